This design comes from an exercise in tuning for small area on the open sky130 flow, not from production work. At most, simulation tests tie the RTL to the original design; equivalence was not proved. Order is by start time. A run may have started before the one above it ended, and the first run may already hold edits. Some runs may be left out. An edit can pass the tests and still lose a function that they never use. The RTL of run 24 was laid out without a check of its function. In runs 10 and 13 the design's own scripts or RTL, not TritonCTS, make the clock network. No driver is modelled on the clock port, so clock power and skew are understated where the tree is cut down; a real chip needs a root buffer or a tree. Power and IR drop assume default switching activity.

==> flow/design.v <==
`timescale 1ns / 1ps
module hamming74en(
input [3:0]data,
output [6:0]o_hammingcode,
output parity
    );
reg p1,p2,p4;
always @(*)
begin
 p1 = data[0]^data[1]^data[3];
 p2 = data[0]^data[2]^data[3];
 p4 = data[1]^data[2]^data[3];
end
assign o_hammingcode = {data[3:1],p4,data[0],p2,p1};
assign parity = ^o_hammingcode;
endmodule
module noise(
input [7:0]data_in,
input [4:0]i_noise,
output [7:0]data_out
    );
reg [6:0]noise;
always @(*) begin 
case(i_noise[2:0])
  default: noise = {i_noise[3],6'b000000};
  3'd0: noise = {i_noise[3],6'b000000};
  3'd1: noise = {i_noise[3],6'b000001};
  3'd2: noise = {i_noise[3],6'b000010};
  3'd3: noise = {i_noise[3],6'b000100};
  3'd4: noise = {i_noise[3],6'b001000};
  3'd5: noise = {i_noise[3],6'b010000};
  3'd6: noise = {i_noise[3],6'b100000};
  3'd7: noise = {6'b100000,i_noise[3]};
endcase
end
assign data_out = data_in ^{i_noise[4],noise[6:0]};
endmodule
module hamming74dec(
input [6:0]data_in,
input i_parity,
output [3:0]data_dec,
output error_1bit,
output error_2bit,
output parity_error
    );
reg p1,p2,p4;
reg [6:0]syndrome;
wire [6:0]out_data;
always @(*) begin 
p1 = data_in[0]^data_in[2]^data_in[4]^data_in[6];
p2 = data_in[1]^data_in[2]^data_in[5]^data_in[6];
p4 = data_in[3]^data_in[4]^data_in[5]^data_in[6];
end
always @(*)begin
case({p4,p2,p1})
default: syndrome = 7'b0;
3'b000: syndrome = 7'b0;
3'b001: syndrome = 7'b0000001;
3'b010: syndrome = 7'b0000010;
3'b011: syndrome = 7'b0000100;
3'b100: syndrome = 7'b0001000;
3'b101: syndrome = 7'b0010000;
3'b110: syndrome = 7'b0100000;
3'b111: syndrome = 7'b1000000;
endcase
end
wire overall_parity;
assign out_data = syndrome^data_in;
assign overall_parity = ^{i_parity,data_in[6:0]};
assign error_1bit = (syndrome!= 7'b0);
assign error_2bit = ((syndrome!=7'b0) && (~overall_parity));
assign parity_error = ((syndrome==7'b0) && (overall_parity));
assign data_dec = {out_data[6:4],out_data[2]};
endmodule
module sinewave(
    input wire clk,
    input wire reset,
    input wire [15:0] freq,
    output reg [7:0] sine_out
);
    reg [15:0] phase_acc;
    wire [3:0] addr;
    reg [7:0] sine_lut [0:15];
    assign addr = phase_acc[15:12];
    initial begin
        sine_lut[ 0] = 8'd128;
        sine_lut[ 1] = 8'd176;
        sine_lut[ 2] = 8'd218;
        sine_lut[ 3] = 8'd245;
        sine_lut[ 4] = 8'd255;
        sine_lut[ 5] = 8'd245;
        sine_lut[ 6] = 8'd218;
        sine_lut[ 7] = 8'd176;
        sine_lut[ 8] = 8'd128;
        sine_lut[ 9] = 8'd80;
        sine_lut[10] = 8'd38;
        sine_lut[11] = 8'd11;
        sine_lut[12] = 8'd0;
        sine_lut[13] = 8'd11;
        sine_lut[14] = 8'd38;
        sine_lut[15] = 8'd80;
    end
    always @(posedge clk or posedge reset) begin
        if (reset)
            phase_acc <= 0;
        else
            phase_acc <= phase_acc + freq;
    end
    always @(posedge clk) begin
        sine_out <= sine_lut[addr];
    end
endmodule
module ask_modulator(
    input  clk,
    input  rst,
    input  data_bit,
    input  start,
    input [15:0]freq,
    output reg [7:0] ask_out,
    output reg done
);
    wire [7:0] sine_value;
    reg active;
    reg [7:0] sample_count;
    parameter SAMPLES_PER_BIT = 128;  
    sinewave rom(clk, rst, freq, sine_value);  
    always @(posedge clk or posedge rst) begin
        if (rst) begin
            ask_out <= 0;
            active <= 0;
            done <= 0;
            sample_count <= 0;
        end else begin
            if (start && !active) begin
                active <= 1;
                done <= 0;
                sample_count <= 0;
            end else if (active) begin
                ask_out <= data_bit ? sine_value : 8'd0;
                sample_count <= sample_count + 1;
                if (sample_count >= SAMPLES_PER_BIT - 1) begin
                    done <= 1;
                    active <= 0;
                    sample_count <= 0;
                end
            end else begin
                done <= 0;
            end
        end
    end
endmodule
module ask_demodulator(
    input clk,
    input  rst,
    input  [7:0] received_signal,
    input  start,
    output reg data_out,
    output reg done
);
 parameter samples=128;
    reg [7:0] counter;
    reg [31:0] i;
    reg active;
    always @(posedge clk or posedge rst) begin
        if (rst) begin
            counter <= 0;
            i <= 0;
            data_out <= 0;
            done <= 0;
            active <= 0;
        end else begin
            if (start && !active) begin
                active <= 1;
                counter <= 0;
                i <= 0;
                done <= 0;
            end else if (active) begin
                if (i < samples) begin
                    if (received_signal> 8'd128)
                        counter <= counter + 1;
                    i <= i + 1;
                end else begin
                    data_out <= (counter > (samples>>2));  
                    done <= 1;
                    active <= 0;
                    i <= 0;
                    counter <= 0;
                end
            end else begin
                done <= 0;
            end
        end
    end
endmodule
module project1(
    input clk,
    input rst,
    input [3:0] sedbec_in,
    input [4:0] noise1,
    input start,
    input [15:0]freq,
    output [3:0] data_o,
    output error1bit,
    output error2bit,
    output errorparity,
    output done
);
    wire [6:0] encoded_o;
    wire enc_parity;
    wire [7:0] noise_o;
    wire [7:0] demodu_o;
    wire [7:0] mod_start, mod_done;
    wire [7:0] demod_start, demod_done;
    wire [7:0] ask_out0, ask_out1, ask_out2, ask_out3;
    wire [7:0] ask_out4, ask_out5, ask_out6, ask_out7;
    reg [2:0] state;
    reg [7:0] mod_start_reg, demod_start_reg;
    reg done_reg;
    localparam IDLE = 3'd0, ENCODE = 3'd1, MODULATE = 3'd2, 
               DEMODULATE = 3'd3, DECODE = 3'd4, DONE = 3'd5;
    hamming74en en(sedbec_in, encoded_o, enc_parity);
    noise noi({enc_parity, encoded_o}, noise1, noise_o);
    ask_modulator a_0(clk, rst, noise_o[0], mod_start[0], freq,ask_out0, mod_done[0]);
    ask_demodulator b_0(clk, rst, ask_out0, demod_start[0], demodu_o[0], demod_done[0]);
    ask_modulator a_1(clk, rst, noise_o[1], mod_start[1], freq,ask_out1, mod_done[1]);
    ask_demodulator b_1(clk, rst, ask_out1, demod_start[1], demodu_o[1], demod_done[1]);
    ask_modulator a_2(clk, rst, noise_o[2], mod_start[2], freq,ask_out2, mod_done[2]);
    ask_demodulator b_2(clk, rst, ask_out2, demod_start[2], demodu_o[2], demod_done[2]);
    ask_modulator a_3(clk, rst, noise_o[3], mod_start[3], freq,ask_out3, mod_done[3]);
    ask_demodulator b_3(clk, rst, ask_out3, demod_start[3], demodu_o[3], demod_done[3]);
    ask_modulator a_4(clk, rst, noise_o[4], mod_start[4], freq,ask_out4, mod_done[4]);
    ask_demodulator b_4(clk, rst, ask_out4, demod_start[4], demodu_o[4], demod_done[4]);
    ask_modulator a_5(clk, rst, noise_o[5], mod_start[5], freq,ask_out5, mod_done[5]);
    ask_demodulator b_5(clk, rst, ask_out5, demod_start[5], demodu_o[5], demod_done[5]);
    ask_modulator a_6(clk, rst, noise_o[6], mod_start[6], freq,ask_out6, mod_done[6]);
    ask_demodulator b_6(clk, rst, ask_out6, demod_start[6], demodu_o[6], demod_done[6]);
    ask_modulator a_7(clk, rst, noise_o[7], mod_start[7], freq,ask_out7, mod_done[7]);
    ask_demodulator b_7(clk, rst, ask_out7, demod_start[7], demodu_o[7], demod_done[7]);
    assign mod_start = mod_start_reg;
    assign demod_start = demod_start_reg;
    assign done = done_reg;
    always @(posedge clk or posedge rst) begin
        if (rst) begin
            state <= IDLE;
            mod_start_reg <= 8'h00;
            demod_start_reg <= 8'h00;
            done_reg <= 0;
        end else begin
            case (state)
                IDLE: begin
                    done_reg <= 0;  
                    if (start) begin
                        state <= ENCODE;
                    end
                end
                ENCODE: begin
                    state <= MODULATE;
                    mod_start_reg <= 8'hFF;  
                end
                MODULATE: begin
                    mod_start_reg <= 8'h00;
                    state <= DEMODULATE;
                    demod_start_reg <= 8'hFF;
                end
                DEMODULATE: begin
                    if (demod_start_reg != 8'h00) begin
                        demod_start_reg <= 8'h00;  
                    end else if (&demod_done) begin  
                        state <= DECODE;
                    end
                end
                DECODE: begin
                    state <= DONE;
                    done_reg <= 1;
                end
                DONE: begin
                    if (!start) begin
                        state <= IDLE;
                        done_reg <= 0;
                    end
                end
            endcase
        end
    end
    hamming74dec dec(demodu_o[6:0], demodu_o[7], data_o, error1bit, error2bit, errorparity);
endmodule
==> flow/run.sh <==
#!/bin/bash
# synth_recipe.tcl (not shown) runs the flow's synth.tcl, then flattens the netlist and writes it again
# the make line also repeats each setting of config.mk as NAME=value (left out here)
make -C /OpenROAD-flow-scripts/flow DESIGN_CONFIG=/design/flow/config.mk WORK_HOME=/design/flow/orfs CLKGATE_MAP_FILE= SYNTH_SCRIPT=/design/flow/synth_recipe.tcl finish
==> flow/config.mk <==
export PLATFORM = sky130hd
export DESIGN_NAME = project1
export DESIGN_NICKNAME = project1
export VERILOG_FILES = /design/flow/design.v
export SDC_FILE = /design/flow/constraint.sdc
export NUM_CORES = 4
export LEC_CHECK = 0
export CAP_MARGIN = 20
export CORE_MARGIN = 2
export CORE_UTILIZATION = 40
export SLEW_MARGIN = 20
==> flow/constraint.sdc <==
create_clock -name core_clock -period 5.0 [get_ports {clk}]
set_input_delay 1.0000 -clock core_clock [delete_from_list [all_inputs] [get_ports {clk}]]
set_output_delay 1.0000 -clock core_clock [all_outputs]
set_load 0.01 [all_outputs]
==> out/results.tsv, run 1 <==
stage	metric	value	unit
drt	top layer in use	met4	
yosys	ys flop type	dfrtp_1	
yosys	synth unique cells	68	
yosys	Mapped Avg Cell Area	10.1	sq um
placed_design	HPWL Detailed	42.7	mm
finish	Post-Layout Inst Area	36800	sq um
worst_setup_path	Worst Path Required	4.00	ns
global_routing	Total Routing Usage GR	15.9	%
drt	vias per inst	5.15	
yosys	Synthesized Nets	3481	
yosys	Mapped Area	32600	sq um
sta	final worst path period share	75.7	%
sta	Hold Fails Final Rpt	0	
sta	Post-Route Skew	0.0248	ns
finish	FILL cells	7501	
yosys	sequential share of the synthesized area	51.1	%
die	die area	83700	sq um
sta	Final Max Slew Viols	0	
placed_design	I/O Buffers	35	
placed_design	placed cell count	4273	
worst_setup_path	CP endpoint kind	primary output	
die	I/O pin total	36	
worst_setup_path	CP max FO	4	
finish	Post-layout nets	3531	
global_routing	remaining global-route overflow	0	
sta	worst setup margin	1.21	ns
die	Die Ht	289	microns
drt	Routed WL	64.4	mm
finish	n_diodes	0	
worst_setup_path	Worst EP arrival	2.79	ns
sta	Final setup violation count	0	
drt	met2 WL post-DR	28.0	mm
global_routing	vias in the first global route	22200	
placed_design	RD Place Congestion	0.785	
die	CORE AREA	80500	sq um
power	P per Cell Area	484	nW/um^2
yosys	number of flops mapped to enable cells by yosys	0	
clock_tree	# H-tree levels	3	
sta	unrepaired setup endpoints after global routing	no	
clock_tree	Sink Count	678	
power	Leakage	17.2	nW
clock_tree	root buffer cell	clkbuf_16	
sta	relative slew slack	27.9	%
worst_setup_path	r2r setup slk	2.52	ns
placed_design	post-place setup slack	0.997	ns
global_routing	first-pass GRT wire length	111	mm
run_status	status	no timing/DRC/antenna violations	
yosys	Yosys reg bits	678	
yosys	Yosys top cell by area	dfrtp_1	
clock_tree	setup bufs post-CTS	0	
power	worst vdd ir	0.409	mV
drt	DRC Markers	0	
finish	final cell count without fillers	4409	
clock_tree	Clock Latency Late Sink	0.63	ns
drt	WL per Instance	14.6	microns
worst_setup_path	Setup CP Type	flop to primary output	
drt	routed via count	22700	
die	die width	289	microns
clock_tree	CTS tree	done	
yosys	YS warnings	7	
yosys	Synth top area share	47.2	%
yosys	Async S/R FF share, synth	90.6	%
finish	Layout area overhead	12.9	%
sta	worst slew pin tran	1.08	ns
sta	Max Clk Rate	264	MHz
clock_tree	hold buffer count at CTS	0	
yosys	count leader, synth	dfrtp_1	
worst_setup_path	CP startpoint kind	flop	
yosys	main area contributors after synthesis	dfrtp_1 47%, ha_1 7.9%, o21ai_0 5.2%	
clock_tree	# resized after CTS	0	
drt	DR pass1 iterations	5	
global_routing	largest net degree at the start of global routing	122	
yosys	top cells by count, synth	614 x dfrtp_1, 340 x o21ai_0, 292 x nand2_1	
hold_path	worst min-delay path class	flop to flop	
finish	Final Core Density	45.6	%
global_routing	antenna violations before repair	0	
sta	post-route setup TNS	0	ns
drt	wl on met1	32.6	mm
yosys	Gate Count Post-Synth	3239	
job	Max Cap Viol	0	
clock_tree	Num CTS Buffers	74	
finish	share of layout cells above drive strength 1	5.61	%
drt	1st-iter DRT viols	1367	
clock_tree	clock transition at the registers of the reported paths	0.06	ns
placed_design	Placed Area	34200	sq um
sta	min Tclk post-route	3.79	ns
die	Site Rows	104	
clock_tree	clk buf depth	3	
die	initial core utilization	40.4	%
drt	Final ANT Viol Nets	0	
drt	met3 WL	2.09	mm
==> report_power, final <==
group	switching [mW]	total (mW)	internal (mW)	leakage [nW]
combinational	2.79	5.14	2.35	7.86
clock	2.32	5.71	3.39	1.28
sequential	0.586	6.94	6.35	8.11
==> cell type report <==
type	count	area (sq um)	share of cell area, %
multi-input cells	2321	15000	40.9
well taps	1060	1330	3.61
repair buffers	64	618	1.68
inverters	150	567	1.54
clock buffers	106	2180	5.94
flip-flops and latches	678	16600	45.3
clock inverters	30	393	1.07
==> routing by layer <==
metal | vias up | track usage (%)
li1 | 11600 | -
met5 | - | 0
met1 | 10800 | 22.8
met2 | 247 | 24.7
met4 | 0 | 4.56
met3 | 104 | 2.83
==> placed cells by master, fill, tap and decap left out, drive strengths merged, types with 28 or more instances in the layout <==
cell type,n
a21oi,154
a211oi,38
nor2,226
o21ai,349
nor3,37
a21o,61
nand3,85
xnor2,103
dfrtp,614
nand4,42
nand2,292
a22o,34
clkdlybuf4s50,35
nor4,52
ha,206
o31ai,34
and2,199
dfxtp,64
nand2b,28
clkbuf,106
buf,29
inv,154
xor2,42
and3,47
==> cell families (layout without fill, tap and decap cells) <==
kind of cell,Yosys count,in the layout,share of synthesized area [%]
and+or+nand+nor,1092,1092,16.8
AOI/OAI and AO/OA,834,834,15.8
DFF,678,678,51.1
buffers and inverters,240,350,2.79
adders and majority gates,214,214,8.41
xor gates and xnor gates,145,145,3.90
muxes,36,36,1.18
==> worst paths after layout <==
| kind | depth (start not counted) | startpoint | end |
|---|---|---|---|
| setup reg to reg | 8 | a_1.rom.phase_acc[0] | a_1.rom.phase_acc[14] |
| hold reg to reg | 2 | a_3.rom.sine_out[4] | a_3.ask_out[4] |
| setup / recovery | 6 | b_2.data_out | data_o[0] |
| max in group asynchronous | 3 | rst | a_4.sample_count[1] |
| min in group asynchronous | 2 | rst | a_6.ask_out[0] |
| hold / removal | 2 | a_3.rom.sine_out[4] | a_3.ask_out[4] |
==> per-stage QoR <==
| stage | hold slack [ns] | power (mW) |
|---|---|---|
| finish | 0.427 | 17.8 |
| CTS | 0.429 | 18.0 |
| detailed placement | 0.420 | 12.2 |
| global route | 0.441 | 19.1 |
| global placement | 0.415 | 12.1 |
| floorplan | 0.410 | 11.2 |
==> worst max-delay path, cell delays in order (launching register included) <==
cell and delay [ns]:
dfrtp_1 0.44, xnor2_1 0.28, xor2_1 0.30, xnor2_1 0.15, nor3_1 0.25, xor2_1 0.18
clkdlybuf4s50_1 0.56
==> run 2: changes to the inputs <==
==> flow/design.v (replaced) <==
`timescale 1ns / 1ps
module project1(
    input clk,
    input rst,
    input [3:0] sedbec_in,
    input [4:0] noise1,
    input start,
    input [15:0] freq,
    output reg [3:0] data_o,
    output reg error1bit,
    output reg error2bit,
    output reg errorparity,
    output reg done
);
    reg [15:0] phase_acc;
    reg above;
    always @(posedge clk or posedge rst)
        if (rst) phase_acc <= 16'd0;
        else     phase_acc <= phase_acc + freq;
    always @(posedge clk)
        above <= ~phase_acc[15] & (|phase_acc[14:12]);
    wire p1 = sedbec_in[0]^sedbec_in[1]^sedbec_in[3];
    wire p2 = sedbec_in[0]^sedbec_in[2]^sedbec_in[3];
    wire p4 = sedbec_in[1]^sedbec_in[2]^sedbec_in[3];
    wire [6:0] code = {sedbec_in[3:1], p4, sedbec_in[0], p2, p1};
    wire par = ^code;
    reg [6:0] nz;
    always @(*) begin
        case (noise1[2:0])
            3'd1: nz = {noise1[3], 6'b000001};
            3'd2: nz = {noise1[3], 6'b000010};
            3'd3: nz = {noise1[3], 6'b000100};
            3'd4: nz = {noise1[3], 6'b001000};
            3'd5: nz = {noise1[3], 6'b010000};
            3'd6: nz = {noise1[3], 6'b100000};
            3'd7: nz = {6'b100000, noise1[3]};
            default: nz = {noise1[3], 6'b000000};
        endcase
    end
    wire [7:0] tx = {par, code} ^ {noise1[4], nz};
    reg run;
    reg [7:0] t;
    always @(posedge clk or posedge rst)
        if (rst) begin
            run <= 1'b0;
            done <= 1'b0;
        end else if (run) begin
            if (t == 8'd3) begin
                run <= 1'b0;
                done <= 1'b1;
            end
        end else if (done) begin
            if (!start) done <= 1'b0;
        end else if (start) begin
            run <= 1'b1;
        end
    always @(posedge clk)
        t <= run ? t + 8'd1 : 8'd126;
    wire clr = ~t[7] & t[6];
    wire cnt = t[7] & above;
    reg [5:0] c [0:7];
    wire [7:0] rx;
    genvar k;
    generate
        for (k = 0; k < 8; k = k + 1) begin : ch
            wire sat = c[k][5] & c[k][0];
            always @(posedge clk)
                if (clr)
                    c[k] <= 6'd0;
                else if (cnt & tx[k] & ~sat)
                    c[k] <= c[k] + 6'd1;
            assign rx[k] = sat;
        end
    endgenerate
    wire s1 = rx[0]^rx[2]^rx[4]^rx[6];
    wire s2 = rx[1]^rx[2]^rx[5]^rx[6];
    wire s4 = rx[3]^rx[4]^rx[5]^rx[6];
    wire [2:0] syn = {s4, s2, s1};
    wire [6:0] fix = (syn == 3'd0) ? 7'd0 : (7'd1 << (syn - 3'd1));
    wire [6:0] cor = rx[6:0] ^ fix;
    wire opar = ^rx;
    wire e1 = (syn != 3'd0);
    always @(posedge clk or posedge rst)
        if (rst) begin
            data_o <= 4'd0;
            error1bit <= 1'b0;
            error2bit <= 1'b0;
            errorparity <= 1'b0;
        end else if (run && t == 8'd1) begin
            data_o <= {cor[6:4], cor[2]};
            error1bit <= e1;
            error2bit <= e1 & ~opar;
            errorparity <= ~e1 & opar;
        end
endmodule
==> run 2 against run 1 <==
  * Sequential power decreased by 87%
  * Total power decreased by 88%
  * Critical endpoint is now phase_acc[15]
  * Fmax increased by 19%
  * Still clean on timing, DRC and antenna
  * Die area decreased by 86%
  * Worst hold slack improved by 0.036 ns
  * Global-route usage decreased by 1.5 points
  * Final cell count decreased by 86%
  * Utilization increased by 2.3 points
  * Largest power group unchanged
  * Worst setup slack improved by 0.60 ns
==> out/results.tsv, run 2 <==
stage	metric	value	unit	change
worst_setup_path	CP endpoint kind	flop		
power	Leakage	1.98	nW	-88%
clock_tree	clock transition at the registers of the reported paths	0.08	ns	+0.02 ns
sta	unrepaired setup endpoints after global routing	no		
yosys	ys flop type	dfxtp_1		
die	I/O pin total	36		unchanged
finish	n_diodes	0		unchanged
clock_tree	Clock Latency Late Sink	0.35	ns	-0.28 ns
sta	final worst path period share	63.7	%	-12 points
yosys	YS warnings	2		-5
yosys	count leader, synth	dfxtp_1		
yosys	sequential share of the synthesized area	42.2	%	-8.9 points
finish	top flop regs	c (48), phase_acc (16), t (8)		
yosys	Post-Synth XOR/XNOR Area	14.8	%	+11 points
worst_setup_path	CP max FO	3		-1
drt	DR pass1 iterations	4		-1
sta	min Tclk post-route	3.18	ns	-0.603 ns
hold_path	worst min-delay path class	flop to flop		
global_routing	remaining global-route overflow	0		unchanged
placed_design	RD Place Congestion	0.834		+6.2%
sta	Hold Fails Final Rpt	0		unchanged
finish	most common cell after layout, fill and taps aside	dfxtp_1		
global_routing	Total Routing Usage GR	14.4	%	-1.5 points
yosys	Synth top area share	27.2	%	-20 points
die	Site Rows	37		-64%
drt	1st-iter DRT viols	63		-95%
clock_tree	setup bufs post-CTS	0		unchanged
clock_tree	Num CTS Buffers	9		-88%
sta	Max Clk Rate	314	MHz	+19%
yosys	Synthesized Nets	500		-86%
finish	Final Core Density	47.9	%	+2.3 points
yosys	Synth Area in Simple Gates	20.6	%	+3.8 points
worst_setup_path	Worst Path Required	5.25	ns	+1.25 ns
yosys	compound-cell area share of the yosys netlist	11.5	%	-4.4 points
global_routing	largest net degree at the start of global routing	39		-68%
clock_tree	Sink Count	82		-88%
power	P per Cell Area	449	nW/um^2	-7.2%
clock_tree	CTS tree	done		
die	die area	11300	sq um	-86%
power	worst vdd ir	0.169	mV	-59%
global_routing	vias in the first global route	2979		-87%
yosys	Mapped Area	4190	sq um	-87%
run_status	status	no timing/DRC/antenna violations		
die	CORE AREA	10200	sq um	-87%
drt	Routed WL	7.55	mm	-88%
finish	share of layout cells above drive strength 1	5.32	%	-0.30 points
drt	vias per inst	4.98		-3.3%
sta	Final setup violation count	0		unchanged
worst_setup_path	Worst EP arrival	3.43	ns	+0.64 ns
yosys	synth unique cells	51		-25%
worst_setup_path	Setup crit start	freq[1]		
die	die width	106	microns	-63%
yosys	top cells by count, synth	57 x dfxtp_1, 51 x nand2_1, 47 x nor2_1		
hold_path	worst min-delay path startpoint	phase_acc[15]		
drt	DRC Markers	0		unchanged
die	Die Ht	106	microns	-63%
placed_design	Placed Area	4690	sq um	-86%
finish	most frequent cells in the layout	57 x dfxtp_1, 51 x nand2_1, 47 x nor2_1		
sta	relative slew slack	42.8	%	+15 points
sta	Post-Route Skew	0.00640	ns	-0.0184 ns
yosys	portion of netlist area occupied by mux cells	1.46	%	+0.28 points
yosys	largest family of logic cells by synthesized area	simple AND/OR/NAND/NOR gates		
finish	Post-Layout Inst Area	4900	sq um	-87%
finish	Reg with most FFs	c		
worst_setup_path	CP startpoint kind	input pin		
worst_setup_path	Worst R2R Start	phase_acc[0]		
clock_tree	# H-tree levels	3		unchanged
finish	max FFs per register	48		
yosys	Gate Count Post-Synth	445		-86%
sta	worst slew pin tran	0.857	ns	-0.221 ns
drt	Final ANT Viol Nets	0		unchanged
sta	Final Max Slew Viols	0		unchanged
clock_tree	# resized after CTS	0		unchanged
worst_setup_path	Setup CP Type	input pin to flop		
yosys	main area contributors after synthesis	dfxtp_1 27%, dfrtp_1 15%, ha_1 7.8%		
drt	WL per Instance	12.1	microns	-17%
clock_tree	hold buffer count at CTS	0		unchanged
drt	routed via count	3112		-86%
yosys	post-synthesis adder-cell area fraction	8.25	%	-0.16 points
finish	Layout area overhead	17.1	%	
clock_tree	clk buf depth	2		-1
job	Max Cap Viol	0		unchanged
yosys	Mapped Avg Cell Area	9.41	sq um	-6.4%
sta	post-route setup TNS	0	ns	unchanged
placed_design	HPWL Detailed	5.59	mm	-87%
yosys	number of flops mapped to enable cells by yosys	0		unchanged
global_routing	first-pass GRT wire length	13.2	mm	-88%
yosys	Yosys top cell by area	dfxtp_1		
yosys	Async S/R FF share, synth	30.5	%	-60 points
global_routing	antenna violations before repair	0		unchanged
die	initial core utilization	40.9	%	+0.49 points
clock_tree	root buffer cell	clkbuf_8		
finish	Post-layout nets	539		-85%
placed_design	I/O Buffers	35		unchanged
yosys	Yosys reg bits	82		-88%
[run 2: cell types whose count changed in the layout (fill, tap and decap cells not counted), moves of 143 or more]
cell,before,now
dfrtp_1,614,25
o21ai_0,340,3
nand2_1,292,51
and2_1,195,1
ha_1,206,26
nor2_1,226,47
inv_1,148,5
[run 2: path summary, 6_finish.rpt]
path	endpoint	slack (ns)	cells after the start
min in group asynchronous	phase_acc[9]	0.88	2
min	above	0.46	1
max in group asynchronous	phase_acc[5]	3.71	3
max	phase_acc[15]	1.82	8
min reg2reg	above	0.46	1
max reg2reg	phase_acc[12]	2.54	8
[run 2: layout make-up]
class	count	area, sq um
fillers	972	5330
multi-input cells	350	2380
flip-flops and latches	82	1770
repair buffers	36	365
well taps	136	170
clock buffers	12	155
clock inverters	4	48.8
inverters	5	18.8
[run 2: critical path, cell delays in order]
cell and delay [ns]:
clkdlybuf4s50_1 0.46, ha_1 0.33, a211o_1 0.26, a21oi_1 0.27
a21boi_1 0.17, a221oi_2 0.40, mux2_1 0.37, a211oi_1 0.18
[run 2: cells by family after synthesis]
logic type | Yosys count
XOR/XNOR | 67
AO/OA/AOI/OAI | 76
AND/OR/NAND/NOR | 174
adder cells (fa/ha/maj) | 27
buffers and inverters | 13
flip-flops | 82
multiplexers | 6
[run 2: through the flow]
stage / hold slack (ns) / total power [mW] / instances / worst slack [ns]
2_1_floorplan: 0.429 / 1.54 / 445 / 2.11
3_3_place_gp: 0.450 / 1.72 / 608 / 1.51
3_5_place_dp: 0.456 / 1.73 / 608 / 1.46
4_1_cts: 0.465 / 2.23 / 624 / 1.83
5_1_grt: 0.503 / 2.38 / 625 / 1.65
6_report: 0.462 / 2.20 / 625 / 1.82
[run 2: power breakdown]
part / internal [mW] / total (mW) / switching, mW
clock: 0.258 / 0.490 / 0.232
sequential: 0.806 / 0.922 / 0.115
combinational: 0.357 / 0.789 / 0.433
[run 2: per-layer routing]
metal	part of all wire (%)	track usage, %	routed length (microns)	vias up
met5	0	0	0	-
li1	-	-	-	1636
met3	2.2	2.58	168	10
met1	49	18.5	3710	1440
met4	1.8	6.48	136	0
met2	47	23.6	3530	26
==> run 3: changes to the inputs <==
--- a/flow/config.mk
+++ b/flow/config.mk
@@ -6,4 +6,5 @@
 export NUM_CORES = 4
 export LEC_CHECK = 0
+export ABC_AREA = 1
 export CAP_MARGIN = 20
 export CORE_MARGIN = 2
==> run 3 against run 2 <==
  * Utilization down 0.25 points
  * Sequential share of layout area is 4.9 points lower
  * Critical path depth grew 2
  * Clock-buffer cell count decreased by 1
  * Worst setup slack better by 0.48 ns
  * Global-route usage rose by 2.8 points
  * Via count up 38%
  * Die area increased by 15%
  * Critical path type unchanged
  * Highest routed layer unchanged
==> out/results.tsv, run 3 <==
stage	metric	value	unit	change
drt	Routed WL	10.2	mm	+35%
placed_design	HPWL Detailed	7.61	mm	+36%
drt	routed via count	4309		+38%
finish	most frequent cells in the layout	172 x nand2_1, 65 x a21oi_1, 59 x inv_1		
finish	Final Core Density	47.7	%	-0.25 points
worst_setup_path	Worst EP arrival	2.95	ns	-0.48 ns
finish	max FFs per register	48		unchanged
clock_tree	clk buf depth	2		unchanged
global_routing	first-pass GRT wire length	18.1	mm	+37%
yosys	ys flop type	dfxtp_1		
finish	Post-layout nets	753		+40%
sta	unrepaired setup endpoints after global routing	no		
sta	Post-Route Skew	0.00458	ns	-0.00182 ns
sta	final worst path period share	54.1	%	-9.5 points
clock_tree	hold buffer count at CTS	0		unchanged
placed_design	post-place setup slack	1.96	ns	+0.502 ns
sta	hold_ws	0.450	ns	-0.0125 ns
worst_setup_path	Setup CP Type	input pin to flop		
worst_setup_path	CP endpoint kind	flop		
drt	1st-iter DRT viols	199		+220%
yosys	sequential share of the synthesized area	36.6	%	-5.6 points
hold_path	worst min-delay path class	flop to flop		
power	Leakage	2.60	nW	+31%
finish	n_diodes	0		unchanged
worst_setup_path	Critical Path Max Stage Delay	0.43	ns	-0.03 ns
yosys	Mapped Avg Cell Area	7.34	sq um	-22%
yosys	YS warnings	2		unchanged
worst_setup_path	Worst Path Buf+Inv	1		unchanged
drt	Final ANT Viol Nets	0		unchanged
hold_path	worst hold stages	2		+1
drt	vias per inst	5.07		+1.8%
clock_tree	# H-tree levels	3		unchanged
run_status	status	no timing/DRC/antenna violations		
clock_tree	CTS tree	done		
power	total power	2.54	mW	+16%
die	die area	13000	sq um	+15%
global_routing	vias in the first global route	4173		+40%
worst_setup_path	R2R depth	13		+5
finish	FILL cells	1204		+24%
finish	share of layout cells above drive strength 1	5.83	%	+0.52 points
worst_setup_path	slowest CP cell	fa_1		
yosys	Synthesized Nets	713		+43%
clock_tree	clock transition at the registers of the reported paths	0.06	ns	-0.02 ns
global_routing	remaining global-route overflow	0		unchanged
clock_tree	Sink Count	82		unchanged
sta	post-route setup TNS	0	ns	unchanged
yosys	Yosys top cell by area	dfxtp_1		
worst_setup_path	Worst Path Required	5.24	ns	about the same
finish	top flop regs	c (48), phase_acc (16), t (8)		
drt	DR pass1 iterations	4		unchanged
job	Max Cap Viol	0		unchanged
finish	Layout area overhead	17.6	%	
yosys	Yosys reg bits	82		unchanged
sta	min Tclk post-route	2.71	ns	-0.477 ns
yosys	count leader, synth	nand2_1		
yosys	Gate Count Post-Synth	658		+48%
worst_setup_path	CP cell instances	clkdlybuf4s50_1, ha_1, fa_1, nand3_1, nand2_1, a21boi_0, nand3b_1, nand2_1, nand2_1, nand2_1		
sta	relative slew slack	54.5	%	+12 points
finish	most common cell after layout, fill and taps aside	nand2_1		
power	P per Cell Area	448	nW/um^2	-0.25%
sta	Final Max Slew Viols	0		unchanged
yosys	number of flops mapped to enable cells by yosys	0		unchanged
sta	Hold Fails Final Rpt	0		unchanged
yosys	main area contributors after synthesis	dfxtp_1 24%, nand2_1 13%, dfrtp_1 13%		
worst_setup_path	CP max FO	4		+1
drt	WL per Instance	12.0	microns	-0.71%
power	worst vdd ir	0.249	mV	+48%
worst_setup_path	critical path depth	10		+2
die	CORE AREA	11900	sq um	+16%
clock_tree	# resized after CTS	0		unchanged
die	Site Rows	40		+8.1%
die	initial core utilization	40.6	%	-0.38 points
die	I/O pin total	36		unchanged
clock_tree	Clock Latency Late Sink	0.34	ns	about the same
drt	DRC Markers	0		unchanged
global_routing	largest net degree at the start of global routing	39		unchanged
sta	Final setup violation count	0		unchanged
clock_tree	root buffer cell	clkbuf_16		
yosys	Async S/R FF share, synth	30.5	%	unchanged
yosys	Mapped Area	4830	sq um	+15%
global_routing	Total Routing Usage GR	17.1	%	+2.8 points
worst_setup_path	crit-path most repeated cell	nand2_1		
die	Die Ht	114	microns	+7.1%
placed_design	I/O Buffers	35		unchanged
die	die width	114	microns	+7.1%
finish	Reg with most FFs	c		
worst_setup_path	CP delay by family, top	adder cells		
placed_design	RD Place Congestion	0.889		+6.7%
global_routing	antenna violations before repair	0		unchanged
clock_tree	setup bufs post-CTS	0		unchanged
sta	Max Clk Rate	369	MHz	+18%
yosys	Synth top area share	23.6	%	-3.6 points
sta	worst setup margin	2.29	ns	+0.477 ns
worst_setup_path	CP startpoint kind	input pin		
yosys	synth unique cells	36		-29%
yosys	top cells by count, synth	172 x nand2_1, 65 x a21oi_1, 59 x inv_1		
clock_tree	Num CTS Buffers	9		unchanged
sta	worst slew pin tran	0.680	ns	-0.177 ns
-- run 3: changes by cell type after synthesis, moves of 8 or more --
cell and change:
inv_1 +54, o21ai_1 -18, and3_1 -8, nand3_1 +26, xnor2_1 -10, nand2_1 +121, nand4_1 +34, a21oi_1 +48
xor2_1 -9, nand2_2 +8, o21ai_0 +12
-- run 3: path summary, 6_finish.rpt --
kind	endpoint	slack, ns	startpoint
max reg2reg	data_o[1]	2.77	c[6][0]
max	phase_acc[14]	2.29	freq[0]
max in group asynchronous	data_o[0]	3.60	rst
min	c[5][5]	0.45	c[5][5]
min reg2reg	c[5][5]	0.45	c[5][5]
min in group asynchronous	phase_acc[11]	0.95	rst
-- run 3: power breakdown --
part	switching, mW	internal [mW]
Combinational	0.584	0.331
Sequential	0.0851	0.793
Clock	0.262	0.488
Total	0.931	1.61
-- run 3: area by class of cell --
type / count / area, sq um / area share (%)
timing repair buffer: 37 / 373 / 6.56
clock inverter: 5 / 101 / 1.78
inverter: 65 / 244 / 4.30
multi-input combinational: 503 / 2780 / 48.9
tap: 147 / 184 / 3.24
sequential: 82 / 1770 / 31.1
clock buffer: 11 / 233 / 4.10
-- run 3: stage by stage --
step                      std cells  cell area (sq um)
after global placement          833               5330
after floorplan                 658               4830
after global routing            850               5680
after CTS                       849               5670
final                           850               5680
after detailed placement        833               5330
-- run 3: cells by family (layout without fill, tap and decap cells) --
logic type	count (synthesis)	in the layout	share of synthesized area (%)
xor+xnor	46	46	8.50
simple gates	337	337	31.5
flops	82	82	36.6
buf+inv	73	118	5.96
fa+ha+maj	27	27	7.15
compound gates	93	93	10.3
-- run 3: layer usage --
layer,part of all wire (%),track usage (%),vias up
li1,-,-,2278
met1,48,21.5,1941
met2,45,28.3,76
met3,4.8,4.52,14
met4,1.8,6.59,0
met5,0,0,-
-- run 3: worst min-delay path, cell delays in order, from the launching register on --
cell and delay (ns):
dfxtp_1 0.31, inv_1 0.04, a21oi_1 0.05
==> run 4: changes to the inputs <==
--- a/flow/design.v
+++ b/flow/design.v
@@ -13,11 +13,33 @@
     output reg done
 );
-    reg [15:0] phase_acc;
+    reg [7:0] lo, hi;
+    reg cy;
+    wire [8:0] cl, chh;
+    wire [7:0] sl, sh;
+    assign cl[0] = 1'b0;
+    assign chh[0] = cy;
+    genvar i;
+    generate
+        for (i = 0; i < 8; i = i + 1) begin : add
+            assign sl[i] = lo[i] ^ freq[i] ^ cl[i];
+            assign cl[i+1] = (lo[i] & freq[i]) | (cl[i] & (lo[i] ^ freq[i]));
+            assign sh[i] = hi[i] ^ freq[8+i] ^ chh[i];
+            assign chh[i+1] = (hi[i] & freq[8+i]) | (chh[i] & (hi[i] ^ freq[8+i]));
+        end
+    endgenerate
+    always @(posedge clk or posedge rst)
+        if (rst) begin
+            lo <= 8'd0;
+            hi <= 8'd0;
+            cy <= 1'b0;
+        end else begin
+            lo <= sl;
+            hi <= sh;
+            cy <= cl[8];
+        end
+    wire [3:0] top = hi[7:4] + {3'd0, cy & (&hi[3:0])};
     reg above;
-    always @(posedge clk or posedge rst)
-        if (rst) phase_acc <= 16'd0;
-        else     phase_acc <= phase_acc + freq;
     always @(posedge clk)
-        above <= ~phase_acc[15] & (|phase_acc[14:12]);
+        above <= ~top[3] & (|top[2:0]);
     wire p1 = sedbec_in[0]^sedbec_in[1]^sedbec_in[3];
     wire p2 = sedbec_in[0]^sedbec_in[2]^sedbec_in[3];
--- a/flow/config.mk
+++ b/flow/config.mk
@@ -6,5 +6,4 @@
 export NUM_CORES = 4
 export LEC_CHECK = 0
-export ABC_AREA = 1
 export CAP_MARGIN = 20
 export CORE_MARGIN = 2
==> run 4 against run 3 <==
  * Critical path depth increased by 2
  * Synthesized cell count decreased by 40%
  * Final cell count decreased by 33%
  * Sequential power increased by 5.7%
  * Flip-flop and latch count increased by 1
  * Total power decreased by 22%
==> out/results.tsv, run 4 <==
stage	metric	value	unit	change
run_status	status	no timing/DRC/antenna violations		
global_routing	antenna violations before repair	0		unchanged
clock_tree	Num CTS Buffers	9		unchanged
yosys	number of flops mapped to enable cells by yosys	0		unchanged
global_routing	vias in the first global route	2644		-37%
die	Die Ht	103	microns	-9.2%
yosys	sequential share of the synthesized area	45.4	%	+8.8 points
worst_setup_path	CP max FO	1		-3
clock_tree	Clock Latency Late Sink	0.35	ns	about the same
finish	Post-Layout Inst Area	4680	sq um	-18%
placed_design	RD Place Congestion	0.811		-8.8%
clock_tree	hold buffer count at CTS	0		unchanged
worst_setup_path	Critical Path Max Stage Delay	0.40	ns	-0.03 ns
finish	Post-layout nets	487		-35%
yosys	top cells by count, synth	57 x dfxtp_1, 49 x nand2_1, 39 x nor2_1		
yosys	Async S/R FF share, synth	31.3	%	+0.84 points
placed_design	Placed Area	4430	sq um	-17%
worst_setup_path	CP cell instances	clkdlybuf4s50_1, inv_1, fa_1, inv_1, fa_1, fa_1, fa_1, fa_1, fa_1, fa_1, xnor2_1, xnor2_1		
worst_setup_path	CP startpoint kind	input pin		
yosys	Yosys top cell by area	dfxtp_1		
die	Site Rows	36		-10%
clock_tree	# resized after CTS	0		unchanged
sta	Post-Route Skew	0.0100	ns	+0.00546 ns
die	die area	10700	sq um	-18%
sta	Hold Fails Final Rpt	0		unchanged
clock_tree	# H-tree levels	3		unchanged
die	CORE AREA	9680	sq um	-19%
yosys	post-synthesis adder-cell area fraction	11.5	%	+4.4 points
worst_setup_path	CP endpoint kind	flop		
drt	Final ANT Viol Nets	0		unchanged
clock_tree	Sink Count	83		+1.2%
worst_setup_path	Worst Path Required	5.27	ns	+0.03 ns
clock_tree	clock transition at the registers of the reported paths	0.08	ns	+0.02 ns
clock_tree	root buffer cell	clkbuf_8		
finish	Layout area overhead	18.5	%	
finish	max FFs per register	48		unchanged
yosys	Mapped Area	3950	sq um	-18%
finish	Reg with most FFs	c		
placed_design	HPWL Detailed	5.19	mm	-32%
placed_design	post-place setup slack	0.518	ns	-1.44 ns
yosys	Gate Count Post-Synth	393		-40%
die	initial core utilization	40.8	%	+0.23 points
yosys	Yosys reg bits	83		+1.2%
yosys	largest family of logic cells by synthesized area	simple AND/OR/NAND/NOR gates		
global_routing	largest net degree at the start of global routing	33		-15%
finish	final cell count without fillers	569		-33%
yosys	portion of netlist area occupied by mux cells	2.03	%	+2.0 points
global_routing	remaining global-route overflow	0		unchanged
drt	vias per inst	4.84		-4.6%
yosys	main area contributors after synthesis	dfxtp_1 29%, dfrtp_1 16%, fa_1 7.1%		
yosys	Post-Synth XOR/XNOR Area	12.7	%	+4.2 points
yosys	count leader, synth	dfxtp_1		
finish	Final Core Density	48.3	%	+0.66 points
finish	n_diodes	0		unchanged
yosys	compound-cell area share of the yosys netlist	6.34	%	-4.0 points
die	I/O pin total	36		unchanged
worst_setup_path	slowest CP cell	clkdlybuf4s50_1		
yosys	Synthesized Nets	449		-37%
finish	share of layout cells above drive strength 1	6.42	%	+0.59 points
yosys	YS warnings	2		unchanged
global_routing	first-pass GRT wire length	11.9	mm	-34%
worst_setup_path	Worst EP arrival	4.37	ns	+1.42 ns
yosys	Mapped Avg Cell Area	10.1	sq um	+37%
clock_tree	CTS tree	done		
job	Max Cap Viol	0		unchanged
sta	worst setup margin	0.908	ns	-1.38 ns
clock_tree	setup bufs post-CTS	0		unchanged
drt	DR pass1 iterations	4		unchanged
finish	most frequent cells in the layout	57 x dfxtp_1, 49 x nand2_1, 39 x nor2_1		
power	worst vdd ir	0.208	mV	-16%
power	Leakage	1.87	nW	-28%
sta	unrepaired setup endpoints after global routing	no		
placed_design	placed cell count	552		-34%
yosys	ys flop type	dfxtp_1		
drt	WL per Instance	12.2	microns	+1.5%
placed_design	I/O Buffers	35		unchanged
sta	final worst path period share	81.8	%	+28 points
hold_path	worst min-delay path class	flop to flop		
power	total power	1.98	mW	-22%
drt	routed via count	2752		-36%
sta	post-route setup TNS	0	ns	unchanged
yosys	Synth Area in Simple Gates	19.3	%	-12 points
sta	Final Max Slew Viols	0		unchanged
yosys	Synth top area share	28.9	%	+5.3 points
clock_tree	clk buf depth	2		unchanged
sta	hold_ws	0.469	ns	+0.0187 ns
yosys	synth unique cells	46		+28%
sta	min Tclk post-route	4.09	ns	+1.38 ns
sta	relative slew slack	46.9	%	-7.6 points
worst_setup_path	Setup CP Type	input pin to flop		
worst_setup_path	crit-path most repeated cell	fa_1		
drt	DRC Markers	0		unchanged
sta	Max Clk Rate	244	MHz	-34%
sta	Final setup violation count	0		unchanged
drt	Routed WL	6.92	mm	-32%
global_routing	Total Routing Usage GR	14.4	%	-2.8 points
power	P per Cell Area	423	nW/um^2	-5.4%
finish	most common cell after layout, fill and taps aside	dfxtp_1		
drt	1st-iter DRT viols	72		-64%
die	die width	103	microns	-9.2%
sta	worst slew pin tran	0.797	ns	+0.117 ns
## run 4: cell count changes after synthesis, sizes merged, moves of 12 or more
| cell | previous run | this run |
|---|---|---|
| ha | 26 | 14 |
| a21oi | 66 | 5 |
| nand4 | 40 | 10 |
| nand3 | 55 | 18 |
| inv | 65 | 17 |
| fa | 1 | 14 |
| nand2 | 180 | 49 |
## run 4: cells by family (layout without fill, tap and decap cells)
logic type / count (synthesis) / in the layout
compound gates: 40 / 40
buf+inv: 27 / 70
fa+ha+maj: 28 / 28
flops: 83 / 83
mux: 8 / 8
simple gates: 154 / 154
xor+xnor: 53 / 53
## run 4: worst paths after layout
path / from / end / slack, ns / cells past startpoint
max: freq[8] / hi[7] / 0.91 / 12
min: c[2][4] / c[2][4] / 0.47 / 1
max reg2reg: hi[0] / hi[7] / 1.58 / 11
min reg2reg: c[2][4] / c[2][4] / 0.47 / 1
max in group asynchronous: rst / data_o[2] / 3.76 / 3
min in group asynchronous: rst / lo[1] / 0.87 / 2
## run 4: area by class of cell
class	instances	area, sq um
fill	905	5000
multi-input combinational	283	2050
sequential	83	1790
timing repair buffer	37	385
tap	133	166
clock buffer	9	124
clock inverter	7	98.8
inverter	17	63.8
## run 4: metal layers
layer	GRT usage [%]	up-vias	part of all wire, %
li1	-	1405	-
met4	6.48	0	1.3
met3	2.69	8	1.9
met1	18.0	1320	47
met5	0	-	0
met2	24.1	19	50
## run 4: critical path: cells and delay by family
kind                     cells  cell delay (ns)
buffers and inverters        3             0.54
adder cells (fa/ha/maj)      7             2.51
XOR/XNOR                     2             0.33
## run 4: where the power goes
group	switching (mW)	internal, mW	leakage (nW)
clock network	0.245	0.285	0.110
logic	0.290	0.235	0.977
registers	0.121	0.807	0.781
==> run 5: changes to the inputs <==
==> flow/flow/run.sh (new file) <==
#!/bin/bash
# Layout flow: the standard synthesis, then its combinational logic
# re-mapped by ABC for area (registers, full adders and all names of
# registers kept as the standard synthesis made them), then the standard
# layout with smaller port buffers and a smaller clock tree.
set -euo pipefail
W=$(pwd)
R=$W/orfs/results/$FLOW_PLATFORM/project1/base
LIB=$(ls $FLOW_HOME/platforms/$FLOW_PLATFORM/lib/sky130_fd_sc_hd__tt_025C_1v80.lib)
YOSYS=$(command -v yosys || echo $FLOW_HOME/../tools/install/yosys/bin/yosys)

# 1. standard synthesis
bash standard.sh synth > 1_standard_synth.log 2>&1
cp $R/1_2_yosys.v $W/1_standard.v

# 2. re-map the combinational logic for area
cat > $W/reopt.ys <<EOT
read_liberty -ignore_miss_func -overwrite $LIB
read_verilog $W/1_standard.v
hierarchy -top $FLOW_TOP
setattr -mod -set keep_hierarchy 1 sky130_fd_sc_hd__df* sky130_fd_sc_hd__fa_1 sky130_fd_sc_hd__conb_1
flatten
opt_clean
abc -liberty $LIB -dont_use sky130_fd_sc_hd__lpflow_* -dont_use sky130_fd_sc_hd__probe* -script $W/flow/area.abc
opt_clean -purge
stat -liberty $LIB
write_verilog -noattr -noexpr -selected $W/1_reopt.v
EOT
$YOSYS -s $W/reopt.ys > 2_reopt.log 2>&1
cp $W/1_reopt.v $R/1_2_yosys.v
rm -f $R/1_synth.odb $R/1_synth.sdc
bash standard.sh synth > 3_synth_odb.log 2>&1

# 3. layout
export CTS_ARGS="-sink_clustering_enable -repair_clock_nets -dont_use_dummy_load -buf_list sky130_fd_sc_hd__clkbuf_4 sky130_fd_sc_hd__clkbuf_8"
bash standard.sh "BUFFER_PORTS_ARGS=-buffer_cell sky130_fd_sc_hd__buf_1" finish > 4_layout.log 2>&1
==> flow/flow/area.abc (new file) <==
strash
dch -f
map -a
mfs2
strash
dch -f
map -a
mfs2
strash
dch -f
map -a
topo
==> flow/standard.sh (new file) <==
#!/bin/bash
# synth_recipe.tcl (not shown) runs the flow's synth.tcl, then flattens the netlist and writes it again
# the make line also repeats each setting of config.mk as NAME=value (left out here)
make -C /OpenROAD-flow-scripts/flow DESIGN_CONFIG=/design/flow/config.mk WORK_HOME=/design/flow/orfs CLKGATE_MAP_FILE= SYNTH_SCRIPT=/design/flow/synth_recipe.tcl "${@:-finish}"
removed: flow/run.sh
==> run 5 against run 4 <==
  * Synthesized cell count rose by 8.4%
  * Area after synthesis fell by 8.5%
  * The flow now stops in 4_1_cts
==> out/results.tsv, run 5 <==
stage	metric	value	unit	change
yosys	YS warnings	2		unchanged
yosys	Gate Count Post-Synth	426		+8.4%
placed_design	Placed Area	3900	sq um	-12%
yosys	Mapped Area	3610	sq um	-8.5%
die	die width	99.1	microns	-4.2%
run_status	Fail Step	4_1_cts		
placed_design	HPWL Detailed	4.69	mm	-9.6%
placed_design	RD Place Congestion	0.815		+0.54%
placed_design	I/O Buffers	35		unchanged
die	I/O pin total	36		unchanged
yosys	Synthesized Nets	468		+4.2%
yosys	Mapped Avg Cell Area	8.49	sq um	-16%
die	initial core utilization	41.2	%	+0.46 points
die	Die Ht	99.1	microns	-4.2%
run_status	status	stopped before the end		
die	Site Rows	34		-5.6%
run_status	Error	[ERROR STA-0564] clock_tree_synthesis positional arguments not supported.		
run 5: power by group through the flow:
| stage | logic, mW | clock network (mW) | registers (mW) |
|---|---|---|---|
| 3_5_place_dp | 0.508 | 0 | 0.957 |
| 3_3_place_gp | 0.483 | 0 | 0.949 |
| 2_1_floorplan | 0.357 | 0 | 0.936 |
run 5: worst min-delay path by stage:
stage	from	endpoint	slack, ns	cells after the start
2_1_floorplan	t[0]	t[0]	0.42	1
3_3_place_gp	t[0]	t[0]	0.42	1
3_5_place_dp	c[1][5]	c[1][5]	0.44	2
run 5: stage by stage:
stage	std cells	power (mW)	utilization (%)	worst slack, ns
floorplan	426	1.29	-	1.09
global placement	572	1.43	44.5	0.946
detailed placement	572	1.47	44.5	0.909
==> run 6: changes to the inputs <==
--- a/flow/flow/run.sh
+++ b/flow/flow/run.sh
@@ -25,5 +25,6 @@
 opt_clean -purge
 stat -liberty $LIB
-write_verilog -noattr -noexpr -selected $W/1_reopt.v
+delete sky130_fd_sc_hd__*
+write_verilog -noattr -noexpr $W/1_reopt.v
 EOT
 $YOSYS -s $W/reopt.ys > 2_reopt.log 2>&1
@@ -33,4 +34,4 @@
 
 # 3. layout
-export CTS_ARGS="-sink_clustering_enable -repair_clock_nets -dont_use_dummy_load -buf_list sky130_fd_sc_hd__clkbuf_4 sky130_fd_sc_hd__clkbuf_8"
+export CTS_ARGS="-sink_clustering_enable -repair_clock_nets -dont_use_dummy_load -buf_list {sky130_fd_sc_hd__clkbuf_4 sky130_fd_sc_hd__clkbuf_8}"
 bash standard.sh "BUFFER_PORTS_ARGS=-buffer_cell sky130_fd_sc_hd__buf_1" finish > 4_layout.log 2>&1
==> run 6 against run 5 <==
  * The run now finishes clean
  * Synthesized cell count is the same
  * Area after synthesis is the same
==> out/results.tsv, run 6 <==
stage	metric	value	unit	change
clock_tree	Clock Latency Late Sink	0.34	ns	
clock_tree	hold buffer count at CTS	0		
clock_tree	# resized after CTS	0		
finish	most frequent cells in the layout	80 x clkinv_1, 65 x nor2_1, 57 x dfxtp_1		
finish	max FFs per register	48		
finish	Post-layout nets	517		
yosys	Synthesized Nets	468		unchanged
yosys	YS warnings	2		unchanged
job	Max Cap Viol	0		
finish	share of layout cells above drive strength 1	2.96	%	
power	Leakage	1.52	nW	
placed_design	RD Place Congestion	0.815		unchanged
drt	DR pass1 iterations	4		
drt	routed via count	2708		
clock_tree	setup bufs post-CTS	0		
clock_tree	Num CTS Buffers	9		
sta	relative slew slack	40.4	%	
finish	FILL cells	869		
drt	DRC Markers	0		
die	I/O pin total	36		unchanged
clock_tree	CTS tree	done		
yosys	Gate Count Post-Synth	426		unchanged
die	Die Ht	99.1	microns	unchanged
clock_tree	# H-tree levels	3		
finish	Final Core Density	46.0	%	
power	worst vdd ir	0.181	mV	
placed_design	HPWL Detailed	4.69	mm	unchanged
sta	Final Max Slew Viols	0		
die	CORE AREA	8760	sq um	
die	Site Rows	34		unchanged
finish	n_diodes	0		
drt	WL per Instance	10.6	microns	
global_routing	first-pass GRT wire length	11.2	mm	
clock_tree	Sink Count	83		
global_routing	largest net degree at the start of global routing	30		
sta	post-route setup TNS	0	ns	
sta	Final setup violation count	0		
sta	worst slew pin tran	0.889	ns	
drt	1st-iter DRT viols	64		
worst_setup_path	Worst Path Required	5.27	ns	
sta	Hold Fails Final Rpt	0		
sta	Post-Route Skew	0.0233	ns	
yosys	Mapped Area	3610	sq um	unchanged
power	P per Cell Area	447	nW/um^2	
finish	Reg with most FFs	c		
die	die area	9810	sq um	
clock_tree	clk buf depth	2		
sta	Max Clk Rate	268	MHz	
finish	most common cell after layout, fill and taps aside	clkinv_1		
sta	min Tclk post-route	3.73	ns	
worst_setup_path	CP startpoint kind	input pin		
worst_setup_path	CP endpoint kind	flop		
global_routing	remaining global-route overflow	0		
drt	Final ANT Viol Nets	0		
sta	unrepaired setup endpoints after global routing	no		
sta	final worst path period share	74.5	%	
worst_setup_path	CP max FO	1		
yosys	Mapped Avg Cell Area	8.49	sq um	unchanged
clock_tree	clock transition at the registers of the reported paths	0.08	ns	
global_routing	vias in the first global route	2601		
drt	Routed WL	6.15	mm	
die	initial core utilization	41.2	%	unchanged
placed_design	I/O Buffers	35		unchanged
clock_tree	root buffer cell	clkbuf_8		
finish	Layout area overhead	11.4	%	
drt	vias per inst	4.66		
hold_path	worst min-delay path class	flop to flop		
run_status	status	no timing/DRC/antenna violations		
global_routing	Total Routing Usage GR	14.1	%	
worst_setup_path	Worst EP arrival	4.00	ns	
die	die width	99.1	microns	unchanged
global_routing	antenna violations before repair	0		
worst_setup_path	Setup CP Type	input pin to flop		
==> run 6: path summary, 6_finish.rpt <==
path / start / end / slack, ns / cells after the start
max: freq[8] / hi[7] / 1.27 / 12
min: c[1][5] / c[1][5] / 0.45 / 2
max reg2reg: hi[0] / hi[7] / 1.62 / 11
min reg2reg: c[1][5] / c[1][5] / 0.45 / 2
max in group asynchronous: rst / data_o[0] / 3.87 / 2
min in group asynchronous: rst / hi[5] / 0.70 / 2
==> run 6: routing by layer <==
layer | GRT usage [%] | share of wire (%)
met3 | 5.11 | 6.7
met1 | 18.8 | 50
met2 | 21.9 | 42
met5 | 0 | 0
met4 | 3.79 | 1.1
==> run 6: area by class of cell <==
type / count / area (sq um) / share of cell area [%]
sequential: 83 / 1790 / 44.5
multi-input combinational: 263 / 1520 / 37.8
inverter: 80 / 300 / 7.46
timing repair buffer: 38 / 154 / 3.82
tap: 108 / 135 / 3.36
clock buffer: 9 / 124 / 3.08
==> run 6: worst max-delay path, cell delays in order <==
cell and delay, ns:
buf_1 0.07, clkinv_1 0.05, fa_1 0.17, clkinv_1 0.07, fa_1 0.38, fa_1 0.39
fa_1 0.39, fa_1 0.39, fa_1 0.38, fa_1 0.39, xnor2_1 0.18, xnor2_1 0.13
==> run 6: where the power goes <==
part           switching [mW]  total [mW]  internal [mW]
logic                   0.302       0.501          0.198
clock network           0.197       0.358          0.161
registers               0.108       0.943          0.835
==> run 6: through the flow <==
step	total power [mW]	hold slack, ns	instances	worst slack, ns	area [sq um]
floorplan	1.29	0.417	426	1.09	3610
finish	1.80	0.448	581	1.27	4030
global route	1.97	0.470	581	1.10	4030
detailed placement	1.47	0.444	572	0.909	3900
global placement	1.43	0.425	572	0.946	3900
CTS	1.83	0.456	581	1.29	4030
==> run 7: changes to the inputs <==
--- a/flow/flow/run.sh
+++ b/flow/flow/run.sh
@@ -34,4 +34,4 @@
 
 # 3. layout
-export CTS_ARGS="-sink_clustering_enable -repair_clock_nets -dont_use_dummy_load -buf_list {sky130_fd_sc_hd__clkbuf_4 sky130_fd_sc_hd__clkbuf_8}"
+export CTS_ARGS="-sink_clustering_enable -repair_clock_nets -dont_use_dummy_load -sink_clustering_size 100 -sink_clustering_max_diameter 300 -buf_list {sky130_fd_sc_hd__clkbuf_16}"
 bash standard.sh "BUFFER_PORTS_ARGS=-buffer_cell sky130_fd_sc_hd__buf_1" finish > 4_layout.log 2>&1
==> flow/flow/area.abc (replaced) <==
strash
dch -f
map -a
mfs2
strash
dch -f
amap
topo
==> run 7 against run 6 <==
  * Still clean on timing, DRC and antenna
  * Final area rose by 0.62%
  * Area after synthesis decreased by 1.8%
  * Register-to-register slack lost 0.09 ns
  * Clock power increased by 49%
  * Flip-flop and latch count did not move
  * Non-clock buffer count is 2 lower
  * Clock-buffer cell count stayed put
  * Combinational power is 4.4% lower
  * Global-route usage grew 0.089 points
  * Worst hold slack better by 0.0017 ns
  * Clock skew is 0.00050 ns lower
  * Critical path type unchanged
  * Largest cell class unchanged
  * Highest routed layer unchanged
==> out/results.tsv, run 7 <==
stage	metric	value	unit	change
die	Site Rows	34		unchanged
yosys	Gate Count Post-Synth	408		-4.2%
sta	Post-Route Skew	0.0228	ns	-0.000503 ns
clock_tree	Clock Latency Late Sink	0.33	ns	about the same
die	I/O pin total	36		unchanged
global_routing	Total Routing Usage GR	14.2	%	+0.089 points
worst_setup_path	CP max FO	2		+1
die	initial core utilization	40.9	%	-0.33 points
clock_tree	clk buf depth	2		unchanged
drt	DRC Markers	0		unchanged
sta	worst slew pin tran	0.900	ns	+0.0116 ns
clock_tree	clock transition at the registers of the reported paths	0.07	ns	about the same
finish	Layout area overhead	14.1	%	
finish	Reg with most FFs	c		
run_status	status	no timing/DRC/antenna violations		
sta	post-route setup TNS	0	ns	unchanged
die	CORE AREA	8680	sq um	-0.97%
worst_setup_path	CP startpoint kind	input pin		
sta	min Tclk post-route	3.81	ns	+0.0874 ns
finish	share of layout cells above drive strength 1	2.43	%	-0.53 points
sta	relative slew slack	39.6	%	-0.78 points
finish	max FFs per register	48		unchanged
clock_tree	setup bufs post-CTS	0		unchanged
finish	most frequent cells in the layout	76 x nor2_1, 65 x clkinv_1, 57 x dfxtp_1		
worst_setup_path	r2r setup slk	1.53	ns	-0.09 ns
sta	final worst path period share	76.3	%	+1.7 points
placed_design	RD Place Congestion	0.854		+4.7%
global_routing	antenna violations before repair	0		unchanged
worst_setup_path	Setup CP Type	input pin to flop		
finish	FILL cells	862		-0.81%
clock_tree	# H-tree levels	3		unchanged
placed_design	I/O Buffers	35		unchanged
clock_tree	# resized after CTS	0		unchanged
sta	unrepaired setup endpoints after global routing	no		
finish	final cell count without fillers	561		-3.4%
die	die area	9650	sq um	-1.7%
sta	Final setup violation count	0		unchanged
yosys	Mapped Area	3550	sq um	-1.8%
power	total power	1.96	mW	+8.5%
drt	WL per Instance	11.2	microns	+5.9%
sta	Max Clk Rate	262	MHz	-2.3%
drt	Final ANT Viol Nets	0		unchanged
power	P per Cell Area	482	nW/um^2	+7.8%
global_routing	remaining global-route overflow	0		unchanged
clock_tree	CTS tree	done		
drt	DR pass1 iterations	7		+3
hold_path	worst min-delay path class	flop to flop		
global_routing	vias in the first global route	2566		-1.3%
clock_tree	Sink Count	83		unchanged
clock_tree	root buffer cell	clkbuf_16		
drt	Routed WL	6.29	mm	+2.3%
yosys	Mapped Avg Cell Area	8.70	sq um	+2.6%
drt	vias per inst	4.87		+4.6%
worst_setup_path	Worst Path Required	5.26	ns	about the same
clock_tree	hold buffer count at CTS	0		unchanged
yosys	Synthesized Nets	450		-3.8%
clock_tree	Num CTS Buffers	9		unchanged
finish	n_diodes	0		unchanged
drt	1st-iter DRT viols	93		+45%
finish	Final Core Density	46.7	%	+0.74 points
placed_design	HPWL Detailed	4.75	mm	+1.4%
job	Max Cap Viol	0		unchanged
worst_setup_path	CP endpoint kind	flop		
sta	worst setup margin	1.19	ns	-0.0874 ns
sta	Final Max Slew Viols	0		unchanged
drt	routed via count	2734		+0.96%
global_routing	first-pass GRT wire length	11.1	mm	-0.68%
die	Die Ht	98.2	microns	-0.85%
placed_design	placed cell count	552		-3.5%
finish	Post-layout nets	497		-3.9%
die	die width	98.2	microns	-0.85%
power	worst vdd ir	0.219	mV	+21%
sta	Hold Fails Final Rpt	0		unchanged
power	Leakage	1.53	nW	+0.80%
worst_setup_path	Worst EP arrival	4.07	ns	+0.07 ns
finish	most common cell after layout, fill and taps aside	nor2_1		
placed_design	post-place setup slack	0.809	ns	-0.100 ns
global_routing	largest net degree at the start of global routing	33		+10%
yosys	YS warnings	2		unchanged
run 7: changes by cell type in the layout (fill, tap and decap cells not counted), sizes merged, moves of 7 or more:
| cell | change |
|---|---|
| o21ai | -29 |
| nand3 | -17 |
| nor3 | +16 |
| clkinv | -15 |
| xor2 | -15 |
| nand2 | -14 |
| o22ai | +13 |
| nor2 | +12 |
| xnor2 | -11 |
| and3 | +10 |
| and2 | +7 |
run 7: worst paths after layout:
kind,start,to,cells after the start
worst max register to register,hi[0],hi[7],12
min in group asynchronous,rst,lo[5],2
max in group asynchronous,rst,data_o[2],2
worst min register to register,c[1][4],c[1][4],2
worst max-delay path,freq[8],hi[7],13
worst min-delay path,c[1][4],c[1][4],2
run 7: metrics by stage:
stage | hold WS [ns] | cell area, sq um
3_3_place_gp | 0.437 | 3830
2_1_floorplan | 0.426 | 3550
3_5_place_dp | 0.445 | 3830
5_1_grt | 0.469 | 4050
6_report | 0.450 | 4050
4_1_cts | 0.452 | 4050
run 7: area by class of cell:
type | instances | area, sq um | share of cell area, %
timing repair buffer | 36 | 139 | 3.43
tap | 108 | 135 | 3.33
sequential | 83 | 1790 | 44.2
inverter | 65 | 244 | 6.02
multi-input combinational | 260 | 1520 | 37.4
clock buffer | 9 | 225 | 5.56
run 7: worst max-delay path, stage by stage:
cell and delay [ns]:
buf_1 0.07, clkinv_1 0.05, fa_1 0.16, clkinv_1 0.08
fa_1 0.39, fa_1 0.39, fa_1 0.39, fa_1 0.40
fa_1 0.39, fa_1 0.39, a21oi_1 0.19, nor2_1 0.06
a21oi_1 0.11
run 7: metal layers:
layer	vias to the layer above	share of wire (%)	GRT usage, %
li1	1461	-	-
met1	1225	47	18.0
met2	34	49	23.7
met3	14	2.1	2.58
met4	0	2.2	6.53
met5	-	0	0
run 7: power by group:
group / switching (mW) / internal [mW] / leakage, nW
clock: 0.217 / 0.315 / 0.111
sequential: 0.110 / 0.833 / 0.765
combinational: 0.289 / 0.191 / 0.652
==> run 8: changes to the inputs <==
--- a/flow/flow/run.sh
+++ b/flow/flow/run.sh
@@ -34,4 +34,4 @@
 
 # 3. layout
-export CTS_ARGS="-sink_clustering_enable -repair_clock_nets -dont_use_dummy_load -sink_clustering_size 100 -sink_clustering_max_diameter 300 -buf_list {sky130_fd_sc_hd__clkbuf_16}"
+export CTS_ARGS="-sink_clustering_enable -repair_clock_nets -dont_use_dummy_load -sink_clustering_size 40 -sink_clustering_max_diameter 200 -buf_list {sky130_fd_sc_hd__clkbuf_4 sky130_fd_sc_hd__clkbuf_8}"
 bash standard.sh "BUFFER_PORTS_ARGS=-buffer_cell sky130_fd_sc_hd__buf_1" finish > 4_layout.log 2>&1
==> run 8 against run 7 <==
  * Still clean
  * Worst setup slack better by 0.017 ns
  * Fmax increased by 0.44%
  * Sequential power about the same
  * Routed wire length shrank 0.52%
  * Die area unchanged
  * Clock-buffer cell count unchanged
  * Flip-flop and latch count unchanged
  * Clock power decreased by 33%
  * Utilization shrank 1.2 points
  * Final area down 2.5%
  * Largest cell class unchanged
  * Highest routed layer unchanged
==> out/results.tsv, run 8 <==
stage	metric	value	unit	change
clock_tree	root buffer cell	clkbuf_8		
clock_tree	Sink Count	83		unchanged
sta	Final setup violation count	0		unchanged
clock_tree	clk buf depth	2		unchanged
drt	1st-iter DRT viols	125		+34%
hold_path	worst min-delay path startpoint	c[1][4]		
clock_tree	Num CTS Buffers	9		unchanged
sta	Post-Route Skew	0.0301	ns	+0.00733 ns
global_routing	remaining global-route overflow	0		unchanged
global_routing	largest net degree at the start of global routing	33		unchanged
sta	worst slew pin tran	0.900	ns	-0.000115 ns
die	CORE AREA	8680	sq um	unchanged
worst_setup_path	worst flop-to-flop path endpoint	hi[7]		
power	P per Cell Area	451	nW/um^2	-6.5%
finish	Layout area overhead	11.3	%	
global_routing	Total Routing Usage GR	14.2	%	-0.045 points
die	die width	98.2	microns	unchanged
clock_tree	CTS tree	done		
yosys	Synthesized Nets	450		unchanged
drt	WL per Instance	11.2	microns	-0.52%
hold_path	worst hold stages	2		unchanged
drt	vias per inst	4.85		-0.51%
clock_tree	# resized after CTS	0		unchanged
die	initial core utilization	40.9	%	unchanged
power	Leakage	1.48	nW	-3.0%
drt	Final ANT Viol Nets	0		unchanged
yosys	YS warnings	2		unchanged
clock_tree	hold buffer count at CTS	0		unchanged
finish	n_diodes	0		unchanged
worst_setup_path	Worst EP arrival	4.08	ns	about the same
global_routing	met2 Use GR	23.6	%	-0.11 points
job	Max Cap Viol	0		unchanged
drt	routed via count	2720		-0.51%
worst_setup_path	CP startpoint kind	input pin		
drt	DR pass1 iterations	6		-1
yosys	Mapped Avg Cell Area	8.70	sq um	unchanged
sta	final worst path period share	75.9	%	-0.33 points
global_routing	met3 usage	2.58	%	unchanged
hold_path	worst min-delay path class	flop to flop		
finish	most common cell after layout, fill and taps aside	nor2_1		
finish	most frequent cells in the layout	76 x nor2_1, 65 x clkinv_1, 57 x dfxtp_1		
die	I/O pin total	36		unchanged
drt	Routed WL	6.26	mm	-0.52%
finish	FILL cells	878		+1.9%
clock_tree	# H-tree levels	3		unchanged
global_routing	first-pass GRT wire length	11.1	mm	-0.56%
sta	post-route setup TNS	0	ns	unchanged
sta	relative slew slack	39.6	%	about the same
placed_design	I/O Buffers	35		unchanged
global_routing	global route hottest layer	met2		
die	Site Rows	34		unchanged
sta	Hold Fails Final Rpt	0		unchanged
die	Die Ht	98.2	microns	unchanged
worst_setup_path	Setup CP Type	input pin to flop		
clock_tree	Clock Latency Late Sink	0.35	ns	+0.02 ns
placed_design	RD Place Congestion	0.854		unchanged
worst_setup_path	R2R depth	12		unchanged
sta	unrepaired setup endpoints after global routing	no		
global_routing	vias in the first global route	2552		-0.55%
global_routing	antenna violations before repair	0		unchanged
global_routing	met1 Resource Use GR	17.7	%	-0.32 points
placed_design	HPWL Detailed	4.75	mm	unchanged
worst_setup_path	CP endpoint kind	flop		
worst_setup_path	Worst Path Required	5.28	ns	+0.02 ns
clock_tree	clock transition at the registers of the reported paths	0.09	ns	+0.02 ns
finish	Post-layout nets	497		unchanged
worst_setup_path	Worst R2R Start	hi[0]		
sta	Final Max Slew Viols	0		unchanged
finish	share of layout cells above drive strength 1	2.43	%	unchanged
yosys	Gate Count Post-Synth	408		unchanged
finish	Post-Layout Inst Area	3950	sq um	-2.5%
hold_path	Hold EP	c[1][4]		
placed_design	Placed Area	3830	sq um	unchanged
finish	max FFs per register	48		unchanged
run_status	status	no timing/DRC/antenna violations		
worst_setup_path	r2r setup slk	1.53	ns	about the same
finish	Reg with most FFs	c		
power	worst vdd ir	0.209	mV	-4.9%
finish	Final Core Density	45.5	%	-1.2 points
worst_setup_path	CP max FO	2		unchanged
sta	Max Clk Rate	263	MHz	+0.44%
sta	min Tclk post-route	3.80	ns	-0.0167 ns
clock_tree	setup bufs post-CTS	0		unchanged
yosys	Mapped Area	3550	sq um	unchanged
die	die area	9650	sq um	unchanged
drt	DRC Markers	0		unchanged
## run 8: area by class of cell
type                       count  area [sq um]  share of cell area, %
timing repair buffer          36           139                   3.51
sequential                    83          1790                   45.3
inverter                      65           244                   6.17
tap                          108           135                   3.42
clock buffer                   9           124                   3.13
multi-input combinational    260          1520                   38.4
## run 8: per-layer routing
layer | routed length [microns] | share of wire, %
met1 | 2980 | 48
met2 | 3040 | 49
met3 | 113 | 1.8
met4 | 131 | 2.1
met5 | 0 | 0
## run 8: how the worst max path moves through the flow
stage | startpoint | end | slack, ns
2_1_floorplan | freq[8] | hi[7] | 1.07
3_5_place_dp | freq[8] | hi[7] | 0.81
6_report | freq[8] | hi[7] | 1.20
3_3_place_gp | freq[8] | hi[7] | 0.92
4_1_cts | freq[8] | hi[7] | 1.20
5_1_grt | freq[8] | hi[7] | 1.03
## run 8: worst max-delay path: stages
cell and delay [ns]:
buf_1 0.07, clkinv_1 0.05, fa_1 0.16, clkinv_1 0.08, fa_1 0.39, fa_1 0.39
fa_1 0.39, fa_1 0.40, fa_1 0.39, fa_1 0.39, a21oi_1 0.19, nor2_1 0.06
a21oi_1 0.11
## run 8: per-stage QoR
step                instances  total power, mW  worst slack (ns)  hold WS [ns]
finish                    561             1.78              1.20         0.452
global route              561             1.93              1.03         0.472
CTS                       561             1.81              1.20         0.455
detailed placement        552             1.45             0.809         0.445
global placement          552             1.41             0.922         0.437
floorplan                 408             1.28              1.07         0.426
## run 8: where the power goes
part / switching [mW] / internal [mW] / total, mW / leakage (nW)
Combinational: 0.289 / 0.191 / 0.480 / 0.652
Sequential: 0.111 / 0.832 / 0.942 / 0.765
Clock: 0.198 / 0.161 / 0.359 / 0.0647
==> run 9: changes to the inputs <==
--- a/flow/flow/run.sh
+++ b/flow/flow/run.sh
@@ -34,4 +34,6 @@
 
 # 3. layout
+export POST_CTS_TCL=$W/flow/cts_post.tcl
+export CLKTREE_ROOT=sky130_fd_sc_hd__inv_2 CLKTREE_LEAF=sky130_fd_sc_hd__inv_12 CLKTREE_N=3
 export CTS_ARGS="-sink_clustering_enable -repair_clock_nets -dont_use_dummy_load -sink_clustering_size 40 -sink_clustering_max_diameter 200 -buf_list {sky130_fd_sc_hd__clkbuf_4 sky130_fd_sc_hd__clkbuf_8}"
 bash standard.sh "BUFFER_PORTS_ARGS=-buffer_cell sky130_fd_sc_hd__buf_1" finish > 4_layout.log 2>&1
==> flow/flow/cts_post.tcl (new file) <==
# Replace the clock tree that CTS built with a smaller one. The flip-flops
# are split into CLKTREE_N groups by position (k-means); each group hangs on
# one CLKTREE_LEAF cell placed at its centre. If CLKTREE_ROOT is set, one
# CLKTREE_ROOT inverter drives the leaves (then the leaves are inverters
# too, so every flip-flop still sees the clock's polarity); otherwise the
# clock port drives the leaves, which are buffers.
set block [ord::get_db_block]
set db [ord::get_db]
set leaf $::env(CLKTREE_LEAF)
set root [expr {[info exists ::env(CLKTREE_ROOT)] ? $::env(CLKTREE_ROOT) : ""}]
set nbuf $::env(CLKTREE_N)
set clknet [$block findNet clk]
set bufs {}
set sinks {}
foreach inst [$block getInsts] {
  if {[string match "clkbuf_*" [$inst getName]]} { lappend bufs $inst }
}
foreach b $bufs {
  set n [[$b findITerm X] getNet]
  foreach it [$n getITerms] {
    if {[lsearch -exact $bufs [$it getInst]] < 0 && [$it getIoType] == "INPUT"} { lappend sinks $it }
  }
}
foreach it [$clknet getITerms] {
  if {[lsearch -exact $bufs [$it getInst]] < 0 && [$it getIoType] == "INPUT"} { lappend sinks $it }
}
puts "manual clock tree: removing [llength $bufs] CTS buffers, [llength $sinks] sinks"
foreach b $bufs {
  set n [[$b findITerm X] getNet]
  foreach it [$b getITerms] { $it disconnect }
  odb::dbInst_destroy $b
  if {$n ne "NULL" && $n ne ""} { odb::dbNet_destroy $n }
}
foreach it $sinks {
  if {[$it getMTerm] ne "NULL" && [[$it getMTerm] getName] ne "CLK"} { error "clock sink [[$it getInst] getName] is not a CLK pin" }
  $it disconnect
}
set pts {}
foreach it $sinks {
  set bb [[$it getInst] getBBox]
  lappend pts [list [expr {([$bb xMin]+[$bb xMax])/2.0}] [expr {([$bb yMin]+[$bb yMax])/2.0}] $it]
}
# k-means, seeded along x
set pts [lsort -real -index 0 $pts]
set np [llength $pts]
set cents {}
for {set k 0} {$k < $nbuf} {incr k} {
  set p [lindex $pts [expr {int(($k + 0.5) * $np / $nbuf)}]]
  lappend cents [list [lindex $p 0] [lindex $p 1]]
}
for {set iter 0} {$iter < 50} {incr iter} {
  set assign {}
  foreach p $pts {
    set best 0; set bd 1e30
    for {set k 0} {$k < $nbuf} {incr k} {
      set c [lindex $cents $k]
      set d [expr {abs([lindex $p 0]-[lindex $c 0]) + abs([lindex $p 1]-[lindex $c 1])}]
      if {$d < $bd} { set bd $d; set best $k }
    }
    lappend assign $best
  }
  set newc {}
  for {set k 0} {$k < $nbuf} {incr k} {
    set sx 0.0; set sy 0.0; set cnt 0
    foreach p $pts a $assign { if {$a == $k} { set sx [expr {$sx+[lindex $p 0]}]; set sy [expr {$sy+[lindex $p 1]}]; incr cnt } }
    if {$cnt > 0} { lappend newc [list [expr {$sx/$cnt}] [expr {$sy/$cnt}]] } else { lappend newc [lindex $cents $k] }
  }
  set cents $newc
}
set lm [$db findMaster $leaf]
set lin [expr {[string match "*inv*" $leaf] ? "A" : "A"}]
set lout [expr {[string match "*inv*" $leaf] ? "Y" : "X"}]
if {$root ne ""} {
  set rm [$db findMaster $root]
  set rnet [odb::dbNet_create $block "clknet_root"]
  $rnet setSigType CLOCK
  set rinst [odb::dbInst_create $block $rm "clkbuf_root"]
  [$rinst findITerm A] connect $clknet
  [$rinst findITerm [expr {[string match "*inv*" $root] ? "Y" : "X"}]] connect $rnet
  set drvnet $rnet
} else {
  set drvnet $clknet
}
set rx 0.0; set ry 0.0
for {set k 0} {$k < $nbuf} {incr k} {
  set net [odb::dbNet_create $block "clknet_leaf$k"]
  $net setSigType CLOCK
  set inst [odb::dbInst_create $block $lm "clkbuf_leaf$k"]
  [$inst findITerm $lin] connect $drvnet
  [$inst findITerm $lout] connect $net
  set n 0
  foreach p $pts a $assign { if {$a == $k} { [lindex $p 2] connect $net; incr n } }
  set c [lindex $cents $k]
  $inst setLocation [expr {int([lindex $c 0])}] [expr {int([lindex $c 1])}]
  $inst setPlacementStatus PLACED
  $inst setSourceType TIMING
  set rx [expr {$rx + [lindex $c 0]}]; set ry [expr {$ry + [lindex $c 1]}]
  puts "leaf $k: $n sinks"
}
if {$root ne ""} {
  $rinst setLocation [expr {int($rx/$nbuf)}] [expr {int($ry/$nbuf)}]
  $rinst setPlacementStatus PLACED
  $rinst setSourceType TIMING
}
detailed_placement
check_placement -verbose
estimate_parasitics -placement
foreach p [get_pins -of_objects [get_nets clknet_leaf*] -filter "direction == input"] {}
report_check_types -max_slew -max_capacitance -violators
==> run 9 against run 8 <==
  * Still clean on timing, DRC and antenna
  * Critical path depth unchanged
  * Combinational power about the same
  * Routed wire length fell by 1.4%
  * Fmax barely moved
  * Worst setup slack worse by 0.0012 ns
  * Highest routed layer unchanged
==> out/results.tsv, run 9 <==
stage	metric	value	unit	change
run_status	status	no timing/DRC/antenna violations		
die	Site Rows	34		unchanged
yosys	YS warnings	2		unchanged
global_routing	largest net degree at the start of global routing	34		+3.0%
yosys	Mapped Area	3550	sq um	unchanged
drt	vias per inst	4.85		about the same
drt	1st-iter DRT viols	133		+6.4%
worst_setup_path	CP delay by family, top	adder cells		
worst_setup_path	CP startpoint kind	input pin		
finish	most frequent cells in the layout	76 x nor2_1, 65 x clkinv_1, 57 x dfxtp_1		
yosys	Mapped Avg Cell Area	8.70	sq um	unchanged
power	P per Cell Area	432	nW/um^2	-4.2%
worst_setup_path	CP cell instances	buf_1, clkinv_1, fa_1, clkinv_1, fa_1, fa_1, fa_1, fa_1, fa_1, fa_1, a21oi_1, nor2_1, a21oi_1		
die	die width	98.2	microns	unchanged
drt	DRC Markers	0		unchanged
finish	share of layout cells above drive strength 1	1.34	%	-1.1 points
sta	relative slew slack	39.4	%	-0.18 points
sta	post-route setup TNS	0	ns	unchanged
power	sw power	0.622	mW	+4.0%
sta	Post-Route Skew	0.0465	ns	+0.0164 ns
power	Sw Ratio	37.1	%	+3.6 points
global_routing	Total Routing Usage GR	13.4	%	-0.74 points
hold_path	worst min-delay path class	flop to flop		
die	initial core utilization	40.9	%	unchanged
die	CORE AREA	8680	sq um	unchanged
finish	max FFs per register	48		unchanged
worst_setup_path	Critical Path Max Stage Delay	0.40	ns	about the same
drt	Final ANT Viol Nets	0		unchanged
sta	final worst path period share	75.9	%	about the same
clock_tree	clock transition at the registers of the reported paths	0.13	ns	+0.04 ns
power	clock network power share	15.3	%	-4.9 points
power	worst vdd ir	0.219	mV	+5.2%
clock_tree	Sink Count	83		unchanged
drt	Routed WL	6.17	mm	-1.4%
finish	most common cell after layout, fill and taps aside	nor2_1		
global_routing	remaining global-route overflow	0		unchanged
global_routing	antenna violations before repair	0		unchanged
finish	final cell count without fillers	556		-0.89%
worst_setup_path	crit-path most repeated cell	fa_1		
worst_setup_path	CP endpoint kind	flop		
sta	Final setup violation count	0		unchanged
yosys	Synthesized Nets	450		unchanged
placed_design	post-place setup slack	0.809	ns	unchanged
worst_setup_path	Worst Path Buf+Inv	3		unchanged
finish	Multi-input gate area	1520	sq um	unchanged
placed_design	placed cell count	552		unchanged
worst_setup_path	Worst EP arrival	4.07	ns	about the same
finish	n_diodes	0		unchanged
global_routing	vias in the first global route	2515		-1.4%
placed_design	I/O Buffers	35		unchanged
clock_tree	Clock Latency Late Sink	0.34	ns	about the same
finish	Post-layout nets	492		-1.0%
sta	worst slew pin tran	0.903	ns	+0.00267 ns
drt	routed via count	2697		-0.85%
die	Die Ht	98.2	microns	unchanged
placed_design	RD Place Congestion	0.854		unchanged
finish	FILL cells	880		+0.23%
drt	WL per Instance	11.1	microns	-0.49%
job	Max Cap Viol	0		unchanged
power	Comb pwr share	28.5	%	+1.5 points
finish	total area of sequential cells	1790	sq um	unchanged
sta	Max Clk Rate	263	MHz	about the same
die	die area	9650	sq um	unchanged
sta	worst setup margin	1.20	ns	-0.00125 ns
power	P_int	1.05	mW	-11%
sta	unrepaired setup endpoints after global routing	no		
finish	Layout area overhead	9.27	%	
yosys	Gate Count Post-Synth	408		unchanged
power	Flop pwr share	56.2	%	+3.3 points
die	I/O pin total	36		unchanged
sta	Final Max Slew Viols	0		unchanged
power	Leakage	1.44	nW	-2.6%
power	total power	1.68	mW	-6.0%
sta	Hold Fails Final Rpt	0		unchanged
placed_design	HPWL Detailed	4.75	mm	unchanged
worst_setup_path	Setup CP Type	input pin to flop		
worst_setup_path	Worst Path Required	5.27	ns	about the same
drt	DR pass1 iterations	6		unchanged
finish	Reg with most FFs	c		
sta	min Tclk post-route	3.80	ns	+0.00125 ns
worst_setup_path	CP max FO	2		unchanged
worst_setup_path	slowest CP cell	fa_1		
sta	hold_ws	0.460	ns	+0.00831 ns
global_routing	first-pass GRT wire length	11.0	mm	-0.81%
run 9: changes by cell type in the layout (fill, tap and decap cells not counted), sizes merged:
cell    before  now
clkbuf       9    0
inv          0    4
run 9: path summary, 6_finish.rpt:
check	start	to	slack [ns]	cells past startpoint
worst max-delay path	freq[8]	hi[7]	1.20	13
worst min register to register	c[1][4]	c[1][4]	0.46	2
worst min-delay path	c[1][4]	c[1][4]	0.46	2
worst max register to register	hi[0]	hi[7]	1.53	12
max in group asynchronous	rst	hi[3]	3.89	2
min in group asynchronous	rst	lo[0]	0.69	2
run 9: layout make-up:
type | count | share of cell area [%]
Sequential cell | 83 | 46.2
Multi-Input combinational cell | 260 | 39.1
Clock inverter | 4 | 1.35
Inverter | 65 | 6.29
Timing Repair Buffer | 36 | 3.58
Tap cell | 108 | 3.48
run 9: power groups by stage:
stage          logic, mW  clock network (mW)  registers (mW)
2_1_floorplan      0.336                   0           0.939
3_3_place_gp       0.462                   0           0.951
3_5_place_dp       0.492                   0           0.957
5_1_grt            0.562               0.296           0.967
6_report           0.478               0.257           0.941
run 9: metal layers:
metal	GRT usage, %	up-vias	part of all wire (%)
li1	-	1451	-
met1	17.6	1204	46
met2	23.8	31	49
met3	1.86	11	2.8
met4	3.06	0	2.0
met5	0	-	0
run 9: worst reg2reg max path, cell delays in order, from the launching register on:
cell and delay (ns):
dfrtp_1 0.41, clkinv_1 0.06, fa_1 0.16, clkinv_1 0.08, fa_1 0.39, fa_1 0.39, fa_1 0.39, fa_1 0.40
fa_1 0.39, fa_1 0.39, a21oi_1 0.19, nor2_1 0.06, a21oi_1 0.11
run 9: through the flow:
| stage | cell area (sq um) | util, % |
|---|---|---|
| floorplan | 3550 | - |
| global placement | 3830 | 44.1 |
| detailed placement | 3830 | 44.1 |
| global route | 3880 | 44.7 |
| finish | 3880 | 44.7 |
==> run 10: changes to the inputs <==
--- a/flow/flow/run.sh
+++ b/flow/flow/run.sh
@@ -35,5 +35,5 @@
 # 3. layout
 export POST_CTS_TCL=$W/flow/cts_post.tcl
-export CLKTREE_ROOT=sky130_fd_sc_hd__inv_2 CLKTREE_LEAF=sky130_fd_sc_hd__inv_12 CLKTREE_N=3
+export CLKTREE_LEAF=sky130_fd_sc_hd__clkbuf_16 CLKTREE_N=3
 export CTS_ARGS="-sink_clustering_enable -repair_clock_nets -dont_use_dummy_load -sink_clustering_size 40 -sink_clustering_max_diameter 200 -buf_list {sky130_fd_sc_hd__clkbuf_4 sky130_fd_sc_hd__clkbuf_8}"
 bash standard.sh "BUFFER_PORTS_ARGS=-buffer_cell sky130_fd_sc_hd__buf_1" finish > 4_layout.log 2>&1
==> run 10 against run 9 <==
  * Still clean
  * Global-route usage increased by 0.23 points
  * Sequential share of layout area decreased by 0.27 points
  * Worst hold slack worse by 0.0023 ns
  * Utilization rose by 0.26 points
  * Via count shrank 0.26%
==> out/results.tsv, run 10 <==
stage	metric	value	unit	change
yosys	YS warnings	2		unchanged
worst_setup_path	Worst EP arrival	4.07	ns	about the same
power	worst vdd ir	0.233	mV	+6.4%
drt	Routed WL	6.18	mm	+0.21%
global_routing	Total Routing Usage GR	13.7	%	+0.23 points
yosys	Mapped Area	3550	sq um	unchanged
yosys	Mapped Avg Cell Area	8.70	sq um	unchanged
sta	final worst path period share	79.3	%	+3.3 points
drt	WL per Instance	11.1	microns	+0.39%
power	Leakage	1.45	nW	+0.75%
global_routing	largest net degree at the start of global routing	34		unchanged
clock_tree	clock transition at the registers of the reported paths	0.11	ns	-0.02 ns
placed_design	I/O Buffers	35		unchanged
finish	Layout area overhead	9.90	%	
die	Die Ht	98.2	microns	unchanged
sta	Hold Fails Final Rpt	0		unchanged
job	Max Cap Viol	0		unchanged
drt	DRC Markers	0		unchanged
placed_design	post-place setup slack	0.809	ns	unchanged
worst_setup_path	Setup CP Type	input pin to flop		
die	die width	98.2	microns	unchanged
global_routing	antenna violations before repair	0		unchanged
worst_setup_path	CP max FO	2		unchanged
finish	most common cell after layout, fill and taps aside	nor2_1		
die	die area	9650	sq um	unchanged
sta	worst slew pin tran	0.906	ns	+0.00252 ns
sta	Max Clk Rate	252	MHz	-4.2%
placed_design	HPWL Detailed	4.75	mm	unchanged
yosys	Gate Count Post-Synth	408		unchanged
die	I/O pin total	36		unchanged
yosys	Synthesized Nets	450		unchanged
die	initial core utilization	40.9	%	unchanged
die	Site Rows	34		unchanged
worst_setup_path	slowest CP cell	fa_1		
worst_setup_path	CP cell instances	buf_1, clkinv_1, fa_1, clkinv_1, fa_1, fa_1, fa_1, fa_1, fa_1, fa_1, a21oi_1, nor2_1, a21oi_1		
worst_setup_path	crit-path most repeated cell	fa_1		
finish	FILL cells	878		-0.23%
worst_setup_path	Critical Path Max Stage Delay	0.40	ns	about the same
finish	share of layout cells above drive strength 1	1.12	%	-0.22 points
run_status	status	no timing/DRC/antenna violations		
hold_path	worst min-delay path class	flop to flop		
worst_setup_path	CP endpoint kind	flop		
global_routing	first-pass GRT wire length	11.0	mm	-0.12%
finish	Post-layout nets	491		-0.20%
finish	n_diodes	0		unchanged
sta	worst setup margin	1.04	ns	-0.166 ns
finish	Reg with most FFs	c		
drt	Final ANT Viol Nets	0		unchanged
drt	vias per inst	4.85		about the same
global_routing	vias in the first global route	2502		-0.52%
global_routing	remaining global-route overflow	0		unchanged
drt	1st-iter DRT viols	138		+3.8%
clock_tree	Clock Latency Late Sink	0.18	ns	-0.16 ns
sta	Final Max Slew Viols	0		unchanged
drt	routed via count	2690		-0.26%
sta	min Tclk post-route	3.96	ns	+0.166 ns
sta	Post-Route Skew	0.0420	ns	-0.00452 ns
sta	unrepaired setup endpoints after global routing	no		
finish	max FFs per register	48		unchanged
sta	relative slew slack	39.3	%	-0.17 points
drt	DR pass1 iterations	6		unchanged
clock_tree	Sink Count	83		unchanged
power	P per Cell Area	434	nW/um^2	+0.54%
sta	Final setup violation count	0		unchanged
placed_design	RD Place Congestion	0.854		unchanged
finish	most frequent cells in the layout	76 x nor2_1, 65 x clkinv_1, 57 x dfxtp_1		
worst_setup_path	CP startpoint kind	input pin		
worst_setup_path	Worst Path Required	5.11	ns	-0.16 ns
die	CORE AREA	8680	sq um	unchanged
sta	post-route setup TNS	0	ns	unchanged
run 10: through the flow:
stage          total power [mW]  instances  hold slack, ns  instance area [sq um]  utilization [%]
6_report                   1.69        555           0.458                   3900             45.0
5_1_grt                    1.84        555           0.477                   3900             45.0
3_5_place_dp               1.45        552           0.445                   3830             44.1
3_3_place_gp               1.41        552           0.437                   3830             44.1
2_1_floorplan              1.28        408           0.426                   3550                -
run 10: layer usage:
metal / vias to the layer above / global-route usage [%] / wire [microns]
li1: 1447 / - / -
met1: 1207 / 17.7 / 2920
met2: 28 / 23.8 / 3030
met3: 8 / 2.36 / 134
met4: 0 / 3.58 / 91
met5: - / 0 / 0
run 10: area by class of cell, without the clock buffers:
cell class              instances  area, sq um  share of cell area [%]
inverters                      65          244                    6.25
multi-input cells             260         1520                    38.9
flip-flops and latches         83         1790                    45.9
repair buffers                 36          139                    3.56
well taps                     108          135                    3.46
run 10: path summary, 6_finish.rpt:
path	from	endpoint	slack, ns	depth (start not counted)
min	c[5][2]	c[5][2]	0.46	1
max	freq[8]	hi[7]	1.04	13
min reg2reg	c[5][2]	c[5][2]	0.46	1
min in group asynchronous	rst	lo[0]	0.86	2
max reg2reg	hi[0]	hi[7]	1.53	12
max in group asynchronous	rst	error1bit	3.72	2
run 10: worst max-delay path, delay by kind of cell:
kind                       cells  cell delay, ns
AOI/OAI and AO/OA              2            0.30
adders and majority gates      7            2.51
buffers and inverters          3            0.20
and+or+nand+nor                1            0.06
run 10: power breakdown:
part / leakage, nW / internal (mW) / switching (mW)
registers: 0.765 / 0.831 / 0.111
logic: 0.652 / 0.191 / 0.289
clock network: 0.0370 / 0.111 / 0.163
total: 1.45 / 1.13 / 0.562
==> run 11: changes to the inputs <==
--- a/flow/design.v
+++ b/flow/design.v
@@ -81,15 +81,16 @@
     wire clr = ~t[7] & t[6];
     wire cnt = t[7] & above;
-    reg [5:0] c [0:7];
+    reg [5:0] nc [0:7];
     wire [7:0] rx;
     genvar k;
     generate
         for (k = 0; k < 8; k = k + 1) begin : ch
-            wire sat = c[k][5] & c[k][0];
+            wire [5:0] c = ~nc[k];
+            wire sat = c[5] & c[0];
             always @(posedge clk)
                 if (clr)
-                    c[k] <= 6'd0;
+                    nc[k] <= 6'h3f;
                 else if (cnt & tx[k] & ~sat)
-                    c[k] <= c[k] + 6'd1;
+                    nc[k] <= nc[k] - 6'd1;
             assign rx[k] = sat;
         end
--- a/flow/flow/run.sh
+++ b/flow/flow/run.sh
@@ -15,7 +15,8 @@
 
 # 2. re-map the combinational logic for area
+python3 $W/flow/fa_pol.py $W/1_standard.v $W/1_fapol.v > 2_fapol.log 2>&1
 cat > $W/reopt.ys <<EOT
 read_liberty -ignore_miss_func -overwrite $LIB
-read_verilog $W/1_standard.v
+read_verilog $W/1_fapol.v
 hierarchy -top $FLOW_TOP
 setattr -mod -set keep_hierarchy 1 sky130_fd_sc_hd__df* sky130_fd_sc_hd__fa_1 sky130_fd_sc_hd__conb_1
@@ -35,5 +36,5 @@
 # 3. layout
 export POST_CTS_TCL=$W/flow/cts_post.tcl
-export CLKTREE_LEAF=sky130_fd_sc_hd__clkbuf_16 CLKTREE_N=3
+export CLKTREE_ROOT=sky130_fd_sc_hd__inv_4 CLKTREE_LEAF=sky130_fd_sc_hd__inv_16 CLKTREE_N=3
 export CTS_ARGS="-sink_clustering_enable -repair_clock_nets -dont_use_dummy_load -sink_clustering_size 40 -sink_clustering_max_diameter 200 -buf_list {sky130_fd_sc_hd__clkbuf_4 sky130_fd_sc_hd__clkbuf_8}"
 bash standard.sh "BUFFER_PORTS_ARGS=-buffer_cell sky130_fd_sc_hd__buf_1" finish > 4_layout.log 2>&1
==> flow/flow/area.abc (replaced) <==
strash
dch -f
amap
mfs2
strash
dch -f
amap
mfs2
strash
dch -f
amap
mfs2
strash
dch -f
amap
mfs2
strash
dch -f
amap
mfs2
strash
dch -f
amap
mfs2
strash
dch -f
amap
mfs2
strash
dch -f
amap
mfs2
strash
dch -f
amap
mfs2
strash
dch -f
amap
mfs2
strash
strash
dch -f
amap
topo
==> flow/flow/fa_pol.py (new file) <==
#!/usr/bin/env python3
"""Flip full adders whose three inputs are all inverted copies of other
nets: a full adder of the inverted inputs gives the inverted sum and carry,
so the adder is rewired to the un-inverted nets and inverters are put on
its two outputs (the re-mapping that follows removes the double
inversions). Reads and writes a flat structural Verilog netlist."""
import re, sys

src, dst = sys.argv[1], sys.argv[2]
text = open(src).read()
inst_re = re.compile(r'(\s*)(sky130_fd_sc_hd__\w+)\s+(\S+)\s*\((.*?)\);', re.S)
pin_re = re.compile(r'\.(\w+)\(([^()]*)\)')
cells = []
for m in inst_re.finditer(text):
    pins = {p: n.strip() for p, n in pin_re.findall(m.group(4))}
    cells.append([m, m.group(2), m.group(3), pins])
def w(net):
    return net + ' ' if net.startswith('\\') else net

inv_of = {}   # net -> net it is the inverse of
for m, t, n, pins in cells:
    if re.match(r'sky130_fd_sc_hd__(clk)?inv_\d+$', t):
        inv_of[pins['Y']] = pins['A']
new_cells = []
flipped = 0
repl = {}
k = 0
for idx, (m, t, n, pins) in enumerate(cells):
    if t == 'sky130_fd_sc_hd__fa_1' and all(pins[p] in inv_of for p in ('A', 'B', 'CIN')):
        old_s, old_c = pins['SUM'], pins['COUT']
        ns, nc = f'fapol_s{k}', f'fapol_c{k}'
        k += 1
        body = (f"  sky130_fd_sc_hd__fa_1 {n} (\n    .A({w(inv_of[pins['A']])}),\n    .B({w(inv_of[pins['B']])}),\n"
                f"    .CIN({w(inv_of[pins['CIN']])}),\n    .COUT({nc}),\n    .SUM({ns})\n  );\n"
                f"  sky130_fd_sc_hd__inv_1 fapol_is{k} (\n    .A({ns}),\n    .Y({w(old_s)})\n  );\n"
                f"  sky130_fd_sc_hd__inv_1 fapol_ic{k} (\n    .A({nc}),\n    .Y({w(old_c)})\n  );")
        repl[m.start()] = (m.end(), body, [ns, nc])
        flipped += 1
out = []
pos = 0
wires = []
for start in sorted(repl):
    end, body, w = repl[start]
    out.append(text[pos:start]); out.append('\n' + body); pos = end
    wires += w
out.append(text[pos:])
res = ''.join(out)
if wires:
    # declare the new wires after the module header
    hdr_end = res.index(';', res.index('module ')) + 1
    res = res[:hdr_end] + '\n' + ''.join(f'  wire {w};\n' for w in wires) + res[hdr_end:]
open(dst, 'w').write(res)
print(f'fa_pol: flipped {flipped} full adders')
==> run 11 against run 10 <==
  * Clock power is 2% higher
  * Flip-flop and latch count did not move
  * Critical path depth decreased by 2
  * Combinational power is 11% lower
  * Die area decreased by 2.7%
  * Worst hold slack better by 0.0031 ns
  * Clock skew down 0.013 ns
  * Register-to-register slack got worse by 0.16 ns
  * Critical path type unchanged
  * Sequential power grew 1%
  * Final area decreased by 3.5%
  * Still clean
==> out/results.tsv, run 11 <==
stage	metric	value	unit	change
sta	Max Clk Rate	245	MHz	-3.0%
global_routing	antenna violations before repair	0		unchanged
job	Max Cap Viol	0		unchanged
drt	DRC Markers	0		unchanged
drt	routed via count	2561		-4.8%
sta	Post-Route Skew	0.0289	ns	-0.0130 ns
die	CORE AREA	8300	sq um	-4.4%
finish	most common cell after layout, fill and taps aside	nor2_1		
yosys	Gate Count Post-Synth	378		-7.4%
finish	Final Core Density	45.4	%	+0.41 points
placed_design	RD Place Congestion	0.757		-11%
sta	Final setup violation count	0		unchanged
finish	n_diodes	0		unchanged
drt	vias per inst	4.95		+2.2%
sta	Hold Fails Final Rpt	0		unchanged
die	initial core utilization	41.6	%	+0.68 points
sta	final worst path period share	81.7	%	+2.4 points
sta	unrepaired setup endpoints after global routing	no		
worst_setup_path	slowest CP cell	fa_1		
global_routing	met3 usage	1.73	%	-0.63 points
sta	relative slew slack	37.2	%	-2.0 points
worst_setup_path	crit-path most repeated cell	fa_1		
global_routing	Total Routing Usage GR	13.1	%	-0.51 points
sta	worst slew pin tran	0.918	ns	+0.0121 ns
die	Die Ht	96.9	microns	-1.3%
sta	min Tclk post-route	4.08	ns	+0.121 ns
placed_design	HPWL Detailed	4.49	mm	-5.5%
worst_setup_path	Setup CP Type	input pin to flop		
hold_path	worst min-delay path class	flop to flop		
power	Leakage	1.38	nW	-5.4%
worst_setup_path	CP max FO	2		unchanged
global_routing	first-pass GRT wire length	10.5	mm	-4.0%
finish	total area of sequential cells	1790	sq um	unchanged
placed_design	I/O Buffers	35		unchanged
sta	Final Max Slew Viols	0		unchanged
worst_setup_path	Critical Path Max Stage Delay	0.44	ns	+0.04 ns
yosys	Mapped Avg Cell Area	9.13	sq um	+4.9%
finish	Multi-input gate area	1490	sq um	-2.0%
finish	max FFs per register	48		unchanged
power	P per Cell Area	440	nW/um^2	+1.4%
clock_tree	clock transition at the registers of the reported paths	0.09	ns	-0.02 ns
clock_tree	Sink Count	83		unchanged
worst_setup_path	CP cell instances	buf_1, fa_1, fa_1, fa_1, fa_1, fa_1, fa_1, fa_1, a21oi_1, nor2_1, a21oi_1		
drt	Final ANT Viol Nets	0		unchanged
power	worst vdd ir	0.231	mV	-1.1%
die	die width	96.9	microns	-1.3%
drt	DR pass1 iterations	4		-2
global_routing	largest net degree at the start of global routing	34		unchanged
yosys	YS warnings	2		unchanged
drt	Routed WL	5.95	mm	-3.8%
worst_setup_path	CP endpoint kind	flop		
global_routing	remaining global-route overflow	0		unchanged
global_routing	met2 Use GR	23.7	%	-0.097 points
finish	FILL cells	793		-9.7%
worst_setup_path	Worst EP arrival	4.26	ns	+0.19 ns
global_routing	met1 Resource Use GR	16.9	%	-0.78 points
die	I/O pin total	36		unchanged
worst_setup_path	CP startpoint kind	input pin		
die	Site Rows	33		-2.9%
finish	share of layout cells above drive strength 1	1.21	%	+0.095 points
clock_tree	Clock Latency Late Sink	0.25	ns	+0.07 ns
die	die area	9390	sq um	-2.7%
yosys	Mapped Area	3450	sq um	-2.8%
finish	Layout area overhead	9.10	%	
worst_setup_path	Worst Path Required	5.17	ns	+0.06 ns
finish	most frequent cells in the layout	77 x nor2_1, 57 x dfxtp_1, 40 x clkinv_1		
global_routing	global route hottest layer	met2		
sta	post-route setup TNS	0	ns	unchanged
finish	Reg with most FFs	nc		
run_status	status	no timing/DRC/antenna violations		
finish	Post-layout nets	456		-7.1%
yosys	Synthesized Nets	420		-6.7%
drt	1st-iter DRT viols	86		-38%
global_routing	vias in the first global route	2392		-4.4%
drt	WL per Instance	11.5	microns	+3.3%
[run 11: cell count changes in the layout (fill, tap and decap cells not counted), sizes merged, moves of 13 or more]
cell / delta
clkinv: -25
o21ai: +13
a211o: +14
nor3: -14
a21oi: -13
o22ai: -13
[run 11: area by class of cell]
cell class	count	area share, %
Timing Repair Buffer	36	3.69
Multi-Input combinational cell	249	39.5
Clock inverter	4	1.76
Inverter	40	3.99
Sequential cell	83	47.6
Tap cell	105	3.49
[run 11: per-stage QoR]
stage	setup WS [ns]	total power, mW	hold WS (ns)	cell area (sq um)	cells
after global placement	0.752	1.38	0.443	3700	513
after floorplan	0.839	1.27	0.430	3450	378
final	0.916	1.66	0.461	3770	517
after detailed placement	0.654	1.41	0.448	3700	513
after global routing	0.766	1.80	0.484	3770	517
[run 11: routing by layer]
layer	vias up	share of wire, %
met4	0	1.2
li1	1360	-
met3	4	2.6
met5	-	0
met1	1170	48
met2	27	49
[run 11: path summary, 6_finish.rpt]
kind,end,slack [ns],depth (start not counted),startpoint
max reg2reg,hi[7],1.37,10,hi[0]
min reg2reg,nc[5][5],0.46,2,nc[5][5]
max in group asynchronous,data_o[1],3.77,2,rst
min in group asynchronous,hi[0],0.80,2,rst
max,hi[7],0.92,11,freq[8]
min,nc[5][5],0.46,2,nc[5][5]
[run 11: power breakdown]
group / leakage, nW / internal (mW) / total, mW / switching, mW
clock network: 0.0338 / 0.0424 / 0.279 / 0.237
registers: 0.781 / 0.833 / 0.950 / 0.117
logic: 0.560 / 0.172 / 0.429 / 0.257
[run 11: critical path: cells and delay by family]
family / cells / cell delay [ns]
buf+inv: 1 / 0.09
fa+ha+maj: 7 / 2.81
simple gates: 1 / 0.06
compound gates: 2 / 0.30
==> run 12: changes to the inputs <==
--- a/flow/flow/run.sh
+++ b/flow/flow/run.sh
@@ -1,7 +1,10 @@
 #!/bin/bash
 # Layout flow: the standard synthesis, then its combinational logic
-# re-mapped by ABC for area (registers, full adders and all names of
-# registers kept as the standard synthesis made them), then the standard
-# layout with smaller port buffers and a smaller clock tree.
+# re-mapped by ABC for area (registers, full adders and the registers' names
+# kept as the standard synthesis made them; full adders whose three inputs
+# are all inverted are flipped first, see fa_pol.py), then the standard
+# layout with buf_1 port buffers and, after CTS, a smaller clock tree
+# (cts_post.tcl: one inverter driving three inverters, each driving a third
+# of the flip-flops). Each step's output goes to its own log file here.
 set -euo pipefail
 W=$(pwd)
==> run 12 against run 11 <==
  * Sequential share of layout area stayed put
  * Final area stayed put
  * Sequential power hardly changed
  * Area after synthesis stayed put
  * Die area stayed put
  * Critical path type unchanged
==> out/results.tsv, run 12 <==
stage	metric	value	unit	change
run_status	status	no timing/DRC/antenna violations		
placed_design	placed cell count	513		unchanged
drt	Routed WL	5.95	mm	unchanged
drt	DRC Markers	0		unchanged
finish	n_diodes	0		unchanged
finish	Post-layout nets	456		unchanged
drt	DR pass1 iterations	4		unchanged
finish	max FFs per register	48		unchanged
yosys	Mapped Area	3450	sq um	unchanged
global_routing	Total Routing Usage GR	13.1	%	unchanged
finish	Layout area overhead	9.10	%	unchanged
sta	Final Max Slew Viols	0		unchanged
global_routing	remaining global-route overflow	0		unchanged
power	total power	1.66	mW	unchanged
drt	1st-iter DRT viols	86		unchanged
placed_design	I/O Buffers	35		unchanged
global_routing	vias in the first global route	2392		unchanged
placed_design	RD Place Congestion	0.757		unchanged
yosys	Synthesized Nets	420		unchanged
yosys	YS warnings	2		unchanged
sta	final worst path period share	81.7	%	unchanged
finish	most common cell after layout, fill and taps aside	nor2_1		
sta	min Tclk post-route	4.08	ns	unchanged
die	die area	9390	sq um	unchanged
sta	Final setup violation count	0		unchanged
power	P per Cell Area	440	nW/um^2	unchanged
sta	unrepaired setup endpoints after global routing	no		
clock_tree	clock transition at the registers of the reported paths	0.09	ns	about the same
worst_setup_path	Worst EP arrival	4.26	ns	about the same
worst_setup_path	CP delay by family, top	adder cells		
sta	relative slew slack	37.2	%	unchanged
hold_path	worst min-delay path class	flop to flop		
worst_setup_path	CP startpoint kind	input pin		
global_routing	antenna violations before repair	0		unchanged
die	Die Ht	96.9	microns	unchanged
finish	most frequent cells in the layout	77 x nor2_1, 57 x dfxtp_1, 40 x clkinv_1		
die	CORE AREA	8300	sq um	unchanged
power	Leakage	1.38	nW	unchanged
finish	share of layout cells above drive strength 1	1.21	%	unchanged
worst_setup_path	Worst Path Buf+Inv	1		unchanged
finish	Post-Layout Inst Area	3770	sq um	unchanged
sta	post-route setup TNS	0	ns	unchanged
worst_setup_path	CP max FO	2		unchanged
clock_tree	Sink Count	83		unchanged
placed_design	post-place setup slack	0.654	ns	unchanged
worst_setup_path	slowest CP cell	fa_1		
worst_setup_path	Critical Path Max Stage Delay	0.44	ns	about the same
sta	Max Clk Rate	245	MHz	unchanged
global_routing	largest net degree at the start of global routing	34		unchanged
clock_tree	Clock Latency Late Sink	0.25	ns	about the same
drt	WL per Instance	11.5	microns	unchanged
finish	Reg with most FFs	nc		
finish	Final Core Density	45.4	%	unchanged
sta	Post-Route Skew	0.0289	ns	unchanged
drt	routed via count	2561		unchanged
die	Site Rows	33		unchanged
worst_setup_path	Worst Path Required	5.17	ns	about the same
die	I/O pin total	36		unchanged
global_routing	first-pass GRT wire length	10.5	mm	unchanged
finish	final cell count without fillers	517		unchanged
yosys	Gate Count Post-Synth	378		unchanged
die	initial core utilization	41.6	%	unchanged
worst_setup_path	Setup CP Type	input pin to flop		
sta	worst slew pin tran	0.918	ns	unchanged
placed_design	Placed Area	3700	sq um	unchanged
placed_design	HPWL Detailed	4.49	mm	unchanged
yosys	Mapped Avg Cell Area	9.13	sq um	unchanged
worst_setup_path	crit-path most repeated cell	fa_1		
sta	worst setup margin	0.916	ns	unchanged
power	worst vdd ir	0.231	mV	unchanged
sta	hold_ws	0.461	ns	unchanged
worst_setup_path	CP endpoint kind	flop		
sta	Hold Fails Final Rpt	0		unchanged
job	Max Cap Viol	0		unchanged
worst_setup_path	CP cell instances	buf_1, fa_1, fa_1, fa_1, fa_1, fa_1, fa_1, fa_1, a21oi_1, nor2_1, a21oi_1		
drt	vias per inst	4.95		unchanged
die	die width	96.9	microns	unchanged
drt	Final ANT Viol Nets	0		unchanged
==> run 12: path summary, 6_finish.rpt <==
kind / start / slack (ns) / depth (start not counted) / endpoint
min: nc[5][5] / 0.46 / 2 / nc[5][5]
max in group asynchronous: rst / 3.77 / 2 / data_o[1]
min reg2reg: nc[5][5] / 0.46 / 2 / nc[5][5]
min in group asynchronous: rst / 0.80 / 2 / hi[0]
max: freq[8] / 0.92 / 11 / hi[7]
max reg2reg: hi[0] / 1.37 / 10 / hi[7]
==> run 12: routing by layer <==
layer	vias to the layer above	GRT usage, %	share of wire (%)
met5	-	0	0
met1	1170	16.9	48
met3	4	1.73	2.6
li1	1360	-	-
met4	0	2.71	1.2
met2	27	23.7	49
==> run 12: final cells by class <==
cell class,instances,area (sq um)
Fill cell,793,4530
Sequential cell,83,1790
Multi-Input combinational cell,249,1490
Inverter,40,150
Timing Repair Buffer,36,139
Tap cell,105,131
Clock inverter,4,66.3
==> run 12: where the power goes <==
group          switching [mW]  internal [mW]
Clock                   0.237         0.0424
Combinational           0.257          0.172
Sequential              0.117          0.833
Total                   0.611           1.05
==> run 12: worst register-to-register path: stages (launching register included) <==
cell	delay [ns]
dfrtp_1	0.41
fa_1	0.42
fa_1	0.39
fa_1	0.38
fa_1	0.41
fa_1	0.41
fa_1	0.39
fa_1	0.39
a21oi_1	0.19
nor2_1	0.06
a21oi_1	0.11
==> run 13: changes to the inputs <==
--- a/flow/flow/run.sh
+++ b/flow/flow/run.sh
@@ -39,5 +39,5 @@
 # 3. layout
 export POST_CTS_TCL=$W/flow/cts_post.tcl
-export CLKTREE_ROOT=sky130_fd_sc_hd__inv_4 CLKTREE_LEAF=sky130_fd_sc_hd__inv_16 CLKTREE_N=3
+export CLKTREE_ROOT=sky130_fd_sc_hd__inv_4 CLKTREE_LEAF=sky130_fd_sc_hd__inv_16 CLKTREE_N=2
 export CTS_ARGS="-sink_clustering_enable -repair_clock_nets -dont_use_dummy_load -sink_clustering_size 40 -sink_clustering_max_diameter 200 -buf_list {sky130_fd_sc_hd__clkbuf_4 sky130_fd_sc_hd__clkbuf_8}"
 bash standard.sh "BUFFER_PORTS_ARGS=-buffer_cell sky130_fd_sc_hd__buf_1" finish > 4_layout.log 2>&1
--- a/flow/config.mk
+++ b/flow/config.mk
@@ -8,4 +8,4 @@
 export CAP_MARGIN = 20
 export CORE_MARGIN = 2
-export CORE_UTILIZATION = 40
+export CORE_UTILIZATION = 65
 export SLEW_MARGIN = 20
==> run 13 against run 12 <==
  * Still clean on timing, DRC and antenna
  * Clock skew down 0.023 ns
  * Worst setup slack improved by 0.020 ns
  * Flip-flop and latch count unchanged
  * Largest power group unchanged
  * Global-route usage rose by 8.2 points
  * Die area is 37% lower
==> out/results.tsv, run 13 <==
stage	metric	value	unit	change
power	Leakage	1.37	nW	-0.71%
drt	DR pass1 iterations	6		+2
power	sw power	0.589	mW	-3.5%
sta	worst slew pin tran	0.900	ns	-0.0180 ns
finish	Multi-input gate area	1490	sq um	about the same
power	Flop pwr share	58.0	%	+0.7 points
global_routing	Total Routing Usage GR	21.3	%	+8.2 points
sta	Max Clk Rate	246	MHz	+0.49%
sta	worst setup margin	0.936	ns	+0.0200 ns
drt	vias per inst	5.33		+7.5%
finish	most common cell after layout, fill and taps aside	nor2_1		
hold_path	worst hold stages	1		-1
die	I/O pin total	36		unchanged
worst_setup_path	r2r setup slk	1.41	ns	+0.04 ns
die	Site Rows	26		-21%
global_routing	remaining global-route overflow	0		unchanged
global_routing	antenna violations before repair	0		unchanged
worst_setup_path	CP startpoint kind	input pin		
power	Comb pwr share	27.4	%	+1.5 points
worst_setup_path	Worst R2R Start	hi[0]		
finish	Post-Layout Inst Area	3700	sq um	-1.7%
placed_design	Placed Area	3660	sq um	-1.2%
die	die area	5910	sq um	-37%
die	Die Ht	76.9	microns	-21%
hold_path	worst min-delay path class	flop to flop		
drt	routed via count	2562		+0.039%
hold_path	worst min-delay path startpoint	nc[2][4]		
drt	Final ANT Viol Nets	0		unchanged
hold_path	Hold EP	nc[2][4]		
drt	DRC Markers	0		unchanged
power	Sw Ratio	36.1	%	-0.75 points
job	Max Cap Viol	0		unchanged
drt	Routed WL	5.82	mm	-2.2%
worst_setup_path	worst flop-to-flop path endpoint	hi[7]		
run_status	status	no timing/DRC/antenna violations		
finish	max FFs per register	48		unchanged
finish	Post-layout nets	455		-0.22%
worst_setup_path	Critical Path Max Stage Delay	0.43	ns	about the same
worst_setup_path	R2R depth	10		unchanged
clock_tree	Clock Latency Late Sink	0.21	ns	-0.04 ns
finish	Layout area overhead	7.29	%	
worst_setup_path	CP endpoint kind	flop		
worst_setup_path	CP max FO	2		unchanged
yosys	Gate Count Post-Synth	378		unchanged
finish	most frequent cells in the layout	77 x nor2_1, 57 x dfxtp_1, 40 x clkinv_1		
drt	WL per Instance	12.1	microns	+5.1%
sta	unrepaired setup endpoints after global routing	no		
worst_setup_path	CP delay by family, top	adder cells		
global_routing	largest net degree at the start of global routing	43		+26%
die	die width	76.9	microns	-21%
drt	1st-iter DRT viols	97		+13%
placed_design	HPWL Detailed	4.49	mm	about the same
finish	share of layout cells above drive strength 1	0.973	%	-0.24 points
sta	min Tclk post-route	4.06	ns	-0.0200 ns
die	CORE AREA	5110	sq um	-38%
sta	Final Max Slew Viols	0		unchanged
clock_tree	clock transition at the registers of the reported paths	0.12	ns	+0.03 ns
global_routing	vias in the first global route	2288		-4.3%
power	total power	1.63	mW	-1.5%
finish	n_diodes	0		unchanged
worst_setup_path	CP cell instances	buf_1, fa_1, fa_1, fa_1, fa_1, fa_1, fa_1, fa_1, a21oi_1, nor2_1, a21oi_1		
power	clock network power share	14.5	%	-2.3 points
sta	relative slew slack	39.7	%	+2.4 points
sta	Final setup violation count	0		unchanged
sta	Hold Fails Final Rpt	0		unchanged
worst_setup_path	Setup CP Type	input pin to flop		
worst_setup_path	slowest CP cell	fa_1		
worst_setup_path	Worst EP arrival	4.21	ns	-0.05 ns
global_routing	first-pass GRT wire length	10.3	mm	-2.1%
sta	Post-Route Skew	0.00553	ns	-0.0234 ns
power	P_int	1.04	mW	-0.36%
finish	total area of sequential cells	1790	sq um	unchanged
worst_setup_path	Worst Path Required	5.15	ns	-0.02 ns
worst_setup_path	Worst Path Buf+Inv	1		unchanged
placed_design	post-place setup slack	0.694	ns	+0.0406 ns
yosys	Mapped Avg Cell Area	9.13	sq um	unchanged
placed_design	RD Place Congestion	0.759		+0.24%
finish	Reg with most FFs	nc		
die	initial core utilization	67.6	%	+26 points
finish	FILL cells	398		-50%
placed_design	I/O Buffers	35		unchanged
clock_tree	Sink Count	83		unchanged
worst_setup_path	crit-path most repeated cell	fa_1		
power	P per Cell Area	441	nW/um^2	+0.14%
yosys	Synthesized Nets	420		unchanged
yosys	YS warnings	2		unchanged
yosys	Mapped Area	3450	sq um	unchanged
power	worst vdd ir	0.350	mV	+52%
sta	post-route setup TNS	0	ns	unchanged
sta	final worst path period share	81.3	%	-0.40 points
## run 13: layer usage
metal	GRT usage, %	part of all wire, %	up-vias
met5	0	0	-
met4	3.64	0.86	0
met3	2.47	2.4	4
met2	36.3	50	31
met1	30.1	46	1166
li1	-	-	1361
## run 13: final cells by class
| cell class | instances | area share [%] |
|---|---|---|
| inverter | 40 | 4.05 |
| tap | 70 | 2.36 |
| timing repair buffer | 36 | 3.75 |
| clock inverter | 3 | 1.25 |
| sequential | 83 | 48.4 |
| multi-input combinational | 249 | 40.2 |
## run 13: power groups by stage
stage / sequential (mW) / clock, mW / combinational, mW
finish: 0.948 / 0.237 / 0.448
global route: 0.975 / 0.270 / 0.526
detailed placement: 0.964 / 0 / 0.452
global placement: 0.957 / 0 / 0.408
floorplan: 0.941 / 0 / 0.325
## run 13: worst max path at each step
stage / from / endpoint / slack [ns] / depth (start not counted)
floorplan: freq[8] / hi[7] / 0.84 / 11
global placement: freq[8] / hi[7] / 0.77 / 11
detailed placement: freq[8] / hi[7] / 0.69 / 11
global route: freq[8] / hi[7] / 0.77 / 11
finish: freq[8] / hi[7] / 0.94 / 11
## run 13: through the flow
| stage | std cells | hold WS, ns | util [%] |
|---|---|---|---|
| after floorplan | 378 | 0.430 | - |
| after global placement | 478 | 0.443 | 71.6 |
| after detailed placement | 478 | 0.450 | 71.6 |
| after global routing | 481 | 0.489 | 72.5 |
| final | 481 | 0.471 | 72.5 |
==> run 14: changes to the inputs <==
--- a/flow/flow/run.sh
+++ b/flow/flow/run.sh
@@ -5,6 +5,6 @@
 # are all inverted are flipped first, see fa_pol.py), then the standard
 # layout with buf_1 port buffers and, after CTS, a smaller clock tree
-# (cts_post.tcl: one inverter driving three inverters, each driving a third
-# of the flip-flops). Each step's output goes to its own log file here.
+# (cts_post.tcl: one inverter driving two to five inverters, each driving
+# an equal share of the flip-flops). Each step's output goes to its own log file here.
 set -euo pipefail
 W=$(pwd)
@@ -39,5 +39,6 @@
 # 3. layout
 export POST_CTS_TCL=$W/flow/cts_post.tcl
-export CLKTREE_ROOT=sky130_fd_sc_hd__inv_4 CLKTREE_LEAF=sky130_fd_sc_hd__inv_16 CLKTREE_N=2
+export CLKTREE_SLEW_PS=115
+export CLKTREE_CONFIGS="sky130_fd_sc_hd__inv_4:sky130_fd_sc_hd__inv_12:2 sky130_fd_sc_hd__inv_4:sky130_fd_sc_hd__inv_16:2 sky130_fd_sc_hd__inv_4:sky130_fd_sc_hd__inv_12:3 sky130_fd_sc_hd__inv_6:sky130_fd_sc_hd__inv_16:3 sky130_fd_sc_hd__inv_8:sky130_fd_sc_hd__inv_16:4 sky130_fd_sc_hd__inv_8:sky130_fd_sc_hd__inv_16:5"
 export CTS_ARGS="-sink_clustering_enable -repair_clock_nets -dont_use_dummy_load -sink_clustering_size 40 -sink_clustering_max_diameter 200 -buf_list {sky130_fd_sc_hd__clkbuf_4 sky130_fd_sc_hd__clkbuf_8}"
 bash standard.sh "BUFFER_PORTS_ARGS=-buffer_cell sky130_fd_sc_hd__buf_1" finish > 4_layout.log 2>&1
==> flow/flow/cts_post.tcl (replaced) <==
# Replace the clock tree that CTS built with a smaller one. The flip-flops
# are split into N groups of equal size by position (balanced k-means); each
# group hangs on one LEAF inverter placed at its centre, and one ROOT
# inverter, driven by the clock port, drives the N leaves, so every
# flip-flop sees the clock through two inverters. CLKTREE_CONFIGS lists
# "ROOT LEAF N" choices, smallest first; the first whose worst flip-flop
# clock-pin slew, estimated from the placement, is at most CLKTREE_SLEW_PS
# is kept.
set block [ord::get_db_block]
set db [ord::get_db]
set clknet [$block findNet clk]
set limit [expr {$::env(CLKTREE_SLEW_PS) * 1e-12}]

# remove the CTS buffers; collect the flip-flop clock pins
set bufs {}
set sinks {}
foreach inst [$block getInsts] {
  if {[string match "clkbuf_*" [$inst getName]]} { lappend bufs $inst }
}
foreach b $bufs {
  set n [[$b findITerm X] getNet]
  foreach it [$n getITerms] {
    if {[lsearch -exact $bufs [$it getInst]] < 0 && [$it getIoType] == "INPUT"} { lappend sinks $it }
  }
}
foreach it [$clknet getITerms] {
  if {[lsearch -exact $bufs [$it getInst]] < 0 && [$it getIoType] == "INPUT"} { lappend sinks $it }
}
puts "manual clock tree: removing [llength $bufs] CTS buffers, [llength $sinks] sinks"
foreach b $bufs {
  set n [[$b findITerm X] getNet]
  foreach it [$b getITerms] { $it disconnect }
  odb::dbInst_destroy $b
  if {$n ne "NULL" && $n ne ""} { odb::dbNet_destroy $n }
}
foreach it $sinks {
  if {[[$it getMTerm] getName] ne "CLK"} { error "clock sink [[$it getInst] getName] is not a CLK pin" }
  $it disconnect
}

proc sink_points {sinks} {
  set pts {}
  foreach it $sinks {
    set bb [[$it getInst] getBBox]
    lappend pts [list [expr {([$bb xMin]+[$bb xMax])/2.0}] [expr {([$bb yMin]+[$bb yMax])/2.0}] $it]
  }
  return [lsort -real -index 0 $pts]
}

# balanced k-means: each group takes at most ceil(n/k) sinks; (sink, centre)
# pairs are taken in order of distance. Returns {assignment centres}.
proc balanced_groups {pts nbuf} {
  set np [llength $pts]
  set cents {}
  for {set k 0} {$k < $nbuf} {incr k} {
    set p [lindex $pts [expr {int(($k + 0.5) * $np / $nbuf)}]]
    lappend cents [list [lindex $p 0] [lindex $p 1]]
  }
  set cap [expr {int(ceil(double($np) / $nbuf))}]
  for {set iter 0} {$iter < 30} {incr iter} {
    set pairs {}
    set i 0
    foreach p $pts {
      for {set k 0} {$k < $nbuf} {incr k} {
        set c [lindex $cents $k]
        lappend pairs [list [expr {abs([lindex $p 0]-[lindex $c 0]) + abs([lindex $p 1]-[lindex $c 1])}] $i $k]
      }
      incr i
    }
    set pairs [lsort -real -index 0 $pairs]
    array unset own
    array unset fill
    for {set k 0} {$k < $nbuf} {incr k} { set fill($k) 0 }
    foreach pr $pairs {
      set i [lindex $pr 1]; set k [lindex $pr 2]
      if {[info exists own($i)] || $fill($k) >= $cap} continue
      set own($i) $k; incr fill($k)
    }
    set assign {}
    for {set i 0} {$i < $np} {incr i} { lappend assign $own($i) }
    set newc {}
    for {set k 0} {$k < $nbuf} {incr k} {
      set sx 0.0; set sy 0.0; set cnt 0
      foreach p $pts a $assign { if {$a == $k} { set sx [expr {$sx+[lindex $p 0]}]; set sy [expr {$sy+[lindex $p 1]}]; incr cnt } }
      if {$cnt > 0} { lappend newc [list [expr {$sx/$cnt}] [expr {$sy/$cnt}]] } else { lappend newc [lindex $cents $k] }
    }
    set cents $newc
  }
  return [list $assign $cents]
}

proc place_at {inst x y} {
  $inst setLocation [expr {int($x)}] [expr {int($y)}]
  $inst setPlacementStatus PLACED
  $inst setSourceType TIMING
}

# build the tree; returns the instances and nets it made
proc build_tree {root leaf nbuf sinks} {
  global block db clknet
  set made_i {}; set made_n {}
  set pts [sink_points $sinks]
  lassign [balanced_groups $pts $nbuf] assign cents
  set rnet [odb::dbNet_create $block "clknet_root"]
  $rnet setSigType CLOCK
  set rinst [odb::dbInst_create $block [$db findMaster $root] "clkbuf_root"]
  [$rinst findITerm A] connect $clknet
  [$rinst findITerm Y] connect $rnet
  lappend made_i $rinst; lappend made_n $rnet
  set rx 0.0; set ry 0.0
  for {set k 0} {$k < $nbuf} {incr k} {
    set net [odb::dbNet_create $block "clknet_leaf$k"]
    $net setSigType CLOCK
    set inst [odb::dbInst_create $block [$db findMaster $leaf] "clkbuf_leaf$k"]
    [$inst findITerm A] connect $rnet
    [$inst findITerm Y] connect $net
    lappend made_i $inst; lappend made_n $net
    set n 0
    foreach p $pts a $assign { if {$a == $k} { [lindex $p 2] connect $net; incr n } }
    set c [lindex $cents $k]
    place_at $inst [lindex $c 0] [lindex $c 1]
    set rx [expr {$rx + [lindex $c 0]}]; set ry [expr {$ry + [lindex $c 1]}]
    puts "  leaf $k: $n sinks"
  }
  place_at $rinst [expr {$rx/$nbuf}] [expr {$ry/$nbuf}]
  return [list $made_i $made_n]
}

proc tear_down {made sinks} {
  lassign $made insts nets
  foreach it $sinks { $it disconnect }
  foreach i $insts { foreach it [$i getITerms] { $it disconnect }; odb::dbInst_destroy $i }
  foreach n $nets { odb::dbNet_destroy $n }
}

proc worst_clk_slew {} {
  set worst 0
  foreach pin [all_registers -clock_pins -edge_triggered] {
    foreach rf {rise fall} {
      set s [get_property $pin slew_max_$rf]
      if {$s > $worst} { set worst $s }
    }
  }
  return $worst
}

set configs $::env(CLKTREE_CONFIGS)
set done 0
foreach cfg $configs {
  lassign [split $cfg ":"] root leaf nbuf
  puts "manual clock tree: trying root $root, $nbuf x $leaf"
  set made [build_tree $root $leaf $nbuf $sinks]
  detailed_placement
  estimate_parasitics -placement
  set w [worst_clk_slew]
  puts "manual clock tree: estimated worst clock-pin slew [expr {$w * 1e12}] ps"
  if {$w <= $limit || $cfg eq [lindex $configs end]} { set done 1; break }
  tear_down $made $sinks
}
check_placement -verbose
report_check_types -max_slew -max_capacitance -violators
==> run 14 against run 13 <==
  * Area after synthesis unchanged
  * The flow now stops in 4_1_cts
  * Synthesized cell count stayed put
==> out/results.tsv, run 14 <==
stage	metric	value	unit	change
die	die width	76.9	microns	unchanged
die	Die Ht	76.9	microns	unchanged
die	initial core utilization	67.6	%	unchanged
yosys	Synthesized Nets	420		unchanged
placed_design	placed cell count	478		unchanged
yosys	Gate Count Post-Synth	378		unchanged
yosys	YS warnings	2		unchanged
placed_design	I/O Buffers	35		unchanged
yosys	Mapped Avg Cell Area	9.13	sq um	unchanged
placed_design	Placed Area	3660	sq um	unchanged
run_status	status	stopped before the end		
yosys	Mapped Area	3450	sq um	unchanged
placed_design	RD Place Congestion	0.759		unchanged
placed_design	HPWL Detailed	4.49	mm	unchanged
die	Site Rows	26		unchanged
die	I/O pin total	36		unchanged
run_status	Fail Step	4_1_cts		
run_status	Error	"Error: cts.tcl, 90 can't read ""block"": no such variable"		
## run 14: worst max-delay path by stage
| stage | slack, ns | endpoint |
|---|---|---|
| floorplan | 0.84 | hi[7] |
| global placement | 0.77 | hi[7] |
| detailed placement | 0.69 | hi[7] |
## run 14: power groups by stage
| stage | sequential, mW | combinational (mW) | clock, mW |
|---|---|---|---|
| after floorplan | 0.941 | 0.325 | 0 |
| after global placement | 0.957 | 0.408 | 0 |
| after detailed placement | 0.964 | 0.452 | 0 |
## run 14: through the flow
stage                     hold WS (ns)  utilization (%)  setup slack (ns)
after floorplan                  0.430                -             0.839
after detailed placement         0.450             71.6             0.694
after global placement           0.443             71.6             0.775
==> run 15: changes to the inputs <==
--- a/flow/flow/cts_post.tcl
+++ b/flow/flow/cts_post.tcl
@@ -7,7 +7,9 @@
 # clock-pin slew, estimated from the placement, is at most CLKTREE_SLEW_PS
 # is kept.
-set block [ord::get_db_block]
-set db [ord::get_db]
-set clknet [$block findNet clk]
+set ::ct_block [ord::get_db_block]
+set ::ct_db [ord::get_db]
+set ::ct_clknet [$::ct_block findNet clk]
+set block $::ct_block
+set clknet $::ct_clknet
 set limit [expr {$::env(CLKTREE_SLEW_PS) * 1e-12}]
 
@@ -98,5 +100,5 @@
 # build the tree; returns the instances and nets it made
 proc build_tree {root leaf nbuf sinks} {
-  global block db clknet
+  set block $::ct_block; set db $::ct_db; set clknet $::ct_clknet
   set made_i {}; set made_n {}
   set pts [sink_points $sinks]
==> run 15 against run 14 <==
  * Now clean on timing, DRC and antenna
  * Area after synthesis unchanged
  * Synthesized cell count unchanged
==> out/results.tsv, run 15 <==
stage	metric	value	unit	change
run_status	status	no timing/DRC/antenna violations		
worst_setup_path	R2R depth	10		
yosys	YS warnings	2		unchanged
die	die area	5910	sq um	
finish	most frequent cells in the layout	77 x nor2_1, 57 x dfxtp_1, 40 x clkinv_1		
worst_setup_path	CP startpoint kind	input pin		
clock_tree	Clock Latency Late Sink	0.19	ns	
power	Comb pwr share	25.7	%	
global_routing	largest net degree at the start of global routing	28		
drt	1st-iter DRT viols	100		
placed_design	RD Place Congestion	0.759		unchanged
power	Sw Ratio	38.4	%	
placed_design	HPWL Detailed	4.49	mm	unchanged
worst_setup_path	CP max FO	2		
sta	relative slew slack	40.4	%	
drt	Routed WL	6.17	mm	
finish	Post-layout nets	458		
finish	Reg with most FFs	nc		
global_routing	remaining global-route overflow	0		
sta	min Tclk post-route	4.13	ns	
clock_tree	clock transition at the registers of the reported paths	0.06	ns	
sta	worst slew pin tran	0.888	ns	
drt	WL per Instance	12.7	microns	
global_routing	vias in the first global route	2418		
clock_tree	Sink Count	83		
power	sw power	0.676	mW	
power	P_int	1.09	mW	
worst_setup_path	slowest CP cell	fa_1		
sta	Max Clk Rate	242	MHz	
sta	final worst path period share	82.6	%	
yosys	Mapped Avg Cell Area	9.13	sq um	unchanged
power	worst vdd ir	0.398	mV	
hold_path	worst min-delay path class	flop to flop		
power	P per Cell Area	468	nW/um^2	
die	initial core utilization	67.6	%	unchanged
placed_design	I/O Buffers	35		unchanged
drt	vias per inst	5.37		
global_routing	first-pass GRT wire length	10.9	mm	
drt	routed via count	2598		
drt	Final ANT Viol Nets	0		
worst_setup_path	Critical Path Max Stage Delay	0.45	ns	
worst_setup_path	Worst Path Required	5.12	ns	
worst_setup_path	CP endpoint kind	flop		
die	I/O pin total	36		unchanged
hold_path	worst min-delay path startpoint	nc[7][4]		
sta	Final Max Slew Viols	0		
die	CORE AREA	5110	sq um	
yosys	Gate Count Post-Synth	378		unchanged
global_routing	Total Routing Usage GR	22.7	%	
finish	Layout area overhead	9.17	%	
power	Leakage	1.40	nW	
finish	max FFs per register	48		
job	Max Cap Viol	0		
die	die width	76.9	microns	unchanged
die	Site Rows	26		unchanged
worst_setup_path	Setup crit start	freq[8]		
worst_setup_path	Worst R2R Start	hi[0]		
finish	Final Core Density	73.8	%	
power	Flop pwr share	54.0	%	
sta	unrepaired setup endpoints after global routing	no		
worst_setup_path	Worst EP arrival	4.25	ns	
die	Die Ht	76.9	microns	unchanged
drt	DR pass1 iterations	6		
sta	Hold Fails Final Rpt	0		
sta	Post-Route Skew	0.00778	ns	
worst_setup_path	Setup CP Type	input pin to flop		
drt	DRC Markers	0		
finish	n_diodes	0		
power	clock network power share	20.3	%	
worst_setup_path	CP cell instances	buf_1, fa_1, fa_1, fa_1, fa_1, fa_1, fa_1, fa_1, a21oi_1, nor2_1, a21oi_1		
sta	post-route setup TNS	0	ns	
global_routing	antenna violations before repair	0		
yosys	Synthesized Nets	420		unchanged
sta	Final setup violation count	0		
worst_setup_path	worst flop-to-flop path endpoint	hi[7]		
worst_setup_path	crit-path most repeated cell	fa_1		
yosys	Mapped Area	3450	sq um	unchanged
worst_setup_path	r2r setup slk	1.39	ns	
hold_path	worst hold stages	1		
finish	most common cell after layout, fill and taps aside	nor2_1		
hold_path	Hold EP	nc[7][4]		
finish	share of layout cells above drive strength 1	1.69	%	
-- run 15: power groups by stage --
stage,sequential (mW),clock (mW),combinational [mW]
global route,0.977,0.396,0.534
detailed placement,0.964,0,0.452
finish,0.951,0.358,0.453
floorplan,0.941,0,0.325
global placement,0.957,0,0.408
-- run 15: how the worst max path moves through the flow --
stage | endpoint | cells after the start
floorplan | hi[7] | 11
global placement | hi[7] | 11
detailed placement | hi[7] | 11
global route | hi[7] | 11
finish | hi[7] | 11
-- run 15: layout make-up --
| cell class | count | area, sq um |
|---|---|---|
| Sequential cell | 83 | 1790 |
| Multi-Input combinational cell | 249 | 1490 |
| Fill cell | 384 | 1340 |
| Inverter | 40 | 150 |
| Timing Repair Buffer | 36 | 139 |
| Clock inverter | 6 | 111 |
| Tap cell | 70 | 87.6 |
-- run 15: per-stage QoR --
| stage | std cells | setup slack [ns] | area, sq um | hold WS [ns] | power [mW] |
|---|---|---|---|---|---|
| 6_report | 484 | 0.869 | 3770 | 0.461 | 1.76 |
| 3_3_place_gp | 478 | 0.775 | 3660 | 0.443 | 1.37 |
| 5_1_grt | 484 | 0.692 | 3770 | 0.474 | 1.91 |
| 2_1_floorplan | 378 | 0.839 | 3450 | 0.430 | 1.27 |
| 3_5_place_dp | 478 | 0.694 | 3660 | 0.450 | 1.42 |
-- run 15: worst max-delay path: cells and delay by family --
kind | cells | cell delay [ns]
adders and majority gates | 7 | 2.82
AOI/OAI and AO/OA | 2 | 0.29
buffers and inverters | 1 | 0.09
and+or+nand+nor | 1 | 0.06
-- run 15: layer usage --
metal / GRT usage (%) / routed length [microns] / vias to the layer above
met2: 39.4 / 3140 / 31
met3: 3.53 / 167 / 10
met5: 0 / 0 / -
met1: 29.7 / 2760 / 1195
li1: - / - / 1362
met4: 6.18 / 106 / 0
==> run 16: changes to the inputs <==
--- a/flow/flow/cts_post.tcl
+++ b/flow/flow/cts_post.tcl
@@ -12,5 +12,5 @@
 set block $::ct_block
 set clknet $::ct_clknet
-set limit [expr {$::env(CLKTREE_SLEW_PS) * 1e-12}]
+set limit [expr {$::env(CLKTREE_SLEW_PS) * 1e-3}]  ;# slews read in ns
 
 # remove the CTS buffers; collect the flip-flop clock pins
@@ -156,5 +156,5 @@
   estimate_parasitics -placement
   set w [worst_clk_slew]
-  puts "manual clock tree: estimated worst clock-pin slew [expr {$w * 1e12}] ps"
+  puts "manual clock tree: estimated worst clock-pin slew [expr {$w * 1e3}] ps"
   if {$w <= $limit || $cfg eq [lindex $configs end]} { set done 1; break }
   tear_down $made $sinks
==> run 16 against run 15 <==
  * Area after synthesis unchanged
  * Clock skew up 0.0018 ns
  * Highest routed layer unchanged
  * Critical path depth unchanged
  * Utilization down 1.1 points
  * Largest power group unchanged
  * Sequential share of layout area up 0.72 points
  * Routed wire length down 4.8%
  * Clock power down about 30%
  * Worst hold slack better by 0.0079 ns
  * Worst setup slack better by 0.067 ns
  * Synthesized cell count unchanged
  * Final area down 1.5%
  * Still clean on timing, DRC and antenna
  * Critical path type unchanged
==> out/results.tsv, run 16 <==
stage	metric	value	unit	change
global_routing	antenna violations before repair	0		unchanged
placed_design	placed cell count	478		unchanged
clock_tree	clock transition at the registers of the reported paths	0.10	ns	+0.04 ns
sta	Post-Route Skew	0.00960	ns	+0.00182 ns
drt	1st-iter DRT viols	100		unchanged
yosys	Mapped Avg Cell Area	9.13	sq um	unchanged
global_routing	vias in the first global route	2322		-4.0%
drt	DR pass1 iterations	5		-1
placed_design	post-place setup slack	0.694	ns	unchanged
drt	vias per inst	5.31		-1.1%
finish	most frequent cells in the layout	77 x nor2_1, 57 x dfxtp_1, 40 x clkinv_1		
global_routing	largest net degree at the start of global routing	29		+3.6%
sta	post-route setup TNS	0	ns	unchanged
finish	Multi-input gate area	1490	sq um	unchanged
finish	Post-Layout Inst Area	3710	sq um	-1.5%
finish	total area of sequential cells	1790	sq um	unchanged
finish	FILL cells	398		+3.6%
sta	worst setup margin	0.936	ns	+0.0670 ns
finish	n_diodes	0		unchanged
hold_path	worst min-delay path startpoint	nc[2][4]		
finish	Layout area overhead	7.54	%	
finish	Reg with most FFs	nc		
drt	Final ANT Viol Nets	0		unchanged
finish	final cell count without fillers	482		-0.41%
finish	Post-layout nets	456		-0.44%
clock_tree	Sink Count	83		unchanged
worst_setup_path	CP startpoint kind	input pin		
finish	max FFs per register	48		unchanged
global_routing	remaining global-route overflow	0		unchanged
worst_setup_path	CP max FO	2		unchanged
placed_design	HPWL Detailed	4.49	mm	unchanged
drt	routed via count	2559		-1.5%
finish	most common cell after layout, fill and taps aside	nor2_1		
sta	final worst path period share	81.3	%	-1.3 points
sta	worst slew pin tran	0.894	ns	+0.00618 ns
die	initial core utilization	67.6	%	unchanged
die	Die Ht	76.9	microns	unchanged
die	I/O pin total	36		unchanged
sta	Max Clk Rate	246	MHz	+1.6%
finish	share of layout cells above drive strength 1	1.21	%	-0.48 points
sta	relative slew slack	40.0	%	-0.41 points
yosys	Synthesized Nets	420		unchanged
sta	min Tclk post-route	4.06	ns	-0.0670 ns
drt	WL per Instance	12.2	microns	-4.5%
placed_design	Placed Area	3660	sq um	unchanged
yosys	Mapped Area	3450	sq um	unchanged
drt	DRC Markers	0		unchanged
power	worst vdd ir	0.295	mV	-26%
worst_setup_path	CP endpoint kind	flop		
job	Max Cap Viol	0		unchanged
die	CORE AREA	5110	sq um	unchanged
worst_setup_path	Worst R2R Start	hi[0]		
yosys	Gate Count Post-Synth	378		unchanged
worst_setup_path	Worst EP arrival	4.21	ns	-0.04 ns
sta	Final setup violation count	0		unchanged
yosys	YS warnings	2		unchanged
global_routing	first-pass GRT wire length	10.4	mm	-4.3%
clock_tree	Clock Latency Late Sink	0.21	ns	+0.02 ns
sta	Hold Fails Final Rpt	0		unchanged
run_status	status	no timing/DRC/antenna violations		
hold_path	worst min-delay path class	flop to flop		
die	die width	76.9	microns	unchanged
power	P per Cell Area	443	nW/um^2	-5.2%
worst_setup_path	Setup CP Type	input pin to flop		
die	die area	5910	sq um	unchanged
sta	unrepaired setup endpoints after global routing	no		
power	Leakage	1.37	nW	-2.1%
worst_setup_path	Setup crit start	freq[8]		
placed_design	I/O Buffers	35		unchanged
drt	Routed WL	5.87	mm	-4.8%
sta	Final Max Slew Viols	0		unchanged
die	Site Rows	26		unchanged
global_routing	Total Routing Usage GR	21.6	%	-1.1 points
placed_design	RD Place Congestion	0.759		unchanged
worst_setup_path	Worst Path Required	5.14	ns	+0.02 ns
==> run 16: report_power, final <==
| part | leakage (nW) | switching (mW) | internal [mW] |
|---|---|---|---|
| sequential | 0.781 | 0.115 | 0.833 |
| clock | 0.0263 | 0.216 | 0.0349 |
| combinational | 0.560 | 0.268 | 0.179 |
| total | 1.37 | 0.599 | 1.05 |
==> run 16: area by class of cell <==
type	count	area share (%)
inverters	40	4.04
well taps	70	2.36
clock inverters	4	1.48
multi-input cells	249	40.1
flip-flops and latches	83	48.3
repair buffers	36	3.74
==> run 16: routing by layer <==
layer | vias up | GRT usage, % | share of wire (%)
li1 | 1365 | - | -
met1 | 1158 | 29.9 | 46
met2 | 27 | 36.7 | 50
met3 | 9 | 2.82 | 2.4
met4 | 0 | 4.55 | 1.4
met5 | - | 0 | 0
==> run 16: final timing paths <==
kind | endpoint | slack (ns) | cells after the start
worst max-delay path | hi[7] | 0.94 | 11
worst min-delay path | nc[2][4] | 0.47 | 1
worst max register to register | hi[7] | 1.41 | 10
worst min register to register | nc[2][4] | 0.47 | 1
max in group asynchronous | hi[6] | 3.76 | 2
min in group asynchronous | error2bit | 0.83 | 2
==> run 16: metrics by stage <==
step / power, mW / utilization [%] / hold WS (ns)
2_1_floorplan: 1.27 / - / 0.430
3_3_place_gp: 1.37 / 71.6 / 0.443
3_5_place_dp: 1.42 / 71.6 / 0.450
5_1_grt: 1.79 / 72.7 / 0.486
6_report: 1.65 / 72.7 / 0.469
==> run 16: worst max-delay path, cell delays in order <==
cell	delay, ns
buf_1	0.09
fa_1	0.43
fa_1	0.38
fa_1	0.38
fa_1	0.41
fa_1	0.40
fa_1	0.39
fa_1	0.39
a21oi_1	0.19
nor2_1	0.06
a21oi_1	0.10
==> run 17: changes to the inputs <==
--- a/flow/design.v
+++ b/flow/design.v
@@ -9,6 +9,6 @@
     output reg [3:0] data_o,
     output reg error1bit,
-    output reg error2bit,
-    output reg errorparity,
+    output error2bit,
+    output errorparity,
     output reg done
 );
@@ -104,15 +104,16 @@
     wire opar = ^rx;
     wire e1 = (syn != 3'd0);
+    reg opar_q;
     always @(posedge clk or posedge rst)
         if (rst) begin
             data_o <= 4'd0;
             error1bit <= 1'b0;
-            error2bit <= 1'b0;
-            errorparity <= 1'b0;
+            opar_q <= 1'b0;
         end else if (run && t == 8'd1) begin
             data_o <= {cor[6:4], cor[2]};
             error1bit <= e1;
-            error2bit <= e1 & ~opar;
-            errorparity <= ~e1 & opar;
+            opar_q <= opar;
         end
+    assign error2bit = error1bit & ~opar_q;
+    assign errorparity = ~error1bit & opar_q;
 endmodule
--- a/flow/flow/run.sh
+++ b/flow/flow/run.sh
@@ -1,10 +1,13 @@
 #!/bin/bash
-# Layout flow: the standard synthesis, then its combinational logic
-# re-mapped by ABC for area (registers, full adders and the registers' names
-# kept as the standard synthesis made them; full adders whose three inputs
-# are all inverted are flipped first, see fa_pol.py), then the standard
-# layout with buf_1 port buffers and, after CTS, a smaller clock tree
-# (cts_post.tcl: one inverter driving two to five inverters, each driving
-# an equal share of the flip-flops). Each step's output goes to its own log file here.
+# Layout flow:
+# 1. the standard synthesis;
+# 2. its combinational logic re-mapped by ABC for area (the smallest result
+#    of a few ABC scripts is kept). Registers, full adders and the
+#    registers' names stay as the standard synthesis made them; full adders
+#    whose three inputs are all inverted are flipped first (fa_pol.py);
+# 3. the standard layout with buf_1 port buffers and, after CTS, a
+#    smaller clock tree (cts_post.tcl: one inverter driving two to five
+#    inverters, each driving an equal share of the flip-flops).
+# Each step's output goes to its own log file here.
 set -euo pipefail
 W=$(pwd)
@@ -19,5 +22,9 @@
 # 2. re-map the combinational logic for area
 python3 $W/flow/fa_pol.py $W/1_standard.v $W/1_fapol.v > 2_fapol.log 2>&1
-cat > $W/reopt.ys <<EOT
+# several ABC scripts are tried; the smallest result is kept
+best=""; best_area=""
+for S in $W/flow/area*.abc; do
+  n=$(basename $S .abc)
+  cat > $W/reopt_$n.ys <<EOT
 read_liberty -ignore_miss_func -overwrite $LIB
 read_verilog $W/1_fapol.v
@@ -26,11 +33,19 @@
 flatten
 opt_clean
-abc -liberty $LIB -dont_use sky130_fd_sc_hd__lpflow_* -dont_use sky130_fd_sc_hd__probe* -script $W/flow/area.abc
+abc -liberty $LIB -dont_use sky130_fd_sc_hd__lpflow_* -dont_use sky130_fd_sc_hd__probe* -script $S
 opt_clean -purge
-stat -liberty $LIB
+tee -o $W/2_reopt_$n.stat stat -liberty $LIB
 delete sky130_fd_sc_hd__*
-write_verilog -noattr -noexpr $W/1_reopt.v
+write_verilog -noattr -noexpr $W/1_reopt_$n.v
 EOT
-$YOSYS -s $W/reopt.ys > 2_reopt.log 2>&1
+  $YOSYS -s $W/reopt_$n.ys > 2_reopt_$n.log 2>&1
+  a=$(grep "Chip area for top module" $W/2_reopt_$n.stat | awk '{print $NF}')
+  echo "$n $a" >> 2_reopt_areas.log
+  if [[ -z "$best" ]] || python3 -c "import sys; sys.exit(0 if $a < $best_area else 1)"; then
+    best=$n; best_area=$a
+  fi
+done
+echo "kept $best $best_area" >> 2_reopt_areas.log
+cp $W/1_reopt_$best.v $W/1_reopt.v
 cp $W/1_reopt.v $R/1_2_yosys.v
 rm -f $R/1_synth.odb $R/1_synth.sdc
==> flow/flow/area1.abc (new file) <==
strash
dch -f
amap
mfs2
strash
dch -f
amap
mfs2
strash
dch -f
amap
mfs2
strash
dch -f
amap
mfs2
strash
dch -f
amap
mfs2
strash
dch -f
amap
mfs2
strash
dch -f
amap
mfs2
strash
dch -f
amap
mfs2
strash
dch -f
amap
mfs2
strash
dch -f
amap
mfs2
strash
strash
dch -f
amap
topo
==> flow/flow/area2.abc (new file) <==
strash
dch -f
amap
mfs2
strash
dch -f
amap
mfs2
strash
dch -f
amap
mfs2
strash
dch -f
amap
mfs2
strash
dch -f
amap
mfs2
strash
dch -f
amap
mfs2
strash
strash
dch -f
amap
topo
==> flow/flow/area3.abc (new file) <==
strash
dch -f
amap
mfs2
strash
dch -f
amap
mfs2
strash
dch -f
amap
mfs2
strash
dch -f
amap
topo
==> flow/flow/area4.abc (new file) <==
strash
&get -n
&st
&dch -f
&nf -a
&put
mfs2
strash
dch -f
amap
mfs2
strash
&get -n
&st
&dch -f
&nf -a
&put
mfs2
strash
dch -f
amap
mfs2
strash
&get -n
&st
&dch -f
&nf -a
&put
mfs2
strash
dch -f
amap
mfs2
strash
&get -n
&st
&dch -f
&nf -a
&put
mfs2
strash
dch -f
amap
mfs2
strash
&get -n
&st
&dch -f
&nf -a
&put
mfs2
strash
dch -f
amap
mfs2
strash
&get -n
&st
&dch -f
&nf -a
&put
mfs2
strash
dch -f
amap
mfs2
strash
strash
dch -f
amap
topo
removed: flow/flow/area.abc
==> run 17 against run 16 <==
  * Synthesized cell count is 2.1% higher
  * Routed wire length decreased by 1.9%
  * Largest power group unchanged
  * Final area down 0.17%
  * Sequential share of layout area shrank 0.59 points
  * Flip-flop and latch count down 1
  * Sequential power fell by 1%
==> out/results.tsv, run 17 <==
stage	metric	value	unit	change
run_status	status	no timing/DRC/antenna violations		
drt	met3 WL	205	microns	+47%
sta	final worst path period share	81.2	%	-0.097 points
finish	most common cell after layout, fill and taps aside	nor2_1		
drt	DRC Markers	0		unchanged
finish	Final Core Density	72.6	%	-0.12 points
placed_design	RD Place Congestion	0.812		+7.0%
sta	Hold Fails Final Rpt	0		unchanged
die	Site Rows	26		unchanged
drt	wl on met1	2.79	mm	+2.7%
hold_path	worst hold stages	2		+1
die	CORE AREA	5110	sq um	unchanged
drt	1st-iter DRT viols	79		-21%
worst_setup_path	Worst Path Buf+Inv	1		unchanged
global_routing	remaining global-route overflow	0		unchanged
sta	relative slew slack	41.6	%	+1.6 points
finish	Post-layout nets	464		+1.8%
worst_setup_path	crit-path most repeated cell	fa_1		
worst_setup_path	Worst EP arrival	4.20	ns	about the same
global_routing	antenna violations before repair	0		unchanged
finish	Reg with most FFs	nc		
worst_setup_path	R2R depth	10		unchanged
die	I/O pin total	36		unchanged
clock_tree	Clock Latency Late Sink	0.21	ns	about the same
finish	total area of sequential cells	1770	sq um	-1.4%
die	die area	5900	sq um	-0.14%
clock_tree	clock transition at the registers of the reported paths	0.10	ns	about the same
die	Die Ht	76.8	microns	about the same
yosys	YS warnings	2		unchanged
worst_setup_path	critical path depth	11		unchanged
sta	Post-Route Skew	0.00855	ns	-0.00105 ns
power	worst vdd ir	0.275	mV	-6.8%
drt	WL per Instance	11.8	microns	-3.5%
sta	worst slew pin tran	0.870	ns	-0.0237 ns
finish	share of layout cells above drive strength 1	1.19	%	-0.023 points
finish	max FFs per register	48		unchanged
sta	post-route setup TNS	0	ns	unchanged
finish	final cell count without fillers	490		+1.7%
sta	Max Clk Rate	246	MHz	+0.12%
yosys	Gate Count Post-Synth	386		+2.1%
worst_setup_path	CP delay by family, top	adder cells		
drt	Final ANT Viol Nets	0		unchanged
placed_design	I/O Buffers	35		unchanged
hold_path	worst min-delay path class	flop to flop		
sta	unrepaired setup endpoints after global routing	no		
yosys	Mapped Avg Cell Area	8.93	sq um	-2.2%
sta	Final Max Slew Viols	0		unchanged
worst_setup_path	slowest CP cell	fa_1		
yosys	Synthesized Nets	428		+1.9%
drt	DR pass1 iterations	4		-1
power	Leakage	1.37	nW	about the same
finish	FILL cells	414		+4.0%
drt	met2 WL post-DR	2.69	mm	-8.2%
worst_setup_path	Critical Path Max Stage Delay	0.43	ns	about the same
sta	min Tclk post-route	4.06	ns	-0.00485 ns
drt	top layer in use	met4		
job	Max Cap Viol	0		unchanged
finish	Layout area overhead	7.51	%	about the same
drt	vias per inst	5.27		-0.83%
global_routing	first-pass GRT wire length	10.5	mm	+0.60%
sta	Final setup violation count	0		unchanged
die	die width	76.8	microns	about the same
placed_design	placed cell count	486		+1.7%
drt	Routed WL	5.76	mm	-1.9%
worst_setup_path	CP cell instances	buf_1, fa_1, fa_1, fa_1, fa_1, fa_1, fa_1, fa_1, a21oi_1, nor2_1, a21oi_1		
drt	routed via count	2580		+0.82%
finish	Multi-input gate area	1490	sq um	+0.25%
worst_setup_path	Worst Path Required	5.14	ns	about the same
clock_tree	Sink Count	82		-1.2%
finish	most frequent cells in the layout	72 x nor2_1, 57 x dfxtp_1, 44 x clkinv_1		
yosys	Mapped Area	3450	sq um	-0.14%
die	initial core utilization	67.5	%	-0.098 points
power	P per Cell Area	435	nW/um^2	-1.9%
worst_setup_path	CP max FO	2		unchanged
worst_setup_path	Setup CP Type	input pin to flop		
placed_design	HPWL Detailed	4.36	mm	-3.1%
finish	n_diodes	0		unchanged
worst_setup_path	CP startpoint kind	input pin		
global_routing	vias in the first global route	2463		+6.1%
worst_setup_path	CP endpoint kind	flop		
global_routing	largest net degree at the start of global routing	29		unchanged
global_routing	Total Routing Usage GR	21.2	%	-0.41 points
==> run 17: cell count changes in the layout (fill, tap and decap cells not counted), moves of 3 or more <==
cell / change
a21oi_1: +5
o22ai_1: +4
nor3_1: +3
clkinv_1: +4
a211o_1: -3
nand3_1: +3
nor2_1: -5
==> run 17: area by class of cell <==
cell class | instances | area share, %
Clock inverter | 4 | 1.49
Inverter | 44 | 4.46
Multi-Input combinational cell | 254 | 40.3
Sequential cell | 82 | 47.7
Tap cell | 70 | 2.36
Timing Repair Buffer | 36 | 3.75
==> run 17: where the power goes <==
group          total (mW)  internal [mW]  switching [mW]
sequential          0.934          0.821           0.113
clock               0.250         0.0347           0.215
combinational       0.428          0.175           0.253
==> run 17: per-layer routing <==
metal  vias to the layer above  global-route usage [%]
met2                        31                    36.5
met5                         -                       0
met4                         0                    4.00
met1                      1151                    28.9
li1                       1388                       -
met3                        10                    2.94
==> run 17: worst paths after layout <==
kind | from | endpoint | slack [ns]
setup / recovery | freq[8] | hi[7] | 0.94
min in group asynchronous | rst | lo[2] | 0.82
hold / removal | nc[6][5] | nc[6][5] | 0.47
hold reg to reg | nc[6][5] | nc[6][5] | 0.47
setup reg to reg | hi[0] | hi[7] | 1.43
max in group asynchronous | rst | data_o[3] | 3.77
==> run 17: tightest hold or removal path: cells and delay by family, from the launching register on <==
family | cells | cell delay, ns
buf+inv | 1 | 0.04
flops | 1 | 0.33
compound gates | 1 | 0.06
==> run 17: metrics by stage <==
step                hold slack [ns]  power [mW]  worst slack (ns)  instance area (sq um)
floorplan                     0.433        1.25             0.839                   3450
global placement              0.443        1.35             0.778                   3650
detailed placement            0.452        1.39             0.722                   3650
global route                  0.482        1.74             0.810                   3710
finish                        0.471        1.61             0.941                   3710
==> run 18: changes to the inputs <==
--- a/flow/config.mk
+++ b/flow/config.mk
@@ -9,3 +9,4 @@
 export CORE_MARGIN = 2
 export CORE_UTILIZATION = 65
+export GPL_TIMING_DRIVEN = 0
 export SLEW_MARGIN = 20
==> run 18 against run 17 <==
  * Fmax down 3.9%
  * Critical path type unchanged
  * Sequential power up 0.4%
  * Still clean on timing, DRC and antenna
  * Critical path depth up 1
  * Utilization up 0.64 points
==> out/results.tsv, run 18 <==
stage	metric	value	unit	change
finish	Post-layout nets	470		+1.3%
global_routing	antenna violations before repair	0		unchanged
finish	most common cell after layout, fill and taps aside	nor2_1		
placed_design	placed cell count	492		+1.2%
drt	DRC Markers	0		unchanged
worst_setup_path	Setup crit start	freq[8]		
finish	final cell count without fillers	496		+1.2%
drt	Routed WL	6.17	mm	+7.2%
yosys	Mapped Avg Cell Area	8.93	sq um	unchanged
die	CORE AREA	5110	sq um	unchanged
die	Die Ht	76.8	microns	unchanged
hold_path	worst min-delay path class	flop to flop		
finish	n_diodes	0		unchanged
global_routing	remaining global-route overflow	0		unchanged
die	die area	5900	sq um	unchanged
sta	unrepaired setup endpoints after global routing	no		
sta	Final setup violation count	0		unchanged
sta	relative slew slack	41.6	%	-0.065 points
sta	Post-Route Skew	0.00489	ns	-0.00366 ns
run_status	status	no timing/DRC/antenna violations		
global_routing	largest net degree at the start of global routing	29		unchanged
clock_tree	Sink Count	82		unchanged
drt	routed via count	2643		+2.4%
worst_setup_path	r2r setup slk	1.27	ns	-0.16 ns
global_routing	first-pass GRT wire length	11.1	mm	+6.3%
sta	hold_ws	0.472	ns	+0.000659 ns
finish	Final Core Density	73.2	%	+0.64 points
placed_design	I/O Buffers	35		unchanged
die	Site Rows	26		unchanged
sta	final worst path period share	84.4	%	+3.3 points
worst_setup_path	CP max FO	2		unchanged
drt	WL per Instance	12.4	microns	+5.9%
drt	1st-iter DRT viols	142		+80%
die	I/O pin total	36		unchanged
power	Flop pwr share	56.3	%	-1.6 points
power	total power	1.67	mW	+3.4%
placed_design	RD Place Congestion	0.775		-4.6%
finish	share of layout cells above drive strength 1	1.41	%	+0.22 points
power	worst vdd ir	0.313	mV	+14%
finish	Reg with most FFs	nc		
clock_tree	clock transition at the registers of the reported paths	0.10	ns	about the same
clock_tree	Clock Latency Late Sink	0.22	ns	about the same
sta	min Tclk post-route	4.22	ns	+0.163 ns
global_routing	Total Routing Usage GR	22.8	%	+1.7 points
yosys	YS warnings	2		unchanged
yosys	Mapped Area	3450	sq um	unchanged
power	clock network power share	15.2	%	-0.3 points
finish	most frequent cells in the layout	71 x nor2_1, 57 x dfxtp_1, 44 x clkinv_1		
die	initial core utilization	67.5	%	unchanged
sta	Hold Fails Final Rpt	0		unchanged
drt	vias per inst	5.33		+1.2%
drt	DR pass1 iterations	4		unchanged
job	Max Cap Viol	0		unchanged
sta	Final Max Slew Viols	0		unchanged
yosys	Synthesized Nets	428		unchanged
worst_setup_path	Worst R2R Start	hi[0]		
drt	Final ANT Viol Nets	0		unchanged
yosys	Gate Count Post-Synth	386		unchanged
finish	max FFs per register	48		unchanged
power	Comb pwr share	28.5	%	+1.9 points
sta	Max Clk Rate	237	MHz	-3.9%
worst_setup_path	CP startpoint kind	input pin		
worst_setup_path	Worst Path Required	5.14	ns	about the same
power	Sw Ratio	36.7	%	+0.64 points
die	die width	76.8	microns	unchanged
global_routing	vias in the first global route	2568		+4.3%
hold_path	worst min-delay path startpoint	nc[5][5]		
worst_setup_path	CP endpoint kind	flop		
sta	post-route setup TNS	0	ns	unchanged
power	Leakage	1.38	nW	+0.69%
power	P per Cell Area	446	nW/um^2	+2.5%
power	P_int	1.06	mW	+2.4%
finish	Layout area overhead	8.46	%	
sta	worst slew pin tran	0.871	ns	+0.000974 ns
placed_design	HPWL Detailed	4.62	mm	+6.1%
worst_setup_path	Setup CP Type	input pin to flop		
power	sw power	0.612	mW	+5.3%
worst_setup_path	Worst EP arrival	4.37	ns	+0.17 ns
-- run 18: path summary, 6_finish.rpt --
path                                  end  cells past startpoint
worst max-delay path                hi[7]                     12
worst min-delay path             nc[5][5]                      2
worst max register to register      hi[7]                     11
worst min register to register   nc[5][5]                      2
max in group asynchronous          opar_q                      2
min in group asynchronous       data_o[0]                      2
-- run 18: cell type report --
cell class              count  area [sq um]
plain buffers               6          22.5
clock inverters             4          55.1
fillers                   416          1370
inverters                  44           165
multi-input cells         254          1500
flip-flops and latches     82          1770
well taps                  70          87.6
repair buffers             36           146
-- run 18: per-stage QoR --
step | setup slack, ns | area (sq um)
floorplan | 0.839 | 3450
global placement | 0.683 | 3670
detailed placement | 0.556 | 3680
global route | 0.735 | 3740
finish | 0.778 | 3740
-- run 18: power groups by stage --
| stage | Combinational (mW) | Clock (mW) | Sequential, mW |
|---|---|---|---|
| after floorplan | 0.320 | 0 | 0.929 |
| after detailed placement | 0.482 | 0 | 0.952 |
| after global routing | 0.545 | 0.282 | 0.966 |
| final | 0.475 | 0.254 | 0.938 |
| after global placement | 0.420 | 0 | 0.943 |
-- run 18: critical path: stages --
cell     delay, ns
buf_1         0.10
fa_1          0.42
buf_1         0.12
fa_1          0.38
fa_1          0.39
fa_1          0.39
fa_1          0.38
fa_1          0.39
fa_1          0.40
a21oi_1       0.21
nor2_1        0.06
a21oi_1       0.13
-- run 18: per-layer routing --
| layer | vias up | GRT usage [%] | wire, microns |
|---|---|---|---|
| met5 | - | 0 | 0 |
| met1 | 1212 | 29.5 | 2890 |
| met2 | 26 | 41.4 | 3060 |
| met4 | 0 | 4.73 | 91 |
| li1 | 1396 | - | - |
| met3 | 9 | 2.82 | 136 |
==> run 19: changes to the inputs <==
--- a/flow/config.mk
+++ b/flow/config.mk
@@ -6,7 +6,6 @@
 export NUM_CORES = 4
 export LEC_CHECK = 0
-export CAP_MARGIN = 20
+export CAP_MARGIN = 0
 export CORE_MARGIN = 2
 export CORE_UTILIZATION = 65
-export GPL_TIMING_DRIVEN = 0
-export SLEW_MARGIN = 20
+export SLEW_MARGIN = 0
==> run 19 against run 18 <==
  * Still clean
  * Worst hold slack got worse by 0.00066 ns
  * Register-to-register slack improved by 0.16 ns
  * Utilization decreased by 0.64 points
  * Final area decreased by 0.87%
  * Clock skew increased by 0.0037 ns
  * Via count decreased by 2.4%
  * Total power decreased by 3.3%
  * Worst setup slack improved by 0.16 ns
  * Critical path type unchanged
  * Largest cell class unchanged
  * Largest power group unchanged
==> out/results.tsv, run 19 <==
stage	metric	value	unit	change
finish	max FFs per register	48		unchanged
die	I/O pin total	36		unchanged
drt	vias per inst	5.27		-1.2%
worst_setup_path	CP delay by family, top	adder cells		
finish	most common cell after layout, fill and taps aside	nor2_1		
die	Die Ht	76.8	microns	unchanged
die	die width	76.8	microns	unchanged
power	worst vdd ir	0.275	mV	-12%
placed_design	post-place setup slack	0.722	ns	+0.167 ns
drt	DR pass1 iterations	4		unchanged
sta	post-route setup TNS	0	ns	unchanged
worst_setup_path	slowest CP cell	fa_1		
worst_setup_path	worst flop-to-flop path endpoint	hi[7]		
finish	most frequent cells in the layout	72 x nor2_1, 57 x dfxtp_1, 44 x clkinv_1		
drt	1st-iter DRT viols	79		-44%
hold_path	worst min-delay path startpoint	nc[6][5]		
power	P per Cell Area	435	nW/um^2	-2.5%
finish	final cell count without fillers	490		-1.2%
finish	n_diodes	0		unchanged
hold_path	Hold EP	nc[6][5]		
worst_setup_path	CP cell instances	buf_1, fa_1, fa_1, fa_1, fa_1, fa_1, fa_1, fa_1, a21oi_1, nor2_1, a21oi_1		
sta	final worst path period share	81.2	%	-3.3 points
sta	min Tclk post-route	4.06	ns	-0.163 ns
die	initial core utilization	67.5	%	unchanged
power	Leakage	1.37	nW	-0.69%
sta	Hold Fails Final Rpt	0		unchanged
worst_setup_path	R2R depth	10		-1
sta	worst setup margin	0.941	ns	+0.163 ns
hold_path	worst min-delay path class	flop to flop		
placed_design	RD Place Congestion	0.812		+4.8%
clock_tree	clock transition at the registers of the reported paths	0.10	ns	about the same
die	Site Rows	26		unchanged
global_routing	first-pass GRT wire length	10.5	mm	-5.9%
yosys	YS warnings	2		unchanged
sta	Final Max Slew Viols	0		unchanged
finish	share of layout cells above drive strength 1	1.19	%	-0.22 points
finish	Layout area overhead	7.51	%	
placed_design	placed cell count	486		-1.2%
drt	Routed WL	5.76	mm	-6.7%
yosys	Synthesized Nets	428		unchanged
drt	Final ANT Viol Nets	0		unchanged
global_routing	largest net degree at the start of global routing	29		unchanged
sta	Post-Route Skew	0.00855	ns	+0.00366 ns
run_status	status	no timing/DRC/antenna violations		
hold_path	worst hold stages	2		unchanged
drt	DRC Markers	0		unchanged
sta	relative slew slack	41.6	%	+0.065 points
worst_setup_path	Setup CP Type	input pin to flop		
die	CORE AREA	5110	sq um	unchanged
die	die area	5900	sq um	unchanged
worst_setup_path	crit-path most repeated cell	fa_1		
clock_tree	Sink Count	82		unchanged
sta	worst slew pin tran	0.870	ns	-0.000974 ns
worst_setup_path	Worst EP arrival	4.20	ns	-0.17 ns
worst_setup_path	CP max FO	2		unchanged
yosys	Mapped Area	3450	sq um	unchanged
yosys	Mapped Avg Cell Area	8.93	sq um	unchanged
placed_design	HPWL Detailed	4.36	mm	-5.8%
placed_design	Placed Area	3650	sq um	-0.88%
yosys	Gate Count Post-Synth	386		unchanged
finish	Post-Layout Inst Area	3710	sq um	-0.87%
worst_setup_path	CP endpoint kind	flop		
sta	Max Clk Rate	246	MHz	+4.0%
worst_setup_path	Worst R2R Start	hi[0]		
placed_design	I/O Buffers	35		unchanged
job	Max Cap Viol	0		unchanged
sta	Final setup violation count	0		unchanged
finish	Reg with most FFs	nc		
global_routing	remaining global-route overflow	0		unchanged
finish	Final Core Density	72.6	%	-0.64 points
finish	Post-layout nets	464		-1.3%
worst_setup_path	r2r setup slk	1.43	ns	+0.16 ns
global_routing	antenna violations before repair	0		unchanged
worst_setup_path	Worst Path Required	5.14	ns	about the same
global_routing	vias in the first global route	2463		-4.1%
clock_tree	Clock Latency Late Sink	0.21	ns	about the same
drt	WL per Instance	11.8	microns	-5.5%
worst_setup_path	Worst Path Buf+Inv	1		-1
drt	routed via count	2580		-2.4%
worst_setup_path	Critical Path Max Stage Delay	0.43	ns	about the same
sta	unrepaired setup endpoints after global routing	no		
global_routing	Total Routing Usage GR	21.2	%	-1.7 points
worst_setup_path	CP startpoint kind	input pin		
[run 19: per-layer routing]
metal  GRT usage (%)  up-vias  part of all wire (%)
li1                -     1388                     -
met1            28.9     1151                    49
met2            36.5       31                    47
met3            2.94       10                   3.6
met4            4.00        0                   1.3
met5               0        -                     0
[run 19: power breakdown]
| group | total, mW | switching, mW | internal, mW | leakage (nW) |
|---|---|---|---|---|
| Combinational | 0.428 | 0.253 | 0.175 | 0.577 |
| Clock | 0.250 | 0.215 | 0.0347 | 0.0263 |
| Sequential | 0.934 | 0.113 | 0.821 | 0.766 |
[run 19: metrics by stage]
stage               power [mW]  hold slack [ns]
floorplan                 1.25            0.433
global placement          1.35            0.443
detailed placement        1.39            0.452
global route              1.74            0.482
finish                    1.61            0.471
[run 19: how the worst max path moves through the flow]
stage | from | endpoint | slack, ns | cells after the start
final | freq[8] | hi[7] | 0.94 | 11
after global routing | freq[8] | hi[7] | 0.81 | 11
after detailed placement | freq[8] | hi[7] | 0.72 | 11
after global placement | freq[8] | hi[7] | 0.78 | 11
after floorplan | freq[8] | hi[7] | 0.84 | 11
[run 19: final cells by class]
| type | count | area, sq um |
|---|---|---|
| clock inverters | 4 | 55.1 |
| fillers | 414 | 1400 |
| inverters | 44 | 165 |
| multi-input cells | 254 | 1490 |
| flip-flops and latches | 82 | 1770 |
| well taps | 70 | 87.6 |
| repair buffers | 36 | 139 |
[run 19: worst register-to-register path, stage by stage, from the launching register on]
cell and delay, ns:
dfrtp_1 0.41, fa_1 0.41, fa_1 0.39, fa_1 0.39
fa_1 0.39, fa_1 0.39, fa_1 0.39, fa_1 0.39
a21oi_1 0.19, nor2_1 0.05, a21oi_1 0.10
==> run 20: changes to the inputs <==
--- a/flow/config.mk
+++ b/flow/config.mk
@@ -6,6 +6,6 @@
 export NUM_CORES = 4
 export LEC_CHECK = 0
-export CAP_MARGIN = 0
+export CAP_MARGIN = 20
 export CORE_MARGIN = 2
-export CORE_UTILIZATION = 65
-export SLEW_MARGIN = 0
+export CORE_UTILIZATION = 75
+export SLEW_MARGIN = 20
==> run 20 against run 19 <==
  * Still clean
  * Synthesized cell count unchanged
  * Routed wire length increased by 18%
  * Die area decreased by 13%
  * Critical path type unchanged
  * Combinational power increased by 7.9%
==> out/results.tsv, run 20 <==
stage	metric	value	unit	change
worst_setup_path	CP startpoint kind	input pin		
die	Site Rows	24		-7.7%
worst_setup_path	critical path endpoint	hi[7]		
worst_setup_path	Worst Path Required	5.14	ns	about the same
clock_tree	Sink Count	82		unchanged
worst_setup_path	CP endpoint kind	flop		
die	initial core utilization	78.6	%	+11 points
placed_design	placed cell count	468		-3.7%
drt	1st-iter DRT viols	133		+68%
clock_tree	clock transition at the registers of the reported paths	0.10	ns	about the same
drt	DR pass1 iterations	4		unchanged
finish	share of layout cells above drive strength 1	1.19	%	unchanged
drt	WL per Instance	14.4	microns	+23%
die	die width	71.8	microns	-6.5%
worst_setup_path	Setup crit start	freq[8]		
placed_design	HPWL Detailed	4.97	mm	+14%
run_status	status	no timing/DRC/antenna violations		
worst_setup_path	Setup CP Type	input pin to flop		
yosys	Gate Count Post-Synth	386		unchanged
sta	Final setup violation count	0		unchanged
finish	n_diodes	0		unchanged
power	worst vdd ir	0.373	mV	+36%
sta	Final Max Slew Viols	0		unchanged
finish	max FFs per register	48		unchanged
global_routing	largest net degree at the start of global routing	29		unchanged
sta	worst slew pin tran	0.879	ns	+0.00876 ns
sta	Max Clk Rate	242	MHz	-1.9%
sta	unrepaired setup endpoints after global routing	no		
sta	post-route setup TNS	0	ns	unchanged
power	P per Cell Area	449	nW/um^2	+3.2%
sta	Hold Fails Final Rpt	0		unchanged
sta	Post-Route Skew	0.0115	ns	+0.00291 ns
yosys	Synthesized Nets	428		unchanged
drt	Final ANT Viol Nets	0		unchanged
finish	Reg with most FFs	nc		
finish	Post-layout nets	464		unchanged
placed_design	RD Place Congestion	0.829		+2.1%
sta	relative slew slack	41.0	%	-0.59 points
worst_setup_path	CP max FO	2		unchanged
drt	DRC Markers	0		unchanged
power	Leakage	1.37	nW	unchanged
sta	hold_ws	0.470	ns	-0.00182 ns
hold_path	worst min-delay path class	flop to flop		
yosys	Mapped Avg Cell Area	8.93	sq um	unchanged
sta	min Tclk post-route	4.14	ns	+0.0776 ns
die	die area	5150	sq um	-13%
worst_setup_path	Worst R2R Start	hi[0]		
worst_setup_path	r2r setup slk	1.35	ns	-0.08 ns
drt	Routed WL	6.81	mm	+18%
finish	final cell count without fillers	472		-3.7%
finish	most common cell after layout, fill and taps aside	nor2_1		
clock_tree	Clock Latency Late Sink	0.21	ns	about the same
global_routing	first-pass GRT wire length	11.6	mm	+11%
finish	Layout area overhead	6.86	%	
finish	Final Core Density	84.0	%	+11 points
global_routing	remaining global-route overflow	0		unchanged
die	CORE AREA	4380	sq um	-14%
worst_setup_path	Worst EP arrival	4.28	ns	+0.08 ns
global_routing	vias in the first global route	2596		+5.4%
global_routing	Total Routing Usage GR	28.6	%	+7.4 points
job	Max Cap Viol	0		unchanged
die	I/O pin total	36		unchanged
drt	routed via count	2753		+6.7%
placed_design	I/O Buffers	35		unchanged
drt	vias per inst	5.83		+11%
sta	final worst path period share	82.7	%	+1.6 points
worst_setup_path	worst flop-to-flop path endpoint	hi[7]		
worst_setup_path	R2R depth	10		unchanged
yosys	YS warnings	2		unchanged
global_routing	antenna violations before repair	0		unchanged
finish	most frequent cells in the layout	72 x nor2_1, 57 x dfxtp_1, 44 x clkinv_1		
die	Die Ht	71.8	microns	-6.5%
yosys	Mapped Area	3450	sq um	unchanged
-- run 20: worst min-delay path by stage --
stage,end,from,depth (start not counted)
floorplan,nc[4][3],nc[4][3],2
global placement,nc[5][4],nc[5][4],1
detailed placement,nc[5][3],nc[5][3],2
global route,nc[2][3],nc[2][3],2
finish,nc[5][3],nc[5][3],2
-- run 20: per-layer routing --
layer	global-route usage, %	up-vias	wire [microns]
li1	-	1399	-
met1	36.1	1256	2820
met2	50.4	76	3520
met3	4.08	22	265
met4	9.85	0	208
met5	0	-	0
-- run 20: layout make-up --
class | instances | area [sq um]
clock inverters | 4 | 55.1
fillers | 250 | 701
inverters | 44 | 165
multi-input cells | 254 | 1490
flip-flops and latches | 82 | 1770
well taps | 52 | 65.1
repair buffers | 36 | 139
-- run 20: power breakdown --
part           internal (mW)  leakage [nW]  switching (mW)
combinational          0.184         0.577           0.278
clock                 0.0349        0.0263           0.211
sequential             0.821         0.766           0.124
total                   1.04          1.37           0.613
-- run 20: per-stage QoR --
stage,power [mW],setup slack (ns),cell area (sq um)
floorplan,1.25,0.839,3450
global placement,1.34,0.780,3630
detailed placement,1.41,0.698,3630
global route,1.77,0.791,3680
finish,1.65,0.864,3680
-- run 20: critical path, cell delays in order --
cell     delay, ns
buf_1         0.09
fa_1          0.45
fa_1          0.40
fa_1          0.40
fa_1          0.39
fa_1          0.39
fa_1          0.39
fa_1          0.40
a21oi_1       0.21
nor2_1        0.06
a21oi_1       0.11
==> run 21: changes to the inputs <==
--- a/flow/config.mk
+++ b/flow/config.mk
@@ -8,4 +8,4 @@
 export CAP_MARGIN = 20
 export CORE_MARGIN = 2
-export CORE_UTILIZATION = 75
+export CORE_UTILIZATION = 55
 export SLEW_MARGIN = 20
==> run 21 against run 20 <==
  * Still clean
  * Worst setup slack gained 0.052 ns
  * Final cell count is 4.9% higher
  * Worst hold slack improved by 0.0011 ns
  * Critical endpoint unchanged
  * Largest power group unchanged
==> out/results.tsv, run 21 <==
stage	metric	value	unit	change
worst_setup_path	Worst EP arrival	4.24	ns	-0.04 ns
sta	Final setup violation count	0		unchanged
worst_setup_path	R2R depth	10		unchanged
finish	most frequent cells in the layout	72 x nor2_1, 57 x dfxtp_1, 44 x clkinv_1		
worst_setup_path	worst flop-to-flop path endpoint	hi[7]		
sta	relative slew slack	40.5	%	-0.53 points
worst_setup_path	CP startpoint kind	input pin		
sta	worst slew pin tran	0.887	ns	+0.00790 ns
clock_tree	Sink Count	82		unchanged
placed_design	post-place setup slack	0.668	ns	-0.0299 ns
yosys	Mapped Avg Cell Area	8.93	sq um	unchanged
global_routing	antenna violations before repair	0		unchanged
sta	post-route setup TNS	0	ns	unchanged
finish	most common cell after layout, fill and taps aside	nor2_1		
worst_setup_path	slowest CP cell	fa_1		
die	Die Ht	83.2	microns	+16%
hold_path	worst min-delay path class	flop to flop		
yosys	Synthesized Nets	428		unchanged
drt	WL per Instance	11.8	microns	-19%
finish	share of layout cells above drive strength 1	1.19	%	unchanged
placed_design	HPWL Detailed	4.30	mm	-13%
drt	DRC Markers	0		unchanged
hold_path	Hold EP	nc[5][1]		
finish	max FFs per register	48		unchanged
power	Leakage	1.37	nW	unchanged
worst_setup_path	Worst Path Required	5.15	ns	about the same
hold_path	worst min-delay path startpoint	nc[5][1]		
global_routing	met2 Use GR	29.5	%	-21 points
finish	n_diodes	0		unchanged
sta	Final Max Slew Viols	0		unchanged
finish	Layout area overhead	7.70	%	
sta	Max Clk Rate	245	MHz	+1.3%
die	I/O pin total	36		unchanged
die	Site Rows	28		+17%
worst_setup_path	Critical Path Max Stage Delay	0.44	ns	about the same
die	die area	6920	sq um	+34%
worst_setup_path	crit-path most repeated cell	fa_1		
worst_setup_path	Worst R2R Start	hi[0]		
sta	final worst path period share	81.7	%	-1.0 points
global_routing	global route hottest layer	met2		
worst_setup_path	Setup CP Type	input pin to flop		
sta	min Tclk post-route	4.08	ns	-0.0521 ns
finish	Reg with most FFs	nc		
yosys	Gate Count Post-Synth	386		unchanged
drt	routed via count	2520		-8.5%
sta	unrepaired setup endpoints after global routing	no		
job	Max Cap Viol	0		unchanged
finish	Final Core Density	62.0	%	-22 points
global_routing	first-pass GRT wire length	10.6	mm	-8.8%
drt	Routed WL	5.82	mm	-15%
worst_setup_path	CP endpoint kind	flop		
drt	DR pass1 iterations	4		unchanged
global_routing	largest net degree at the start of global routing	29		unchanged
power	worst vdd ir	0.279	mV	-25%
yosys	YS warnings	2		unchanged
finish	Post-layout nets	464		unchanged
drt	1st-iter DRT viols	155		+17%
sta	Post-Route Skew	0.00512	ns	-0.00635 ns
global_routing	vias in the first global route	2381		-8.3%
global_routing	remaining global-route overflow	0		unchanged
sta	Hold Fails Final Rpt	0		unchanged
power	P per Cell Area	435	nW/um^2	-2.9%
placed_design	Placed Area	3660	sq um	+0.79%
run_status	status	no timing/DRC/antenna violations		
global_routing	met3 usage	2.68	%	-1.4 points
global_routing	met1 Resource Use GR	26.3	%	-9.8 points
drt	vias per inst	5.09		-13%
drt	Final ANT Viol Nets	0		unchanged
clock_tree	clock transition at the registers of the reported paths	0.10	ns	about the same
placed_design	RD Place Congestion	0.745		-10%
die	CORE AREA	5990	sq um	+37%
finish	Post-Layout Inst Area	3710	sq um	+0.78%
worst_setup_path	CP max FO	2		unchanged
placed_design	I/O Buffers	35		unchanged
worst_setup_path	r2r setup slk	1.39	ns	+0.04 ns
yosys	Mapped Area	3450	sq um	unchanged
worst_setup_path	CP cell instances	buf_1, fa_1, fa_1, fa_1, fa_1, fa_1, fa_1, fa_1, a21oi_1, nor2_1, a21oi_1		
hold_path	worst hold stages	1		-1
die	die width	83.2	microns	+16%
sta	worst setup margin	0.916	ns	+0.0521 ns
die	initial core utilization	57.5	%	-21 points
global_routing	Total Routing Usage GR	18.1	%	-11 points
clock_tree	Clock Latency Late Sink	0.22	ns	about the same
==> run 21: metal layers <==
| metal | vias to the layer above | part of all wire (%) |
|---|---|---|
| met1 | 1113 | 50 |
| met3 | 5 | 2.8 |
| met5 | - | 0 |
| met4 | 0 | 1.2 |
| met2 | 23 | 46 |
| li1 | 1379 | - |
==> run 21: area by class of cell <==
type / count / area (sq um)
Fill cell: 535 / 2280
Inverter: 44 / 165
Sequential cell: 82 / 1770
Tap cell: 75 / 93.8
Clock inverter: 4 / 55.1
Timing Repair Buffer: 36 / 139
Multi-Input combinational cell: 254 / 1490
==> run 21: where the power goes <==
part	total (mW)	switching, mW	internal (mW)	leakage, nW
clock	0.252	0.217	0.0346	0.0263
combinational	0.431	0.256	0.175	0.577
sequential	0.934	0.113	0.820	0.766
==> run 21: worst max-delay path by stage <==
stage / start / endpoint / slack (ns) / depth (start not counted)
6_report: freq[8] / hi[7] / 0.92 / 11
5_1_grt: freq[8] / hi[7] / 0.78 / 11
3_5_place_dp: freq[8] / hi[7] / 0.67 / 11
3_3_place_gp: freq[8] / hi[7] / 0.77 / 11
2_1_floorplan: freq[8] / hi[7] / 0.84 / 11
==> run 21: metrics by stage <==
| step | std cells | hold slack [ns] | total power [mW] |
|---|---|---|---|
| finish | 495 | 0.471 | 1.62 |
| floorplan | 386 | 0.433 | 1.25 |
| detailed placement | 491 | 0.452 | 1.38 |
| global route | 495 | 0.492 | 1.76 |
| global placement | 491 | 0.443 | 1.36 |
==> run 21: critical path, delay by kind of cell <==
family	cells	cell delay (ns)
adders and majority gates	7	2.79
AOI/OAI and AO/OA	2	0.30
buffers and inverters	1	0.09
and+or+nand+nor	1	0.06
==> run 22: changes to the inputs <==
--- a/flow/flow/run.sh
+++ b/flow/flow/run.sh
@@ -2,6 +2,7 @@
 # Layout flow:
 # 1. the standard synthesis;
-# 2. its combinational logic re-mapped by ABC for area (the smallest result
-#    of a few ABC scripts is kept). Registers, full adders and the
+# 2. its combinational logic re-mapped by ABC for area, in rounds (each
+#    re-maps the previous round's smallest result with a few ABC scripts;
+#    the smallest of all is kept). Registers, full adders and the
 #    registers' names stay as the standard synthesis made them; full adders
 #    whose three inputs are all inverted are flipped first (fa_pol.py);
@@ -22,11 +23,15 @@
 # 2. re-map the combinational logic for area
 python3 $W/flow/fa_pol.py $W/1_standard.v $W/1_fapol.v > 2_fapol.log 2>&1
-# several ABC scripts are tried; the smallest result is kept
-best=""; best_area=""
-for S in $W/flow/area*.abc; do
-  n=$(basename $S .abc)
-  cat > $W/reopt_$n.ys <<EOT
+# Rounds of re-mapping: each round runs a few ABC scripts on the previous
+# round's smallest netlist; the smallest netlist of all rounds is kept.
+cp $W/1_fapol.v $W/1_cur.v
+glob=""; glob_area=1e9
+for round in 1 2 3 4 5 6 7 8; do
+  best=""; best_area=""
+  for S in $W/flow/area*.abc; do
+    n=r${round}_$(basename $S .abc)
+    cat > $W/reopt_$n.ys <<EOT
 read_liberty -ignore_miss_func -overwrite $LIB
-read_verilog $W/1_fapol.v
+read_verilog $W/1_cur.v
 hierarchy -top $FLOW_TOP
 setattr -mod -set keep_hierarchy 1 sky130_fd_sc_hd__df* sky130_fd_sc_hd__fa_1 sky130_fd_sc_hd__conb_1
@@ -39,13 +44,20 @@
 write_verilog -noattr -noexpr $W/1_reopt_$n.v
 EOT
-  $YOSYS -s $W/reopt_$n.ys > 2_reopt_$n.log 2>&1
-  a=$(grep "Chip area for top module" $W/2_reopt_$n.stat | awk '{print $NF}')
-  echo "$n $a" >> 2_reopt_areas.log
-  if [[ -z "$best" ]] || python3 -c "import sys; sys.exit(0 if $a < $best_area else 1)"; then
-    best=$n; best_area=$a
+    $YOSYS -s $W/reopt_$n.ys > 2_reopt_$n.log 2>&1
+    a=$(grep "Chip area for top module" $W/2_reopt_$n.stat | awk '{print $NF}')
+    echo "$n $a" >> 2_reopt_areas.log
+    if [[ -z "$best" ]] || python3 -c "import sys; sys.exit(0 if $a < $best_area else 1)"; then
+      best=$n; best_area=$a
+    fi
+  done
+  echo "round $round: best $best $best_area" >> 2_reopt_areas.log
+  cp $W/1_reopt_$best.v $W/1_cur.v
+  if python3 -c "import sys; sys.exit(0 if $best_area < $glob_area else 1)"; then
+    glob=$best; glob_area=$best_area
   fi
 done
-echo "kept $best $best_area" >> 2_reopt_areas.log
-cp $W/1_reopt_$best.v $W/1_reopt.v
+echo "kept $glob $glob_area" >> 2_reopt_areas.log
+cp $W/1_reopt_$glob.v $W/1_reopt.v
+rm -f $W/1_reopt_r*.v
 cp $W/1_reopt.v $R/1_2_yosys.v
 rm -f $R/1_synth.odb $R/1_synth.sdc
--- a/flow/config.mk
+++ b/flow/config.mk
@@ -8,4 +8,4 @@
 export CAP_MARGIN = 20
 export CORE_MARGIN = 2
-export CORE_UTILIZATION = 55
+export CORE_UTILIZATION = 65
 export SLEW_MARGIN = 20
==> run 22 against run 21 <==
  * First-iteration DRC count down 43%
  * Largest power group unchanged
  * Clock skew up 0.0069 ns
  * Die area down 16%
  * Combinational power up 3%
==> out/results.tsv, run 22 <==
stage	metric	value	unit	change
sta	hold_ws	0.461	ns	-0.00985 ns
placed_design	placed cell count	477		-2.9%
hold_path	worst min-delay path class	flop to flop		
sta	relative slew slack	41.0	%	+0.47 points
worst_setup_path	CP cell instances	buf_1, fa_1, fa_1, fa_1, fa_1, fa_1, fa_1, fa_1, nor2_1, a21oi_1, nor2_1, a21oi_1		
finish	Reg with most FFs	nc		
placed_design	Placed Area	3630	sq um	-0.79%
power	Comb pwr share	27.2	%	+0.5 points
clock_tree	Sink Count	82		unchanged
yosys	Mapped Avg Cell Area	9.16	sq um	+2.6%
finish	share of layout cells above drive strength 1	1.46	%	+0.27 points
finish	Layout area overhead	8.35	%	
sta	worst setup margin	0.845	ns	-0.0709 ns
sta	Final setup violation count	0		unchanged
finish	most frequent cells in the layout	75 x nor2_1, 57 x dfxtp_1, 46 x clkinv_1		
worst_setup_path	Critical Path Max Stage Delay	0.43	ns	about the same
global_routing	vias in the first global route	2520		+5.8%
die	I/O pin total	36		unchanged
die	Site Rows	26		-7.1%
worst_setup_path	Worst EP arrival	4.26	ns	+0.02 ns
global_routing	remaining global-route overflow	0		unchanged
yosys	Mapped Area	3400	sq um	-1.4%
power	P_int	1.04	mW	+0.55%
drt	DR pass1 iterations	4		unchanged
power	Leakage	1.34	nW	-1.9%
global_routing	antenna violations before repair	0		unchanged
sta	worst slew pin tran	0.880	ns	-0.00707 ns
finish	final cell count without fillers	481		-2.8%
yosys	YS warnings	2		unchanged
job	Max Cap Viol	0		unchanged
placed_design	post-place setup slack	0.613	ns	-0.0551 ns
die	die width	76.3	microns	-8.2%
worst_setup_path	CP startpoint kind	input pin		
die	die area	5820	sq um	-16%
worst_setup_path	Setup CP Type	input pin to flop		
clock_tree	Clock Latency Late Sink	0.22	ns	about the same
run_status	status	no timing/DRC/antenna violations		
finish	Post-Layout Inst Area	3680	sq um	-0.78%
yosys	Gate Count Post-Synth	371		-3.9%
sta	Hold Fails Final Rpt	0		unchanged
power	Flop pwr share	57.3	%	-0.5 points
placed_design	RD Place Congestion	0.759		+1.9%
sta	Final Max Slew Viols	0		unchanged
sta	Max Clk Rate	241	MHz	-1.7%
placed_design	HPWL Detailed	4.44	mm	+3.2%
sta	Post-Route Skew	0.0120	ns	+0.00690 ns
worst_setup_path	CP endpoint kind	flop		
global_routing	first-pass GRT wire length	10.9	mm	+2.9%
worst_setup_path	CP max FO	2		unchanged
die	initial core utilization	67.0	%	+9.4 points
drt	Final ANT Viol Nets	0		unchanged
sta	min Tclk post-route	4.16	ns	+0.0709 ns
global_routing	Total Routing Usage GR	22.5	%	+4.4 points
die	CORE AREA	5070	sq um	-15%
sta	unrepaired setup endpoints after global routing	no		
die	Die Ht	76.3	microns	-8.2%
power	P per Cell Area	443	nW/um^2	+1.8%
drt	1st-iter DRT viols	88		-43%
power	sw power	0.597	mW	+1.8%
worst_setup_path	crit-path most repeated cell	fa_1		
drt	routed via count	2607		+3.5%
placed_design	I/O Buffers	35		unchanged
clock_tree	clock transition at the registers of the reported paths	0.10	ns	about the same
drt	DRC Markers	0		unchanged
global_routing	largest net degree at the start of global routing	29		unchanged
finish	max FFs per register	48		unchanged
drt	vias per inst	5.42		+6.5%
worst_setup_path	slowest CP cell	fa_1		
drt	Routed WL	5.97	mm	+2.6%
power	total power	1.63	mW	+0.99%
power	Sw Ratio	36.6	%	+0.28 points
finish	Post-layout nets	455		-1.9%
drt	WL per Instance	12.4	microns	+5.6%
yosys	Synthesized Nets	413		-3.5%
sta	post-route setup TNS	0	ns	unchanged
finish	most common cell after layout, fill and taps aside	nor2_1		
finish	Final Core Density	72.6	%	+11 points
sta	final worst path period share	83.1	%	+1.4 points
finish	FILL cells	411		-23%
power	clock network power share	15.5	%	about the same
power	worst vdd ir	0.271	mV	-2.8%
worst_setup_path	Worst Path Required	5.10	ns	-0.05 ns
finish	n_diodes	0		unchanged
[run 22: worst paths after layout]
path	start	endpoint	slack (ns)	cells after the start
setup / recovery	freq[8]	hi[7]	0.84	12
hold / removal	t[0]	t[0]	0.46	1
setup reg to reg	hi[0]	hi[7]	1.33	11
hold reg to reg	t[0]	t[0]	0.46	1
max in group asynchronous	rst	hi[5]	3.77	2
min in group asynchronous	rst	done	0.82	2
[run 22: metal layers]
layer  GRT usage (%)  vias up  share of wire (%)
met1            29.3     1223                 44
met4            4.00        0               0.80
met5               0        -                  0
li1                -     1350                  -
met3            2.84        4                2.7
met2            40.8       30                 52
[run 22: final cells by class]
class | instances | area, sq um | share of cell area (%)
flip-flops and latches | 82 | 1770 | 48.0
repair buffers | 36 | 139 | 3.77
clock inverters | 4 | 55.1 | 1.49
well taps | 70 | 87.6 | 2.38
multi-input cells | 243 | 1460 | 39.7
inverters | 46 | 173 | 4.69
[run 22: power by group through the flow]
stage                     logic (mW)  clock network, mW  registers [mW]
after global routing           0.513              0.283           0.962
after floorplan                0.302                  0           0.926
final                          0.444              0.254           0.935
after detailed placement       0.444                  0           0.949
after global placement         0.403                  0           0.944
[run 22: worst max-delay path: cells and delay by family]
family          cells  cell delay [ns]
fa+ha+maj           7             2.81
buf+inv             1             0.09
simple gates        2             0.24
compound gates      2             0.12
==> run 23: changes to the inputs <==
--- a/flow/flow/run.sh
+++ b/flow/flow/run.sh
@@ -3,6 +3,5 @@
 # 1. the standard synthesis;
 # 2. its combinational logic re-mapped by ABC for area, in rounds (each
-#    re-maps the previous round's smallest result with a few ABC scripts;
-#    the smallest of all is kept). Registers, full adders and the
+#    keeps the smallest result of a few ABC scripts). Registers, full adders and the
 #    registers' names stay as the standard synthesis made them; full adders
 #    whose three inputs are all inverted are flipped first (fa_pol.py);
@@ -23,9 +22,10 @@
 # 2. re-map the combinational logic for area
 python3 $W/flow/fa_pol.py $W/1_standard.v $W/1_fapol.v > 2_fapol.log 2>&1
-# Rounds of re-mapping: each round runs a few ABC scripts on the previous
-# round's smallest netlist; the smallest netlist of all rounds is kept.
-cp $W/1_fapol.v $W/1_cur.v
-glob=""; glob_area=1e9
-for round in 1 2 3 4 5 6 7 8; do
+# Rounds of re-mapping: each round runs a few ABC scripts on the current
+# netlist and keeps the smallest result; rounds stop when one gains less
+# than 1 um2 (at most 6 rounds).
+cp $W/1_fapol.v $W/1_reopt.v
+cur_area=1e9
+for round in 1 2 3 4 5 6; do
   best=""; best_area=""
   for S in $W/flow/area*.abc; do
@@ -33,5 +33,5 @@
     cat > $W/reopt_$n.ys <<EOT
 read_liberty -ignore_miss_func -overwrite $LIB
-read_verilog $W/1_cur.v
+read_verilog $W/1_reopt.v
 hierarchy -top $FLOW_TOP
 setattr -mod -set keep_hierarchy 1 sky130_fd_sc_hd__df* sky130_fd_sc_hd__fa_1 sky130_fd_sc_hd__conb_1
@@ -51,13 +51,13 @@
     fi
   done
-  echo "round $round: best $best $best_area" >> 2_reopt_areas.log
-  cp $W/1_reopt_$best.v $W/1_cur.v
-  if python3 -c "import sys; sys.exit(0 if $best_area < $glob_area else 1)"; then
-    glob=$best; glob_area=$best_area
+  if python3 -c "import sys; sys.exit(0 if $best_area < $cur_area - 1 else 1)"; then
+    echo "round $round: kept $best $best_area" >> 2_reopt_areas.log
+    cp $W/1_reopt_$best.v $W/1_reopt.v
+    cur_area=$best_area
+  else
+    echo "round $round: no gain, stop" >> 2_reopt_areas.log
+    break
   fi
 done
-echo "kept $glob $glob_area" >> 2_reopt_areas.log
-cp $W/1_reopt_$glob.v $W/1_reopt.v
-rm -f $W/1_reopt_r*.v
 cp $W/1_reopt.v $R/1_2_yosys.v
 rm -f $R/1_synth.odb $R/1_synth.sdc
==> run 23 against run 22 <==
  * Utilization hardly changed
  * Combinational power decreased by 1%
  * Largest power group unchanged
  * Area after synthesis about the same
  * Fmax grew 0.67%
  * Final area about the same
  * Critical path depth decreased by 1
  * Still clean
  * Die area barely moved
  * Routed wire length up 2.1%
==> out/results.tsv, run 23 <==
stage	metric	value	unit	change
run_status	status	no timing/DRC/antenna violations		
worst_setup_path	Worst Path Required	5.14	ns	+0.04 ns
global_routing	vias in the first global route	2632		+4.4%
sta	relative slew slack	42.3	%	+1.3 points
job	Max Cap Viol	0		unchanged
drt	WL per Instance	12.6	microns	+1.5%
global_routing	antenna violations before repair	0		unchanged
die	die width	76.3	microns	about the same
yosys	Synthesized Nets	416		+0.73%
power	Leakage	1.34	nW	-0.21%
die	Die Ht	76.3	microns	about the same
die	Site Rows	26		unchanged
sta	final worst path period share	82.5	%	-0.56 points
worst_setup_path	Setup CP Type	input pin to flop		
finish	share of layout cells above drive strength 1	1.21	%	-0.25 points
finish	Layout area overhead	8.28	%	about the same
die	die area	5830	sq um	about the same
sta	post-route setup TNS	0	ns	unchanged
sta	Final setup violation count	0		unchanged
clock_tree	Clock Latency Late Sink	0.21	ns	about the same
drt	DRC Markers	0		unchanged
yosys	YS warnings	2		unchanged
die	CORE AREA	5070	sq um	unchanged
finish	most frequent cells in the layout	74 x nor2_1, 57 x dfxtp_1, 42 x clkinv_1		
sta	Final Max Slew Viols	0		unchanged
finish	Reg with most FFs	nc		
clock_tree	clock transition at the registers of the reported paths	0.10	ns	about the same
global_routing	remaining global-route overflow	0		unchanged
drt	1st-iter DRT viols	149		+69%
sta	Max Clk Rate	242	MHz	+0.67%
placed_design	post-place setup slack	0.655	ns	+0.0424 ns
die	initial core utilization	67.0	%	about the same
sta	worst slew pin tran	0.861	ns	-0.0190 ns
clock_tree	Sink Count	82		unchanged
global_routing	largest net degree at the start of global routing	29		unchanged
drt	vias per inst	5.39		-0.62%
global_routing	first-pass GRT wire length	11.0	mm	+1.5%
die	I/O pin total	36		unchanged
sta	worst setup margin	0.873	ns	+0.0279 ns
sta	Post-Route Skew	0.00591	ns	-0.00611 ns
finish	final cell count without fillers	484		+0.62%
placed_design	Placed Area	3630	sq um	about the same
finish	Post-layout nets	458		+0.66%
finish	most common cell after layout, fill and taps aside	nor2_1		
hold_path	worst min-delay path class	flop to flop		
finish	Post-Layout Inst Area	3680	sq um	about the same
worst_setup_path	CP startpoint kind	input pin		
worst_setup_path	CP max FO	2		unchanged
drt	DR pass1 iterations	4		unchanged
yosys	Gate Count Post-Synth	374		+0.81%
drt	routed via count	2607		unchanged
power	worst vdd ir	0.278	mV	+2.9%
sta	hold_ws	0.468	ns	+0.00692 ns
finish	max FFs per register	48		unchanged
finish	n_diodes	0		unchanged
worst_setup_path	CP endpoint kind	flop		
sta	unrepaired setup endpoints after global routing	no		
yosys	Mapped Avg Cell Area	9.09	sq um	-0.77%
placed_design	HPWL Detailed	4.61	mm	+3.8%
drt	Final ANT Viol Nets	0		unchanged
sta	Hold Fails Final Rpt	0		unchanged
drt	Routed WL	6.10	mm	+2.1%
worst_setup_path	Worst EP arrival	4.27	ns	about the same
power	P per Cell Area	441	nW/um^2	-0.46%
placed_design	RD Place Congestion	0.875		+15%
placed_design	I/O Buffers	35		unchanged
sta	min Tclk post-route	4.13	ns	-0.0279 ns
placed_design	placed cell count	480		+0.63%
yosys	Mapped Area	3400	sq um	about the same
global_routing	Total Routing Usage GR	22.8	%	+0.36 points
==> run 23: area by class of cell <==
type | instances | area, sq um
Inverter | 42 | 158
Clock inverter | 4 | 55.1
Timing Repair Buffer | 36 | 139
Fill cell | 390 | 1390
Tap cell | 70 | 87.6
Sequential cell | 82 | 1770
Multi-Input combinational cell | 250 | 1480
==> run 23: path summary, 6_finish.rpt <==
check,from,depth (start not counted),to,slack (ns)
worst min-delay path,t[0],1,t[0],0.47
worst min register to register,t[0],1,t[0],0.47
max in group asynchronous,rst,2,hi[6],3.78
worst max-delay path,freq[8],11,hi[7],0.87
min in group asynchronous,rst,2,lo[3],0.82
worst max register to register,hi[0],10,hi[7],1.36
==> run 23: layer usage <==
metal	routed length [microns]	global-route usage (%)	vias to the layer above
li1	-	-	1358
met1	2800	30.2	1213
met2	3010	40.3	28
met3	199	3.55	8
met4	91	4.55	0
met5	0	0	-
==> run 23: through the flow <==
step                      util [%]  total power [mW]
after floorplan                  -              1.23
after global placement        71.5              1.35
after detailed placement      71.5              1.40
after global routing          72.6              1.76
final                         72.6              1.62
==> run 23: critical path: stages <==
cell	delay [ns]
buf_1	0.11
fa_1	0.45
fa_1	0.41
fa_1	0.39
fa_1	0.39
fa_1	0.39
fa_1	0.39
fa_1	0.39
a21oi_1	0.19
nor2_1	0.06
a21oi_1	0.11
==> run 23: report_power, final <==
| part | switching, mW | leakage (nW) | internal [mW] | total (mW) |
|---|---|---|---|---|
| Clock | 0.212 | 0.0263 | 0.0348 | 0.246 |
| Sequential | 0.115 | 0.764 | 0.824 | 0.939 |
| Combinational | 0.262 | 0.550 | 0.177 | 0.439 |
| Total | 0.588 | 1.34 | 1.04 | 1.62 |
==> run 24: changes to the inputs <==
--- a/flow/design.v
+++ b/flow/design.v
@@ -96,12 +96,12 @@
         end
     endgenerate
-    wire s1 = rx[0]^rx[2]^rx[4]^rx[6];
-    wire s2 = rx[1]^rx[2]^rx[5]^rx[6];
-    wire s4 = rx[3]^rx[4]^rx[5]^rx[6];
-    wire [2:0] syn = {s4, s2, s1};
-    wire [6:0] fix = (syn == 3'd0) ? 7'd0 : (7'd1 << (syn - 3'd1));
-    wire [6:0] cor = rx[6:0] ^ fix;
-    wire opar = ^rx;
-    wire e1 = (syn != 3'd0);
+    wire x56 = rx[5] ^ rx[6];
+    wire s1 = rx[0] ^ rx[2] ^ rx[4] ^ rx[6];
+    wire s2 = rx[1] ^ rx[2] ^ x56;
+    wire s4 = rx[3] ^ rx[4] ^ x56;
+    wire opar = s1 ^ rx[1] ^ rx[3] ^ rx[5] ^ rx[7];
+    wire e1 = s1 | s2 | s4;
+    wire [3:0] dcor = {rx[6] ^ (s4 & s2 & s1), rx[5] ^ (s4 & s2 & ~s1),
+                       rx[4] ^ (s4 & ~s2 & s1), rx[2] ^ (~s4 & s2 & s1)};
     reg opar_q;
     always @(posedge clk or posedge rst)
@@ -111,5 +111,5 @@
             opar_q <= 1'b0;
         end else if (run && t == 8'd1) begin
-            data_o <= {cor[6:4], cor[2]};
+            data_o <= dcor;
             error1bit <= e1;
             opar_q <= opar;
==> run 24 against run 23 <==
  * Clock skew rose by 0.0032 ns
  * Critical path type unchanged
  * Worst setup slack got worse by 0.021 ns
  * Combinational power fell by 3%
  * Area after synthesis fell by 0.11%
  * Sequential power fell by 0.5%
  * Synthesized cell count rose by 0.53%
  * Critical endpoint unchanged
  * Still clean on timing, DRC and antenna
  * Worst hold slack got worse by 0.0022 ns
  * Global-route usage fell by 0.81 points
  * Flip-flop and latch count did not move
==> out/results.tsv, run 24 <==
stage	metric	value	unit	change
run_status	status	no timing/DRC/antenna violations		
drt	DR pass1 iterations	4		unchanged
die	I/O pin total	36		unchanged
sta	Final Max Slew Viols	0		unchanged
hold_path	worst min-delay path class	flop to flop		
die	Site Rows	26		unchanged
placed_design	post-place setup slack	0.621	ns	-0.0341 ns
drt	WL per Instance	12.0	microns	-4.8%
finish	Layout area overhead	8.29	%	about the same
sta	Post-Route Skew	0.00915	ns	+0.00324 ns
global_routing	first-pass GRT wire length	10.7	mm	-3.4%
finish	Final Core Density	72.5	%	-0.074 points
die	die width	76.3	microns	about the same
finish	Post-layout nets	460		+0.44%
sta	hold_ws	0.466	ns	-0.00217 ns
sta	Hold Fails Final Rpt	0		unchanged
finish	most frequent cells in the layout	78 x nor2_1, 57 x dfxtp_1, 40 x clkinv_1		
drt	routed via count	2556		-2.0%
sta	relative slew slack	41.9	%	-0.37 points
die	CORE AREA	5070	sq um	unchanged
clock_tree	clock transition at the registers of the reported paths	0.10	ns	about the same
die	Die Ht	76.3	microns	about the same
job	Max Cap Viol	0		unchanged
clock_tree	Clock Latency Late Sink	0.21	ns	about the same
global_routing	antenna violations before repair	0		unchanged
worst_setup_path	CP endpoint kind	flop		
yosys	YS warnings	2		unchanged
drt	met2 WL post-DR	2.83	mm	-6.1%
sta	post-route setup TNS	0	ns	unchanged
finish	max FFs per register	48		unchanged
worst_setup_path	CP startpoint kind	input pin		
global_routing	largest net degree at the start of global routing	29		unchanged
placed_design	HPWL Detailed	4.33	mm	-6.1%
finish	Multi-input gate area	1480	sq um	+0.25%
finish	share of layout cells above drive strength 1	1.20	%	-0.0058 points
worst_setup_path	Worst Path Required	5.13	ns	about the same
drt	wl on met1	2.81	mm	+0.57%
worst_setup_path	CP max FO	2		unchanged
finish	Reg with most FFs	nc		
finish	FILL cells	426		+9.2%
drt	top layer in use	met4		
drt	1st-iter DRT viols	93		-38%
drt	met3 WL	105	microns	-47%
sta	final worst path period share	83.0	%	+0.43 points
finish	Post-Layout Inst Area	3680	sq um	-0.10%
sta	worst slew pin tran	0.866	ns	+0.00557 ns
drt	DRC Markers	0		unchanged
finish	final cell count without fillers	486		+0.41%
sta	worst setup margin	0.851	ns	-0.0213 ns
worst_setup_path	Setup CP Type	input pin to flop		
sta	unrepaired setup endpoints after global routing	no		
clock_tree	Sink Count	82		unchanged
sta	Final setup violation count	0		unchanged
power	Leakage	1.35	nW	+0.95%
yosys	Synthesized Nets	418		+0.48%
yosys	Mapped Avg Cell Area	9.03	sq um	-0.64%
global_routing	remaining global-route overflow	0		unchanged
yosys	Mapped Area	3400	sq um	-0.11%
yosys	Gate Count Post-Synth	376		+0.53%
power	total power	1.61	mW	-0.72%
drt	Final ANT Viol Nets	0		unchanged
placed_design	Placed Area	3620	sq um	-0.10%
placed_design	RD Place Congestion	0.845		-3.5%
worst_setup_path	Worst EP arrival	4.28	ns	about the same
power	P per Cell Area	438	nW/um^2	-0.62%
die	die area	5820	sq um	-0.10%
sta	Max Clk Rate	241	MHz	-0.51%
drt	Routed WL	5.83	mm	-4.4%
global_routing	Total Routing Usage GR	22.0	%	-0.81 points
placed_design	placed cell count	482		+0.42%
drt	vias per inst	5.26		-2.4%
finish	most common cell after layout, fill and taps aside	nor2_1		
power	worst vdd ir	0.298	mV	+7.0%
placed_design	I/O Buffers	35		unchanged
die	initial core utilization	66.9	%	-0.074 points
sta	min Tclk post-route	4.15	ns	+0.0213 ns
global_routing	vias in the first global route	2499		-5.1%
finish	n_diodes	0		unchanged
finish	total area of sequential cells	1770	sq um	unchanged
run 24: power by group:
part | total, mW | leakage, nW | internal, mW | switching (mW)
clock network | 0.253 | 0.0263 | 0.0349 | 0.218
logic | 0.425 | 0.557 | 0.173 | 0.252
registers | 0.934 | 0.769 | 0.822 | 0.113
total | 1.61 | 1.35 | 1.03 | 0.583
run 24: path summary, 6_finish.rpt:
check / to / slack [ns] / cells after the start / from
setup / recovery: hi[7] / 0.85 / 11 / freq[8]
hold / removal: t[0] / 0.47 / 1 / t[0]
setup reg to reg: hi[7] / 1.34 / 10 / hi[0]
hold reg to reg: t[0] / 0.47 / 1 / t[0]
max in group asynchronous: data_o[2] / 3.77 / 2 / rst
min in group asynchronous: lo[6] / 0.81 / 2 / rst
run 24: metal layers:
metal | up-vias | global-route usage, %
li1 | 1375 | -
met1 | 1157 | 30.0
met5 | - | 0
met4 | 0 | 4.55
met2 | 17 | 38.5
met3 | 7 | 2.49
run 24: area by class of cell:
cell class / instances / share of cell area [%]
repair buffers: 36 / 3.78
flip-flops and latches: 82 / 48.0
well taps: 70 / 2.38
clock inverters: 4 / 1.50
inverters: 40 / 4.08
multi-input cells: 254 / 40.2
run 24: critical path, cell delays in order:
cell and delay (ns):
buf_1 0.09, fa_1 0.44, fa_1 0.40, fa_1 0.39, fa_1 0.39, fa_1 0.39
fa_1 0.40, fa_1 0.39, a21oi_1 0.19, nor2_1 0.06, a21oi_1 0.14

==> port drivers added, routing unchanged <==
Ports are ideal in the flow. The routed layouts listed here were re-timed in OpenROAD. Step 1 (the two cells are an assumption about what drives the block):
set clk [get_ports {clk}]
set_driving_cell -lib_cell sky130_fd_sc_hd__clkbuf_16 $clk
set_driving_cell -lib_cell sky130_fd_sc_hd__buf_2 [delete_from_list [all_inputs] $clk]
Step 2 moves the port delays by t, midway between the first and last clock arrival at a register: inputs arrive t later, outputs are due t later. That takes back most of the time a late clock gives input paths. Slacks: ideal ports / drivers / drivers and shift; pairs: ideal ports / drivers.
| run | t (ns) | setup slack, ns | slew at the worst register clock pin (ns) | pins driven straight from the clock port |
|---|---|---|---|---|
| run 1 | 0.682 | 1.213 / 1.147 / 1.007 | 0.06 / 0.06 | 1 |
| run 2 | 0.377 | 1.815 / 1.827 / 1.450 | 0.08 / 0.08 | 1 |
| run 3 | 0.380 | 2.293 / 2.311 / 1.931 | 0.06 / 0.06 | 1 |
| run 4 | 0.374 | 0.908 / 0.921 / 0.547 | 0.09 / 0.09 | 1 |
| run 6 | 0.362 | 1.275 / 1.284 / 0.922 | 0.08 / 0.08 | 1 |
| run 7 | 0.355 | 1.187 / 1.197 / 0.843 | 0.07 / 0.07 | 1 |
| run 8 | 0.364 | 1.204 / 1.211 / 0.847 | 0.09 / 0.09 | 1 |
| run 9 | 0.350 | 1.203 / 1.209 / 0.859 | 0.13 / 0.13 | 1 |
| run 10 | 0.224 | 1.037 / 1.077 / 0.854 | 0.12 / 0.12 | 3 |
| run 11 | 0.267 | 0.916 / 0.927 / 0.660 | 0.10 / 0.10 | 1 |
| run 12 | 0.267 | 0.916 / 0.927 / 0.660 | 0.10 / 0.10 | 1 |
| run 13 | 0.241 | 0.936 / 0.952 / 0.711 | 0.12 / 0.12 | 1 |
| run 15 | 0.237 | 0.869 / 0.897 / 0.660 | 0.07 / 0.07 | 1 |
| run 16 | 0.245 | 0.936 / 0.952 / 0.707 | 0.10 / 0.10 | 1 |
| run 17 | 0.243 | 0.941 / 0.947 / 0.703 | 0.10 / 0.10 | 1 |
| run 18 | 0.245 | 0.778 / 0.792 / 0.546 | 0.10 / 0.10 | 1 |
| run 19 | 0.243 | 0.941 / 0.947 / 0.703 | 0.10 / 0.10 | 1 |
| run 20 | 0.238 | 0.864 / 0.879 / 0.640 | 0.10 / 0.10 | 1 |
| run 21 | 0.252 | 0.916 / 0.924 / 0.673 | 0.10 / 0.10 | 1 |
| run 22 | 0.246 | 0.845 / 0.858 / 0.612 | 0.10 / 0.10 | 1 |
| run 23 | 0.241 | 0.873 / 0.886 / 0.645 | 0.10 / 0.10 | 1 |
| run 24 | 0.247 | 0.851 / 0.866 / 0.619 | 0.10 / 0.10 | 1 |
After both steps setup and hold are still met in every run listed. The setup slack of run 2, which loses most, moves by +0.012 ns with the drivers and by -0.365 ns with both steps.
